Context: an optimization exercise on an open-source flow, tuned for small area. The choices shown serve that exercise and are no tape-out recipe. Where RTL was checked, it was by simulation tests only, not by an equivalence proof against the original. The runs stand in the order in which they began. Some may have run side by side, so a run need not build on the results above it, and the first need not be the original design. Not every run is shown, and edits may drop behaviour that the tests do not exercise. The RTL of runs 4 and 13 was laid out without a check of its function. Power is estimated from default activity; no workload was simulated.

## design/flow/run.sh

```bash
#!/bin/bash
# synth_recipe.tcl (not shown) runs the flow's synth.tcl, then flattens the netlist and writes it again
# the make line also repeats each setting of config.mk as NAME=value (left out here)
make -C /OpenROAD-flow-scripts/flow DESIGN_CONFIG=/design/flow/config.mk WORK_HOME=/design/flow/orfs CLKGATE_MAP_FILE= SYNTH_SCRIPT=/design/flow/synth_recipe.tcl finish
```

## design/flow/config.mk

```make
export PLATFORM = sky130hd
export DESIGN_NAME = pong
export DESIGN_NICKNAME = pong
export VERILOG_FILES = /design/flow/design.v
export SDC_FILE = /design/flow/constraint.sdc
export NUM_CORES = 4
export LEC_CHECK = 0
export CAP_MARGIN = 20
export CORE_MARGIN = 2
export CORE_UTILIZATION = 40
export SLEW_MARGIN = 20
```

## design/flow/constraint.sdc

```tcl
create_clock -name core_clock -period 20.0 [get_ports {CLK_DRV}]
set_input_delay 4.0000 -clock core_clock [delete_from_list [all_inputs] [get_ports {CLK_DRV}]]
set_output_delay 4.0000 -clock core_clock [all_outputs]
set_load 0.01 [all_outputs]
```

## design/flow/design.v

```verilog
module oneshot_555(
  input   logic   CLK,     
  input   logic   FPGA_RESET,  
  input   logic   TRG_N,   
  output  logic   OUT      
);
  parameter COUNTS = 1000;
  parameter BIT_WIDTH = $clog2(COUNTS);
  typedef enum logic [1:0] {
    IDLE, COUNT, END
  } state_t;
  state_t state;
  logic prev_trg_n;
  logic detect;
  always_ff @(posedge CLK) begin
    prev_trg_n <= TRG_N;
  end
  assign detect = prev_trg_n & ~TRG_N;
  logic [BIT_WIDTH-1 : 0] counter;
  logic count_end;
  always_ff @(posedge CLK) begin
    if (FPGA_RESET)
      counter <= '0;
    else if (state == IDLE | state == END)
      counter <= '0;
    else if (state == COUNT)
      counter <= counter + 'd1;
  end
  assign count_end = (counter == COUNTS - 1);
  state_t next_state;
  always_ff @(posedge CLK) begin
    if (FPGA_RESET) state <= IDLE;
    else state <= next_state;
  end
  always_comb begin
    case (state)
      IDLE:     if (detect) next_state = COUNT;
                else next_state = IDLE;
      COUNT:    if (count_end) next_state = END;
                else next_state = COUNT;
      END:      next_state = IDLE;
      default:  next_state = IDLE;
    endcase
  end
  always_comb begin
    if (state == COUNT)
      OUT = 1'b1;
    else
      OUT = 1'b0;
  end
endmodule
module pong(
  input   logic   CLK_DRV,
  input   logic   FPGA_RESET,
  input   logic   COIN_SW,
  input   logic   SW1A, SW1B,
  input   logic   PAD1_OUT, PAD2_OUT,
  output  logic   PAD_TRG_N,
  output  logic   CSYNC, VIDEO, SCORE,
  output  logic   SOUND
);
  wire rst = FPGA_RESET;
  logic       c;                  
  logic [8:0] h_p;                
  logic       hrn_p;              
  logic [8:0] v_p;                
  logic       vrn_p;              
  logic       hbn_p;              
  logic       hbn_pp;             
  logic       hs_p;               
  logic       vbn_p;              
  logic [3:0] p1_p, p2_p;         
  logic       p1in_p, p2in_p;     
  logic       h3a_p;              
  logic [3:0] s1_p, s2_p;         
  logic       s1e_p, s2e_p;       
  logic       stop_g;             
  logic [3:0] f1_p;               
  logic       f1cq;               
  logic       h2a_p, h2b_p;       
  logic       h3b_p, h3bcq;       
  logic [3:0] g7_p, h7_p;         
  logic       g6b_p;
  logic [2:0] a5_p;               
  logic       a2a_p;              
  logic [3:0] b3_p, a3_p;         
  logic       f3a_p, c2a_p;       
  logic       q1c;                
  logic       b5b_p, b5bcq;       
  logic       coin_p, missn_p, attn_p, hit_p;
  logic hrn, hreset;
  logic [8:0] H;
  assign hrn    = c ? ~(h_p[1] & h_p[2] & h_p[6] & h_p[7] & h_p[8]) : hrn_p;
  assign hreset = ~hrn;
  assign H      = hreset ? 9'd0 : h_p + {8'd0, ~c};
  logic vrn, vreset;
  logic [8:0] V;
  assign vrn    = (hreset & hrn_p) ? ~(v_p[0] & v_p[2] & v_p[8]) : vrn_p;
  assign vreset = ~vrn;
  assign V      = vreset ? 9'd0 : v_p + {8'd0, hrn & ~hrn_p & vrn_p};
  logic g5b, hbdn, HBLANK_N, HBLANK, hs_q, HSYNC_N, hs_clr_n, VBLANK_N, VBLANK, VSYNC_N;
  assign g5b  = ~(H[4] & H[6]);
  assign hbdn = (g5b ^ hrn) ? (~g5b & hrn) : hbn_p;
  assign HBLANK_N = hbn_p;
  assign HBLANK   = ~hbn_p;
  assign hs_clr_n = ~(H[6] | HBLANK_N);
  assign hs_q = ~hs_clr_n ? 1'b0 : (H[4] & ~h_p[4]) ? ~(~h_p[6] & h_p[5]) : hs_p;
  assign HSYNC_N = ~hs_q;
  assign VBLANK_N = (vreset ^ V[4]) ? V[4] : vbn_p;
  assign VBLANK   = ~VBLANK_N;
  assign VSYNC_N  = ~(VBLANK & V[2] & ~V[3]);
  logic ATTRACT_N, ATTRACT, SERVE_N, SERVE, e5a, F4_OUT, SC;
  assign ATTRACT_N = ~(stop_g | q1c);
  assign ATTRACT   = ~ATTRACT_N;
  logic NET;
  assign NET = ~V[2] & ~VBLANK & H[8] & (H[7:0] == 8'd0);
  logic [3:0] p1, p2;
  logic a7b_q, a7a_q, pfall, PAD1, PAD2, h3a_q, g3c;
  assign a7b_q = ~&p1_p;
  assign a7a_q = ~&p2_p;
  assign pfall = HSYNC_N & hs_p;    
  assign p1 = PAD1_OUT ? 4'd0 : p1_p + {3'd0, a7b_q & pfall & ~p1in_p};
  assign p2 = PAD2_OUT ? 4'd0 : p2_p + {3'd0, a7a_q & pfall & ~p2in_p};
  assign h3a_q = ~ATTRACT_N ? 1'b1 : (H[2] & ~h_p[2] & attn_p) ? h_p[7] : h3a_p;
  assign g3c  = ~(H[7] & ~h3a_q);
  assign PAD1 = ~PAD1_OUT & a7b_q & ~H[8] & ~g3c;
  assign PAD2 = ~PAD2_OUT & a7a_q &  H[8] & ~g3c;
  logic [3:0] f1, g7, h7;
  logic g6b, e1d_q, e1c_p, h1a_p, h1d_p, f1fall;
  logic HIT_SOUND, RST_SPEED, MISS_N;
  logic g1c, g1c_p, h1c, h1b, h1c_p, h1b_p, e1c, h1a, h1d, move_p, h2b, h2a, MOVE;
  logic L, R, h3b, hit1_n, hit2_n, HIT, HIT_N, d1a;
  logic e1b, e1b_p, bfall, ld_p, g7rco, h7rco, HVID_N;
  assign MISS_N    = HVID_N | HBLANK_N;
  assign RST_SPEED = COIN_SW | ~MISS_N;
  assign HIT_SOUND = ~c2a_q;
  logic c2a_q;
  assign e1c_p = ~(f1_p[2] & f1_p[3]);
  assign e1d_q = ~(e1c_p & ~c2a_p);                
  assign f1fall = ~e1d_q & f1cq;
  assign f1 = RST_SPEED ? 4'd0 : f1_p + {3'd0, f1fall};
  assign e1c = ~(f1[2] & f1[3]);
  assign h1a = f1[2] | f1[3];
  assign h1d = ~(e1c & h1a);
  assign h1c = ~(vreset & h1d);
  assign h1b = ~(vreset & h1a);
  assign g1c = H[8] & ~vreset;
  assign h1a_p = f1_p[2] | f1_p[3];
  assign h1d_p = ~(e1c_p & h1a_p);
  assign h1c_p = ~(~vrn_p & h1d_p);
  assign h1b_p = ~(~vrn_p & h1a_p);
  assign g1c_p = h_p[8] & vrn_p;
  assign move_p = ~(h2b_p & h2a_p);
  assign h2b = ~h1c ? 1'b0 : (~g1c & h1c_p & g1c_p) ? (move_p ? ~h2b_p : 1'b1) : h2b_p;
  assign h2a = ~h1b ? 1'b0 : (~g1c & h1b_p & g1c_p) ? (h2b_p | h2a_p) : h2a_p;
  assign MOVE = ~(h2b & h2a);
  assign d1a = SC & ATTRACT;
  assign h3b = ~hit2_n ? 1'b1 : ~hit1_n ? 1'b0 : (d1a & ~h3bcq) ? ~h3b_p : h3b_p;
  assign L = h3b;
  assign R = ~h3b;
  assign e1b   = ~(ATTRACT_N & SERVE);
  assign e1b_p = ~(attn_p & ~b5b_p);
  assign bfall = c & e1b_p;
  assign ld_p  = &g7_p & hbn_pp & &h7_p & g6b_p;   
  always_comb begin
    g7 = g7_p; h7 = h7_p;
    if (bfall) begin
      if (ld_p) begin
        g7 = {1'b1, 1'b0, ~(~h3b_p & move_p), move_p};
        h7 = 4'b1000;
      end else begin
        g7 = g7_p + {3'd0, hbn_pp};
        h7 = h7_p + {3'd0, &g7_p & hbn_pp};
      end
    end
    if (~e1b) begin g7 = 4'd0; h7 = 4'd0; end
  end
  assign h7rco = &h7;
  assign g6b = ~e1b ? 1'b0 : (e1b_p & &h7_p & ~h7rco) ? ~g6b_p : g6b_p;
  assign g7rco = &g7 & HBLANK_N;
  assign HVID_N = ~(g7[2] & g7[3] & h7rco & g6b);
  logic [2:0] a5;
  logic a2a, VVID, VVID_N, vvid_p, bvfall, vld_p, a3rco, a3rco_p;
  logic [3:0] b3, a3, ld_v;
  logic [2:0] a6_p;
  logic a4c_p, a4b_p, b6a_p;
  assign a6_p = h_p[8] ? ~p2_p[3:1] : ~p1_p[3:1];
  assign a5 = ~ATTRACT_N ? 3'd0 : (HIT & attn_p & ~hit_p) ? a6_p : a5_p;
  assign vvid_p = b3_p[2] & b3_p[3] & a3rco_p;
  assign a3rco_p = &a3_p;
  assign a2a = HIT ? 1'b0 : (~VBLANK & ~hit_p & ~vbn_p & vvid_p) ? ~a2a_p : a2a_p;
  assign a4c_p = a5_p[0] ^ a2a_p;
  assign a4b_p = a5_p[1] ^ a2a_p;
  assign b6a_p = a5_p[2] ^ a2a_p;
  assign ld_v = {1'b0, b6a_p, a4b_p, a4c_p} + {1'b0, 1'b1, 1'b1, ~b6a_p};
  assign bvfall = ~hs_q & hs_p;
  assign vld_p = &b3_p & vbn_p & a3rco_p;
  always_comb begin
    b3 = b3_p; a3 = a3_p;
    if (bvfall) begin
      if (vld_p) begin
        b3 = ld_v; a3 = 4'd0;
      end else begin
        b3 = b3_p + {3'd0, vbn_p};
        a3 = a3_p + {3'd0, &b3_p & vbn_p};
      end
    end
  end
  assign a3rco  = &a3;
  assign VVID   = b3[2] & b3[3] & a3rco;
  assign VVID_N = ~VVID;
  logic g1b;
  assign g1b = ~HVID_N & VVID;
  assign hit1_n = ~(g1b & PAD1);
  assign hit2_n = ~(g1b & PAD2);
  assign HIT   = ~(hit1_n & hit2_n);
  assign HIT_N = ~HIT;
  logic f5b, f5a, f5b_p, f5a_p;
  logic [3:0] s1, s2;
  logic s1e, s2e;
  assign f5b = ~L & ~MISS_N & ATTRACT_N;
  assign f5a = ~R & ~MISS_N & ATTRACT_N;
  assign f5b_p = ~h3b_p & ~missn_p & attn_p & ~coin_p;
  assign f5a_p =  h3b_p & ~missn_p & attn_p & ~coin_p;
  function automatic logic [4:0] cnt7490(input logic [3:0] q_p, input logic e_p, input logic ck);
    logic a, b, cc, d, e;
    a = ck ? ~q_p[0] : q_p[0];
    if (q_p[0] & ~a) begin         
      b = ~q_p[3] ? ~q_p[1] : 1'b0;
      if (q_p[1] & q_p[2] & ~q_p[3]) d = 1'b1;
      else if (~(q_p[1] & q_p[2]) & q_p[3]) d = 1'b0;
      else d = q_p[3];
    end else begin
      b = q_p[1];
      d = q_p[3];
    end
    cc = (q_p[1] & ~b) ? ~q_p[2] : q_p[2];
    e  = (q_p[3] & ~d) ? ~e_p : e_p;
    cnt7490 = {e, d, cc, b, a};
  endfunction
  always_comb begin
    {s1e, s1} = cnt7490(s1_p, s1e_p, ~f5b & f5b_p);
    {s2e, s2} = cnt7490(s2_p, s2e_p, ~f5a & f5a_p);
    if (COIN_SW) begin
      {s1e, s1} = 5'd0;
      {s2e, s2} = 5'd0;
    end
  end
  logic sa, sb, sc_, sd;
  always_comb begin
    unique case ({H[6], H[5]})
      2'b00: {sd, sc_, sb, sa} = {~s1e, ~s1e, ~s1e, 1'b1};
      2'b01: {sd, sc_, sb, sa} = {s1[3], s1[2], s1[1], s1[0]};
      2'b10: {sd, sc_, sb, sa} = {~s2e, ~s2e, ~s2e, 1'b1};
      2'b11: {sd, sc_, sb, sa} = {s2[3], s2[2], s2[1], s2[0]};
    endcase
  end
  logic e3a, e3b, e3c, d2c, f2a;
  assign e3a = ~H[7];
  assign e3b = ~(H[8] | H[6] | e3a);
  assign e3c = H[8] & H[6] & e3a;
  assign d2c = ~(e3b | e3c);
  assign f2a = ~(~V[5] | V[6] | V[7] | d2c);
  logic sa_, sb_, sc2, sd_, se, sf, sg;
  always_comb begin
    if (!f2a)
      {sa_, sb_, sc2, sd_, se, sf, sg} = 7'b0000000;
    else
      unique case ({sd, sc_, sb, sa})
        4'b0000: {sa_, sb_, sc2, sd_, se, sf, sg} = 7'b1111110;
        4'b0001: {sa_, sb_, sc2, sd_, se, sf, sg} = 7'b0110000;
        4'b0010: {sa_, sb_, sc2, sd_, se, sf, sg} = 7'b1101101;
        4'b0011: {sa_, sb_, sc2, sd_, se, sf, sg} = 7'b1111001;
        4'b0100: {sa_, sb_, sc2, sd_, se, sf, sg} = 7'b0110011;
        4'b0101: {sa_, sb_, sc2, sd_, se, sf, sg} = 7'b1011011;
        4'b0110: {sa_, sb_, sc2, sd_, se, sf, sg} = 7'b0011111;
        4'b0111: {sa_, sb_, sc2, sd_, se, sf, sg} = 7'b1110000;
        4'b1000: {sa_, sb_, sc2, sd_, se, sf, sg} = 7'b1111111;
        4'b1001: {sa_, sb_, sc2, sd_, se, sf, sg} = 7'b1110011;
        4'b1010: {sa_, sb_, sc2, sd_, se, sf, sg} = 7'b0001101;
        4'b1011: {sa_, sb_, sc2, sd_, se, sf, sg} = 7'b0011001;
        4'b1100: {sa_, sb_, sc2, sd_, se, sf, sg} = 7'b0100011;
        4'b1101: {sa_, sb_, sc2, sd_, se, sf, sg} = 7'b1001011;
        4'b1110: {sa_, sb_, sc2, sd_, se, sf, sg} = 7'b0001111;
        4'b1111: {sa_, sb_, sc2, sd_, se, sf, sg} = 7'b0000000;
      endcase
  end
  logic fe, bc, ga, gd;
  assign fe = H[4] & ~H[2] & ~H[3];
  assign bc = H[4] & H[2] & H[3];
  assign ga = H[4] & ~V[2] & ~V[3];
  assign gd = H[4] & V[2] & V[3];
  assign SCORE = (fe & ~V[4] & sf) | (fe & V[4] & se) | (bc & ~V[4] & sb_) | (bc & V[4] & sc2)
               | (ga & ~V[4] & sa_) | (gd & ~V[4] & sg) | (gd & V[4] & sd_);
  logic b2a;
  assign b2a = (s1[0] & (SW1A ? s1[2] : 1'b1) & s1e) | (s2[0] & (SW1B ? s2[2] : 1'b1) & s2e);
  logic f3a;
  assign f3a = ~SERVE_N ? 1'b0 : (~VBLANK & b5b_p & ~vbn_p) ? vvid_p : f3a_p;
  assign c2a_q = HIT ? 1'b0 : (a3rco & ~(hit_p | a3rco_p)) ? 1'b1 : c2a_p;
  oneshot_555 #(.COUNTS(54142)) sound_os(
    .CLK(CLK_DRV), .FPGA_RESET, .TRG_N(MISS_N), .OUT(SC));
  assign SOUND = ~(ATTRACT_N & ~((~a3[1] | ~f3a) & ~(HIT_SOUND & a3[0]) & ~(V[5] & SC)));
  oneshot_555 #(.COUNTS(381698)) serve_os(
    .CLK(CLK_DRV), .FPGA_RESET, .TRG_N(~COIN_SW & MISS_N), .OUT(F4_OUT));
  assign e5a = ATTRACT_N & ~F4_OUT;
  assign SERVE_N = ~e5a ? 1'b0 : (PAD1 & ~b5bcq) ? 1'b1 : b5b_p;
  assign SERVE = ~SERVE_N;
  assign PAD_TRG_N = ~V[8];
  assign CSYNC = ~(HSYNC_N ^ VSYNC_N);
  assign VIDEO = (g1b | NET | PAD1 | PAD2) & HBLANK_N & VBLANK_N;
  always_ff @(posedge CLK_DRV) begin
    if (rst) begin
      c <= 1'b0; h_p <= '0; hrn_p <= 1'b0; v_p <= '0; vrn_p <= 1'b0;
      hbn_p <= 1'b0; hs_p <= 1'b0; vbn_p <= 1'b0;
      p1_p <= '0; p2_p <= '0; h3a_p <= 1'b0;
      s1_p <= '0; s2_p <= '0; s1e_p <= 1'b0; s2e_p <= 1'b0;
      f1_p <= '0; h2a_p <= 1'b0; h2b_p <= 1'b0; h3b_p <= 1'b0;
      g7_p <= '0; h7_p <= '0; g6b_p <= 1'b0;
      a5_p <= '0; a2a_p <= 1'b0; b3_p <= '0; a3_p <= '0;
      f3a_p <= 1'b0; c2a_p <= 1'b0; q1c <= 1'b1; b5b_p <= 1'b0;
    end else begin
      c <= ~c; h_p <= H; hrn_p <= hrn; v_p <= V; vrn_p <= vrn;
      hbn_p <= hbdn; hs_p <= hs_q; vbn_p <= VBLANK_N;
      p1_p <= p1; p2_p <= p2; h3a_p <= h3a_q;
      s1_p <= s1; s2_p <= s2; s1e_p <= s1e; s2e_p <= s2e;
      f1_p <= f1; h2a_p <= h2a; h2b_p <= h2b; h3b_p <= h3b;
      g7_p <= g7; h7_p <= h7; g6b_p <= g6b;
      a5_p <= a5; a2a_p <= a2a; b3_p <= b3; a3_p <= a3;
      f3a_p <= f3a; c2a_p <= c2a_q; b5b_p <= SERVE_N;
      if (stop_g) q1c <= 1'b1;
      else if (COIN_SW) q1c <= 1'b0;
    end
  end
  always_ff @(posedge CLK_DRV) begin
    hbn_pp  <= hbn_p;
    p1in_p  <= PAD1_OUT;
    p2in_p  <= PAD2_OUT;
    stop_g  <= b2a;
    f1cq    <= ~RST_SPEED & e1d_q;
    h3bcq   <= ~hit2_n | ~hit1_n | d1a;
    b5bcq   <= ~e5a | PAD1;
    coin_p  <= COIN_SW;
    missn_p <= MISS_N;
    attn_p  <= ATTRACT_N;
    hit_p   <= HIT;
  end
endmodule
```

==> results.toml, run 1 <==
[setup_path]
path_buf_inv = 4
path_cells = "clkdlybuf4s50_1 > a41o_1 > nor3_1 > nand3_1 > o31ai_4 > nand4_4 > or4_1 > o21ai_1 > a311oi_1 > ha_1 > and4_1 > o21a_1 > o32a_1 > nand2_1 > inv_1 > ha_1 > inv_1 > a21oi_1 > mux2_1 > a311oi_1 > o31ai_1 > clkdlybuf4s50_1"
r2r_slack_ns = 15.38
cp-start-kind = "input pin"
worstPathArrival_ns = 9.23
critPathKind = "input pin to primary output"
cp_top_family = "compound AO/OA/AOI/OAI gates"
critical-path-max-stage-delay_ns = 0.55
cp.required_ns = 16.00
endpoint_kind = "primary output"
cp_slowest_cell = "or4_1"
critPathMaxFanout = 8

[timing]
relSlewSlack_pct = 25.03
hold_viol_final = 0
period_share_pct = 66.16
final_max_slew_viol_count = 0
max_freq_ghz = 0.07557
fin_setup_tns_ns = 0
final-setup-viol-count = 0
grt_setup_unrepaired = "no"
fin_skew_ns = 0.006498
max_slew.worst_pin.slew_ns = 1.116
layout_min_cycle_time_ns = 13.23
fin_hold_ws_ns = 0.4443

[place]
dp_hpwl_mm = 10.44
gp_congestion = 0.8414
portBuffers = 11

[die]
start_util_pct = 40.58
core_um2 = 16410
io_pins = 12
row_count = 47
dieArea_um2 = 17690
die_w_um = 133.0
die_h_um = 133.0

[outcome]
run_status = "complete, no violations"

[synthesis]
muxShareOfSynthArea_pct = 1.823
synth_fa_ha_area_share_pct = 6.390
ys_seq_area_share_pct = 37.89
yosys.area_share.xor_xnor_pct = 7.104
synth-async-reset-ratio_pct = 0
ys_seq_elements = 126
synth_ff_type = "dfxtp_1"
yosysUniqueCellTypes = 73
synthSimpleGateAreaFrac_pct = 28.68
synth-compound-area-share_pct = 14.55
syn_nets = 833
yosys_warnings = 3
synth_edf_count = 0
synthesis.area_um2 = 6658
syn_inst = 792
synth_top_family_by_area = "simple AND/OR/NAND/NOR gates"
avgSynthCellArea_um2 = 8.406

[routing]
drc = 0
vias = 5506
drt_iter0_drc = 361
wl_per_cell_um = 14.24
postRouteAntennaNets = 0
postRouteWirelength_mm = 14.63
dr.pass1.iters = 4
avgViaCountPerCell = 5.361

[layout]
final_common_cell = "dfxtp_1"
fill_cells = 1592
seq_area_um2 = 2522
antenna_cells = 0
drive_gt1_share_pct = 6.320
final_cell_mix = "dfxtp_1, nor2_1, nand2_1, nand3_1, a21oi_1"
syn_to_final_growth_pct = 13.27
multi_input_area_um2 = 3897
nets = 835

[pwr]
p_leak_nw = 2.739
vdd_drop_max_uv = 59.50
power.density_nw_per_um2 = 79.15

[clocking]
cts_hold_buf = 0
tritoncts = "yes"
cts_max_level = 4
post-cts-setup-buffers = 0
ctsRootBufferMaster = "clkbuf_16"
clk_latency_ns = 0.41
cts.sinks = 126
clk_pin_slew_ns = 0.06
cts.path.max_buffers = 2
cts_made_buffers = 17
cts_resized = 0

[global_route]
grt_pass1_wl_mm = 25.16
grt.met3_usage_pct = 4.253
antenna_found_initial = 0
grt_use_met2_pct = 27.12
met1_usage_pct = 23.67
grt_max_degree = 61
grt.busiest_layer = "met2"
gr-usage-all-layers_pct = 17.38
grt_overflow_total = 0
grt_pass1_vias = 5163

[min_path]
hold_path.class = "register to register"

[run]
maxCapViolations = 0
[layout make-up]
cell class                 instances  area share [%]
clock buffer                      18           5.691
sequential                       126           33.45
tap                              220           3.650
timing repair buffer              13           1.593
clock inverter                    14           2.539
inverter                          28           1.394
multi-input combinational        608           51.68
[kinds of logic (layout without fill, tap and decap cells)]
family / count (synthesis) / in the layout
AND/OR/NAND/NOR: 365 / 365
AO/OA/AOI/OAI: 143 / 143
flip-flops: 126 / 126
buffers and inverters: 58 / 73
XOR/XNOR: 54 / 54
adder cells (fa/ha/maj): 34 / 34
multiplexers: 12 / 12
[sequential cells by signal, indices dropped and copies added, names as in the netlist, 2 cells and up]
name and flops:
serve_os.counter 19, sound_os.counter 16, h_p 9, v_p 9, a3_p 4, b3_p 4, f1_p 4, g7_p 4
h7_p 4, p1_p 4, p2_p 4, s1_p 4, s2_p 4, a5_p 3, serve_os.state 2, sound_os.state 2
[cells in the mapped netlist (all sizes together), types with 4 or more instances]
| master | n | area, um2 |
|---|---|---|
| or3 | 10 | 63.81 |
| xnor2 | 19 | 166.4 |
| and3b | 4 | 35.03 |
| nor2b | 13 | 81.33 |
| nand4 | 17 | 121.4 |
| o31ai | 7 | 66.31 |
| nand2b | 11 | 68.82 |
| and3 | 16 | 101.4 |
| and2 | 11 | 68.82 |
| a21oi | 38 | 193.9 |
| clkbuf | 22 | 82.58 |
| o21ai | 30 | 153.9 |
| mux2i | 11 | 110.1 |
| nor4 | 11 | 75.07 |
| nand3 | 49 | 250.2 |
| o21a | 5 | 37.54 |
| o211ai | 7 | 52.55 |
| o211a | 4 | 40.04 |
| inv | 28 | 105.1 |
| ha | 34 | 425.4 |
| a211oi | 5 | 37.54 |
| or2 | 5 | 33.78 |
| nor2 | 97 | 364.1 |
| and4 | 11 | 97.59 |
| xor2 | 35 | 306.5 |
| nand2 | 55 | 206.5 |
| a311oi | 6 | 52.55 |
| dfxtp | 126 | 2522 |
| buf | 8 | 50.05 |
| nor3b | 14 | 105.1 |
| o22ai | 4 | 25.02 |
| a21o | 6 | 46.30 |
| nor3 | 31 | 155.2 |
| a31oi | 6 | 37.54 |
[layer usage]
layer	part of all wire [%]	up-vias
met2	46	84
li1	-	2843
met3	3.2	14
met1	50	2565
met4	1.3	0
met5	0	-
[power breakdown]
| part | total (mW) | switching, mW | internal [mW] |
|---|---|---|---|
| Combinational | 0.0166 | 0.0115 | 0.00510 |
| Clock | 0.325 | 0.116 | 0.209 |
| Sequential | 0.255 | 0.00206 | 0.253 |
[per-stage QoR]
step / cell area (um2) / setup WS, ns / util, % / power [mW] / cells
after floorplan: 6658 / 8.172 / - / 0.2715 / 792
after global placement: 6920 / 6.833 / 42.18 / 0.2775 / 995
after detailed placement: 6920 / 6.757 / 42.18 / 0.2773 / 995
after CTS: 7541 / 6.736 / 45.96 / 0.6036 / 1027
after global routing: 7541 / 6.335 / 45.96 / 0.6176 / 1027
final: 7541 / 6.768 / 45.96 / 0.5969 / 1027
[worst paths after layout]
path	from	end	depth (start not counted)
worst max-delay path	PAD1_OUT	SCORE	22
worst min-delay path	stop_g$_DFF_P_	q1c$_SDFFE_PP1P_	1
worst max register to register	c$_SDFF_PP0_	stop_g$_DFF_P_	16
worst min register to register	stop_g$_DFF_P_	q1c$_SDFFE_PP1P_	1
==> inputs of run 2 (changes only) <==
--- a/design/flow/design.v
+++ b/design/flow/design.v
@@ -1,53 +1,27 @@
-module oneshot_555(
-  input   logic   CLK,     
-  input   logic   FPGA_RESET,  
-  input   logic   TRG_N,   
-  output  logic   OUT      
+module oneshot_555 #(
+  parameter int W = 19,
+  parameter int TAP = 5,
+  parameter logic [W-1:0] S0 = 1,
+  parameter logic [W-1:0] SNM1 = 0,
+  parameter int ENDBIT = 0
+) (
+  input   logic   CLK,
+  input   logic   FPGA_RESET,
+  input   logic   DETECT,
+  output  logic   OUT
 );
-  parameter COUNTS = 1000;
-  parameter BIT_WIDTH = $clog2(COUNTS);
-  typedef enum logic [1:0] {
-    IDLE, COUNT, END
-  } state_t;
-  state_t state;
-  logic prev_trg_n;
-  logic detect;
-  always_ff @(posedge CLK) begin
-    prev_trg_n <= TRG_N;
-  end
-  assign detect = prev_trg_n & ~TRG_N;
-  logic [BIT_WIDTH-1 : 0] counter;
-  logic count_end;
+  logic [W-1:0] lfsr;
+  logic run;
   always_ff @(posedge CLK) begin
+    lfsr <= run ? {lfsr[W-2:0], lfsr[W-1] ^ lfsr[TAP]} : S0;
     if (FPGA_RESET)
-      counter <= '0;
-    else if (state == IDLE | state == END)
-      counter <= '0;
-    else if (state == COUNT)
-      counter <= counter + 'd1;
-  end
-  assign count_end = (counter == COUNTS - 1);
-  state_t next_state;
-  always_ff @(posedge CLK) begin
-    if (FPGA_RESET) state <= IDLE;
-    else state <= next_state;
-  end
-  always_comb begin
-    case (state)
-      IDLE:     if (detect) next_state = COUNT;
-                else next_state = IDLE;
-      COUNT:    if (count_end) next_state = END;
-                else next_state = COUNT;
-      END:      next_state = IDLE;
-      default:  next_state = IDLE;
-    endcase
-  end
-  always_comb begin
-    if (state == COUNT)
-      OUT = 1'b1;
+      run <= 1'b0;
+    else if (run)
+      run <= (lfsr != SNM1);
     else
-      OUT = 1'b0;
+      run <= DETECT & (lfsr[ENDBIT] == S0[ENDBIT]);
   end
+  assign OUT = run;
 endmodule
 module pong(
   input   logic   CLK_DRV,
@@ -297,11 +271,11 @@
   logic f3a;
   assign f3a = ~SERVE_N ? 1'b0 : (~VBLANK & b5b_p & ~vbn_p) ? vvid_p : f3a_p;
   assign c2a_q = HIT ? 1'b0 : (a3rco & ~(hit_p | a3rco_p)) ? 1'b1 : c2a_p;
-  oneshot_555 #(.COUNTS(54142)) sound_os(
-    .CLK(CLK_DRV), .FPGA_RESET, .TRG_N(MISS_N), .OUT(SC));
+  oneshot_555 #(.W(16), .TAP(6), .S0(16'd1), .SNM1(16'd59216), .ENDBIT(0)) sound_os(
+    .CLK(CLK_DRV), .FPGA_RESET, .DETECT(missn_p & ~MISS_N), .OUT(SC));
   assign SOUND = ~(ATTRACT_N & ~((~a3[1] | ~f3a) & ~(HIT_SOUND & a3[0]) & ~(V[5] & SC)));
-  oneshot_555 #(.COUNTS(381698)) serve_os(
-    .CLK(CLK_DRV), .FPGA_RESET, .TRG_N(~COIN_SW & MISS_N), .OUT(F4_OUT));
+  oneshot_555 #(.W(19), .TAP(5), .S0(19'd1), .SNM1(19'd300954), .ENDBIT(2)) serve_os(
+    .CLK(CLK_DRV), .FPGA_RESET, .DETECT(~coin_p & missn_p & ~(~COIN_SW & MISS_N)), .OUT(F4_OUT));
   assign e5a = ATTRACT_N & ~F4_OUT;
   assign SERVE_N = ~e5a ? 1'b0 : (PAD1 & ~b5bcq) ? 1'b1 : b5b_p;
   assign SERVE = ~SERVE_N;
==> results.toml, run 2 <==
[outcome]
run_status = "complete, no violations"

[clocking]
post-cts-setup-buffers = 0
cts.sinks = 123
clk_latency_ns = 0.42
cts.path.max_buffers = 2
cts_hold_buf = 0
tritoncts = "yes"
cts_max_level = 4
cts_resized = 0
clk_pin_slew_ns = 0.06
cts_made_buffers = 17
ctsRootBufferMaster = "clkbuf_16"

[setup_path]
path_cells = "clkdlybuf4s50_1 > nor2_1 > nand4b_4 > o31ai_4 > nand3_1 > nor2_1 > o21ai_0 > a31oi_1 > ha_1 > mux2_2 > nand2_1 > nor3_1 > o21ai_0 > nand2_1 > ha_1 > inv_1 > a221oi_1 > a2111oi_0 > o21ai_1 > a31oi_1 > clkdlybuf4s50_1"
reg2reg_to = "stop_g$_DFF_P_"
cp-start-kind = "input pin"
crit_path_start = "PAD1_OUT"
reg2regPathDepth = 18
r2r_slack_ns = 15.46
reg2reg_from = "c$_SDFF_PP0_"
endpoint_kind = "primary output"
cp_top_family = "compound AO/OA/AOI/OAI gates"
path_buf_inv = 3
critPathCapture = "SCORE"
critPathMaxFanout = 6
path_depth = 21
cp.required_ns = 16.00
critical-path-max-stage-delay_ns = 0.55
cp_slowest_cell = "clkdlybuf4s50_1"
critPathKind = "input pin to primary output"
worstPathArrival_ns = 8.87

[timing]
max_freq_ghz = 0.07768
fin_setup_tns_ns = 0
max_slew.worst_pin.slew_ns = 0.9478
relSlewSlack_pct = 35.00
fin_ws_ns = 7.127
layout_min_cycle_time_ns = 12.87
fin_skew_ns = 0.008504
hold_viol_final = 0
grt_setup_unrepaired = "no"
period_share_pct = 64.36
final-setup-viol-count = 0
final_max_slew_viol_count = 0

[synthesis]
synth_commonest_cells = "dfxtp_1, nor2_1, and2_1"
yosysUniqueCellTypes = 81
synth.area.top_cells = "dfxtp_1, ha_1, nor2_1"
yosysTopAreaCell = "dfxtp_1"
synth_edf_count = 0
yosysMostFrequentCell = "dfxtp_1"
avgSynthCellArea_um2 = 8.842
synth_ff_type = "dfxtp_1"
synthesis.area_um2 = 6075
synth-async-reset-ratio_pct = 0
syn_inst = 687
ys_seq_elements = 123
ys_seq_area_share_pct = 40.54
syn_nets = 724
yosys_warnings = 3
synth_top_cell_area_share_pct = 40.54

[layout]
antenna_cells = 0
largest_register_ff_count = 19
final_cell_mix = "dfxtp_1, nor2_1, and2_1, a21oi_1, nand2_1"
drive_gt1_share_pct = 7.977
fill_cells = 1420
top_regs = "serve_os.lfsr (19), sound_os.lfsr (16)"
top_register = "serve_os.lfsr"
syn_to_final_growth_pct = 13.76
nets = 727
final_common_cell = "dfxtp_1"
final_area_um2 = 6910

[routing]
drc = 0
vias = 4797
wl_per_cell_um = 15.02
drt_iter0_drc = 323
postRouteAntennaNets = 0
postRouteWirelength_mm = 13.37
dr.pass1.iters = 7
avgViaCountPerCell = 5.390

[run]
maxCapViolations = 0

[pwr]
vdd_drop_max_uv = 72.90
power.density_nw_per_um2 = 85.02
p_leak_nw = 2.567

[die]
core_um2 = 15030
dieArea_um2 = 16190
io_pins = 12
row_count = 45
die_w_um = 127.2
start_util_pct = 40.41
die_h_um = 127.2

[global_route]
antenna_found_initial = 0
grt_max_degree = 50
gr-usage-all-layers_pct = 17.58
grt_pass1_vias = 4570
grt_overflow_total = 0
grt_pass1_wl_mm = 22.51

[min_path]
hold_path.class = "register to register"

[place]
portBuffers = 11
placed_cell_area_um2 = 6284
gp_congestion = 0.8504
dp_hpwl_mm = 9.516
dpl_worst_slack_ns = 7.145
## run 2: changes by cell type after synthesis, sizes merged, moves of 6 or more
cell and change:
and2 +35, and4 -6, clkbuf -6, inv -6
nand2 -15, nand3 -25, nand4 -10, nor2 -13
o21ai -7, xor2 -24
## run 2: through the flow
| stage | util, % | hold slack [ns] | std cells | total power, mW |
|---|---|---|---|---|
| after global routing | 45.97 | 0.4717 | 890 | 0.6092 |
| after detailed placement | 41.80 | 0.4375 | 859 | 0.2679 |
| after global placement | 41.80 | 0.4330 | 859 | 0.2675 |
| after CTS | 45.97 | 0.4510 | 890 | 0.5952 |
| after floorplan | - | 0.3830 | 687 | 0.2631 |
| final | 45.97 | 0.4489 | 890 | 0.5875 |
## run 2: cell type report
cell class / count / area (um2) / share of cell area, %
Clock inverter: 10 / 166.4 / 2.408
Timing Repair Buffer: 12 / 112.6 / 1.630
Clock buffer: 21 / 460.4 / 6.663
Multi-Input combinational cell: 514 / 3391 / 49.07
Inverter: 22 / 82.58 / 1.195
Tap cell: 188 / 235.2 / 3.404
Sequential cell: 123 / 2462 / 35.63
## run 2: worst min-delay path by stage
| stage | startpoint | end | depth (start not counted) |
|---|---|---|---|
| after floorplan | hbn_p$_SDFFE_PP0P_ | hbn_pp$_DFF_P_ | 0 |
| after CTS | sound_os.lfsr[5]$_SDFF_PN0_ | sound_os.lfsr[6]$_SDFF_PN0_ | 1 |
| after global placement | sound_os.lfsr[5]$_SDFF_PN0_ | sound_os.lfsr[6]$_SDFF_PN0_ | 1 |
| after global routing | sound_os.lfsr[10]$_SDFF_PN0_ | sound_os.lfsr[11]$_SDFF_PN0_ | 1 |
| final | sound_os.lfsr[5]$_SDFF_PN0_ | sound_os.lfsr[6]$_SDFF_PN0_ | 1 |
| after detailed placement | sound_os.lfsr[5]$_SDFF_PN0_ | sound_os.lfsr[6]$_SDFF_PN0_ | 1 |
## run 2: kinds of logic (layout without fill, tap and decap cells)
family	Yosys count	in the layout	share of synthesized area [%]
xor+xnor	29	29	4.181
compound gates	122	122	13.62
simple gates	315	315	28.84
flops	123	123	40.54
mux	18	18	3.007
fa+ha+maj	30	30	6.179
buf+inv	50	65	3.646
## run 2: routing by layer
metal  vias to the layer above  wire [um]  global-route usage [%]
li1                       2441          -                       -
met1                      2256       6290                   22.94
met2                        82       6072                   27.42
met3                        18        811                   5.821
met4                         0        192                   6.076
met5                         -          0                       0
## run 2: report_power, final
part / switching [mW] / internal [mW]
Clock: 0.110 / 0.215
Combinational: 0.00910 / 0.00396
Sequential: 0.00225 / 0.247
## run 2: worst register-to-register path, cell delays in order, from the launching register on
cell and delay [ns]:
dfxtp_1 0.41, inv_1 0.10, ha_1 0.19, ha_1 0.44, nand4_1 0.24, o21ai_1 0.28, a21oi_1 0.13, o21ai_1 0.15
buf_4 0.27, mux2i_1 0.31, nand3_1 0.16, nor2_1 0.18, a21oi_1 0.10, o311a_1 0.31, ha_1 0.24, and3_1 0.20
or3_1 0.42, a21oi_1 0.20, a32o_1 0.16
==> inputs of run 3 (changes only) <==
--- a/design/flow/config.mk
+++ b/design/flow/config.mk
@@ -5,6 +5,7 @@
 export SDC_FILE = /design/flow/constraint.sdc
 export NUM_CORES = 4
 export LEC_CHECK = 0
+export ABC_AREA = 1
 export CAP_MARGIN = 20
 export CORE_MARGIN = 2
 export CORE_UTILIZATION = 40
==> results.toml, run 3 <==
[pwr]
p_leak_nw = 3.119
power.density_nw_per_um2 = 87.33
vdd_drop_max_uv = 63.91

[layout]
nets = 861
top_register = "serve_os.lfsr"
final_common_cell = "nand2_1"
final_cell_mix = "nand2_1, inv_1, dfxtp_1, nor2_1, nand3_1"
syn_to_final_growth_pct = 15.97
fill_cells = 1494
antenna_cells = 0
top_regs = "serve_os.lfsr (19), sound_os.lfsr (16)"
drive_gt1_share_pct = 8.961
largest_register_ff_count = 19
finalNonFillerCells = 1021

[setup_path]
critPathMaxFanout = 5
worstPathArrival_ns = 8.56
critPathKind = "input pin to primary output"
endpoint_kind = "primary output"
path_common_cell = "nand2_1"
cp_slowest_cell = "clkdlybuf4s50_1"
cp.required_ns = 16.00
critical-path-max-stage-delay_ns = 0.53
path_buf_inv = 5
cp_top_family = "simple AND/OR/NAND/NOR gates"
cp-start-kind = "input pin"

[routing]
vias = 4825
postRouteWirelength_mm = 12.47
drc = 0
avgViaCountPerCell = 4.726
wl_per_cell_um = 12.21
drt_iter0_drc = 270
postRouteAntennaNets = 0
dr.pass1.iters = 4

[clocking]
cts_max_level = 4
cts_made_buffers = 17
cts.sinks = 123
cts_resized = 0
ctsRootBufferMaster = "clkbuf_16"
clk_latency_ns = 0.42
cts.path.max_buffers = 2
tritoncts = "yes"
cts_hold_buf = 0
post-cts-setup-buffers = 0
clk_pin_slew_ns = 0.05

[outcome]
run_status = "complete, no violations"

[place]
dpl_worst_slack_ns = 7.468
place_inst = 989
dp_hpwl_mm = 9.219
portBuffers = 11
gp_congestion = 0.8051

[synthesis]
yosysUniqueCellTypes = 41
synth_edf_count = 0
ys_seq_elements = 123
yosysMostFrequentCell = "nand2_1"
yosys_warnings = 3
synth_commonest_cells = "nand2_1, inv_1, dfxtp_1"
syn_nets = 842
avgSynthCellArea_um2 = 7.318
synth_ff_type = "dfxtp_1"
synthesis.area_um2 = 5891
synth.area.top_cells = "dfxtp_1, nand2_1, inv_1"
synth-async-reset-ratio_pct = 0
ys_seq_area_share_pct = 41.80
yosysTopAreaCell = "dfxtp_1"
synth_top_cell_area_share_pct = 41.80
syn_inst = 805

[die]
die_w_um = 125.4
io_pins = 12
start_util_pct = 40.68
dieArea_um2 = 15710
row_count = 44
core_um2 = 14480
die_h_um = 125.4

[global_route]
grt.met3_usage_pct = 4.407
gr-usage-all-layers_pct = 17.18
grt_pass1_wl_mm = 21.50
met1_usage_pct = 23.00
grt_overflow_total = 0
antenna_found_initial = 0
grt.busiest_layer = "met2"
grt_pass1_vias = 4565
grt_max_degree = 45
grt_use_met2_pct = 26.21

[run]
maxCapViolations = 0

[timing]
max_slew.worst_pin.slew_ns = 0.9142
period_share_pct = 62.79
hold_viol_final = 0
final_max_slew_viol_count = 0
grt_setup_unrepaired = "no"
relSlewSlack_pct = 39.05
layout_min_cycle_time_ns = 12.56
fin_skew_ns = 0.007025
final-setup-viol-count = 0
max_freq_ghz = 0.07964
fin_setup_tns_ns = 0
fin_ws_ns = 7.443

[min_path]
hold_path.class = "register to register"
## run 3: changes by cell type after synthesis, moves of 9 or more
cell / change
nand4_1: +16
and3_1: -10
and2_1: -44
mux2i_1: -16
xnor2_1: -9
o21ai_0: +11
nor2_1: +23
nand2b_1: -12
nand3_1: +23
nand2_1: +120
inv_1: +114
a21oi_1: -16
nor3b_1: -9
## run 3: layout make-up
class,instances,area [um2],share of cell area (%)
flip-flops and latches,123,2462,36.04
inverters,144,540.5,7.912
repair buffers,12,112.6,1.648
well taps,184,230.2,3.370
clock buffers,22,484.2,7.088
clock inverters,10,162.7,2.381
multi-input cells,526,2839,41.56
## run 3: cell families (layout without fill, tap and decap cells)
logic type | after synthesis | in the layout | synth area share, %
and+or+nand+nor | 401 | 401 | 31.24
buffers and inverters | 156 | 188 | 10.00
DFF | 123 | 123 | 41.80
AOI/OAI and AO/OA | 73 | 73 | 7.307
adders and majority gates | 30 | 30 | 6.372
xor gates and xnor gates | 22 | 22 | 3.271
## run 3: routing by layer
layer | wire (um) | vias up
met5 | 0 | -
met4 | 223 | 0
met3 | 472 | 13
met2 | 5443 | 54
met1 | 6327 | 2149
li1 | - | 2609
## run 3: where the power goes
group | internal, mW | switching [mW] | leakage, nW
sequential | 0.248 | 0.00226 | 0.995
combinational | 0.00442 | 0.0107 | 1.81
clock | 0.221 | 0.110 | 0.312
total | 0.474 | 0.123 | 3.12
## run 3: worst paths after layout
| path | startpoint | to | slack [ns] | cells past startpoint |
|---|---|---|---|---|
| hold / removal | hbn_p$_SDFFE_PP0P_ | hbn_pp$_DFF_P_ | 0.38 | 0 |
| setup reg to reg | c$_SDFF_PP0_ | stop_g$_DFF_P_ | 15.90 | 31 |
| hold reg to reg | hbn_p$_SDFFE_PP0P_ | hbn_pp$_DFF_P_ | 0.38 | 0 |
| setup / recovery | PAD1_OUT | SCORE | 7.44 | 31 |
## run 3: per-stage QoR
stage | power (mW) | area [um2] | hold slack, ns | util, %
final | 0.5966 | 6832 | 0.3754 | 47.18
after global routing | 0.6168 | 6832 | 0.3805 | 47.18
after CTS | 0.6029 | 6832 | 0.3714 | 47.18
after detailed placement | 0.2707 | 6185 | 0.3642 | 42.72
after global placement | 0.2708 | 6185 | 0.3637 | 42.72
after floorplan | 0.2655 | 5891 | 0.3451 | -
==> inputs of run 4 (changes only) <==
--- a/design/flow/design.v
+++ b/design/flow/design.v
@@ -284,28 +284,35 @@
   assign VIDEO = (g1b | NET | PAD1 | PAD2) & HBLANK_N & VBLANK_N;
   always_ff @(posedge CLK_DRV) begin
     if (rst) begin
-      c <= 1'b0; h_p <= '0; hrn_p <= 1'b0; v_p <= '0; vrn_p <= 1'b0;
-      hbn_p <= 1'b0; hs_p <= 1'b0; vbn_p <= 1'b0;
-      p1_p <= '0; p2_p <= '0; h3a_p <= 1'b0;
+      c <= 1'b0; hrn_p <= 1'b0; vrn_p <= 1'b0; hs_p <= 1'b0;
+      p1_p <= '0; p2_p <= '0;
       s1_p <= '0; s2_p <= '0; s1e_p <= 1'b0; s2e_p <= 1'b0;
-      f1_p <= '0; h2a_p <= 1'b0; h2b_p <= 1'b0; h3b_p <= 1'b0;
+      f1_p <= '0; h2a_p <= 1'b0; h3b_p <= 1'b0;
       g7_p <= '0; h7_p <= '0; g6b_p <= 1'b0;
-      a5_p <= '0; a2a_p <= 1'b0; b3_p <= '0; a3_p <= '0;
-      f3a_p <= 1'b0; c2a_p <= 1'b0; q1c <= 1'b1; b5b_p <= 1'b0;
+      a2a_p <= 1'b0; b3_p <= '0; a3_p <= '0;
+      c2a_p <= 1'b0; q1c <= 1'b1;
     end else begin
-      c <= ~c; h_p <= H; hrn_p <= hrn; v_p <= V; vrn_p <= vrn;
-      hbn_p <= hbdn; hs_p <= hs_q; vbn_p <= VBLANK_N;
-      p1_p <= p1; p2_p <= p2; h3a_p <= h3a_q;
+      c <= ~c; hrn_p <= hrn; vrn_p <= vrn; hs_p <= hs_q;
+      p1_p <= p1; p2_p <= p2;
       s1_p <= s1; s2_p <= s2; s1e_p <= s1e; s2e_p <= s2e;
-      f1_p <= f1; h2a_p <= h2a; h2b_p <= h2b; h3b_p <= h3b;
+      f1_p <= f1; h2a_p <= h2a; h3b_p <= h3b;
       g7_p <= g7; h7_p <= h7; g6b_p <= g6b;
-      a5_p <= a5; a2a_p <= a2a; b3_p <= b3; a3_p <= a3;
-      f3a_p <= f3a; c2a_p <= c2a_q; b5b_p <= SERVE_N;
+      a2a_p <= a2a; b3_p <= b3; a3_p <= a3;
+      c2a_p <= c2a_q;
       if (stop_g) q1c <= 1'b1;
       else if (COIN_SW) q1c <= 1'b0;
     end
   end
   always_ff @(posedge CLK_DRV) begin
+    h_p     <= H;
+    v_p     <= V;
+    hbn_p   <= hbdn;
+    vbn_p   <= VBLANK_N;
+    h3a_p   <= h3a_q;
+    h2b_p   <= h2b;
+    a5_p    <= a5;
+    f3a_p   <= f3a;
+    b5b_p   <= SERVE_N;
     hbn_pp  <= hbn_p;
     p1in_p  <= PAD1_OUT;
     p2in_p  <= PAD2_OUT;
--- a/design/flow/config.mk
+++ b/design/flow/config.mk
@@ -9,4 +9,7 @@
 export CAP_MARGIN = 20
 export CORE_MARGIN = 2
 export CORE_UTILIZATION = 40
+export CTS_BUF_LIST = sky130_fd_sc_hd__clkbuf_8
+export CTS_CLUSTER_DIAMETER = 100
+export CTS_CLUSTER_SIZE = 30
 export SLEW_MARGIN = 20
==> results.toml, run 4 <==
[outcome]
run_status = "complete, no violations"

[synthesis]
yosysUniqueCellTypes = 46
syn_inst = 790
avgSynthCellArea_um2 = 7.376
ys_seq_area_share_pct = 42.43
ys_seq_elements = 123
syn_nets = 827
yosys_warnings = 3
yosysTopAreaCell = "dfxtp_1"
synth.area.top_cells = "dfxtp_1, nand2_1, inv_1"
yosysMostFrequentCell = "nand2_1"
synth_commonest_cells = "nand2_1, inv_1, dfxtp_1"
synthesis.area_um2 = 5827
synth-async-reset-ratio_pct = 0
synth_edf_count = 1
synth_ff_type = "dfxtp_1"
synth_top_cell_area_share_pct = 41.92

[layout]
syn_to_final_growth_pct = 11.79
final_util_pct = 45.33
nets = 847
final_cell_mix = "nand2_1, inv_1, dfxtp_1, nor2_1, nand3_1"
seq_area_um2 = 2472
final_area_um2 = 6514
drive_gt1_share_pct = 8.049
multi_input_area_um2 = 2709
top_regs = "serve_os.lfsr (19), sound_os.lfsr (16)"
top_register = "serve_os.lfsr"
final_common_cell = "nand2_1"
largest_register_ff_count = 19
fill_cells = 1477
antenna_cells = 0

[routing]
drc = 0
postRouteWirelength_mm = 11.97
wl_met2_mm = 5.202
vias = 4709
postRouteAntennaNets = 0
drt_iter0_drc = 255
wl_per_cell_um = 11.92
avgViaCountPerCell = 4.690
highest_layer = "met4"
m1WireLength_mm = 6.146
dr.pass1.iters = 5
route.met3.wl_um = 414

[place]
dp_hpwl_mm = 8.844
portBuffers = 11
placed_cell_area_um2 = 6107
gp_congestion = 0.8416

[die]
die_h_um = 124.7
dieArea_um2 = 15550
io_pins = 12
die_w_um = 124.7
core_um2 = 14370
start_util_pct = 40.55
row_count = 44

[setup_path]
reg2reg_to = "stop_g$_DFF_P_"
cp-start-kind = "input pin"
reg2reg_from = "c$_SDFF_PP0_"
path_common_cell = "nand2_1"
reg2regPathDepth = 22
endpoint_kind = "primary output"
critical-path-max-stage-delay_ns = 0.53
critPathMaxFanout = 6
r2r_slack_ns = 15.71
worstPathArrival_ns = 8.81
cp.required_ns = 16.00
crit_path_start = "PAD1_OUT"
cp_slowest_cell = "clkdlybuf4s50_1"
critPathKind = "input pin to primary output"

[global_route]
antenna_found_initial = 0
grt_max_degree = 30
grt_pass1_vias = 4338
grt_overflow_total = 0
gr-usage-all-layers_pct = 16.11
grt_pass1_wl_mm = 20.27

[clocking]
cts_made_buffers = 17
cts_resized = 0
cts_max_level = 4
cts_hold_buf = 0
clk_pin_slew_ns = 0.07
ctsRootBufferMaster = "clkbuf_8"
tritoncts = "yes"
cts.path.max_buffers = 2
clk_latency_ns = 0.44
post-cts-setup-buffers = 0
cts.sinks = 123

[pwr]
p_leak_nw = 3.023
power.density_nw_per_um2 = 76.12
vdd_drop_max_uv = 51.45

[timing]
period_share_pct = 64.07
max_freq_ghz = 0.07804
relSlewSlack_pct = 38.45
fin_skew_ns = 0.01084
layout_min_cycle_time_ns = 12.81
grt_setup_unrepaired = "no"
fin_setup_tns_ns = 0
max_slew.worst_pin.slew_ns = 0.9232
final_max_slew_viol_count = 0
hold_viol_final = 0
final-setup-viol-count = 0

[min_path]
min_to = "serve_os.lfsr[2]$_SDFF_PN0_"
min_from = "serve_os.lfsr[1]$_SDFF_PN0_"
hold_path.class = "register to register"
hold_path_depth = 2

[run]
maxCapViolations = 0
## run 4: cell count changes after synthesis, sizes merged, moves of 4 or more
cell / change
inv: +10
nand3: -9
nor2: -4
buf: +4
clkbuf: -5
nand4: -6
nand2: -6
## run 4: power breakdown
| group | internal, mW | switching, mW | total [mW] |
|---|---|---|---|
| clock network | 0.134 | 0.0953 | 0.229 |
| logic | 0.00543 | 0.0106 | 0.0160 |
| registers | 0.248 | 0.00268 | 0.251 |
## run 4: how the worst max path moves through the flow
stage / end / slack [ns] / cells after the start
after floorplan: SCORE / 8.57 / 33
after global placement: SCORE / 7.29 / 35
after detailed placement: SCORE / 7.19 / 35
after CTS: SCORE / 7.19 / 35
after global routing: SCORE / 6.59 / 36
final: SCORE / 7.19 / 35
## run 4: cells by family (layout without fill, tap and decap cells)
kind of cell	Yosys count	in the layout	share of synthesized area (%)
fa+ha+maj	30	30	6.442
xor+xnor	19	19	2.856
simple gates	376	376	29.20
flops	123	123	42.43
compound gates	75	75	7.645
mux	2	2	0.3436
buf+inv	165	195	11.08
## run 4: per-stage QoR
| stage | setup slack, ns | instances | hold WS, ns | power [mW] |
|---|---|---|---|---|
| floorplan | 8.572 | 790 | 0.3925 | 0.2675 |
| global placement | 7.293 | 975 | 0.4221 | 0.2728 |
| detailed placement | 7.192 | 975 | 0.4237 | 0.2727 |
| CTS | 7.190 | 1004 | 0.4346 | 0.4998 |
| global route | 6.588 | 1004 | 0.4450 | 0.5133 |
| finish | 7.186 | 1004 | 0.4267 | 0.4958 |
## run 4: layout make-up
type,count,area share [%]
Timing Repair Buffer,12,1.806
Clock inverter,8,1.806
Inverter,154,8.874
Tap cell,184,3.534
Clock buffer,21,4.437
Sequential cell,123,37.96
Multi-Input combinational cell,502,41.59
## run 4: layer usage
layer | GRT usage [%] | vias to the layer above
met3 | 4.253 | 18
met4 | 6.213 | 0
met1 | 21.62 | 2097
li1 | - | 2522
met2 | 24.78 | 72
met5 | 0 | -
## run 4: worst max-delay path, delay by kind of cell
family | cells | cell delay, ns
AO/OA/AOI/OAI | 7 | 1.03
buffers and inverters | 6 | 1.23
adder cells (fa/ha/maj) | 2 | 0.50
AND/OR/NAND/NOR | 20 | 2.05
==> inputs of run 5 (changes only) <==
--- a/design/flow/design.v
+++ b/design/flow/design.v
@@ -1,7 +1,6 @@
 module oneshot_555 #(
   parameter int W = 19,
   parameter int TAP = 5,
-  parameter logic [W-1:0] S0 = 1,
   parameter logic [W-1:0] SNM1 = 0,
   parameter int ENDBIT = 0
 ) (
@@ -10,16 +9,18 @@
   input   logic   DETECT,
   output  logic   OUT
 );
-  logic [W-1:0] lfsr;
+  localparam logic [W-1:0] POL = {(W+1)/2{2'b10}};
+  logic [W-1:0] q, v;
   logic run;
+  assign v = q ^ POL;
   always_ff @(posedge CLK) begin
-    lfsr <= run ? {lfsr[W-2:0], lfsr[W-1] ^ lfsr[TAP]} : S0;
+    q <= (run ? {v[W-2:0], ~(v[W-1] ^ v[TAP])} : '0) ^ POL;
     if (FPGA_RESET)
       run <= 1'b0;
     else if (run)
-      run <= (lfsr != SNM1);
+      run <= (v != SNM1);
     else
-      run <= DETECT & (lfsr[ENDBIT] == S0[ENDBIT]);
+      run <= DETECT & ~v[ENDBIT];
   end
   assign OUT = run;
 endmodule
@@ -271,10 +272,10 @@
   logic f3a;
   assign f3a = ~SERVE_N ? 1'b0 : (~VBLANK & b5b_p & ~vbn_p) ? vvid_p : f3a_p;
   assign c2a_q = HIT ? 1'b0 : (a3rco & ~(hit_p | a3rco_p)) ? 1'b1 : c2a_p;
-  oneshot_555 #(.W(16), .TAP(6), .S0(16'd1), .SNM1(16'd59216), .ENDBIT(0)) sound_os(
+  oneshot_555 #(.W(16), .TAP(6), .SNM1(16'd41679), .ENDBIT(0)) sound_os(
     .CLK(CLK_DRV), .FPGA_RESET, .DETECT(missn_p & ~MISS_N), .OUT(SC));
   assign SOUND = ~(ATTRACT_N & ~((~a3[1] | ~f3a) & ~(HIT_SOUND & a3[0]) & ~(V[5] & SC)));
-  oneshot_555 #(.W(19), .TAP(5), .S0(19'd1), .SNM1(19'd300954), .ENDBIT(2)) serve_os(
+  oneshot_555 #(.W(19), .TAP(5), .SNM1(19'd232822), .ENDBIT(2)) serve_os(
     .CLK(CLK_DRV), .FPGA_RESET, .DETECT(~coin_p & missn_p & ~(~COIN_SW & MISS_N)), .OUT(F4_OUT));
   assign e5a = ATTRACT_N & ~F4_OUT;
   assign SERVE_N = ~e5a ? 1'b0 : (PAD1 & ~b5bcq) ? 1'b1 : b5b_p;
==> design/flow/config.mk (replaced) <==
export PLATFORM = sky130hd
export DESIGN_NAME = pong
export DESIGN_NICKNAME = pong
export VERILOG_FILES = /design/flow/design.v
export SDC_FILE = /design/flow/constraint.sdc
export NUM_CORES = 4
export LEC_CHECK = 0
export CAP_MARGIN = 20
export CORE_MARGIN = 2
export CORE_UTILIZATION = 40
export CTS_BUF_LIST = sky130_fd_sc_hd__clkbuf_4
export CTS_CLUSTER_DIAMETER = 100
export CTS_CLUSTER_SIZE = 30
export SLEW_MARGIN = 20
==> results.toml, run 5 <==
[outcome]
run_status = "complete, no violations"

[setup_path]
reg2regPathDepth = 17
critPathMaxFanout = 6
reg2reg_to = "stop_g$_DFF_P_"
reg2reg_from = "c$_SDFF_PP0_"
cp-start-kind = "input pin"
worstPathArrival_ns = 9.24
r2r_slack_ns = 15.13
critPathKind = "input pin to primary output"
endpoint_kind = "primary output"
cp.required_ns = 16.00

[synthesis]
synth_ff_type = "dfxtp_1"
ys_seq_elements = 123
avgSynthCellArea_um2 = 8.862
synth_top_cell_area_share_pct = 41.32
synth-async-reset-ratio_pct = 0
synthesis.area_um2 = 5911
synth_commonest_cells = "dfxtp_1, nand2_1, nor2_1"
yosysTopAreaCell = "dfxtp_1"
synth_edf_count = 1
synth.area.top_cells = "dfxtp_1, ha_1, nand2_1"
yosysUniqueCellTypes = 70
syn_inst = 667
ys_seq_area_share_pct = 41.83
syn_nets = 704
yosys_warnings = 3
yosysMostFrequentCell = "dfxtp_1"

[die]
die_h_um = 125.6
core_um2 = 14480
dieArea_um2 = 15770
die_w_um = 125.6
row_count = 44
io_pins = 12
start_util_pct = 40.82

[layout]
final_common_cell = "dfxtp_1"
syn_to_final_growth_pct = 9.526
final_util_pct = 44.71
drive_gt1_share_pct = 7.860
fill_cells = 1397
top_regs = "serve_os.q (19), sound_os.q (16)"
top_register = "serve_os.q"
final_cell_mix = "dfxtp_1, nand2_1, nor2_1, a21oi_1, ha_1"
nets = 712
largest_register_ff_count = 19
seq_area_um2 = 2472
multi_input_area_um2 = 3248

[routing]
avgViaCountPerCell = 5.474
dr.pass1.iters = 4
postRouteWirelength_mm = 13.04
vias = 4773
drt_iter0_drc = 319
drc = 0
wl_per_cell_um = 14.96
postRouteAntennaNets = 0

[place]
portBuffers = 11
dp_hpwl_mm = 9.563
gp_congestion = 0.8187

[min_path]
min_from = "sound_os.q[11]$_DFF_P_"
hold_path_depth = 1
min_to = "sound_os.q[12]$_SDFF_PN0_"
hold_path.class = "register to register"

[timing]
period_share_pct = 66.22
fin_skew_ns = 0.02154
grt_setup_unrepaired = "no"
layout_min_cycle_time_ns = 13.24
max_slew.worst_pin.slew_ns = 0.8045
final-setup-viol-count = 0
final_max_slew_viol_count = 0
hold_viol_final = 0
fin_setup_tns_ns = 0
max_freq_ghz = 0.07551
relSlewSlack_pct = 45.80

[clocking]
cts_max_level = 4
cts.path.max_buffers = 2
cts.sinks = 123
ctsRootBufferMaster = "clkbuf_4"
cts_resized = 0
clk_pin_slew_ns = 0.12
cts_made_buffers = 17
post-cts-setup-buffers = 0
tritoncts = "yes"
cts_hold_buf = 0
clk_latency_ns = 0.54

[global_route]
grt_max_degree = 40
gr-usage-all-layers_pct = 17.41
grt_pass1_vias = 4544
grt_overflow_total = 0
antenna_found_initial = 1
grt_pass1_wl_mm = 22.18

[pwr]
p_leak_nw = 2.442
vdd_drop_max_uv = 46.30
power.density_nw_per_um2 = 70.18

[run]
maxCapViolations = 0
## run 5: cell type report
cell class | instances | share of cell area [%]
Tap cell | 184 | 3.556
Antenna cell | 1 | 0.03865
Inverter | 23 | 1.353
Timing Repair Buffer | 13 | 1.933
Multi-Input combinational cell | 497 | 50.17
Clock buffer | 19 | 2.203
Sequential cell | 123 | 38.19
Clock inverter | 12 | 2.551
## run 5: worst max-delay path, cell delays in order
cell	delay, ns
clkdlybuf4s50_1	0.50
a41o_1	0.27
nor2_1	0.09
nand3_1	0.13
o311ai_2	0.27
nand4_1	0.29
nor3b_4	0.45
a21oi_2	0.13
a31oi_1	0.19
ha_1	0.27
nor3b_1	0.20
o21ai_0	0.19
a211o_1	0.31
o211a_1	0.12
nor2_1	0.27
inv_1	0.14
ha_1	0.24
a32o_1	0.23
a21oi_1	0.16
o22ai_1	0.09
a31oi_1	0.14
clkdlybuf4s50_1	0.55
## run 5: stage by stage
stage	power (mW)	setup WS [ns]	hold slack (ns)	area, um2	cells
after global placement	0.2721	6.989	0.3685	6163	840
after detailed placement	0.2723	6.811	0.3742	6163	840
after global routing	0.4744	6.271	0.4007	6474	872
after floorplan	0.2668	8.318	0.3612	5911	667
after CTS	0.4608	6.774	0.3862	6471	871
final	0.4543	6.757	0.3891	6474	872
## run 5: where the power goes
part	internal, mW	switching (mW)	total, mW
combinational	0.00569	0.00997	0.0157
sequential	0.248	0.00337	0.251
clock	0.0905	0.0969	0.187
total	0.344	0.110	0.454
## run 5: cells by family after synthesis
family | share of synthesized area, %
buffers and inverters | 3.218
XOR/XNOR | 4.149
AND/OR/NAND/NOR | 26.67
adder cells (fa/ha/maj) | 6.351
AO/OA/AOI/OAI | 15.22
flip-flops | 41.83
multiplexers | 2.561
## run 5: how the worst max path moves through the flow
| stage | end | start | cells past startpoint | slack, ns |
|---|---|---|---|---|
| after floorplan | SCORE | PAD1_OUT | 20 | 8.32 |
| after global placement | SCORE | PAD1_OUT | 22 | 6.99 |
| after detailed placement | SCORE | PAD1_OUT | 22 | 6.81 |
| after CTS | SCORE | PAD1_OUT | 22 | 6.77 |
| after global routing | SCORE | PAD1_OUT | 22 | 6.27 |
| final | SCORE | PAD1_OUT | 22 | 6.76 |
## run 5: routing by layer
metal  track usage [%]  vias up  wire, um
li1                  -     2407         -
met2             26.39      109      5783
met3             4.621       24       552
met5                 0        -         0
met1             23.38     2233      6366
met4             7.516        0       339
==> inputs of run 6 (changes only) <==
==> design/flow/flow/run.sh (new file) <==
#!/bin/bash
# Standard layout, with two changes: the clock tree is built without dummy
# loads (and with clkbuf_4 buffers), and the port buffers are the smallest buffer.
set -euo pipefail
export CTS_ARGS="-sink_clustering_enable -repair_clock_nets -buf_list sky130_fd_sc_hd__clkbuf_4 -sink_clustering_size 30 -sink_clustering_max_diameter 100 -dont_use_dummy_load"
export BUFFER_PORTS_ARGS="-buffer_cell sky130_fd_sc_hd__buf_1"
bash standard.sh > standard.log 2>&1
==> design/flow/standard.sh (new file) <==
#!/bin/bash
# synth_recipe.tcl (not shown) runs the flow's synth.tcl, then flattens the netlist and writes it again
# the make line also repeats each setting of config.mk as NAME=value (left out here)
make -C /OpenROAD-flow-scripts/flow DESIGN_CONFIG=/design/flow/config.mk WORK_HOME=/design/flow/orfs CLKGATE_MAP_FILE= SYNTH_SCRIPT=/design/flow/synth_recipe.tcl "${@:-finish}"
==> design/flow/config.mk (replaced) <==
export PLATFORM = sky130hd
export DESIGN_NAME = pong
export DESIGN_NICKNAME = pong
export VERILOG_FILES = /design/flow/design.v
export SDC_FILE = /design/flow/constraint.sdc
export NUM_CORES = 4
export LEC_CHECK = 0
export ABC_AREA = 1
export CAP_MARGIN = 20
export CORE_MARGIN = 2
export CORE_UTILIZATION = 40
export SLEW_MARGIN = 20
removed: design/flow/run.sh
==> results.toml, run 6 <==
[layout]
nets = 811
final_cell_mix = "nand2_1, dfxtp_1, nor2_1, inv_1, nand3_1"
final_area_um2 = 6040
top_register = "serve_os.q"
final_util_pct = 43.51
final_common_cell = "nand2_1"
drive_gt1_share_pct = 6.865
top_regs = "serve_os.q (19), sound_os.q (16)"
syn_to_final_growth_pct = 6.556
finalNonFillerCells = 953
largest_register_ff_count = 19

[clocking]
tritoncts = "yes"
clk_latency_ns = 0.54
cts.path.max_buffers = 2
post-cts-setup-buffers = 0
cts_made_buffers = 17
cts_max_level = 4
clk_pin_slew_ns = 0.08
cts_hold_buf = 0
cts_resized = 0
cts.sinks = 123
ctsRootBufferMaster = "clkbuf_4"

[setup_path]
r2r_slack_ns = 15.67
cp_slowest_cell = "ha_1"
critPathKind = "input pin to primary output"
path_depth = 35
critical-path-max-stage-delay_ns = 0.28
endpoint_kind = "primary output"
worstPathArrival_ns = 8.16
reg2regPathDepth = 34
critPathMaxFanout = 6
reg2reg_from = "c$_SDFF_PP0_"
cp-start-kind = "input pin"
crit_path_start = "PAD1_OUT"
critPathCapture = "SCORE"
path_buf_inv = 7
reg2reg_to = "stop_g$_DFF_P_"
cp_top_family = "simple AND/OR/NAND/NOR gates"
path_common_cell = "nand2_1"
cp.required_ns = 16.00

[pwr]
power.density_nw_per_um2 = 63.48
power_uw = 383.4
vdd_drop_max_uv = 29.18
p_leak_nw = 2.583

[die]
row_count = 43
io_pins = 12
die_h_um = 123.0
die_w_um = 123.0
dieArea_um2 = 15140
core_um2 = 13880
start_util_pct = 40.83

[timing]
hold_viol_final = 0
period_share_pct = 60.81
fin_skew_ns = 0.02425
max_slew.worst_pin.slew_ns = 0.8450
final_max_slew_viol_count = 0
grt_setup_unrepaired = "no"
fin_setup_tns_ns = 0
fin_hold_ws_ns = 0.3947
fin_ws_ns = 7.839
relSlewSlack_pct = 43.67
final-setup-viol-count = 0
layout_min_cycle_time_ns = 12.16
max_freq_ghz = 0.08223

[synthesis]
synthesis.area_um2 = 5668
syn_inst = 751
avgSynthCellArea_um2 = 7.547
synth_commonest_cells = "nand2_1, dfxtp_1, nor2_1"
ys_seq_elements = 123
yosys_warnings = 3
yosysMostFrequentCell = "nand2_1"
synth.area.top_cells = "dfxtp_1, nand2_1, nor2_1"
yosysUniqueCellTypes = 46
synth_ff_type = "dfxtp_1"
syn_nets = 788
synth_edf_count = 1
yosysTopAreaCell = "dfxtp_1"
ys_seq_area_share_pct = 43.62
synth-async-reset-ratio_pct = 0
synth_top_cell_area_share_pct = 43.09

[routing]
avgViaCountPerCell = 4.956
m1WireLength_mm = 5.926
drt_iter0_drc = 268
wl_met2_mm = 5.555
drc = 0
vias = 4723
highest_layer = "met4"
wl_per_cell_um = 13.10
route.met3.wl_um = 699
postRouteAntennaNets = 0
dr.pass1.iters = 5
postRouteWirelength_mm = 12.49

[global_route]
grt_max_degree = 30
grt_overflow_total = 0
grt_pass1_wl_mm = 21.09
antenna_found_initial = 1
grt_pass1_vias = 4577
gr-usage-all-layers_pct = 17.99

[place]
dpl_worst_slack_ns = 7.863
placed_cell_area_um2 = 5909
gp_congestion = 0.8550
place_inst = 935
portBuffers = 11
dp_hpwl_mm = 9.558

[outcome]
run_status = "complete, no violations"

[run]
maxCapViolations = 0

[min_path]
hold_path.class = "register to register"
hold_path_depth = 1
-- run 6: worst min-delay path by stage --
stage	endpoint	slack, ns	from
floorplan	sound_os.q[5]$_DFF_P_	0.36	sound_os.q[4]$_SDFF_PN0_
global placement	sound_os.q[5]$_DFF_P_	0.37	sound_os.q[4]$_SDFF_PN0_
detailed placement	serve_os.q[17]$_DFF_P_	0.37	serve_os.q[16]$_SDFF_PN0_
CTS	serve_os.q[17]$_DFF_P_	0.39	serve_os.q[16]$_SDFF_PN0_
global route	serve_os.q[1]$_DFF_P_	0.41	serve_os.q[0]$_SDFF_PN0_
finish	serve_os.q[17]$_DFF_P_	0.39	serve_os.q[16]$_SDFF_PN0_
-- run 6: cell families after synthesis --
kind of cell	Yosys count	synth area share (%)
simple gates	374	30.13
buf+inv	127	8.587
xor+xnor	19	2.936
flops	123	43.62
compound gates	77	7.925
fa+ha+maj	30	6.623
mux	1	0.1766
-- run 6: layout make-up --
| cell class | count | area (um2) |
|---|---|---|
| inverters | 119 | 454.2 |
| clock buffers | 17 | 127.6 |
| multi-input cells | 501 | 2709 |
| repair buffers | 12 | 48.80 |
| well taps | 180 | 225.2 |
| flip-flops and latches | 123 | 2472 |
| diodes | 1 | 2.502 |
| fillers | 1455 | 7841 |
-- run 6: where the power goes --
| group | internal (mW) | switching, mW | leakage [nW] |
|---|---|---|---|
| combinational | 0.00465 | 0.0110 | 1.51 |
| sequential | 0.248 | 0.00267 | 0.998 |
| clock | 0.0387 | 0.0783 | 0.0782 |
| total | 0.291 | 0.0920 | 2.58 |
-- run 6: per-layer routing --
metal	up-vias	track usage (%)
met4	0	7.315
li1	2450	-
met1	2144	23.12
met5	-	0
met2	105	28.59
met3	24	4.935
==> inputs of run 7 (changes only) <==
==> design/flow/flow/run.sh (replaced) <==
#!/bin/bash
# Standard layout, with two changes: the clock tree is built without dummy
# loads (and with clkbuf_8 buffers), and the port buffers are the smallest buffer.
set -euo pipefail
export CTS_ARGS="-sink_clustering_enable -repair_clock_nets -buf_list sky130_fd_sc_hd__clkbuf_8 -sink_clustering_size 30 -sink_clustering_max_diameter 100 -dont_use_dummy_load"
export BUFFER_PORTS_ARGS="-buffer_cell sky130_fd_sc_hd__buf_1"
bash standard.sh > standard.log 2>&1
==> results.toml, run 7 <==
[pwr]
internal-power_uw = 327.6
vdd_drop_max_uv = 33.06
power_frac_clock_pct = 37.1
p_leak_nw = 2.627
power_uw = 424.0
sw_frac_of_total_pct = 22.74
power.density_nw_per_um2 = 69.02
comb_power_share_pct = 3.7
seqPwrFrac_pct = 59.2
p_sw_uw = 96.43

[clocking]
cts_resized = 0
post-cts-setup-buffers = 0
cts.sinks = 123
cts.path.max_buffers = 2
clk_pin_slew_ns = 0.05
tritoncts = "yes"
clk_latency_ns = 0.44
cts_made_buffers = 17
ctsRootBufferMaster = "clkbuf_8"
cts_max_level = 4
cts_hold_buf = 0

[die]
io_pins = 12
dieArea_um2 = 15140
die_h_um = 123.0
row_count = 43
start_util_pct = 40.83
die_w_um = 123.0
core_um2 = 13880

[synthesis]
synth-async-reset-ratio_pct = 0
muxShareOfSynthArea_pct = 0.1766
yosys.area_share.xor_xnor_pct = 2.936
synthesis.area_um2 = 5668
synth-compound-area-share_pct = 7.925
synth_commonest_cells = "nand2_1, dfxtp_1, nor2_1"
ys_seq_elements = 123
yosys_warnings = 3
yosysUniqueCellTypes = 46
synth.area.top_cells = "dfxtp_1, nand2_1, nor2_1"
synthSimpleGateAreaFrac_pct = 30.13
synth_fa_ha_area_share_pct = 6.623
ys_seq_area_share_pct = 43.62
syn_inst = 751
yosysMostFrequentCell = "nand2_1"
synth_edf_count = 1
syn_nets = 788
yosysTopAreaCell = "dfxtp_1"
synth_ff_type = "dfxtp_1"
synth_top_cell_area_share_pct = 43.09
avgSynthCellArea_um2 = 7.547
synth_top_family_by_area = "simple AND/OR/NAND/NOR gates"

[timing]
max_freq_ghz = 0.08226
final_max_slew_viol_count = 0
final-setup-viol-count = 0
period_share_pct = 60.78
relSlewSlack_pct = 45.39
layout_min_cycle_time_ns = 12.16
fin_setup_tns_ns = 0
hold_viol_final = 0
max_slew.worst_pin.slew_ns = 0.8192
grt_setup_unrepaired = "no"
fin_skew_ns = 0.01490

[routing]
drt_iter0_drc = 227
wl_per_cell_um = 13.12
postRouteWirelength_mm = 12.49
drc = 0
vias = 4638
avgViaCountPerCell = 4.872
dr.pass1.iters = 5
postRouteAntennaNets = 0

[place]
placed_cell_area_um2 = 5909
gp_congestion = 0.8550
dp_hpwl_mm = 9.558
place_inst = 935
portBuffers = 11

[setup_path]
path_depth = 35
reg2regPathDepth = 34
critical-path-max-stage-delay_ns = 0.28
cp_slowest_cell = "ha_1"
endpoint_kind = "primary output"
cp_top_family = "simple AND/OR/NAND/NOR gates"
critPathKind = "input pin to primary output"
cp.required_ns = 16.00
cp-start-kind = "input pin"
path_common_cell = "nand2_1"
path_buf_inv = 7
worstPathArrival_ns = 8.16
critPathMaxFanout = 6

[layout]
antenna_cells = 0
fill_cells = 1437
top_register = "serve_os.q"
drive_gt1_share_pct = 6.865
final_util_pct = 44.26
top_regs = "serve_os.q (19), sound_os.q (16)"
final_area_um2 = 6143
seq_area_um2 = 2472
syn_to_final_growth_pct = 8.388
final_common_cell = "nand2_1"
finalNonFillerCells = 952
multi_input_area_um2 = 2709
nets = 811
final_cell_mix = "nand2_1, dfxtp_1, nor2_1, inv_1, nand3_1"
largest_register_ff_count = 19

[min_path]
hold_path_depth = 1
hold_path.class = "register to register"

[global_route]
gr-usage-all-layers_pct = 18.12
grt_pass1_wl_mm = 21.20
antenna_found_initial = 0
grt_overflow_total = 0
grt_max_degree = 30
grt_pass1_vias = 4592

[outcome]
run_status = "complete, no violations"

[run]
maxCapViolations = 0
## run 7: cell counts after synthesis
No cell type changed its count.
## run 7: power groups by stage
stage          Sequential [mW]  Clock [mW]  Combinational, mW
4_1_cts                  0.251       0.163             0.0157
2_1_floorplan            0.255           0             0.0116
5_1_grt                  0.251       0.172             0.0176
3_5_place_dp             0.256           0             0.0156
6_report                 0.251       0.157             0.0156
3_3_place_gp             0.256           0             0.0150
## run 7: cell type report
class / instances / area share, %
sequential: 123 / 40.24
multi-input combinational: 501 / 44.09
timing repair buffer: 12 / 0.7943
tap: 180 / 3.666
clock buffer: 17 / 3.809
inverter: 119 / 7.393
## run 7: kinds of logic (layout without fill, tap and decap cells)
group           after synthesis  in the layout
simple gates                374            374
compound gates               77             77
flops                       123            123
mux                           1              1
fa+ha+maj                    30             30
buf+inv                     127            148
xor+xnor                     19             19
## run 7: path summary, 6_finish.rpt
check                       startpoint                endpoint  slack (ns)
max reg2reg               c$_SDFF_PP0_          stop_g$_DFF_P_       15.66
min          serve_os.q[16]$_SDFF_PN0_  serve_os.q[17]$_DFF_P_        0.39
max                           PAD1_OUT                   SCORE        7.84
min reg2reg  serve_os.q[16]$_SDFF_PN0_  serve_os.q[17]$_DFF_P_        0.39
## run 7: through the flow
step	worst slack, ns	hold WS [ns]
finish	7.844	0.3905
global route	7.254	0.4051
CTS	7.845	0.3883
detailed placement	7.863	0.3744
global placement	8.036	0.3733
floorplan	8.600	0.3611
## run 7: routing by layer
metal / part of all wire [%] / up-vias / wire, um / track usage [%]
li1: - / 2439 / - / -
met1: 48 / 2087 / 6016 / 23.24
met2: 45 / 93 / 5610 / 28.69
met3: 5.0 / 19 / 619 / 5.074
met4: 2.0 / 0 / 244 / 7.528
met5: 0 / - / 0 / 0
==> inputs of run 8 (changes only) <==
==> design/flow/run.sh (new file) <==
#!/bin/bash
# synth_recipe.tcl (not shown) runs the flow's synth.tcl, then flattens the netlist and writes it again
# the make line also repeats each setting of config.mk as NAME=value (left out here)
make -C /OpenROAD-flow-scripts/flow DESIGN_CONFIG=/design/flow/config.mk WORK_HOME=/design/flow/orfs CLKGATE_MAP_FILE= SYNTH_SCRIPT=/design/flow/synth_recipe.tcl finish
--- a/design/flow/config.mk
+++ b/design/flow/config.mk
@@ -9,4 +9,7 @@
 export CAP_MARGIN = 20
 export CORE_MARGIN = 2
 export CORE_UTILIZATION = 40
+export CTS_BUF_LIST = sky130_fd_sc_hd__clkbuf_4
+export CTS_CLUSTER_DIAMETER = 100
+export CTS_CLUSTER_SIZE = 30
 export SLEW_MARGIN = 20
removed: design/flow/flow/run.sh
removed: design/flow/standard.sh
==> results.toml, run 8 <==
[timing]
final_max_slew_viol_count = 0
relSlewSlack_pct = 40.42
fin_setup_tns_ns = 0
grt_setup_unrepaired = "no"
fin_skew_ns = 0.01639
fin_ws_ns = 7.099
layout_min_cycle_time_ns = 12.90
final-setup-viol-count = 0
period_share_pct = 64.50
max_slew.worst_pin.slew_ns = 0.8937
hold_viol_final = 0
max_freq_ghz = 0.07751

[routing]
drc = 0
vias = 4761
drt_iter0_drc = 252
postRouteWirelength_mm = 12.28
postRouteAntennaNets = 0
avgViaCountPerCell = 4.918
dr.pass1.iters = 5
wl_per_cell_um = 12.69

[place]
placed_cell_area_um2 = 5978
dp_hpwl_mm = 9.368
gp_congestion = 0.8739
dpl_worst_slack_ns = 7.135
portBuffers = 11

[synthesis]
yosysMostFrequentCell = "nand2_1"
avgSynthCellArea_um2 = 7.547
muxShareOfSynthArea_pct = 0.1766
synth_top_cell_area_share_pct = 43.09
synth_edf_count = 1
ys_seq_elements = 123
synthesis.area_um2 = 5668
syn_nets = 788
synth_commonest_cells = "nand2_1, dfxtp_1, nor2_1"
yosys_warnings = 3
yosysTopAreaCell = "dfxtp_1"
ys_seq_area_share_pct = 43.62
synth_ff_type = "dfxtp_1"
synth-compound-area-share_pct = 7.925
yosys.area_share.xor_xnor_pct = 2.936
synth-async-reset-ratio_pct = 0
synthSimpleGateAreaFrac_pct = 30.13
synth_top_family_by_area = "simple AND/OR/NAND/NOR gates"
syn_inst = 751
synth_fa_ha_area_share_pct = 6.623
yosysUniqueCellTypes = 46
synth.area.top_cells = "dfxtp_1, nand2_1, nor2_1"

[clocking]
clk_pin_slew_ns = 0.11
tritoncts = "yes"
cts.path.max_buffers = 2
cts_hold_buf = 0
cts_resized = 0
cts_made_buffers = 17
ctsRootBufferMaster = "clkbuf_4"
cts_max_level = 4
clk_latency_ns = 0.56
cts.sinks = 123
post-cts-setup-buffers = 0

[die]
die_h_um = 123.0
start_util_pct = 40.83
core_um2 = 13880
row_count = 43
die_w_um = 123.0
dieArea_um2 = 15140
io_pins = 12

[setup_path]
critPathKind = "input pin to primary output"
path_buf_inv = 7
cp-start-kind = "input pin"
path_common_cell = "nand2_1"
path_depth = 35
endpoint_kind = "primary output"
cp_top_family = "simple AND/OR/NAND/NOR gates"
critPathMaxFanout = 6
cp.required_ns = 16.00
r2r_slack_ns = 15.63
reg2regPathDepth = 33
cp_slowest_cell = "clkdlybuf4s50_1"
worstPathArrival_ns = 8.90
critical-path-max-stage-delay_ns = 0.46

[min_path]
hold_path.class = "register to register"
hold_path_depth = 1

[outcome]
run_status = "complete, no violations"

[layout]
final_cell_mix = "nand2_1, dfxtp_1, nor2_1, inv_1, nand3_1"
largest_register_ff_count = 19
top_register = "serve_os.q"
top_regs = "serve_os.q (19), sound_os.q (16)"
syn_to_final_growth_pct = 12.12
final_common_cell = "nand2_1"
drive_gt1_share_pct = 8.513
nets = 811
final_area_um2 = 6355

[global_route]
grt_pass1_vias = 4465
grt_max_degree = 30
grt_overflow_total = 0
gr-usage-all-layers_pct = 17.81
antenna_found_initial = 1
grt_pass1_wl_mm = 20.72

[pwr]
comb_power_share_pct = 3.3
power.density_nw_per_um2 = 77.23
vdd_drop_max_uv = 48.41
seqPwrFrac_pct = 51.1
sw_frac_of_total_pct = 22.94
p_leak_nw = 2.733
p_sw_uw = 112.6
power_frac_clock_pct = 45.5
internal-power_uw = 378.2

[run]
maxCapViolations = 0
run 8: worst paths after layout:
kind / start / to
setup / recovery: PAD1_OUT / SCORE
hold / removal: serve_os.q[16]$_SDFF_PN0_ / serve_os.q[17]$_DFF_P_
setup reg to reg: c$_SDFF_PP0_ / stop_g$_DFF_P_
hold reg to reg: serve_os.q[16]$_SDFF_PN0_ / serve_os.q[17]$_DFF_P_
run 8: per-layer routing:
metal	up-vias	wire, um	track usage [%]
met4	0	368	8.807
met1	2164	5927	22.90
li1	2467	-	-
met5	-	0	0
met3	28	613	4.889
met2	102	5371	27.52
run 8: kinds of logic (layout without fill, tap and decap cells):
| group | count (synthesis) | after routing |
|---|---|---|
| DFF | 123 | 123 |
| buffers and inverters | 127 | 163 |
| AOI/OAI and AO/OA | 77 | 77 |
| other | 0 | 1 |
| muxes | 1 | 1 |
| and+or+nand+nor | 374 | 374 |
| xor gates and xnor gates | 19 | 19 |
| adders and majority gates | 30 | 30 |
run 8: power by group through the flow:
stage / clock (mW) / combinational [mW] / sequential [mW]
after global routing: 0.240 / 0.0183 / 0.251
after global placement: 0 / 0.0158 / 0.256
after floorplan: 0 / 0.0116 / 0.255
final: 0.223 / 0.0163 / 0.251
after CTS: 0.228 / 0.0163 / 0.251
after detailed placement: 0 / 0.0163 / 0.256
run 8: area by class of cell:
class	count	area, um2
repair buffers	12	117.6
clock inverters	15	246.5
clock buffers	17	127.6
well taps	180	225.2
diodes	1	2.502
multi-input cells	501	2709
fillers	1390	7526
inverters	119	454.2
flip-flops and latches	123	2472
run 8: per-stage QoR:
| stage | total power, mW | utilization (%) | std cells | hold slack [ns] |
|---|---|---|---|---|
| 2_1_floorplan | 0.2670 | - | 751 | 0.3611 |
| 3_3_place_gp | 0.2722 | 43.07 | 935 | 0.3734 |
| 3_5_place_dp | 0.2727 | 43.07 | 935 | 0.3767 |
| 4_1_cts | 0.4957 | 45.76 | 967 | 0.3962 |
| 5_1_grt | 0.5093 | 45.78 | 968 | 0.4011 |
| 6_report | 0.4908 | 45.78 | 968 | 0.3995 |
==> inputs of run 9 (changes only) <==
==> design/flow/flow/run.sh (new file) <==
#!/bin/bash
# Standard layout with three changes: cells are sized down after placement
# where the slack allows (flow/downsize.tcl), the clock tree is built of
# clkbuf_4 without dummy loads, and the port buffers are buf_1.
set -euo pipefail
export POST_RESIZE_TCL="$PWD/flow/downsize.tcl"
export CTS_ARGS="-sink_clustering_enable -repair_clock_nets -buf_list sky130_fd_sc_hd__clkbuf_4 -sink_clustering_size 30 -sink_clustering_max_diameter 100 -dont_use_dummy_load"
export BUFFER_PORTS_ARGS="-buffer_cell sky130_fd_sc_hd__buf_1"
bash standard.sh > standard.log 2>&1
==> design/flow/flow/downsize.tcl (new file) <==
# Hook run after the placement resizer (POST_RESIZE_TCL): the clock period
# leaves a lot of setup slack, so size cells down where timing allows, then
# repair any slew or capacitance violation this causes.
log_cmd estimate_parasitics -placement
log_cmd repair_timing -setup -recover_power 100 -setup_margin 2
log_cmd estimate_parasitics -placement
log_cmd repair_design -cap_margin 20 -slew_margin 20
report_design_area
==> design/flow/standard.sh (new file) <==
#!/bin/bash
# synth_recipe.tcl (not shown) runs the flow's synth.tcl, then flattens the netlist and writes it again
# the make line also repeats each setting of config.mk as NAME=value (left out here)
make -C /OpenROAD-flow-scripts/flow DESIGN_CONFIG=/design/flow/config.mk WORK_HOME=/design/flow/orfs CLKGATE_MAP_FILE= SYNTH_SCRIPT=/design/flow/synth_recipe.tcl "${@:-finish}"
--- a/design/flow/config.mk
+++ b/design/flow/config.mk
@@ -9,7 +9,4 @@
 export CAP_MARGIN = 20
 export CORE_MARGIN = 2
 export CORE_UTILIZATION = 40
-export CTS_BUF_LIST = sky130_fd_sc_hd__clkbuf_4
-export CTS_CLUSTER_DIAMETER = 100
-export CTS_CLUSTER_SIZE = 30
 export SLEW_MARGIN = 20
removed: design/flow/run.sh
==> results.toml, run 9 <==
[outcome]
run_status = "complete, no violations"

[routing]
vias = 4692
wl_per_cell_um = 13.25
drt_iter0_drc = 241
postRouteAntennaNets = 0
dr.pass1.iters = 5
avgViaCountPerCell = 4.923
drc = 0
postRouteWirelength_mm = 12.63

[pwr]
vdd_drop_max_uv = 35.16
power.density_nw_per_um2 = 63.72
p_leak_nw = 2.575
power_frac_clock_pct = 30.4
power_uw = 382.0
seqPwrFrac_pct = 65.7
internal-power_uw = 291.2
comb_power_share_pct = 3.9
p_sw_uw = 90.78
sw_frac_of_total_pct = 23.77

[run]
maxCapViolations = 0

[synthesis]
synth.area.top_cells = "dfxtp_1, nand2_1, nor2_1"
synthSimpleGateAreaFrac_pct = 30.13
synth_top_family_by_area = "simple AND/OR/NAND/NOR gates"
ys_seq_area_share_pct = 43.62
synth_top_cell_area_share_pct = 43.09
syn_nets = 788
yosysUniqueCellTypes = 46
muxShareOfSynthArea_pct = 0.1766
synth_commonest_cells = "nand2_1, dfxtp_1, nor2_1"
synth_fa_ha_area_share_pct = 6.623
yosysMostFrequentCell = "nand2_1"
yosysTopAreaCell = "dfxtp_1"
avgSynthCellArea_um2 = 7.547
synth-async-reset-ratio_pct = 0
yosys_warnings = 3
syn_inst = 751
synth_ff_type = "dfxtp_1"
ys_seq_elements = 123
synth-compound-area-share_pct = 7.925
yosys.area_share.xor_xnor_pct = 2.936
synth_edf_count = 1
synthesis.area_um2 = 5668

[min_path]
hold_path.class = "register to register"

[place]
portBuffers = 11
place_inst = 935
dpl_worst_slack_ns = 7.719
placed_cell_area_um2 = 5864
dp_hpwl_mm = 9.624
gp_congestion = 0.8550

[timing]
layout_min_cycle_time_ns = 12.33
fin_setup_tns_ns = 0
grt_setup_unrepaired = "no"
fin_skew_ns = 0.03313
max_slew.worst_pin.slew_ns = 0.7944
fin_ws_ns = 7.667
final_max_slew_viol_count = 0
period_share_pct = 61.66
relSlewSlack_pct = 47.04
max_freq_ghz = 0.08108
final-setup-viol-count = 0
hold_viol_final = 0

[layout]
largest_register_ff_count = 19
final_area_um2 = 5995
top_register = "serve_os.q"
syn_to_final_growth_pct = 5.762
top_regs = "serve_os.q (19), sound_os.q (16)"
final_common_cell = "nand2_1"
drive_gt1_share_pct = 5.829
nets = 811
final_cell_mix = "nand2_1, dfxtp_1, nor2_1, inv_1, nand3_1"
finalNonFillerCells = 953

[die]
start_util_pct = 40.83
die_h_um = 123.0
die_w_um = 123.0
core_um2 = 13880
row_count = 43
dieArea_um2 = 15140
io_pins = 12

[setup_path]
cp_slowest_cell = "nor2_1"
endpoint_kind = "primary output"
critPathKind = "input pin to primary output"
worstPathArrival_ns = 8.33
path_common_cell = "nand2_1"
critPathMaxFanout = 6
cp.required_ns = 16.00
critical-path-max-stage-delay_ns = 0.30
cp-start-kind = "input pin"

[clocking]
cts_resized = 0
ctsRootBufferMaster = "clkbuf_4"
cts_hold_buf = 0
tritoncts = "yes"
cts.sinks = 123
cts_max_level = 4
post-cts-setup-buffers = 0
clk_latency_ns = 0.54
clk_pin_slew_ns = 0.10
cts.path.max_buffers = 2
cts_made_buffers = 17

[global_route]
grt_pass1_vias = 4596
grt_max_degree = 30
grt_pass1_wl_mm = 21.16
gr-usage-all-layers_pct = 18.09
grt_overflow_total = 0
antenna_found_initial = 1
[run 9: cell types whose count changed in the layout (fill, tap and decap cells not counted), moves of 2 or more]
cell,change
clkdlybuf4s50_1,-11
buf_1,+10
bufinv_16,-6
clkinv_4,-5
nand2_1,+3
nor2_1,+3
clkinv_2,-2
nand2_2,-2
nor2_2,-2
[run 9: kinds of logic (layout without fill, tap and decap cells)]
| family | Yosys count | in the layout |
|---|---|---|
| AO/OA/AOI/OAI | 77 | 77 |
| XOR/XNOR | 19 | 19 |
| adder cells (fa/ha/maj) | 30 | 30 |
| buffers and inverters | 127 | 148 |
| flip-flops | 123 | 123 |
| multiplexers | 1 | 1 |
| other | 0 | 1 |
| AND/OR/NAND/NOR | 374 | 374 |
[run 9: layer usage]
metal	track usage, %	wire length, um
met1	22.86	6076
met2	28.94	5682
met3	5.258	624
met4	7.457	243
met5	0	0
[run 9: area by class of cell]
class / count / area [um2]
Clock buffer: 17 / 127.6
Multi-Input combinational cell: 501 / 2668
Fill cell: 1441 / 7886
Tap cell: 180 / 225.2
Inverter: 119 / 452.9
Antenna cell: 1 / 2.502
Timing Repair Buffer: 12 / 46.29
Sequential cell: 123 / 2472
[run 9: path summary, 6_finish.rpt]
kind | start | to | slack (ns) | cells past startpoint
min reg2reg | serve_os.q[16]$_SDFF_PN0_ | serve_os.q[17]$_DFF_P_ | 0.37 | 1
max reg2reg | c$_SDFF_PP0_ | stop_g$_DFF_P_ | 15.24 | 35
max | PAD1_OUT | SCORE | 7.67 | 35
min | serve_os.q[16]$_SDFF_PN0_ | serve_os.q[17]$_DFF_P_ | 0.37 | 1
[run 9: power by group through the flow]
stage / combinational, mW / clock (mW) / sequential [mW]
CTS: 0.0149 / 0.122 / 0.251
finish: 0.0150 / 0.116 / 0.251
detailed placement: 0.0148 / 0 / 0.256
global route: 0.0170 / 0.132 / 0.251
global placement: 0.0150 / 0 / 0.256
floorplan: 0.0116 / 0 / 0.255
[run 9: per-stage QoR]
stage | hold WS [ns] | utilization, %
final | 0.3722 | 43.19
after global routing | 0.3804 | 43.19
after CTS | 0.3670 | 43.17
after detailed placement | 0.3775 | 42.25
after global placement | 0.3733 | 42.57
after floorplan | 0.3611 | -
[run 9: critical path: cells and delay by family]
| kind | cells | cell delay (ns) |
|---|---|---|
| and+or+nand+nor | 19 | 2.22 |
| adders and majority gates | 2 | 0.51 |
| AOI/OAI and AO/OA | 7 | 1.13 |
| buffers and inverters | 7 | 0.47 |
==> inputs of run 10 (changes only) <==
--- a/design/flow/flow/run.sh
+++ b/design/flow/flow/run.sh
@@ -1,6 +1,6 @@
 #!/bin/bash
-# Standard layout with three changes: cells are sized down after placement
-# where the slack allows (flow/downsize.tcl), the clock tree is built of
+# Standard layout with three changes: combinational cells are sized down to
+# their smallest drive after placement (flow/downsize.tcl), the clock tree is built of
 # clkbuf_4 without dummy loads, and the port buffers are buf_1.
 set -euo pipefail
 export POST_RESIZE_TCL="$PWD/flow/downsize.tcl"
==> design/flow/flow/downsize.tcl (replaced) <==
# Hook run after the placement resizer (POST_RESIZE_TCL). The clock period
# leaves a lot of setup slack, so every combinational cell that synthesis
# mapped at a drive strength above the smallest is swapped for the smallest
# cell of the same function, then slew and capacitance are repaired again
# and timing is recovered where needed.
set n 0
foreach inst [get_cells *] {
  set master [get_property $inst ref_name]
  if { ![regexp {^(sky130_fd_sc_hd__[a-z0-9]+)_([0-9]+)$} $master -> base drive] } { continue }
  if { [regexp {df|dl|clk|tap|fill|decap|conb|diode} $base] } { continue }
  if { $drive <= 1 } { continue }
  foreach d {0 1} {
    if { $d >= $drive } { break }
    set cand [get_lib_cells -quiet */${base}_$d]
    if { [llength $cand] == 0 } { continue }
    if { [lsearch -exact $::env(DONT_USE_CELLS) ${base}_$d] >= 0 } { continue }
    replace_cell $inst [lindex $cand 0]
    incr n
    break
  }
}
puts "downsize: replaced $n cells"
log_cmd estimate_parasitics -placement
log_cmd repair_design -cap_margin 20 -slew_margin 20
log_cmd repair_timing -setup -setup_margin 0
report_design_area
==> results.toml, run 10 <==
[outcome]
run_status = "complete, no violations"

[routing]
postRouteAntennaNets = 0
postRouteWirelength_mm = 12.55
vias = 4721
drt_iter0_drc = 252
dr.pass1.iters = 5
avgViaCountPerCell = 4.954
wl_per_cell_um = 13.17
drc = 0

[synthesis]
syn_inst = 751
ys_seq_elements = 123
ys_seq_area_share_pct = 43.62
yosysTopAreaCell = "dfxtp_1"
yosysMostFrequentCell = "nand2_1"
synth-async-reset-ratio_pct = 0
synth_top_cell_area_share_pct = 43.09
synthesis.area_um2 = 5668
synth_ff_type = "dfxtp_1"
yosys_warnings = 3
synth_commonest_cells = "nand2_1, dfxtp_1, nor2_1"
avgSynthCellArea_um2 = 7.547
yosysUniqueCellTypes = 46
synth.area.top_cells = "dfxtp_1, nand2_1, nor2_1"
syn_nets = 788
synth_edf_count = 1

[clocking]
tritoncts = "yes"
cts_max_level = 4
cts_resized = 0
cts.path.max_buffers = 2
ctsRootBufferMaster = "clkbuf_4"
clk_pin_slew_ns = 0.09
cts.sinks = 123
cts_hold_buf = 0
post-cts-setup-buffers = 0
clk_latency_ns = 0.54
cts_made_buffers = 17

[timing]
fin_setup_tns_ns = 0
relSlewSlack_pct = 36.84
max_slew.worst_pin.slew_ns = 0.9375
hold_viol_final = 0
fin_hold_ws_ns = 0.3931
fin_skew_ns = 0.02475
max_freq_ghz = 0.08125
period_share_pct = 61.54
final-setup-viol-count = 0
grt_setup_unrepaired = "no"
final_max_slew_viol_count = 0
layout_min_cycle_time_ns = 12.31

[global_route]
grt_max_degree = 30
grt_pass1_wl_mm = 21.03
grt_pass1_vias = 4502
gr-usage-all-layers_pct = 17.94
antenna_found_initial = 1
grt_overflow_total = 0

[layout]
syn_to_final_growth_pct = 4.084
drive_gt1_share_pct = 2.332
top_register = "serve_os.q"
top_regs = "serve_os.q (19), sound_os.q (16)"
largest_register_ff_count = 19
fill_cells = 1447
final_common_cell = "nand2_1"
nets = 811
final_util_pct = 42.50
final_cell_mix = "nand2_1, nor2_1, dfxtp_1, inv_1, nand3_1"
final_area_um2 = 5899

[setup_path]
path_common_cell = "nand2_1"
critical-path-max-stage-delay_ns = 0.31
critPathMaxFanout = 6
endpoint_kind = "primary output"
critPathKind = "input pin to primary output"
cp_slowest_cell = "o21ai_0"
cp-start-kind = "input pin"
cp.required_ns = 16.00
worstPathArrival_ns = 8.31

[pwr]
power_uw = 382.4
vdd_drop_max_uv = 27.15
power.density_nw_per_um2 = 64.83
p_leak_nw = 2.563

[place]
placed_cell_area_um2 = 5769
portBuffers = 11
dp_hpwl_mm = 9.559
gp_congestion = 0.8550

[die]
core_um2 = 13880
io_pins = 12
die_w_um = 123.0
start_util_pct = 40.83
row_count = 43
die_h_um = 123.0
dieArea_um2 = 15140

[run]
maxCapViolations = 0

[min_path]
hold_path.class = "register to register"
[run 10: cell types whose count changed in the layout (fill, tap and decap cells not counted), sizes merged]
cell | previous run | this run
buf | 10 | 11
inv | 116 | 117
clkinvlp | 1 | 0
clkbuf | 19 | 18
[run 10: final timing paths]
check / start / to / slack, ns / cells past startpoint
max reg2reg: c$_SDFF_PP0_ / stop_g$_DFF_P_ / 14.78 / 35
max: PAD1_OUT / SCORE / 7.69 / 35
min reg2reg: serve_os.q[8]$_SDFF_PN0_ / serve_os.q[9]$_DFF_P_ / 0.39 / 1
min: serve_os.q[8]$_SDFF_PN0_ / serve_os.q[9]$_DFF_P_ / 0.39 / 1
[run 10: power breakdown]
group	switching, mW	internal, mW
clock	0.0787	0.0387
sequential	0.00248	0.248
combinational	0.0103	0.00416
total	0.0915	0.291
[run 10: stage by stage]
| step | std cells | worst slack (ns) |
|---|---|---|
| after floorplan | 751 | 8.600 |
| after global placement | 935 | 8.036 |
| after detailed placement | 935 | 7.838 |
| after CTS | 952 | 7.791 |
| after global routing | 953 | 7.216 |
| final | 953 | 7.693 |
[run 10: cell type report]
class / count / area [um2] / share of cell area [%]
multi-input combinational: 501 / 2579 / 43.71
sequential: 123 / 2472 / 41.91
inverter: 119 / 446.7 / 7.572
tap: 180 / 225.2 / 3.818
clock buffer: 17 / 127.6 / 2.163
timing repair buffer: 12 / 46.29 / 0.7847
antenna: 1 / 2.502 / 0.04242
[run 10: routing by layer]
metal / up-vias / share of wire [%] / global-route usage (%)
li1: 2453 / - / -
met1: 2166 / 49 / 23.33
met2: 86 / 45 / 28.83
met3: 16 / 4.2 / 4.982
met4: 0 / 1.7 / 5.895
met5: - / 0 / 0
[run 10: cells by family after synthesis]
logic type / synth area share, %
compound gates: 7.925
xor+xnor: 2.936
fa+ha+maj: 6.623
buf+inv: 8.587
flops: 43.62
mux: 0.1766
simple gates: 30.13
[run 10: worst max-delay path: cells and delay by family]
kind / cells / cell delay [ns]
simple gates: 19 / 2.13
compound gates: 7 / 1.18
fa+ha+maj: 2 / 0.51
buf+inv: 7 / 0.49
==> inputs of run 11 (changes only) <==
==> design/flow/flow/run.sh (replaced) <==
#!/bin/bash
# Standard layout with four changes: the combinational logic is re-mapped for
# area before global placement (flow/restructure.tcl), combinational cells
# are sized down to their smallest drive after placement (flow/downsize.tcl),
# the clock tree is built of clkbuf_4 without dummy loads, and the port
# buffers are buf_1.
set -euo pipefail
export PRE_GLOBAL_PLACE_TCL="$PWD/flow/restructure.tcl"
export POST_RESIZE_TCL="$PWD/flow/downsize.tcl"
export CTS_ARGS="-sink_clustering_enable -repair_clock_nets -buf_list sky130_fd_sc_hd__clkbuf_4 -sink_clustering_size 30 -sink_clustering_max_diameter 100 -dont_use_dummy_load"
export BUFFER_PORTS_ARGS="-buffer_cell sky130_fd_sc_hd__buf_1"
bash standard.sh > standard.log 2>&1
==> design/flow/flow/restructure.tcl (new file) <==
# Hook run at the start of global placement, before the ports are buffered
# (PRE_GLOBAL_PLACE_TCL): re-map the combinational logic between the
# registers and ports for area with OpenROAD's restructure (ABC). Registers
# are not touched.
set_dont_use $::env(DONT_USE_CELLS)
set rmp_dir $::env(RESULTS_DIR)/rmp
file mkdir $rmp_dir
set tielo [join $::env(TIELO_CELL_AND_PORT) /]
set tiehi [join $::env(TIEHI_CELL_AND_PORT) /]
report_design_area
log_cmd restructure -target area -liberty_file [lindex $::env(LIB_FILES) 0] \
  -tielo_port $tielo -tiehi_port $tiehi -work_dir $rmp_dir -abc_logfile $rmp_dir/abc.log
report_design_area
==> results.toml, run 11 <==
[outcome]
run_status = "aborted with a tool error"
stop_stage = "3_3_place_gp"
firstError = "Error: global_place.tcl, 5 can't read \"::env(TIELO_CELL_AND_PORT)\": no such variable"

[synthesis]
yosysUniqueCellTypes = 46
ys_seq_area_share_pct = 43.62
avgSynthCellArea_um2 = 7.547
yosysMostFrequentCell = "nand2_1"
synth_edf_count = 1
ys_seq_elements = 123
yosys_warnings = 3
synth_commonest_cells = "nand2_1, dfxtp_1, nor2_1"
synth.area.top_cells = "dfxtp_1, nand2_1, nor2_1"
synth-async-reset-ratio_pct = 0
yosysTopAreaCell = "dfxtp_1"
synthesis.area_um2 = 5668
syn_nets = 788
syn_inst = 751
synth_top_cell_area_share_pct = 43.09
synth_ff_type = "dfxtp_1"

[place]
portBuffers = 0

[die]
die_h_um = 123.0
row_count = 43
start_util_pct = 40.83
die_w_um = 123.0
io_pins = 12
## run 11: cells by family after synthesis
kind of cell	count (synthesis)	synth area share (%)
AND/OR/NAND/NOR	374	30.13
buffers and inverters	127	8.587
AO/OA/AOI/OAI	77	7.925
XOR/XNOR	19	2.936
flip-flops	123	43.62
multiplexers	1	0.1766
adder cells (fa/ha/maj)	30	6.623
==> inputs of run 12 (changes only) <==
--- a/design/flow/flow/restructure.tcl
+++ b/design/flow/flow/restructure.tcl
@@ -5,8 +5,8 @@
 set_dont_use $::env(DONT_USE_CELLS)
 set rmp_dir $::env(RESULTS_DIR)/rmp
 file mkdir $rmp_dir
-set tielo [join $::env(TIELO_CELL_AND_PORT) /]
-set tiehi [join $::env(TIEHI_CELL_AND_PORT) /]
+set tielo sky130_fd_sc_hd__conb_1/LO
+set tiehi sky130_fd_sc_hd__conb_1/HI
 report_design_area
 log_cmd restructure -target area -liberty_file [lindex $::env(LIB_FILES) 0] \
   -tielo_port $tielo -tiehi_port $tiehi -work_dir $rmp_dir -abc_logfile $rmp_dir/abc.log
==> results.toml, run 12 <==
[outcome]
run_status = "complete, no violations"

[die]
start_util_pct = 40.83
dieArea_um2 = 15140
io_pins = 12
die_h_um = 123.0
die_w_um = 123.0
core_um2 = 13880
row_count = 43

[synthesis]
synth_ff_type = "dfxtp_1"
synth.area.top_cells = "dfxtp_1, nand2_1, nor2_1"
syn_inst = 751
ys_seq_area_share_pct = 43.62
synth_commonest_cells = "nand2_1, dfxtp_1, nor2_1"
ys_seq_elements = 123
yosys.area_share.xor_xnor_pct = 2.936
synthesis.area_um2 = 5668
synth_fa_ha_area_share_pct = 6.623
muxShareOfSynthArea_pct = 0.1766
synthSimpleGateAreaFrac_pct = 30.13
synth_top_family_by_area = "simple AND/OR/NAND/NOR gates"
yosys_warnings = 3
yosysTopAreaCell = "dfxtp_1"
synth_edf_count = 1
yosysUniqueCellTypes = 46
synth-async-reset-ratio_pct = 0
yosysMostFrequentCell = "nand2_1"
synth_top_cell_area_share_pct = 43.09
avgSynthCellArea_um2 = 7.547
syn_nets = 788
synth-compound-area-share_pct = 7.925

[routing]
drt_iter0_drc = 218
wl_per_cell_um = 13.54
postRouteAntennaNets = 0
postRouteWirelength_mm = 10.78
drc = 0
avgViaCountPerCell = 5.147
vias = 4097
dr.pass1.iters = 5

[setup_path]
endpoint_kind = "primary output"
critPathKind = "input pin to primary output"
worstPathArrival_ns = 10.13
cp.required_ns = 16.00
critPathMaxFanout = 5
cp-start-kind = "input pin"

[layout]
syn_to_final_growth_pct = -7.505
drive_gt1_share_pct = 3.110
top_register = "serve_os.q"
largest_register_ff_count = 19
finalNonFillerCells = 796
top_regs = "serve_os.q (19), sound_os.q (16)"
nets = 620
final_common_cell = "dfxtp_1"
final_cell_mix = "dfxtp_1, nor2_1, clkinv_1, nand2_1, o21ai_0"

[place]
dp_hpwl_mm = 8.093
gp_congestion = 0.8582
place_inst = 774
portBuffers = 11

[timing]
period_share_pct = 70.67
layout_min_cycle_time_ns = 14.13
hold_viol_final = 0
final-setup-viol-count = 0
fin_skew_ns = 0.04082
final_max_slew_viol_count = 0
max_slew.worst_pin.slew_ns = 0.7015
grt_setup_unrepaired = "no"
max_freq_ghz = 0.07075
relSlewSlack_pct = 52.95
fin_setup_tns_ns = 0

[clocking]
ctsRootBufferMaster = "clkbuf_4"
tritoncts = "yes"
clk_latency_ns = 0.53
post-cts-setup-buffers = 0
cts.path.max_buffers = 2
cts_hold_buf = 0
cts_max_level = 4
cts_made_buffers = 17
cts.sinks = 123
cts_resized = 0
clk_pin_slew_ns = 0.09

[run]
maxCapViolations = 0

[pwr]
p_leak_nw = 1.653
vdd_drop_max_uv = 34.46
power.density_nw_per_um2 = 71.46

[min_path]
hold_path.class = "register to register"

[global_route]
gr-usage-all-layers_pct = 15.61
grt_max_degree = 24
grt_overflow_total = 0
grt_pass1_wl_mm = 18.28
grt_pass1_vias = 3871
antenna_found_initial = 1
-- run 12: cell counts after synthesis --
No cell type changed its count.
-- run 12: cell type report --
class                           count  area, um2
Fill cell                        1465       8638
Sequential cell                   123       2472
Multi-Input combinational cell    385       2057
Inverter                           71      266.5
Tap cell                          180      225.2
Clock buffer                       17      127.6
Timing Repair Buffer               15      81.33
Antenna cell                        5      12.51
-- run 12: through the flow --
step	hold slack (ns)	setup slack (ns)	area, um2	total power [mW]	util [%]
after floorplan	0.3611	8.600	5668	0.2670	-
after global placement	0.3741	6.300	5085	0.2668	36.63
after detailed placement	0.3728	5.995	5102	0.2674	36.76
after CTS	0.3866	5.968	5230	0.3798	37.68
after global routing	0.3915	5.190	5243	0.3913	37.77
final	0.3815	5.867	5243	0.3746	37.77
-- run 12: worst max-delay path, cell delays in order --
cell and delay, ns:
buf_1 0.10, or3_1 0.39, nor3_1 0.17, nor2_1 0.06, nor3_1 0.34, o221ai_1 0.19
or3_1 0.36, or3_1 0.31, nor3_1 0.38, nand2_1 0.09, a22oi_1 0.26, o2111ai_1 0.20
nor2b_1 0.26, clkinv_1 0.12, nor2b_1 0.21, nand2_1 0.14, a311o_1 0.34, o21ai_0 0.29
o221ai_1 0.21, o21ai_0 0.16, clkinv_1 0.21, nor2_1 0.19, clkinv_1 0.10, a2111oi_0 0.41
o211ai_1 0.15, o311a_1 0.14, a31oi_1 0.17, buf_1 0.18
-- run 12: cell families (layout without fill, tap and decap cells) --
family / Yosys count / after routing
AND/OR/NAND/NOR: 374 / 245
buffers and inverters: 127 / 103
flip-flops: 123 / 123
AO/OA/AOI/OAI: 77 / 139
adder cells (fa/ha/maj): 30 / 0
XOR/XNOR: 19 / 1
multiplexers: 1 / 0
other: 0 / 5
-- run 12: per-layer routing --
metal	GRT usage [%]	up-vias	wire length, um
met5	0	-	0
met4	6.605	0	233
met3	4.751	19	492
met2	24.27	96	4838
met1	20.11	1865	5212
li1	-	2117	-
-- run 12: worst paths after layout --
kind / start / to / slack [ns] / cells past startpoint
setup / recovery: PAD1_OUT / SCORE / 5.87 / 28
hold reg to reg: serve_os.q[14]$_SDFF_PN0_ / serve_os.q[15]$_DFF_P_ / 0.38 / 1
setup reg to reg: c$_SDFF_PP0_ / stop_g$_DFF_P_ / 13.23 / 29
hold / removal: serve_os.q[14]$_SDFF_PN0_ / serve_os.q[15]$_DFF_P_ / 0.38 / 1
-- run 12: where the power goes --
| group | total (mW) | leakage (nW) | internal, mW | switching (mW) |
|---|---|---|---|---|
| registers | 0.250 | 0.998 | 0.248 | 0.00219 |
| logic | 0.0119 | 0.577 | 0.00376 | 0.00817 |
| clock network | 0.113 | 0.0782 | 0.0387 | 0.0741 |
| total | 0.375 | 1.65 | 0.290 | 0.0845 |
==> inputs of run 13 (changes only) <==
--- a/design/flow/design.v
+++ b/design/flow/design.v
@@ -41,7 +41,6 @@
   logic [8:0] v_p;                
   logic       vrn_p;              
   logic       hbn_p;              
-  logic       hbn_pp;             
   logic       hs_p;               
   logic       vbn_p;              
   logic [3:0] p1_p, p2_p;         
@@ -136,6 +135,8 @@
   assign e1b   = ~(ATTRACT_N & SERVE);
   assign e1b_p = ~(attn_p & ~b5b_p);
   assign bfall = c & e1b_p;
+  logic hbn_pp;
+  assign hbn_pp = hbn_p & (h_p[8] | h_p[7] | h_p[5] | (|h_p[3:0]));
   assign ld_p  = &g7_p & hbn_pp & &h7_p & g6b_p;   
   always_comb begin
     g7 = g7_p; h7 = h7_p;
@@ -314,7 +315,6 @@
     a5_p    <= a5;
     f3a_p   <= f3a;
     b5b_p   <= SERVE_N;
-    hbn_pp  <= hbn_p;
     p1in_p  <= PAD1_OUT;
     p2in_p  <= PAD2_OUT;
     stop_g  <= b2a;
==> results.toml, run 13 <==
[routing]
drt_iter0_drc = 272
vias = 4174
dr.pass1.iters = 4
avgViaCountPerCell = 5.264
postRouteAntennaNets = 0
wl_per_cell_um = 14.00
postRouteWirelength_mm = 11.10
drc = 0

[setup_path]
critPathMaxFanout = 5
cp_slowest_cell = "or4_1"
reg2reg_to = "stop_g$_DFF_P_"
worstPathArrival_ns = 9.77
critPathCapture = "SCORE"
r2r_slack_ns = 13.51
critPathKind = "input pin to primary output"
cp.required_ns = 16.00
reg2regPathDepth = 35
crit_path_start = "PAD1_OUT"
endpoint_kind = "primary output"
cp-start-kind = "input pin"
critical-path-max-stage-delay_ns = 0.62
reg2reg_from = "h_p[0]$_DFF_P_"

[synthesis]
ys_seq_area_share_pct = 42.39
synth_edf_count = 1
yosys_warnings = 3
synth-async-reset-ratio_pct = 0
ys_seq_elements = 122
syn_nets = 821
synth.area.top_cells = "dfxtp_1, nand2_1, nor2_1"
synth_ff_type = "dfxtp_1"
avgSynthCellArea_um2 = 7.380
synth_commonest_cells = "nand2_1, nor2_1, dfxtp_1"
synth_top_cell_area_share_pct = 41.87
yosysTopAreaCell = "dfxtp_1"
yosysMostFrequentCell = "nand2_1"
syn_inst = 784
yosysUniqueCellTypes = 44
synthesis.area_um2 = 5786

[layout]
drive_gt1_share_pct = 2.936
antenna_cells = 0
top_regs = "serve_os.q (19), sound_os.q (16)"
final_cell_mix = "dfxtp_1, nor2_1, clkinv_1, nand2_1, o21ai_0"
fill_cells = 1462
final_util_pct = 37.18
seq_area_um2 = 2452
top_register = "serve_os.q"
multi_input_area_um2 = 2064
nets = 622
syn_to_final_growth_pct = -10.10
final_common_cell = "dfxtp_1"
largest_register_ff_count = 19

[global_route]
grt_pass1_vias = 3952
antenna_found_initial = 0
grt_pass1_wl_mm = 18.82
grt_max_degree = 30
gr-usage-all-layers_pct = 15.05
grt_overflow_total = 0

[clocking]
clk_pin_slew_ns = 0.09
tritoncts = "yes"
cts_resized = 0
cts_hold_buf = 0
cts_max_level = 4
cts_made_buffers = 17
post-cts-setup-buffers = 0
ctsRootBufferMaster = "clkbuf_4"
clk_latency_ns = 0.52
cts.sinks = 122
cts.path.max_buffers = 2

[timing]
relSlewSlack_pct = 50.93
fin_ws_ns = 6.234
hold_viol_final = 0
fin_skew_ns = 0.02963
max_freq_ghz = 0.07264
max_slew.worst_pin.slew_ns = 0.7284
final-setup-viol-count = 0
fin_setup_tns_ns = 0
period_share_pct = 68.83
final_max_slew_viol_count = 0
grt_setup_unrepaired = "no"
layout_min_cycle_time_ns = 13.77

[min_path]
hold_path.class = "register to register"

[pwr]
vdd_drop_max_uv = 55.74
p_leak_nw = 1.661
power.density_nw_per_um2 = 71.52
power_uw = 372.0

[place]
portBuffers = 11
dpl_worst_slack_ns = 6.335
dp_hpwl_mm = 8.308
gp_congestion = 0.8671

[die]
die_w_um = 124.3
die_h_um = 124.3
row_count = 43
io_pins = 12
core_um2 = 13990
dieArea_um2 = 15440
start_util_pct = 41.36

[outcome]
run_status = "complete, no violations"

[run]
maxCapViolations = 0
[run 13: cell count changes in the layout (fill, tap and decap cells not counted), sizes merged, moves of 3 or more]
cell	change
nor4	+7
o32a	-3
nor2b	+3
o32ai	-3
diode	-5
o22ai	+4
a211oi	-5
a221oi	+3
nor2	-5
[run 13: area by class of cell]
class / count / area share [%]
repair buffers: 15 / 1.107
flip-flops and latches: 122 / 47.15
clock buffers: 17 / 2.454
inverters: 73 / 5.268
multi-input cells: 386 / 39.69
well taps: 180 / 4.330
[run 13: report_power, final]
part           switching [mW]  internal [mW]  leakage (nW)
logic                 0.00861        0.00341         0.594
registers             0.00200          0.246         0.989
clock network          0.0737         0.0387        0.0782
total                  0.0843          0.288          1.66
[run 13: how the worst min path moves through the flow]
stage,slack (ns),depth (start not counted),start,to
2_1_floorplan,0.36,1,sound_os.q[4]$_SDFF_PN0_,sound_os.q[5]$_DFF_P_
3_3_place_gp,0.37,1,sound_os.q[4]$_SDFF_PN0_,sound_os.q[5]$_DFF_P_
3_5_place_dp,0.37,1,sound_os.q[10]$_SDFF_PN0_,sound_os.q[11]$_DFF_P_
4_1_cts,0.40,1,serve_os.q[0]$_SDFF_PN0_,serve_os.q[1]$_DFF_P_
5_1_grt,0.42,1,sound_os.q[14]$_SDFF_PN0_,sound_os.q[15]$_DFF_P_
6_report,0.40,1,serve_os.q[0]$_SDFF_PN0_,serve_os.q[1]$_DFF_P_
[run 13: per-layer routing]
metal / part of all wire, % / track usage [%] / vias up
met2: 46 / 23.79 / 96
met4: 2.0 / 6.808 / 0
li1: - / - / 2116
met5: 0 / 0 / -
met3: 4.0 / 4.424 / 17
met1: 48 / 18.99 / 1945
[run 13: critical path: cells and delay by family]
| kind | cells | cell delay [ns] |
|---|---|---|
| AO/OA/AOI/OAI | 11 | 2.12 |
| buffers and inverters | 6 | 0.79 |
| AND/OR/NAND/NOR | 12 | 2.87 |
[run 13: cell families (layout without fill, tap and decap cells)]
family	after synthesis	after routing	synth area share, %
AO/OA/AOI/OAI	58	134	6.315
XOR/XNOR	18	1	2.725
adder cells (fa/ha/maj)	30	0	6.488
buffers and inverters	122	105	8.002
flip-flops	122	122	42.39
multiplexers	3	0	0.5191
AND/OR/NAND/NOR	431	251	33.56
[run 13: metrics by stage]
step           area (um2)  cells  hold slack [ns]
3_3_place_gp         5087    776           0.3687
2_1_floorplan        5786    784           0.3611
4_1_cts              5201    793           0.4002
6_report             5201    793           0.3964
3_5_place_dp         5074    776           0.3728
5_1_grt              5201    793           0.4177
==> inputs of run 14 (changes only) <==
--- a/design/flow/design.v
+++ b/design/flow/design.v
@@ -47,7 +47,6 @@
   logic       p1in_p, p2in_p;     
   logic       h3a_p;              
   logic [3:0] s1_p, s2_p;         
-  logic       s1e_p, s2e_p;       
   logic       stop_g;             
   logic [3:0] f1_p;               
   logic       f1cq;               
@@ -198,37 +197,20 @@
   assign f5a = ~R & ~MISS_N & ATTRACT_N;
   assign f5b_p = ~h3b_p & ~missn_p & attn_p & ~coin_p;
   assign f5a_p =  h3b_p & ~missn_p & attn_p & ~coin_p;
-  function automatic logic [4:0] cnt7490(input logic [3:0] q_p, input logic e_p, input logic ck);
-    logic a, b, cc, d, e;
-    a = ck ? ~q_p[0] : q_p[0];
-    if (q_p[0] & ~a) begin         
-      b = ~q_p[3] ? ~q_p[1] : 1'b0;
-      if (q_p[1] & q_p[2] & ~q_p[3]) d = 1'b1;
-      else if (~(q_p[1] & q_p[2]) & q_p[3]) d = 1'b0;
-      else d = q_p[3];
-    end else begin
-      b = q_p[1];
-      d = q_p[3];
-    end
-    cc = (q_p[1] & ~b) ? ~q_p[2] : q_p[2];
-    e  = (q_p[3] & ~d) ? ~e_p : e_p;
-    cnt7490 = {e, d, cc, b, a};
-  endfunction
-  always_comb begin
-    {s1e, s1} = cnt7490(s1_p, s1e_p, ~f5b & f5b_p);
-    {s2e, s2} = cnt7490(s2_p, s2e_p, ~f5a & f5a_p);
-    if (COIN_SW) begin
-      {s1e, s1} = 5'd0;
-      {s2e, s2} = 5'd0;
-    end
-  end
+  assign s1 = COIN_SW ? 4'd0 : s1_p + {3'd0, ~f5b & f5b_p};
+  assign s2 = COIN_SW ? 4'd0 : s2_p + {3'd0, ~f5a & f5a_p};
+  logic [3:0] d1, d2;                 
+  assign s1e = s1[3] & (s1[2] | s1[1]);
+  assign s2e = s2[3] & (s2[2] | s2[1]);
+  assign d1 = s1e ? {1'b0, s1[2] & s1[1], s1[2] & ~s1[1], s1[0]} : s1;
+  assign d2 = s2e ? {1'b0, s2[2] & s2[1], s2[2] & ~s2[1], s2[0]} : s2;
   logic sa, sb, sc_, sd;
   always_comb begin
     unique case ({H[6], H[5]})
       2'b00: {sd, sc_, sb, sa} = {~s1e, ~s1e, ~s1e, 1'b1};
-      2'b01: {sd, sc_, sb, sa} = {s1[3], s1[2], s1[1], s1[0]};
+      2'b01: {sd, sc_, sb, sa} = d1;
       2'b10: {sd, sc_, sb, sa} = {~s2e, ~s2e, ~s2e, 1'b1};
-      2'b11: {sd, sc_, sb, sa} = {s2[3], s2[2], s2[1], s2[0]};
+      2'b11: {sd, sc_, sb, sa} = d2;
     endcase
   end
   logic e3a, e3b, e3c, d2c, f2a;
@@ -269,7 +251,7 @@
   assign SCORE = (fe & ~V[4] & sf) | (fe & V[4] & se) | (bc & ~V[4] & sb_) | (bc & V[4] & sc2)
                | (ga & ~V[4] & sa_) | (gd & ~V[4] & sg) | (gd & V[4] & sd_);
   logic b2a;
-  assign b2a = (s1[0] & (SW1A ? s1[2] : 1'b1) & s1e) | (s2[0] & (SW1B ? s2[2] : 1'b1) & s2e);
+  assign b2a = (d1[0] & (SW1A ? d1[2] : 1'b1) & s1e) | (d2[0] & (SW1B ? d2[2] : 1'b1) & s2e);
   logic f3a;
   assign f3a = ~SERVE_N ? 1'b0 : (~VBLANK & b5b_p & ~vbn_p) ? vvid_p : f3a_p;
   assign c2a_q = HIT ? 1'b0 : (a3rco & ~(hit_p | a3rco_p)) ? 1'b1 : c2a_p;
@@ -288,7 +270,7 @@
     if (rst) begin
       c <= 1'b0; hrn_p <= 1'b0; vrn_p <= 1'b0; hs_p <= 1'b0;
       p1_p <= '0; p2_p <= '0;
-      s1_p <= '0; s2_p <= '0; s1e_p <= 1'b0; s2e_p <= 1'b0;
+      s1_p <= '0; s2_p <= '0;
       f1_p <= '0; h2a_p <= 1'b0; h3b_p <= 1'b0;
       g7_p <= '0; h7_p <= '0; g6b_p <= 1'b0;
       a2a_p <= 1'b0; b3_p <= '0; a3_p <= '0;
@@ -296,7 +278,7 @@
     end else begin
       c <= ~c; hrn_p <= hrn; vrn_p <= vrn; hs_p <= hs_q;
       p1_p <= p1; p2_p <= p2;
-      s1_p <= s1; s2_p <= s2; s1e_p <= s1e; s2e_p <= s2e;
+      s1_p <= s1; s2_p <= s2;
       f1_p <= f1; h2a_p <= h2a; h3b_p <= h3b;
       g7_p <= g7; h7_p <= h7; g6b_p <= g6b;
       a2a_p <= a2a; b3_p <= b3; a3_p <= a3;
==> design/flow/flow/restructure.tcl (replaced) <==
# Hook run at the start of global placement, before the ports are buffered
# (PRE_GLOBAL_PLACE_TCL): re-map the combinational logic between the
# registers and ports for area with OpenROAD's restructure (ABC). Registers
# are not touched. restructure does not honour set_dont_use, so it is given
# a copy of the Liberty file without the platform's don't-use cells.

# Copy Liberty file src to dst without the cells named in drop.
proc filter_lib { src dst drop } {
  set f [open $src r]
  set t [read $f]
  close $f
  set out [open $dst w]
  set pos 0
  set n [string length $t]
  set re {\n[ \t]*cell[ \t]*\([ \t]*"?([A-Za-z0-9_]+)"?[ \t]*\)[ \t]*\{}
  while { [regexp -indices -start $pos $re $t m name] } {
    set nm [string range $t [lindex $name 0] [lindex $name 1]]
    set s [lindex $m 0]
    set e [lindex $m 1]
    if { [lsearch -exact $drop $nm] < 0 } {
      puts -nonewline $out [string range $t $pos $e]
      set pos [expr { $e + 1 }]
      continue
    }
    puts -nonewline $out [string range $t $pos [expr { $s - 1 }]]
    set depth 0
    set i $e
    while { $i < $n } {
      set ch [string index $t $i]
      if { $ch eq "\{" } {
        incr depth
      } elseif { $ch eq "\}" } {
        incr depth -1
        if { $depth == 0 } { break }
      }
      incr i
    }
    set pos [expr { $i + 1 }]
  }
  puts -nonewline $out [string range $t $pos end]
  close $out
}

set_dont_use $::env(DONT_USE_CELLS)
set rmp_dir $::env(RESULTS_DIR)/rmp
file mkdir $rmp_dir
set lib $rmp_dir/restructure.lib
filter_lib [lindex $::env(LIB_FILES) 0] $lib $::env(DONT_USE_CELLS)
report_design_area
log_cmd restructure -target area -liberty_file $lib \
  -tielo_port sky130_fd_sc_hd__conb_1/LO -tiehi_port sky130_fd_sc_hd__conb_1/HI \
  -work_dir $rmp_dir -abc_logfile $rmp_dir/abc.log
report_design_area
==> results.toml, run 14 <==
[layout]
top_register = "serve_os.q"
fill_cells = 1434
nets = 642
drive_gt1_share_pct = 3.002
final_common_cell = "dfxtp_1"
final_util_pct = 37.53
largest_register_ff_count = 19
top_regs = "serve_os.q (19), sound_os.q (16)"
syn_to_final_growth_pct = -8.483
final_cell_mix = "dfxtp_1, nor2_1, clkinv_1, nand2_1, o21ai_0"

[place]
dp_hpwl_mm = 8.367
gp_congestion = 0.8720
portBuffers = 11

[die]
core_um2 = 13880
io_pins = 12
die_w_um = 123.3
die_h_um = 123.3
dieArea_um2 = 15200
row_count = 43
start_util_pct = 41.01

[routing]
dr.pass1.iters = 6
postRouteAntennaNets = 0
avgViaCountPerCell = 5.233
vias = 4260
drc = 0
postRouteWirelength_mm = 11.14
drt_iter0_drc = 236
wl_per_cell_um = 13.69

[global_route]
antenna_found_initial = 1
grt_pass1_vias = 3986
gr-usage-all-layers_pct = 15.95
grt_overflow_total = 0
grt_max_degree = 29
grt_pass1_wl_mm = 18.80

[timing]
max_freq_ghz = 0.06852
layout_min_cycle_time_ns = 14.59
hold_viol_final = 0
relSlewSlack_pct = 38.82
final_max_slew_viol_count = 0
fin_setup_tns_ns = 0
fin_skew_ns = 0.02832
max_slew.worst_pin.slew_ns = 0.8945
final-setup-viol-count = 0
grt_setup_unrepaired = "no"
period_share_pct = 72.97

[setup_path]
critPathKind = "input pin to primary output"
critical-path-max-stage-delay_ns = 0.53
cp_slowest_cell = "o21ai_0"
critPathMaxFanout = 6
worstPathArrival_ns = 10.59
path_common_cell = "clkinv_1"
cp.required_ns = 16.00
cp-start-kind = "input pin"
endpoint_kind = "primary output"

[clocking]
cts.sinks = 120
post-cts-setup-buffers = 0
ctsRootBufferMaster = "clkbuf_4"
clk_latency_ns = 0.51
cts_resized = 0
cts_max_level = 4
cts_made_buffers = 17
tritoncts = "yes"
cts.path.max_buffers = 2
cts_hold_buf = 0
clk_pin_slew_ns = 0.10

[run]
maxCapViolations = 0

[synthesis]
avgSynthCellArea_um2 = 7.501
ys_seq_elements = 120
syn_inst = 759
ys_seq_area_share_pct = 42.37
synth_commonest_cells = "nand2_1, dfxtp_1, nor2_1"
synthesis.area_um2 = 5693
synth_ff_type = "dfxtp_1"
yosysUniqueCellTypes = 52
yosysTopAreaCell = "dfxtp_1"
syn_nets = 799
yosysMostFrequentCell = "nand2_1"
yosys_warnings = 3
synth_top_cell_area_share_pct = 41.85
synth-async-reset-ratio_pct = 0
synth_edf_count = 1
synth.area.top_cells = "dfxtp_1, nand2_1, nor2_1"

[pwr]
power_uw = 366.7
power.density_nw_per_um2 = 70.39
p_leak_nw = 1.663
vdd_drop_max_uv = 21.91

[min_path]
hold_path.class = "register to register"

[outcome]
run_status = "complete, no violations"
[run 14: cell types whose count changed in the layout (fill, tap and decap cells not counted), sizes merged, moves of 4 or more]
cell     previous run  this run
nand3               7        15
a21oi              18        23
o221a               4         0
clkinv             73        89
a221oi              4         0
o2bb2ai             6         2
nor2              106       110
nor2b               6         2
or2                 0         5
nor3               32        28
nand2              54        58
[run 14: worst paths after layout]
path	startpoint	endpoint	slack (ns)	depth (start not counted)
worst max register to register	c$_SDFF_PP0_	stop_g$_DFF_P_	12.42	31
worst min-delay path	serve_os.q[12]$_SDFF_PN0_	serve_os.q[13]$_DFF_P_	0.38	1
worst min register to register	serve_os.q[12]$_SDFF_PN0_	serve_os.q[13]$_DFF_P_	0.38	1
worst max-delay path	PAD1_OUT	SCORE	5.41	32
[run 14: layout make-up]
cell class	count	area (um2)	share of cell area (%)
inverter	89	334.1	6.412
antenna	1	2.502	0.04803
sequential	120	2412	46.30
multi-input combinational	392	2034	39.05
tap	180	225.2	4.323
timing repair buffer	15	73.82	1.417
clock buffer	17	127.6	2.450
[run 14: logic make-up after synthesis]
| group | after synthesis | synth area share (%) |
|---|---|---|
| buffers and inverters | 132 | 8.725 |
| adder cells (fa/ha/maj) | 33 | 7.253 |
| multiplexers | 3 | 0.5275 |
| flip-flops | 120 | 42.37 |
| XOR/XNOR | 20 | 3.077 |
| AND/OR/NAND/NOR | 373 | 29.85 |
| AO/OA/AOI/OAI | 78 | 8.198 |
[run 14: per-stage QoR]
| stage | instance area (um2) | std cells | worst slack [ns] | hold slack (ns) |
|---|---|---|---|---|
| 3_3_place_gp | 5070 | 795 | 5.868 | 0.3714 |
| 3_5_place_dp | 5080 | 796 | 5.532 | 0.3750 |
| 2_1_floorplan | 5693 | 759 | 8.484 | 0.3611 |
| 6_report | 5210 | 814 | 5.405 | 0.3767 |
| 5_1_grt | 5210 | 814 | 4.617 | 0.4068 |
| 4_1_cts | 5207 | 813 | 5.505 | 0.3764 |
[run 14: critical path, delay by kind of cell]
kind	cells	cell delay (ns)
AO/OA/AOI/OAI	11	2.09
buffers and inverters	9	1.15
AND/OR/NAND/NOR	12	3.37
[run 14: power breakdown]
part | switching [mW] | total [mW] | internal (mW)
registers | 0.00230 | 0.244 | 0.241
clock network | 0.0730 | 0.112 | 0.0388
logic | 0.00797 | 0.0113 | 0.00328
[run 14: routing by layer]
layer  vias to the layer above  share of wire, %  global-route usage (%)
met1                      1980                48                   20.37
met5                         -                 0                       0
met2                        98                45                   25.41
met3                        26               4.1                   4.105
met4                         0               2.4                   6.960
li1                       2156                 -                       -
==> inputs of run 15 (changes only) <==
==> design/flow/flow/run.sh (replaced) <==
#!/bin/bash
# Standard layout with four changes: the combinational logic is re-mapped for
# area before global placement (flow/restructure.tcl), combinational cells
# are sized down to their smallest drive after placement (flow/downsize.tcl),
# the clock tree is built of clkbuf_8 without dummy loads, and the port
# buffers are buf_1.
set -euo pipefail
export PRE_GLOBAL_PLACE_TCL="$PWD/flow/restructure.tcl"
export POST_RESIZE_TCL="$PWD/flow/downsize.tcl"
export CTS_ARGS="-sink_clustering_enable -repair_clock_nets -buf_list sky130_fd_sc_hd__clkbuf_8 -sink_clustering_size 16 -sink_clustering_max_diameter 200 -dont_use_dummy_load"
export BUFFER_PORTS_ARGS="-buffer_cell sky130_fd_sc_hd__buf_1"
bash standard.sh > standard.log 2>&1
==> results.toml, run 15 <==
[global_route]
grt_overflow_total = 0
grt_max_degree = 29
gr-usage-all-layers_pct = 16.05
antenna_found_initial = 0
grt_pass1_vias = 3992
grt_pass1_wl_mm = 18.89

[clocking]
cts.path.max_buffers = 2
tritoncts = "yes"
ctsRootBufferMaster = "clkbuf_8"
cts_made_buffers = 17
post-cts-setup-buffers = 0
cts.sinks = 120
clk_pin_slew_ns = 0.07
clk_latency_ns = 0.43
cts_resized = 0
cts_max_level = 4
cts_hold_buf = 0

[setup_path]
cp.required_ns = 16.00
critPathKind = "input pin to primary output"
worstPathArrival_ns = 10.62
cp-start-kind = "input pin"
critical-path-max-stage-delay_ns = 0.53
cp_slowest_cell = "o21ai_0"
endpoint_kind = "primary output"
path_common_cell = "clkinv_1"
critPathMaxFanout = 6

[die]
die_h_um = 123.3
start_util_pct = 41.01
row_count = 43
dieArea_um2 = 15200
core_um2 = 13880
io_pins = 12
die_w_um = 123.3

[routing]
wl_per_cell_um = 13.75
postRouteAntennaNets = 0
dr.pass1.iters = 5
drt_iter0_drc = 263
postRouteWirelength_mm = 11.18
avgViaCountPerCell = 5.141
drc = 0
vias = 4180

[timing]
fin_setup_tns_ns = 0
max_freq_ghz = 0.06839
relSlewSlack_pct = 35.14
period_share_pct = 73.11
hold_viol_final = 0
final-setup-viol-count = 0
final_max_slew_viol_count = 0
max_slew.worst_pin.slew_ns = 0.9484
fin_ws_ns = 5.377
grt_setup_unrepaired = "no"
fin_skew_ns = 0.01648
layout_min_cycle_time_ns = 14.62

[layout]
final_area_um2 = 5314
multi_input_area_um2 = 2034
nets = 642
fill_cells = 1418
top_regs = "serve_os.q (19), sound_os.q (16)"
seq_area_um2 = 2412
final_common_cell = "dfxtp_1"
antenna_cells = 0
final_cell_mix = "dfxtp_1, nor2_1, clkinv_1, nand2_1, o21ai_0"
syn_to_final_growth_pct = -6.659
top_register = "serve_os.q"
drive_gt1_share_pct = 3.002
largest_register_ff_count = 19
final_util_pct = 38.28

[synthesis]
yosysTopAreaCell = "dfxtp_1"
yosys_warnings = 3
avgSynthCellArea_um2 = 7.501
ys_seq_area_share_pct = 42.37
yosysMostFrequentCell = "nand2_1"
synth_top_cell_area_share_pct = 41.85
synth_commonest_cells = "nand2_1, dfxtp_1, nor2_1"
synth_ff_type = "dfxtp_1"
synth_edf_count = 1
syn_nets = 799
yosysUniqueCellTypes = 52
ys_seq_elements = 120
synth-async-reset-ratio_pct = 0
synthesis.area_um2 = 5693
syn_inst = 759
synth.area.top_cells = "dfxtp_1, nand2_1, nor2_1"

[pwr]
seqPwrFrac_pct = 59.7
internal-power_uw = 319.6
p_leak_nw = 1.707
sw_frac_of_total_pct = 21.88
vdd_drop_max_uv = 24.60
power.density_nw_per_um2 = 76.99
power_frac_clock_pct = 37.6
p_sw_uw = 89.49
comb_power_share_pct = 2.8
power_uw = 409.1

[place]
portBuffers = 11
placed_cell_area_um2 = 5080
dpl_worst_slack_ns = 5.532
dp_hpwl_mm = 8.367
gp_congestion = 0.8720

[run]
maxCapViolations = 0

[outcome]
run_status = "complete, no violations"

[min_path]
hold_path.class = "register to register"
## run 15: final cells by class
cell class	instances	share of cell area, %
Clock buffer	17	4.403
Inverter	89	6.287
Tap cell	180	4.238
Multi-Input combinational cell	392	38.29
Sequential cell	120	45.40
Timing Repair Buffer	15	1.389
## run 15: final timing paths
path	startpoint	to	slack [ns]	cells after the start
min	serve_os.q[12]$_SDFF_PN0_	serve_os.q[13]$_DFF_P_	0.38	1
min reg2reg	serve_os.q[12]$_SDFF_PN0_	serve_os.q[13]$_DFF_P_	0.38	1
max reg2reg	c$_SDFF_PP0_	stop_g$_DFF_P_	12.43	31
max	PAD1_OUT	SCORE	5.38	32
## run 15: metal layers
metal / global-route usage [%] / share of wire [%] / up-vias
met5: 0 / 0 / -
met4: 7.173 / 2.3 / 0
met3: 4.105 / 4.0 / 22
met2: 25.38 / 45 / 94
met1: 20.60 / 48 / 1912
li1: - / - / 2152
## run 15: worst max-delay path: cells and delay by family
| kind | cells | cell delay, ns |
|---|---|---|
| buffers and inverters | 9 | 1.15 |
| and+or+nand+nor | 12 | 3.39 |
| AOI/OAI and AO/OA | 11 | 2.11 |
## run 15: through the flow
step,hold slack [ns],instances
after floorplan,0.3611,759
after CTS,0.3815,813
after global placement,0.3714,795
final,0.3841,813
after global routing,0.4089,813
after detailed placement,0.3750,796
## run 15: cell families after synthesis
kind of cell | Yosys count | share of synthesized area (%)
flops | 120 | 42.37
fa+ha+maj | 33 | 7.253
mux | 3 | 0.5275
buf+inv | 132 | 8.725
simple gates | 373 | 29.85
compound gates | 78 | 8.198
xor+xnor | 20 | 3.077
## run 15: power groups by stage
| stage | Combinational (mW) | Clock [mW] | Sequential [mW] |
|---|---|---|---|
| floorplan | 0.0113 | 0 | 0.249 |
| finish | 0.0113 | 0.154 | 0.244 |
| CTS | 0.0114 | 0.158 | 0.244 |
| global route | 0.0125 | 0.168 | 0.244 |
| detailed placement | 0.0113 | 0 | 0.249 |
| global placement | 0.0109 | 0 | 0.249 |
==> inputs of run 16 (changes only) <==
==> design/flow/flow/run.sh (replaced) <==
#!/bin/bash
# Standard layout with four changes: the combinational logic is re-mapped for
# area before global placement (flow/restructure.tcl), combinational cells
# are sized down to their smallest drive after placement (flow/downsize.tcl),
# the clock tree is built of clkbuf_4 without dummy loads, and the port
# buffers are buf_1.
set -euo pipefail
export PRE_GLOBAL_PLACE_TCL="$PWD/flow/restructure.tcl"
export POST_RESIZE_TCL="$PWD/flow/downsize.tcl"
export CTS_ARGS="-sink_clustering_enable -repair_clock_nets -buf_list sky130_fd_sc_hd__clkbuf_4 -sink_clustering_size 30 -sink_clustering_max_diameter 100 -dont_use_dummy_load"
export BUFFER_PORTS_ARGS="-buffer_cell sky130_fd_sc_hd__buf_1"
bash standard.sh > standard.log 2>&1
--- a/design/flow/config.mk
+++ b/design/flow/config.mk
@@ -5,7 +5,6 @@
 export SDC_FILE = /design/flow/constraint.sdc
 export NUM_CORES = 4
 export LEC_CHECK = 0
-export ABC_AREA = 1
 export CAP_MARGIN = 20
 export CORE_MARGIN = 2
 export CORE_UTILIZATION = 40
==> results.toml, run 16 <==
[synthesis]
synth_commonest_cells = "dfxtp_1, nand2_1, nor2_1"
synth_edf_count = 1
synth_top_cell_area_share_pct = 39.81
synthesis.area_um2 = 5984
synth_fa_ha_area_share_pct = 7.067
synth-async-reset-ratio_pct = 0
yosysTopAreaCell = "dfxtp_1"
avgSynthCellArea_um2 = 8.698
syn_inst = 688
synth_ff_type = "dfxtp_1"
muxShareOfSynthArea_pct = 2.697
yosysUniqueCellTypes = 81
synthSimpleGateAreaFrac_pct = 28.27
ys_seq_elements = 120
yosys.area_share.xor_xnor_pct = 5.415
synth-compound-area-share_pct = 12.31
yosys_warnings = 3
synth_top_family_by_area = "simple AND/OR/NAND/NOR gates"
yosysMostFrequentCell = "dfxtp_1"
syn_nets = 728
ys_seq_area_share_pct = 40.31
synth.area.top_cells = "dfxtp_1, ha_1, nand2_1"

[timing]
fin_setup_tns_ns = 0
grt_setup_unrepaired = "no"
final_max_slew_viol_count = 0
max_freq_ghz = 0.07553
fin_skew_ns = 0.04463
final-setup-viol-count = 0
layout_min_cycle_time_ns = 13.24
hold_viol_final = 0
relSlewSlack_pct = 33.38
period_share_pct = 66.20
max_slew.worst_pin.slew_ns = 0.9889

[layout]
syn_to_final_growth_pct = -11.92
final_common_cell = "dfxtp_1"
antenna_cells = 0
final_cell_mix = "dfxtp_1, nor2_1, clkinv_1, nand2_1, o21ai_0"
largest_register_ff_count = 19
final_area_um2 = 5271
final_util_pct = 36.13
top_regs = "serve_os.q (19), sound_os.q (16)"
drive_gt1_share_pct = 2.853
nets = 640
top_register = "serve_os.q"

[clocking]
ctsRootBufferMaster = "clkbuf_4"
cts_max_level = 4
clk_pin_slew_ns = 0.12
cts_resized = 0
cts_made_buffers = 17
cts.sinks = 120
cts_hold_buf = 0
cts.path.max_buffers = 2
tritoncts = "yes"
post-cts-setup-buffers = 0
clk_latency_ns = 0.54

[global_route]
grt_overflow_total = 0
gr-usage-all-layers_pct = 14.79
grt_pass1_wl_mm = 19.02
grt_max_degree = 25
antenna_found_initial = 0
grt_pass1_vias = 4066

[pwr]
power.density_nw_per_um2 = 69.42
p_sw_uw = 82.83
internal-power_uw = 283.1
seqPwrFrac_pct = 66.5
vdd_drop_max_uv = 37.57
power_frac_clock_pct = 30.3
comb_power_share_pct = 3.1
sw_frac_of_total_pct = 22.63
p_leak_nw = 1.666

[run]
maxCapViolations = 0

[routing]
avgViaCountPerCell = 5.248
wl_per_cell_um = 13.85
dr.pass1.iters = 5
drt_iter0_drc = 246
postRouteWirelength_mm = 11.29
drc = 0
vias = 4277
postRouteAntennaNets = 0

[setup_path]
cp_slowest_cell = "o311ai_0"
cp.required_ns = 16.00
worstPathArrival_ns = 9.24
endpoint_kind = "primary output"
path_buf_inv = 6
critPathMaxFanout = 4
cp_top_family = "compound AO/OA/AOI/OAI gates"
critPathKind = "input pin to primary output"
cp-start-kind = "input pin"
path_cells = "buf_1 > nor3_1 > clkinv_1 > nor3_1 > o21ai_0 > nor2b_1 > or4_1 > nor2_1 > clkinv_1 > o311ai_0 > nor2b_1 > nand2_1 > clkinv_1 > o21ai_0 > nor4_1 > a41oi_1 > clkinv_1 > o21ai_0 > nor2_1 > o311a_1 > o211ai_1 > nand3_1 > o21ai_0 > buf_1"
critical-path-max-stage-delay_ns = 0.57

[place]
gp_congestion = 0.8498
portBuffers = 11
dp_hpwl_mm = 8.503
placed_cell_area_um2 = 5144

[outcome]
run_status = "complete, no violations"

[die]
die_w_um = 126.3
dieArea_um2 = 15960
io_pins = 12
core_um2 = 14590
row_count = 44
die_h_um = 126.3
start_util_pct = 41.02

[min_path]
hold_path.class = "register to register"
run 16: through the flow:
step	total power, mW	cells	setup WS [ns]	hold slack, ns
floorplan	0.2616	688	8.344	0.3611
global placement	0.2604	798	7.130	0.3737
detailed placement	0.2604	798	6.858	0.3742
CTS	0.3714	815	6.834	0.3532
global route	0.3833	815	6.196	0.3552
finish	0.3659	815	6.760	0.3584
run 16: layer usage:
metal  wire [um]  vias to the layer above  track usage (%)
met4         191                        0            6.723
met3         472                       18            4.175
li1            -                     2193                -
met5           0                        -                0
met1        5208                     1973            18.09
met2        5415                       93            24.26
run 16: logic make-up (layout without fill, tap and decap cells):
kind of cell | count (synthesis) | in the layout
buffers and inverters | 56 | 119
muxes | 16 | 0
xor gates and xnor gates | 37 | 2
adders and majority gates | 34 | 0
DFF | 120 | 120
and+or+nand+nor | 319 | 240
AOI/OAI and AO/OA | 106 | 150
run 16: final timing paths:
check / from / depth (start not counted) / slack [ns] / end
min reg2reg: serve_os.q[4]$_SDFF_PN0_ / 1 / 0.36 / serve_os.q[5]$_DFF_P_
max reg2reg: h_p[0]$_DFF_P_ / 27 / 13.74 / stop_g$_DFF_P_
min: serve_os.q[4]$_SDFF_PN0_ / 1 / 0.36 / serve_os.q[5]$_DFF_P_
max: PAD1_OUT / 24 / 6.76 / SCORE
run 16: final cells by class:
cell class,instances,area (um2)
Fill cell,1478,9318
Sequential cell,120,2412
Multi-Input combinational cell,392,2117
Inverter,87,326.6
Tap cell,184,230.2
Clock buffer,17,127.6
Timing Repair Buffer,15,57.56
run 16: power groups by stage:
| stage | clock, mW | combinational [mW] | sequential, mW |
|---|---|---|---|
| after floorplan | 0 | 0.0128 | 0.249 |
| after global placement | 0 | 0.0114 | 0.249 |
| after detailed placement | 0 | 0.0114 | 0.249 |
| after CTS | 0.116 | 0.0114 | 0.244 |
| after global routing | 0.127 | 0.0129 | 0.244 |
| final | 0.111 | 0.0114 | 0.244 |
==> inputs of run 17 (changes only) <==
--- a/design/flow/flow/run.sh
+++ b/design/flow/flow/run.sh
@@ -7,6 +7,6 @@
 set -euo pipefail
 export PRE_GLOBAL_PLACE_TCL="$PWD/flow/restructure.tcl"
 export POST_RESIZE_TCL="$PWD/flow/downsize.tcl"
-export CTS_ARGS="-sink_clustering_enable -repair_clock_nets -buf_list sky130_fd_sc_hd__clkbuf_4 -sink_clustering_size 30 -sink_clustering_max_diameter 100 -dont_use_dummy_load"
+export CTS_ARGS="-sink_clustering_enable -repair_clock_nets -buf_list sky130_fd_sc_hd__clkbuf_4 -sink_clustering_size 12 -sink_clustering_max_diameter 60 -dont_use_dummy_load"
 export BUFFER_PORTS_ARGS="-buffer_cell sky130_fd_sc_hd__buf_1"
 bash standard.sh > standard.log 2>&1
--- a/design/flow/config.mk
+++ b/design/flow/config.mk
@@ -5,6 +5,7 @@
 export SDC_FILE = /design/flow/constraint.sdc
 export NUM_CORES = 4
 export LEC_CHECK = 0
+export ABC_AREA = 1
 export CAP_MARGIN = 20
 export CORE_MARGIN = 2
 export CORE_UTILIZATION = 40
==> results.toml, run 17 <==
[synthesis]
yosysTopAreaCell = "dfxtp_1"
syn_nets = 799
synth_top_cell_area_share_pct = 41.85
yosysMostFrequentCell = "nand2_1"
ys_seq_elements = 120
ys_seq_area_share_pct = 42.37
synthesis.area_um2 = 5693
synth_ff_type = "dfxtp_1"
synth-async-reset-ratio_pct = 0
yosys_warnings = 3
synth.area.top_cells = "dfxtp_1, nand2_1, nor2_1"
yosysUniqueCellTypes = 52
avgSynthCellArea_um2 = 7.501
synth_commonest_cells = "nand2_1, dfxtp_1, nor2_1"
synth_edf_count = 1
syn_inst = 759

[die]
row_count = 43
core_um2 = 13880
io_pins = 12
die_h_um = 123.3
die_w_um = 123.3
dieArea_um2 = 15200
start_util_pct = 41.01

[setup_path]
critPathKind = "input pin to primary output"
critical-path-max-stage-delay_ns = 0.53
endpoint_kind = "primary output"
worstPathArrival_ns = 10.59
cp-start-kind = "input pin"
path_common_cell = "clkinv_1"
critPathMaxFanout = 6
cp.required_ns = 16.00
cp_slowest_cell = "o21ai_0"

[timing]
final-setup-viol-count = 0
grt_setup_unrepaired = "no"
fin_ws_ns = 5.405
relSlewSlack_pct = 38.82
max_freq_ghz = 0.06852
final_max_slew_viol_count = 0
fin_skew_ns = 0.02832
fin_hold_ws_ns = 0.3767
period_share_pct = 72.97
hold_viol_final = 0
fin_setup_tns_ns = 0
max_slew.worst_pin.slew_ns = 0.8945
layout_min_cycle_time_ns = 14.59

[layout]
top_register = "serve_os.q"
largest_register_ff_count = 19
final_common_cell = "dfxtp_1"
final_util_pct = 37.53
nets = 642
top_regs = "serve_os.q (19), sound_os.q (16)"
final_cell_mix = "dfxtp_1, nor2_1, clkinv_1, nand2_1, o21ai_0"
drive_gt1_share_pct = 3.002
syn_to_final_growth_pct = -8.483

[routing]
postRouteWirelength_mm = 11.14
drt_iter0_drc = 236
dr.pass1.iters = 6
postRouteAntennaNets = 0
wl_per_cell_um = 13.69
drc = 0
vias = 4260
avgViaCountPerCell = 5.233

[place]
gp_congestion = 0.8720
portBuffers = 11
dp_hpwl_mm = 8.367
dpl_worst_slack_ns = 5.532

[clocking]
cts.sinks = 120
cts_hold_buf = 0
post-cts-setup-buffers = 0
tritoncts = "yes"
cts_max_level = 4
cts_resized = 0
cts.path.max_buffers = 2
clk_pin_slew_ns = 0.10
ctsRootBufferMaster = "clkbuf_4"
cts_made_buffers = 17
clk_latency_ns = 0.51

[pwr]
vdd_drop_max_uv = 21.91
p_leak_nw = 1.663
power.density_nw_per_um2 = 70.39
power_uw = 366.7

[global_route]
grt_pass1_vias = 3986
grt_max_degree = 29
antenna_found_initial = 1
gr-usage-all-layers_pct = 15.95
grt_pass1_wl_mm = 18.80
grt_overflow_total = 0

[outcome]
run_status = "complete, no violations"

[run]
maxCapViolations = 0

[min_path]
hold_path.class = "register to register"
==> run 17: area by class of cell <==
type / count / area, um2
Fill cell: 1434 / 8671
Sequential cell: 120 / 2412
Multi-Input combinational cell: 392 / 2034
Inverter: 89 / 334.1
Tap cell: 180 / 225.2
Clock buffer: 17 / 127.6
Timing Repair Buffer: 15 / 73.82
Antenna cell: 1 / 2.502
==> run 17: metrics by stage <==
| stage | cells | instance area (um2) |
|---|---|---|
| after floorplan | 759 | 5693 |
| after global placement | 795 | 5070 |
| after detailed placement | 796 | 5080 |
| after CTS | 813 | 5207 |
| after global routing | 814 | 5210 |
| final | 814 | 5210 |
==> run 17: metal layers <==
metal	global-route usage (%)	share of wire [%]
met1	20.37	48
met2	25.41	45
met3	4.105	4.1
met4	6.960	2.4
met5	0	0
==> run 17: worst max-delay path, delay by kind of cell <==
| kind | cells | cell delay (ns) |
|---|---|---|
| and+or+nand+nor | 12 | 3.37 |
| AOI/OAI and AO/OA | 11 | 2.09 |
| buffers and inverters | 9 | 1.15 |
==> run 17: where the power goes <==
part           internal [mW]  leakage, nW  switching (mW)
sequential             0.241        0.973         0.00230
combinational        0.00328        0.611         0.00797
clock                 0.0388       0.0782          0.0730
total                  0.283         1.66          0.0833
==> run 17: cells by family (layout without fill, tap and decap cells) <==
kind of cell / after synthesis / after routing / synth area share, %
compound gates: 78 / 132 / 8.198
xor+xnor: 20 / 1 / 3.077
fa+ha+maj: 33 / 0 / 7.253
buf+inv: 132 / 121 / 8.725
flops: 120 / 120 / 42.37
mux: 3 / 0 / 0.5275
other cells: 0 / 1 / 0
simple gates: 373 / 259 / 29.85
==> run 17: path summary, 6_finish.rpt <==
path                            cells past startpoint                       from  slack (ns)                endpoint
worst max-delay path                               32                   PAD1_OUT        5.41                   SCORE
worst min register to register                      1  serve_os.q[12]$_SDFF_PN0_        0.38  serve_os.q[13]$_DFF_P_
worst max register to register                     31               c$_SDFF_PP0_       12.42          stop_g$_DFF_P_
worst min-delay path                                1  serve_os.q[12]$_SDFF_PN0_        0.38  serve_os.q[13]$_DFF_P_
==> inputs of run 18 (changes only) <==
--- a/design/flow/flow/run.sh
+++ b/design/flow/flow/run.sh
@@ -7,6 +7,6 @@
 set -euo pipefail
 export PRE_GLOBAL_PLACE_TCL="$PWD/flow/restructure.tcl"
 export POST_RESIZE_TCL="$PWD/flow/downsize.tcl"
-export CTS_ARGS="-sink_clustering_enable -repair_clock_nets -buf_list sky130_fd_sc_hd__clkbuf_4 -sink_clustering_size 12 -sink_clustering_max_diameter 60 -dont_use_dummy_load"
+export CTS_ARGS="-sink_clustering_enable -repair_clock_nets -buf_list {sky130_fd_sc_hd__clkbuf_2 sky130_fd_sc_hd__clkbuf_4} -sink_clustering_size 30 -sink_clustering_max_diameter 100 -dont_use_dummy_load"
 export BUFFER_PORTS_ARGS="-buffer_cell sky130_fd_sc_hd__buf_1"
 bash standard.sh > standard.log 2>&1
==> results.toml, run 18 <==
[place]
portBuffers = 11
gp_congestion = 0.8720
dpl_worst_slack_ns = 5.532
dp_hpwl_mm = 8.367

[setup_path]
cp.required_ns = 16.00
reg2reg_to = "stop_g$_DFF_P_"
r2r_slack_ns = 12.42
critical-path-max-stage-delay_ns = 0.53
reg2reg_from = "c$_SDFF_PP0_"
cp_slowest_cell = "o21ai_0"
endpoint_kind = "primary output"
critPathKind = "input pin to primary output"
reg2regPathDepth = 31
critPathMaxFanout = 6
worstPathArrival_ns = 10.59
cp-start-kind = "input pin"
path_common_cell = "clkinv_1"

[synthesis]
yosysMostFrequentCell = "nand2_1"
synth-async-reset-ratio_pct = 0
ys_seq_elements = 120
synth-compound-area-share_pct = 8.198
yosys.area_share.xor_xnor_pct = 3.077
synth_ff_type = "dfxtp_1"
syn_inst = 759
yosysTopAreaCell = "dfxtp_1"
synthesis.area_um2 = 5693
synth_edf_count = 1
muxShareOfSynthArea_pct = 0.5275
synth_fa_ha_area_share_pct = 7.253
synth_top_cell_area_share_pct = 41.85
synth_commonest_cells = "nand2_1, dfxtp_1, nor2_1"
yosysUniqueCellTypes = 52
synthSimpleGateAreaFrac_pct = 29.85
syn_nets = 799
synth.area.top_cells = "dfxtp_1, nand2_1, nor2_1"
yosys_warnings = 3
synth_top_family_by_area = "simple AND/OR/NAND/NOR gates"
ys_seq_area_share_pct = 42.37
avgSynthCellArea_um2 = 7.501

[global_route]
gr-usage-all-layers_pct = 15.95
grt_pass1_wl_mm = 18.80
grt_max_degree = 29
grt_overflow_total = 0
antenna_found_initial = 1
grt_pass1_vias = 3986

[clocking]
cts.path.max_buffers = 2
ctsRootBufferMaster = "clkbuf_4"
clk_pin_slew_ns = 0.10
tritoncts = "yes"
cts_resized = 0
clk_latency_ns = 0.51
post-cts-setup-buffers = 0
cts_hold_buf = 0
cts.sinks = 120
cts_max_level = 4
cts_made_buffers = 17

[die]
io_pins = 12
die_w_um = 123.3
dieArea_um2 = 15200
core_um2 = 13880
start_util_pct = 41.01
row_count = 43
die_h_um = 123.3

[min_path]
min_to = "serve_os.q[13]$_DFF_P_"
hold_path_depth = 1
hold_path.class = "register to register"
min_from = "serve_os.q[12]$_SDFF_PN0_"

[layout]
top_register = "serve_os.q"
top_regs = "serve_os.q (19), sound_os.q (16)"
largest_register_ff_count = 19
syn_to_final_growth_pct = -8.483
drive_gt1_share_pct = 3.002
nets = 642
fill_cells = 1434
final_common_cell = "dfxtp_1"
final_cell_mix = "dfxtp_1, nor2_1, clkinv_1, nand2_1, o21ai_0"
final_util_pct = 37.53

[timing]
fin_setup_tns_ns = 0
hold_viol_final = 0
fin_ws_ns = 5.405
final-setup-viol-count = 0
period_share_pct = 72.97
layout_min_cycle_time_ns = 14.59
max_freq_ghz = 0.06852
final_max_slew_viol_count = 0
fin_skew_ns = 0.02832
relSlewSlack_pct = 38.82
max_slew.worst_pin.slew_ns = 0.8945
grt_setup_unrepaired = "no"
fin_hold_ws_ns = 0.3767

[outcome]
run_status = "complete, no violations"

[pwr]
power.density_nw_per_um2 = 70.39
vdd_drop_max_uv = 21.91
p_leak_nw = 1.663
power_uw = 366.7

[routing]
vias = 4260
postRouteAntennaNets = 0
postRouteWirelength_mm = 11.14
wl_per_cell_um = 13.69
drc = 0
drt_iter0_drc = 236
avgViaCountPerCell = 5.233
dr.pass1.iters = 6

[run]
maxCapViolations = 0
run 18: cell counts after synthesis:
Identical to the previous run, type by type.
run 18: layout make-up:
type                       instances  area (um2)  share of cell area, %
tap                              180       225.2                  4.323
clock buffer                      17       127.6                  2.450
antenna                            1       2.502                0.04803
inverter                          89       334.1                  6.412
sequential                       120        2412                  46.30
multi-input combinational        392        2034                  39.05
timing repair buffer              15       73.82                  1.417
run 18: how the worst max path moves through the flow:
| stage | startpoint | to | slack (ns) | depth (start not counted) |
|---|---|---|---|---|
| floorplan | PAD1_OUT | SCORE | 8.48 | 29 |
| global placement | PAD1_OUT | SCORE | 5.87 | 32 |
| detailed placement | PAD1_OUT | SCORE | 5.53 | 32 |
| CTS | PAD1_OUT | SCORE | 5.50 | 32 |
| global route | PAD1_OUT | SCORE | 4.62 | 32 |
| finish | PAD1_OUT | SCORE | 5.41 | 32 |
run 18: through the flow:
stage / instance area [um2] / cells
floorplan: 5693 / 759
global placement: 5070 / 795
detailed placement: 5080 / 796
CTS: 5207 / 813
global route: 5210 / 814
finish: 5210 / 814
run 18: cells by family (layout without fill, tap and decap cells):
family | count (synthesis) | in the layout
AND/OR/NAND/NOR | 373 | 259
buffers and inverters | 132 | 121
flip-flops | 120 | 120
AO/OA/AOI/OAI | 78 | 132
adder cells (fa/ha/maj) | 33 | 0
XOR/XNOR | 20 | 1
multiplexers | 3 | 0
other | 0 | 1
run 18: report_power, final:
part | switching [mW] | internal (mW)
clock | 0.0730 | 0.0388
combinational | 0.00797 | 0.00328
sequential | 0.00230 | 0.241
total | 0.0833 | 0.283
run 18: metal layers:
metal	up-vias	global-route usage [%]	part of all wire, %
met4	0	6.960	2.4
met1	1980	20.37	48
met2	98	25.41	45
met5	-	0	0
li1	2156	-	-
met3	26	4.105	4.1
run 18: critical path, delay by kind of cell:
kind,cells,cell delay [ns]
buf+inv,9,1.15
simple gates,12,3.37
compound gates,11,2.09

==> afterwards: timing with drivers on the ports <==
How much do the figures lean on ideal ports? The routed layouts below were timed once more, with nothing changed but the port constraints. Step 1 assumes that a clkbuf_16 drives the clock port and a buf_2 every other input. Step 2 moves the port delays by t, midway between the first and last clock arrival at a register: inputs arrive t later, outputs are due t later. That takes back most of the time a late clock gives input paths. a / b / c = no drivers / after step 1 / after step 2; a / b = the first two.
run	t, ns	slack for setup (ns)	worst register clock-pin slew, ns	worst slew at a driven data input, ns
run 1	0.453	6.767 / 6.744 / 6.744	0.06 / 0.06	0.03
run 2	0.454	7.127 / 7.107 / 7.107	0.06 / 0.06	0.03
run 3	0.461	7.443 / 7.422 / 7.422	0.06 / 0.06	0.03
run 4	0.472	7.186 / 7.163 / 7.163	0.07 / 0.07	0.03
run 5	0.558	6.757 / 6.737 / 6.737	0.12 / 0.12	0.03
run 6	0.564	7.839 / 7.818 / 7.818	0.11 / 0.11	0.03
run 7	0.471	7.844 / 7.824 / 7.824	0.07 / 0.07	0.03
run 8	0.583	7.099 / 7.078 / 7.078	0.12 / 0.12	0.03
run 9	0.550	7.667 / 7.647 / 7.647	0.11 / 0.11	0.03
run 10	0.562	7.693 / 7.673 / 7.673	0.10 / 0.10	0.03
run 12	0.551	5.867 / 5.847 / 5.847	0.11 / 0.11	0.03
run 13	0.540	6.234 / 6.212 / 6.212	0.10 / 0.10	0.03
run 14	0.532	5.405 / 5.386 / 5.386	0.10 / 0.10	0.04
run 15	0.453	5.377 / 5.358 / 5.358	0.07 / 0.07	0.04
run 16	0.544	6.760 / 6.738 / 6.738	0.12 / 0.12	0.03
run 17	0.532	5.405 / 5.386 / 5.386	0.10 / 0.10	0.04
run 18	0.532	5.405 / 5.386 / 5.386	0.10 / 0.10	0.04
After both steps every run listed still meets setup and hold.
